Background: an optimization exercise with open tools, aiming at small area. Do not read the settings as production practice. Where RTL was checked, it was by simulation tests only, not by an equivalence proof against the original. Order is by start time. A run may have started before the one above it ended, and the first run may already hold edits. The series may have gaps, and a smaller design here may also do less where the tests do not look. Only the layout flow was run in runs 5 to 8; the RTL was not checked for function there. No activity file was given, so power comes from the tool's default toggle rates.

[design/flow/design.v]
`timescale 1ns / 1ps
module CV_SYNCH
(
	input RXD, 
	input CLK, 
	input RST,
	output RXD_RG
);
reg a, b, c;
always@(posedge CLK, posedge RST)
begin
	if(RST)
	begin
		a <= 1'b1;
		b <= 1'b1;
		c <= 1'b1;
	end
	else
	begin
		a <= RXD;
		b <= a;
		c <= b;
	end
end 
assign RXD_RG = c;
endmodule
`timescale 1ns / 1ps
module CV_DIVIDER #
(
	parameter DIV_VALUE =  4,
	parameter CNT_WDT = 9
)
(
	input CLK, 
	input RST,
	output reg UART_CE
);
reg [CNT_WDT - 1:0] counter;
always @(posedge CLK, posedge RST) begin
	if(RST)
		counter <= {CNT_WDT{1'b0}};
	else if(counter == DIV_VALUE - 1)
		counter <= {CNT_WDT{1'b0}};
	else
		counter <= counter + 1;
end
always @(posedge CLK, posedge RST) begin
	if(RST)
		UART_CE <= 1'b0;
	else if(counter == {CNT_WDT{1'b0}})
		UART_CE <= 1'b1;
	else
		UART_CE <= 1'b0;
end
endmodule
`timescale 1ns / 1ps
module RX_FSM
(
	input RXD_RG, 
	input CLK, 
	input RST, 
	input RX_CE,
	output reg [9:0] RX_DATA_T, 
	output reg RX_DATA_EN,
	output reg RXCT_R
);
localparam IDLE  = 3'd0,
		   RSTRB = 3'd1,
	       RDT   = 3'd2,
		   RPARB = 3'd3,
	       RSTB1 = 3'd4,
		   WEND  = 3'd5;
reg [2:0] STATE;
reg [2:0] RX_DATA_CT;
always@(posedge CLK, posedge RST)
begin
	if(RST)
	begin
		STATE      <= IDLE;
		RX_DATA_EN <= 1'b0;
		RXCT_R     <= 1'b1;
		RX_DATA_T  <= {10{1'b0}};
		RX_DATA_CT <= {3{1'b0}}; 
	end
	else
	begin
		case(STATE)
			IDLE:
				if(~RXD_RG)
				begin
					RX_DATA_EN   <= 1'b0;
					RX_DATA_T[9] <= 1'b0;
					RXCT_R       <= 1'b0;
					STATE        <= RSTRB;
				end
				else RX_DATA_EN <= 1'b0;
			RSTRB:
				if(RX_CE)
				begin
					if(RXD_RG)
					begin
						RXCT_R <= 1'b1;
						STATE  <= IDLE;
					end
					else STATE <= RDT; 
				end
			RDT:
				if(RX_CE)
				begin
					RX_DATA_T[7:0] <= {RXD_RG, RX_DATA_T[7:1]};
					RX_DATA_CT     <= RX_DATA_CT + 1'b1;
					if(RX_DATA_CT == 4'h7) STATE <= RPARB;
				end
			RPARB:
				if(RX_CE)
				begin		
					RX_DATA_T[8] <= ^(RX_DATA_T[7:0]) ^ RXD_RG;
					STATE <= RSTB1;
				end
			RSTB1:
				if(RX_CE)
				begin
					if(RXD_RG)
						begin
							RX_DATA_EN <= 1'b1;
							RXCT_R     <= 1'b1;
							STATE      <= IDLE;
						end
					else
						begin
							RX_DATA_T[9] <= 1'b1;
							STATE        <= WEND;
						end
				end
			WEND:
				begin
					if(RXD_RG) 
					begin
						RX_DATA_EN <= 1'b1;
						RXCT_R     <= 1'b1;
						STATE      <= IDLE;
					end
				end
		endcase
	end
end
endmodule
`timescale 1ns / 1ps
module RX_SAMPLE_COUNTER
(
	input UART_CE, 
	input RXCT_R, 
	input CLK, 
	input RST,
	output RX_CE
);
reg [3:0] RX_SAMP_CT; 
always@(posedge CLK, posedge RST)
begin
	if(RST) RX_SAMP_CT <= 4'd0;
	else if(RXCT_R) RX_SAMP_CT <= 4'd0;
	else if(UART_CE)
	begin
		RX_SAMP_CT <= RX_SAMP_CT + 1'b1;
	end
end
assign RX_CE = UART_CE & (~RX_SAMP_CT[3]) & RX_SAMP_CT[2] & RX_SAMP_CT[1] & RX_SAMP_CT[0];
endmodule
`timescale 1ns / 1ps
module TX_FSM
(
    input  CLK,
    input RST,
    input UART_CE,
    input TX_CE,
    input [7:0] TX_DATA_R,
    input TX_RDY_T,
    output reg TXCT_R,
    output reg TX_RDY_R,
    output reg TXD
);
localparam IDLE = 3'd0,
           WCE = 3'd1,
           TSTRB = 3'd2,
           TDT = 3'd3,
           TPARB = 3'd4,
           TSTB1 = 3'd5;
reg [2:0] STATE;
reg [2:0] TX_DATA_CT;
reg [7:0] TX_DATA;
reg TX_PAR_BIT_RG;
always@(posedge CLK, posedge RST)
begin
    if(RST)
    begin
        TX_DATA       <= 8'h00;
        TX_PAR_BIT_RG <= 1'b0;
        TX_RDY_R      <= 1'b1;
        TX_DATA_CT    <= 3'b000;
        TXD           <= 1'b1;
        TXCT_R        <= 1'b1;
        STATE         <= IDLE;
    end
    else
    begin
        case(STATE)
            IDLE:
                if (TX_RDY_T)
                begin
                    TX_DATA       <= TX_DATA_R;
                    TX_PAR_BIT_RG <= ^(TX_DATA_R);
                    TX_RDY_R      <= 1'b0;
                    if (UART_CE)
                    begin
                        TXD    <= 1'b0;
                        TXCT_R <= 1'b0;
                        STATE  <= TSTRB;
                    end
                    else STATE <= WCE;
                end 
            WCE:
                if (UART_CE)
                begin
                    TXD    <= 1'b0;
                    TXCT_R <= 1'b0;
                    STATE  <= TSTRB;
                end
            TSTRB:
                if (TX_CE)
                begin
                    TXD     <= TX_DATA[0];
                    TX_DATA <= {1'b0, TX_DATA[7:1]};
                    STATE   <= TDT;
                end
            TDT:
                if (TX_CE)
                begin
                    TX_DATA    <= {1'b0, TX_DATA[7:1]};
                    TX_DATA_CT <= TX_DATA_CT + 1'b1;
                    if (TX_DATA_CT == 4'h7)
                    begin
                        TXD   <= TX_PAR_BIT_RG;
                        STATE <= TPARB;
                    end
                    else TXD <= TX_DATA[0];
                end
           TPARB:
                if (TX_CE)
                begin
                    TXD   <= 1'b1;
                    STATE <= TSTB1;
                end
           TSTB1:
                if (TX_CE)
                begin
                    TXD      <= 1'b1; 
                    STATE    <= IDLE;
                    TX_RDY_R <= 1'b1;
                    TXCT_R   <= 1'b1;
                end
       endcase
    end
end
endmodule
`timescale 1ns / 1ps
module TX_SAMPLE_COUNTER
(
    input UART_CE,
    input TXCT_R,
    input CLK,
    input RST,
    output TX_CE
);
reg [3:0] TX_SAMP_CT;
always@(posedge CLK, posedge RST)
begin
    if (RST) TX_SAMP_CT         <= 4'd0;
    else if (TXCT_R) TX_SAMP_CT <= 4'd0;
    else if (UART_CE)
    begin
        TX_SAMP_CT <= TX_SAMP_CT + 1'b1;
    end
end
assign TX_CE = UART_CE & TX_SAMP_CT[3] & TX_SAMP_CT[2] & TX_SAMP_CT[1] & TX_SAMP_CT[0];
endmodule
`timescale 1ns / 1ps
module CV_UART
(
	input RXD, 
    input CLK, 
    input RST,
    input wire [7:0] TX_DATA_R,
	input TX_RDY_T,
	output wire RX_DATA_EN, 
	output wire [9:0] RX_DATA_T,
	output TX_RDY_R,
	output TXD
);
wire RXD_RG;
wire UART_CE;
wire RXCT_R;
wire RX_CE;
CV_SYNCH synch
(
	.RXD(RXD),
	.CLK(CLK),
	.RST(RST),
	.RXD_RG(RXD_RG)
);
CV_DIVIDER divider
(
	.CLK(CLK),
	.RST(RST),
	.UART_CE(UART_CE)
);
RX_FSM rx_fsm
(
	.RXD_RG(RXD_RG),
	.CLK(CLK),
	.RST(RST),
	.RX_CE(RX_CE),
	.RXCT_R(RXCT_R),
	.RX_DATA_EN(RX_DATA_EN),
	.RX_DATA_T(RX_DATA_T)
);
RX_SAMPLE_COUNTER rx_samp_ct
(
	.UART_CE(UART_CE),
	.CLK(CLK),
	.RST(RST),
	.RXCT_R(RXCT_R),
	.RX_CE(RX_CE)
);
wire TX_CE;
wire TXCT_R;
TX_FSM tx_fsm
(
    .RST(RST),
    .CLK(CLK),
    .UART_CE(UART_CE),
    .TX_CE(TX_CE),
    .TX_RDY_T(TX_RDY_T),
    .TX_DATA_R(TX_DATA_R),
    .TXCT_R(TXCT_R),
    .TX_RDY_R(TX_RDY_R),
    .TXD(TXD)
);
TX_SAMPLE_COUNTER tx_samp_ct
(
    .RST(RST),
    .CLK(CLK),
    .UART_CE(UART_CE),
    .TXCT_R(TXCT_R),
    .TX_CE(TX_CE)
);
endmodule
`timescale 1ns / 1ps
module CV_DC_ASCII_HEX
(
    input [7:0] ASCII,
    output reg [3:0] HEX, 
    output reg HEX_FLG
);
always@(*)
begin
    case(ASCII)
        8'h30: begin
            HEX = 4'h0;
            HEX_FLG = 1'b1;
        end
        8'h31: begin
            HEX = 4'h1;
            HEX_FLG = 1'b1;
        end
        8'h32: begin
            HEX = 4'h2;
            HEX_FLG = 1'b1;
        end
        8'h33: begin
            HEX = 4'h3;
            HEX_FLG = 1'b1;
        end
        8'h34: begin
            HEX = 4'h4;
            HEX_FLG = 1'b1;
        end
        8'h35: begin
            HEX = 4'h5;
            HEX_FLG = 1'b1;
        end
        8'h36: begin
            HEX = 4'h6;
            HEX_FLG = 1'b1;
        end
        8'h37: begin
            HEX = 4'h7;
            HEX_FLG = 1'b1;
        end
        8'h38: begin
            HEX = 4'h8;
            HEX_FLG = 1'b1;
        end
        8'h39: begin
            HEX = 4'h9;
            HEX_FLG = 1'b1;
        end
        8'h41, 8'h61: begin
            HEX = 4'hA;
            HEX_FLG = 1'b1;
        end
        8'h42, 8'h62: begin
            HEX = 4'hB;
            HEX_FLG = 1'b1;
        end
        8'h43, 8'h63: begin
            HEX = 4'hC;
            HEX_FLG = 1'b1;
        end
        8'h44, 8'h64: begin
            HEX = 4'hD;
            HEX_FLG = 1'b1;
        end
        8'h45, 8'h65: begin
            HEX = 4'hE;
            HEX_FLG = 1'b1;
        end 
        8'h46, 8'h66: begin
            HEX = 4'hF;
            HEX_FLG = 1'b1;
        end
        default: begin
            HEX= 4'hF;
            HEX_FLG = 1'b0;
        end
    endcase      
end
endmodule
`timescale 1ns / 1ps
module CV_DC_HEX_ASCII
(
    input [3:0] HEX,
    output reg [7:0] ASCII
);
always@(*)
begin
    case(HEX)
        4'h0: ASCII = 8'h30;
        4'h1: ASCII = 8'h31;
        4'h2: ASCII = 8'h32;
        4'h3: ASCII = 8'h33;
        4'h4: ASCII = 8'h34;
        4'h5: ASCII = 8'h35;
        4'h6: ASCII = 8'h36;
        4'h7: ASCII = 8'h37;
        4'h8: ASCII = 8'h38;
        4'h9: ASCII = 8'h39;
        4'hA: ASCII = 8'h41;
        4'hB: ASCII = 8'h42;
        4'hC: ASCII = 8'h43;
        4'hD: ASCII = 8'h44;
        4'hE: ASCII = 8'h45;
        4'hF: ASCII = 8'h46;
    endcase
end
endmodule
`timescale 1ns / 1ps
module CV_ANALYZER
( 
    input CLK,
    input RST,
    input RX_DATA_EN,
    input [7:0] RX_DATA_R,    
    input HEX_FLG,
    input [3:0] DC_ASCII_HEX,
    input CMD_RDY_R,
    output [7:0] ASCII_DATA,
    output reg [130:0] CMD_DATA_T,
    output reg CMD_RDY_T
);
localparam A_add = 1,
           D_add1 = 2,
           D_add2= 3,
           num3_add = 4,
           num6_add = 5,
           M_mul = 6,
           U_mul = 7,
           L_mul = 8,
           num6_mul = 9,
           num4_mul = 10,
           W_wr = 11,
           R_wr = 12,
           num4_wr = 13,
           num0_wr = 14,
           underline_wr = 15,
           num8_wr = 16,
           O_onff = 17,
           N_on = 18,
           num4_on = 19,
           num0_on = 20,
           underline_on = 21,
           num8_on = 22,
           F_off1 = 24,
           F_off2 = 25,
           num4_off = 26,
           num0_off = 27,
           underline_off = 28,
           num8_off = 29,
           L_led = 30,
           E_led = 31,
           D_led = 32,
           num4_led = 33,
           num0_led = 34,
           underline_led = 35,
           num8_led = 36;
localparam IDLE = 0,
           SROPR = 37,
           TRANS = 38,
           ROPR = 39,
           EROPR = 40,
           ERCMD = 41;
localparam A = 8'h41,
           D = 8'h44,
           E = 8'h45,
           F = 8'h46,
           L = 8'h4C,
           M = 8'h4D,
           N = 8'h4E,
           O = 8'h4F,
           R = 8'h52,
           U = 8'h55,
           W = 8'h57,
           underline = 8'h5F,
           space = 8'h20,
           CR = 8'h0D,
           LF = 8'h0A,
           number_0 = 8'h30,
           number_1 = 8'h31,
           number_2 = 8'h32,
           number_3 = 8'h33,
           number_4 = 8'h34,
           number_5 = 8'h35,
           number_6 = 8'h36,
           number_7 = 8'h37,                        
           number_8 = 8'h38;
localparam ADD36 = 3'b001,
           MUL64 = 3'b010,
           WR40_8 = 3'b111,
           ON40_8 = 3'b000,
           OFF40_8 = 3'b011,
           LED40_8 = 3'b100,
           error = 3'b101;
reg [3:0] END_CT;
reg [5:0] STATE; 
reg [3:0] DATA_CT;
reg OPR2_FLG;
always @(posedge CLK, posedge RST)
    begin
        if (RST)
        begin
            CMD_RDY_T <= 1'b0;
            CMD_DATA_T <= {131{1'b0}};
            DATA_CT <= 4'h0;
            OPR2_FLG <= 1'b0;
            STATE <= IDLE;
        end
        else 
        case(STATE)
            IDLE:
            begin
                if (RX_DATA_EN)
                begin
                    if (RX_DATA_R == A) STATE <= A_add; 
                    else if (RX_DATA_R == M) STATE <= M_mul; 
                    else if (RX_DATA_R == W) STATE <= W_wr;  
                    else if (RX_DATA_R == O) STATE <= O_onff; 
                    else if (RX_DATA_R == L) STATE <= L_led;  
                    else 
                    begin
                        CMD_DATA_T[130 -: 3] <= error;
                        CMD_RDY_T <= 1'b1;
                        STATE <= TRANS;
                    end
                end
            end
            A_add: begin
                if (RX_DATA_EN) 
                begin
                    if (RX_DATA_R == D) STATE <= D_add1;
                    else 
                    begin
                        CMD_DATA_T[130 -: 3] <= error;
                        CMD_RDY_T <= 1'b1;
                        STATE <= TRANS;
                    end
                end 
            end   
            D_add1: begin
                if (RX_DATA_EN)
                    if (RX_DATA_R == D) STATE <= D_add2;
                    else 
                    begin
                        CMD_DATA_T[130 -: 3] <= error;
                        CMD_RDY_T <= 1'b1;
                        STATE <= TRANS;
                    end 
            end    
            D_add2: begin
                if (RX_DATA_EN)
                    if (RX_DATA_R == number_3) STATE <= num3_add;
                    else 
                    begin
                        CMD_DATA_T[130 -: 3] <= error;
                        CMD_RDY_T <= 1'b1;
                        STATE <= TRANS;
                    end
            end
            num3_add: begin
                if (RX_DATA_EN)
                    if (RX_DATA_R == number_6)
                        STATE <= num6_add;
                    else 
                    begin
                        CMD_DATA_T[130 -: 3] <= error;
                        CMD_RDY_T <= 1'b1;
                        STATE <= TRANS;
                    end
            end
            num6_add: begin
                if (RX_DATA_EN)
                    if (RX_DATA_R == space)
                    begin
                        CMD_DATA_T[130 -: 3] <= 3'b001;
                        STATE <= SROPR;
                    end
                    else 
                    begin
                        CMD_DATA_T[130 -: 3] <= error;
                        CMD_RDY_T <= 1'b1;
                        STATE <= TRANS;
                    end
             end
            M_mul: begin
                if (RX_DATA_EN)
                    if (RX_DATA_R == U)
                        STATE <= U_mul;
                    else 
                    begin
                        CMD_DATA_T[130 -: 3] <= error;
                        CMD_RDY_T <= 1'b1;
                        STATE <= TRANS;
                    end
            end
            U_mul: begin
                if (RX_DATA_EN)
                    if (RX_DATA_R == L)
                        STATE <= L_mul;
                    else 
                    begin
                        CMD_DATA_T[130 -: 3] <= error;
                        CMD_RDY_T <= 1'b1;
                        STATE <= TRANS;
                    end
            end
            L_mul: begin
                if (RX_DATA_EN)
                    if (RX_DATA_R == number_6)
                        STATE <= num6_mul;
                    else 
                    begin
                        CMD_DATA_T[130 -: 3] <= error;
                        CMD_RDY_T <= 1'b1;
                        STATE <= TRANS;
                    end
            end
            num6_mul: begin
                if (RX_DATA_EN)
                    if (RX_DATA_R == number_4)
                        STATE <= num4_mul;
                    else 
                    begin
                        CMD_DATA_T[130 -: 3] <= error;
                        CMD_RDY_T <= 1'b1;
                        STATE <= TRANS;
                    end
            end
            num4_mul: begin
                if (RX_DATA_EN)
                    if (RX_DATA_R == space)
                    begin
                        STATE <= SROPR;
                        CMD_DATA_T[130 -: 3] <= MUL64;
                    end
                    else 
                    begin
                        CMD_DATA_T[130 -: 3] <= error;
                        CMD_RDY_T <= 1'b1;
                        STATE <= TRANS;
                    end
            end
            W_wr: begin
                if (RX_DATA_EN)
                    if (RX_DATA_R == R)
                        STATE <= R_wr;
                    else 
                    begin
                        CMD_DATA_T[130 -: 3] <= error;
                        CMD_RDY_T <= 1'b1;
                        STATE <= TRANS;
                    end
            end
            R_wr: begin
                if (RX_DATA_EN)
                    if (RX_DATA_R == number_4)
                        STATE <= num4_wr;
                    else
                    begin
                        CMD_DATA_T[130 -: 3] <= error;
                        CMD_RDY_T <= 1'b1;
                        STATE <= TRANS;
                    end
            end
            num4_wr: begin
                if (RX_DATA_EN)
                    if (RX_DATA_R == number_0)
                        STATE <= num0_wr;
                    else 
                    begin
                        CMD_DATA_T[130 -: 3] <= error;
                        CMD_RDY_T <= 1'b1;
                        STATE <= TRANS;
                    end
            end
            num0_wr: begin
                if (RX_DATA_EN)
                    if (RX_DATA_R == underline)
                        STATE <= underline_wr;
                    else 
                    begin
                        CMD_DATA_T[130 -: 3] <= error;
                        CMD_RDY_T <= 1'b1;
                        STATE <= TRANS;
                    end
            end
            underline_wr: begin
                if (RX_DATA_EN)
                    if (RX_DATA_R == number_8)
                        STATE <= num8_wr;
                    else 
                    begin
                        CMD_DATA_T[130 -: 3] <= error;
                        CMD_RDY_T <= 1'b1;
                        STATE <= TRANS;
                    end
            end
            num8_wr: begin
                if (RX_DATA_EN)
                    if (RX_DATA_R == space)
                    begin
                        STATE <= SROPR;
                        CMD_DATA_T[130 -: 3] <= WR40_8;
                    end
                    else 
                    begin
                        CMD_DATA_T[130 -: 3] <= error;
                        CMD_RDY_T <= 1'b1;
                        STATE <= TRANS;
                    end
            end
            O_onff: begin
                if (RX_DATA_EN)
                    if (RX_DATA_R == N)
                        STATE <= N_on;
                    else if (RX_DATA_R == F)
                        STATE <= F_off1;
                    else
                    begin
                        CMD_DATA_T[130 -: 3] <= error;
                        CMD_RDY_T <= 1'b1;
                        STATE <= TRANS;
                    end
            end
            N_on: begin
                if (RX_DATA_EN)
                    if (RX_DATA_R == number_4)
                        STATE <= num4_on;
                    else 
                    begin
                        CMD_DATA_T[130 -: 3] <= error;
                        CMD_RDY_T <= 1'b1;
                        STATE <= TRANS;
                    end
            end
            num4_on: begin
                if (RX_DATA_EN)
                    if (RX_DATA_R == number_0)
                        STATE <= num0_on;
                    else 
                    begin
                        CMD_DATA_T[130 -: 3] <= error;
                        CMD_RDY_T <= 1'b1;
                        STATE <= TRANS;
                    end
            end
            num0_on: begin
                if (RX_DATA_EN)
                    if (RX_DATA_R == underline)
                        STATE <= underline_on;
                    else 
                    begin
                        CMD_DATA_T[130 -: 3] <= error;
                        CMD_RDY_T <= 1'b1;
                        STATE <= TRANS;
                    end
            end
            underline_on: begin
                if (RX_DATA_EN)
                    if (RX_DATA_R == number_8)
                        STATE <= num8_on;
                    else 
                    begin
                        CMD_DATA_T[130 -: 3] <= error;
                        CMD_RDY_T <= 1'b1;
                        STATE <= TRANS;
                    end
            end
            num8_on: begin
                if (RX_DATA_EN)
                    if (RX_DATA_R == space)
                    begin
                        STATE <= SROPR;
                        CMD_DATA_T[130 -: 3] <= 3'b000;
                    end
                    else 
                    begin
                        CMD_DATA_T[130 -: 3] <= error;
                        CMD_RDY_T <= 1'b1;
                        STATE <= TRANS;
                    end
            end            
            F_off1: begin
                if (RX_DATA_EN)
                    if (RX_DATA_R == F)
                        STATE <= F_off2;
                    else 
                    begin
                        CMD_DATA_T[130 -: 3] <= error;
                        CMD_RDY_T <= 1'b1;
                        STATE <= TRANS;
                    end
            end
            F_off2: begin
                if (RX_DATA_EN)
                    if (RX_DATA_R == number_4)
                        STATE <= num4_off;
                    else 
                    begin
                        CMD_DATA_T[130 -: 3] <= error;
                        CMD_RDY_T <= 1'b1;
                        STATE <= TRANS;
                    end
            end
            num4_off: begin
                if (RX_DATA_EN)
                    if (RX_DATA_R == number_0)
                        STATE <= num0_off;
                    else 
                    begin
                        CMD_DATA_T[130 -: 3] <= error;
                        CMD_RDY_T <= 1'b1;
                        STATE <= TRANS;
                    end
            end
            num0_off: begin
                if (RX_DATA_EN)
                    if (RX_DATA_R == underline)
                        STATE <= underline_off;
                    else 
                    begin
                        CMD_DATA_T[130 -: 3] <= error;
                        CMD_RDY_T <= 1'b1;
                        STATE <= TRANS;
                    end
            end
            underline_off: begin
                if (RX_DATA_EN)
                    if (RX_DATA_R == number_8)
                        STATE <= num8_off;
                    else 
                    begin
                        CMD_DATA_T[130 -: 3] <= error;
                        CMD_RDY_T <= 1'b1;
                        STATE <= TRANS;
                    end
            end
            num8_off: begin
                if (RX_DATA_EN)
                    if (RX_DATA_R == space)
                    begin
                        STATE <= SROPR;
                        CMD_DATA_T[130 -: 3] <= OFF40_8;
                    end
                    else 
                    begin
                        CMD_DATA_T[130 -: 3] <= error;
                        CMD_RDY_T <= 1'b1;
                        STATE <= TRANS;
                    end
            end        
            L_led: begin
                if (RX_DATA_EN)
                    if (RX_DATA_R == E)
                        STATE <= E_led;
                    else 
                    begin
                        CMD_DATA_T[130 -: 3] <= error;
                        CMD_RDY_T <= 1'b1;
                        STATE <= TRANS;
                    end
            end
            E_led: begin
                if (RX_DATA_EN)
                    if (RX_DATA_R == D)
                        STATE <= D_led;
                    else 
                    begin
                        CMD_DATA_T[130 -: 3] <= error;
                        CMD_RDY_T <= 1'b1;
                        STATE <= TRANS;
                    end
            end
            D_led: begin
                if (RX_DATA_EN)
                    if (RX_DATA_R == number_4)
                        STATE <= num4_led;
                    else 
                    begin
                        CMD_DATA_T[130 -: 3] <= error;
                        CMD_RDY_T <= 1'b1;
                        STATE <= TRANS;
                    end
            end
            num4_led: begin
                if (RX_DATA_EN)
                    if (RX_DATA_R == number_0)
                        STATE <= num0_led;
                    else 
                    begin
                        CMD_DATA_T[130 -: 3] <= error;
                        CMD_RDY_T <= 1'b1;
                        STATE <= TRANS;
                    end
            end
            num0_led: begin
                if (RX_DATA_EN)
                    if (RX_DATA_R == underline)
                        STATE <= underline_led;
                    else 
                    begin
                        CMD_DATA_T[130 -: 3] <= error;
                        CMD_RDY_T <= 1'b1;
                        STATE <= TRANS;
                    end
            end
            underline_led: begin
                if (RX_DATA_EN)
                    if (RX_DATA_R == number_8)
                        STATE <= num8_led;
                    else 
                    begin
                        CMD_DATA_T[130 -: 3] <= error;
                        CMD_RDY_T <= 1'b1;
                        STATE <= TRANS;
                    end
            end
            num8_led: begin
                if (RX_DATA_EN)
                    if (RX_DATA_R == space)
                    begin
                        STATE <= SROPR;
                        CMD_DATA_T[130 -: 3] <= LED40_8;
                    end
                    else 
                    begin
                        CMD_DATA_T[130 -: 3] <= error;
                        CMD_RDY_T <= 1'b1;
                        STATE <= TRANS;
                    end
            end        
            SROPR: begin
                if (RX_DATA_EN)
                    if (HEX_FLG)
                    begin
                        CMD_DATA_T[127:0] <= {CMD_DATA_T[123:0], DC_ASCII_HEX};
                        DATA_CT <= DATA_CT + 1'b1;
                        STATE <= ROPR;
                    end
                    else
                    begin
                        CMD_DATA_T[130 -: 3] <= error;
                        CMD_RDY_T <= 1'b1;
                        STATE <= TRANS;
                    end
            end
            ROPR: begin
                if (RX_DATA_EN)
                    if (HEX_FLG)
                    begin
                        CMD_DATA_T[127:0] <= {CMD_DATA_T[123:0], DC_ASCII_HEX};
                        if (DATA_CT == END_CT)
                        begin
                            DATA_CT <= 4'b0000;
                            STATE <= EROPR;
                        end
                        else DATA_CT <= DATA_CT + 1'b1;
                    end
                    else begin
                        CMD_DATA_T[130 -: 3] <= error;
                        CMD_RDY_T <= 1'b1;
                        STATE <= TRANS;
                    end
            end
            EROPR: begin
                if (RX_DATA_EN)
                    if (~OPR2_FLG && (RX_DATA_R == space))
                        begin
                            OPR2_FLG <= 1'b1;
                            STATE <= SROPR;
                        end
                    else if (OPR2_FLG && (RX_DATA_R == CR))
                    begin
                        STATE <= ERCMD;
                    end
                    else
                    begin
                        CMD_DATA_T[130 -: 3] <= error;
                        CMD_RDY_T <= 1'b1;
                        STATE <= TRANS;
                    end
            end
            ERCMD: begin
                if (RX_DATA_EN)
                begin
                    CMD_RDY_T <= 1'b1;
                    if (RX_DATA_R == LF)
                        STATE <= TRANS;
                    else begin
                        CMD_DATA_T[130 -: 3] <= error;
                        STATE <= TRANS;
                    end
                end
            end
            TRANS: begin
                if (CMD_RDY_R)
                begin
                    CMD_RDY_T <= 1'b0;
                    OPR2_FLG <= 1'b0;
                    DATA_CT <= 4'h0;
                    STATE <= IDLE;
                end
            end
        endcase
    end
assign ASCII_DATA[7:0] = RX_DATA_R[7:0];
always @*
begin
    if (~OPR2_FLG) begin
        case (CMD_DATA_T [130 -: 3])
            3'b000: END_CT = 4'd9;
            3'b001: END_CT = 4'd8;
            3'b010: END_CT = 4'd15;
            3'b011: END_CT = 4'd9;
            3'b100: END_CT = 4'd9;
            3'b101: END_CT = 4'd0;
            3'b110: END_CT = 4'd0;
            3'b111: END_CT = 4'd9;
        endcase
    end
    else begin
        case (CMD_DATA_T [130 -: 3])
            3'b000: END_CT = 4'd1;
            3'b001: END_CT = 4'd8;
            3'b010: END_CT = 4'd15;
            3'b011: END_CT = 4'd1;
            3'b100: END_CT = 4'd1;
            3'b101: END_CT = 4'd0;
            3'b110: END_CT = 4'd0;
            3'b111: END_CT = 4'd1;
        endcase
    end
end
endmodule
`timescale 1ns / 1ps
module CV_HANDLER_CMD 
(
    input CLK,
    input RST,
    input CMD_RDY_T,
    input [130:0] CMD_DATA_T, 
    input RES_RDY_R,
    input S_EX_ACK,
    input [7:0] S_D_RD,
    output reg CMD_RDY_R,
    output reg RES_RDY_T,
    output [80:0] RES_DATA_T,
    output reg S_EX_REQ,
    output reg [39:0] S_ADDR, 
    output reg [2:0] S_CMD, 
    output reg [7:0] S_D_WR 
);
reg [2:0] STATE;
localparam WDATA = 0,
           ALZ = 1,
           WR = 2,
           IORD = 3,
           IOWR = 4,
           TRANS = 5;
localparam ADD36 = 3'b001,
           MUL64 = 3'b010,
           WR40_8 = 3'b111,
           ON40_8 = 3'b000,
           OFF40_8 = 3'b011,
           LED40_8 = 3'b100,
           ERR = 3'b101;
reg [63:0] RES_DATA;
reg [6:0] START_ADDR;
reg [6:0] END_ADDR;
wire [2:0] RES_TYPE;
reg [130:0] CMD_DATA;
always @(posedge CLK, posedge RST)
begin
    if (RST)
    begin
        CMD_DATA <= {131{1'b0}}; 
        CMD_RDY_R <= 1'b1;
        RES_RDY_T <= 1'b0;
        RES_DATA <= {64{1'b0}};
        S_EX_REQ <= 1'b0;
        S_ADDR <= {40{1'b0}}; 
        S_CMD <= 3'b000;
        S_D_WR <= 8'h00;
        STATE <= WDATA;
    end
    else case (STATE)
        WDATA:
        if (CMD_RDY_T)
        begin
            CMD_DATA <= CMD_DATA_T; 
            CMD_RDY_R <= 1'b0;
            STATE <= ALZ;
        end
        ALZ:
        if (CMD_DATA[130:128] == 3'b001) 
        begin
            RES_DATA <= CMD_DATA[71:36] + CMD_DATA[35:0];
            RES_RDY_T <= 1'b1;
            STATE <= TRANS;
        end
        else if (CMD_DATA[130:128] == MUL64)
        begin
            RES_DATA <= CMD_DATA[127:64] * CMD_DATA[63:0];
            RES_RDY_T <= 1'b1;
            STATE <= TRANS;
        end
        else if (CMD_DATA[130:128] == ERR)
        begin
            RES_RDY_T <= 1'b1;
            STATE <= TRANS;
        end
        else if (CMD_DATA[130:128] == 3'b000 | CMD_DATA[130:128] == OFF40_8)
        begin
            S_EX_REQ <= 1'b1;
            S_ADDR <= CMD_DATA[47:8];
            S_CMD <= 3'b100; 
            STATE <= IORD;
        end
        else if (CMD_DATA[130:128] == LED40_8)
        begin
            S_EX_REQ <= 1'b1;
            S_ADDR <= CMD_DATA[47:8];
            S_CMD <= 3'b000; 
            S_D_WR <= CMD_DATA[7:0];
            STATE <= WR;
        end
        else if (CMD_DATA[130:128] == WR40_8)
        begin
            S_EX_REQ <= 1'b1;
            S_ADDR <= CMD_DATA[47:8];
            S_CMD <= 3'b001; 
            S_D_WR <= CMD_DATA[7:0];
            STATE <= WR;
        end
        WR:
        if (S_EX_ACK)
        begin
            RES_RDY_T <= 1'b1;
            S_EX_REQ <= 1'b0;
            STATE <= TRANS;
        end
        IORD:
        if (S_EX_ACK)
        begin
            S_CMD <= 3'b000; 
            if (CMD_DATA[130:128] == 3'b000) S_D_WR <= S_D_RD | CMD_DATA[7:0];
            else if (CMD_DATA[130:128] == OFF40_8) S_D_WR <= S_D_RD & ~CMD_DATA[7:0];
            STATE <= IOWR;
        end
        IOWR:
        if (S_EX_ACK)
        begin
            RES_RDY_T <= 1'b1;
            S_EX_REQ <= 1'b0;
            STATE <= TRANS;
        end
        TRANS:
        if (RES_RDY_R)
        begin
            RES_RDY_T <= 1'b0;
            CMD_RDY_R <= 1'b1;
            STATE <= WDATA;
        end
    endcase
end
always @(*)
begin
    case(CMD_DATA[130:128])
        3'b001:
        begin
            START_ADDR <= 7'h00;
            END_ADDR <= 7'h0D;
        end
        MUL64:
        begin
            START_ADDR <= 7'h0E;
            END_ADDR <= 7'h1B;
        end
        WR40_8:
        begin
            START_ADDR <= 7'h1C;
            END_ADDR <= 7'h29;
        end
        3'b000:
        begin
            START_ADDR <= 7'h2A;
            END_ADDR <= 7'h37;
        end
        OFF40_8:
        begin
            START_ADDR <= 7'h38;
            END_ADDR <= 7'h46;
        end
        LED40_8:
        begin
            START_ADDR <= 7'h47;
            END_ADDR <= 7'h55;
        end   
        ERR:
        begin
            START_ADDR <= 7'h56;
            END_ADDR <= 7'h65;
        end  
        default:
        begin
            START_ADDR <= 7'h00;
            END_ADDR <= 7'h00;     
        end
    endcase
end
assign RES_TYPE = CMD_DATA[130:128];
assign RES_DATA_T = {RES_TYPE, START_ADDR, END_ADDR, RES_DATA};
endmodule
`timescale 1ns / 1ps
module CV_GEN_MSG
(
    input CLK,
    input RST,
    input TX_RDY_R,
    output reg TX_RDY_T,
    output reg [7:0] TX_DATA_T,
    input RES_RDY_T,
    input [80:0] RES_DATA_R,
    output reg RES_RDY_R,
    input [7:0] DC_ASCII_DATA,
    output reg [3:0] HEX_DATA,
    input [7:0] DATA,
    output reg [6:0] ADDR
);
localparam IDLE = 0,
           TRES = 1,
           TMEM = 2,
           TDT = 3,
           TCR = 4,
           TLF = 5;
reg [2:0] STATE;
reg [6:0] END_ADDR;
reg [63:0] RES_DATA;
reg RES_FLG;
reg [3:0] RES_CT; 
wire [3:0] CT_MX; 
always@(posedge CLK, posedge RST)
begin
    if (RST)
    begin
        TX_RDY_T <= 1'b0;
        TX_DATA_T <= 8'h00;
        RES_RDY_R <= 1'b1;
        RES_CT <= 4'b0000; 
        ADDR <= {7{1'b0}};
        END_ADDR <= {7{1'b0}};
        RES_DATA <= {64{1'b0}};
        RES_FLG <= 1'b0;
        STATE <= IDLE;
    end
    else
    case (STATE)
        IDLE: 
        begin
            if (RES_RDY_T)
            begin
                RES_RDY_R <= 1'b0;
                ADDR <= RES_DATA_R[77 -: 7];
                END_ADDR <= RES_DATA_R[70 -: 7];
                RES_DATA <= RES_DATA_R[63:0];
                RES_FLG <= (RES_DATA_R[80 -: 3] == 3'b001) | (RES_DATA_R[80 -: 3] == 3'b010);
                RES_CT <= CT_MX; 
                STATE <= TRES;
            end
        end
        TRES:
        begin
            TX_DATA_T <= DATA;
            TX_RDY_T <= 1'b1;
            ADDR <= ADDR + 1'b1;
            STATE <= TMEM;
        end
        TMEM:
        begin
            if (TX_RDY_R)
            begin
                if (ADDR == END_ADDR+1)
                begin
                    if (RES_FLG)
                    begin
                        RES_FLG <= 1'b0;
                        TX_DATA_T <= DC_ASCII_DATA;
                        RES_CT <= RES_CT + 1'b1;
                        STATE <= TDT;
                    end
                    else
                    begin
                        TX_DATA_T <= 8'h0D;
                        STATE <= TCR;
                    end
                end
                else
                begin
                    TX_DATA_T <= DATA;
                    ADDR <= ADDR + 1'b1;
                end
            end
        end
        TDT:
        begin
            if (TX_RDY_R)
            begin
                if (~|RES_CT) 
                begin
                    TX_DATA_T <= 8'h0D;
                    STATE <= TCR; 
                end
                else
                begin
                    TX_DATA_T <= DC_ASCII_DATA;
                    RES_CT <= RES_CT + 1'b1;
                end
            end 
        end
        TCR:
        begin
            if (TX_RDY_R)
            begin
                TX_DATA_T <= 8'h0A;
                STATE <= TLF;
            end
        end
        TLF:
            if (TX_RDY_R)
            begin
                TX_RDY_T <= 1'b0;
                RES_RDY_R <= 1'b1;
                STATE <= IDLE;
            end
    endcase
end
assign CT_MX = (RES_DATA_R[80 -: 3] == 3'b001) ? 7 : 0;
always @*
begin
    case (RES_CT)
        4'b0000: HEX_DATA <= RES_DATA[63:60];
        4'b0001: HEX_DATA <= RES_DATA[59:56];
        4'b0010: HEX_DATA <= RES_DATA[55:52];
        4'b0011: HEX_DATA <= RES_DATA[51:48];
        4'b0100: HEX_DATA <= RES_DATA[47:44];
        4'b0101: HEX_DATA <= RES_DATA[43:40];
        4'b0110: HEX_DATA <= RES_DATA[39:36];
        4'b0111: HEX_DATA <= RES_DATA[35:32];
        4'b1000: HEX_DATA <= RES_DATA[31:28];
        4'b1001: HEX_DATA <= RES_DATA[27:24];
        4'b1010: HEX_DATA <= RES_DATA[23:20];
        4'b1011: HEX_DATA <= RES_DATA[19:16];
        4'b1100: HEX_DATA <= RES_DATA[15:12];
        4'b1101: HEX_DATA <= RES_DATA[11:8];
        4'b1110: HEX_DATA <= RES_DATA[7:4];
        4'b1111: HEX_DATA <= RES_DATA[3:0];
    endcase
end
endmodule
`timescale 1ns / 1ps
module CV_INFS_40B
(
    input T_S_EX_REQ,
          input wire [39:0] T_S_ADDR,
          input wire [2:0] T_S_CMD,
          input wire [7:0] T_S_D_WR,
    output T_S_EX_ACK,
           output wire [7:0] T_S_D_RD,
    output I1_S_EX_REQ,
           output I1_S_ADDR,
           output wire [2:0] I1_S_CMD,
           output wire [7:0] I1_S_D_WR,
    input I1_S_EX_ACK,
          input wire [7:0] I1_S_D_RD,
    output I2_S_EX_REQ,
           output wire [4:0] I2_S_ADDR,
           output wire [2:0] I2_S_CMD,
           output wire [7:0] I2_S_D_WR,
    input I2_S_EX_ACK,
          input wire [7:0] I2_S_D_RD                             
);
reg [1:0] EN;
always@(*)
begin
    casex({T_S_CMD, T_S_ADDR})
        43'bx00001011110111010100111001100110001110111x: EN = 2'b01;
        43'bx0110011011011111010001101011000101111xxxxx: EN = 2'b10;
        default: EN = 2'b00;
    endcase
end
assign I1_S_EX_REQ = EN[0] & T_S_EX_REQ;
assign I2_S_EX_REQ = EN[1] & T_S_EX_REQ;
assign I1_S_ADDR = T_S_ADDR[0];
assign I2_S_ADDR = T_S_ADDR[4:0];
assign I1_S_CMD = T_S_CMD;
assign I2_S_CMD = T_S_CMD;
assign I1_S_D_WR = T_S_D_WR;
assign I2_S_D_WR = T_S_D_WR;
assign T_S_EX_ACK = (I1_S_EX_ACK | ~EN[0]) & (I2_S_EX_ACK | ~EN[1]);
assign T_S_D_RD = (I1_S_D_RD | ~{8{EN[0]}}) & (I2_S_D_RD | ~{8{EN[1]}});
endmodule
`timescale 1ns / 1ps
module CV_RAM #(parameter AW = 5)
(
    input CLK,
    input S_EX_REQ,
    input [AW - 1:0] S_ADDR,
    input [2:0] S_CMD,
    input [7:0] S_D_WR,
    output S_EX_ACK,
    output [7:0] S_D_RD,
    input [AW - 1:0] ADDR,
    output [7:0] DATA
);
assign S_EX_ACK = 1;
reg [7:0] ROM0 [0:2**AW - 1];
assign DATA = ROM0[ADDR];
assign S_D_RD = ROM0[S_ADDR];
always@(posedge CLK) begin
    if(S_CMD[2:0]==1 & S_EX_REQ) begin
        ROM0[S_ADDR] <= S_D_WR;
    end
end
endmodule
`timescale 1ns / 1ps
module CV_CNTRL_LEDS 
(
    input CLK,
    input RST,
    input S_EX_REQ,
    input S_ADDR,
    input [2:0] S_CMD,
    input [7:0] S_D_WR,
    output S_EX_ACK,
    output reg [7:0] S_D_RD,
    output [7:0] LED,
    input [7:0] DATA,
    output reg [4:0] ADDR
);
reg [7:0] MASK;
always @*
begin
    if (S_ADDR)
        S_D_RD <= {3'b000, ADDR};
    else
        S_D_RD <= MASK;
end
always @(posedge CLK, posedge RST) begin
    if (RST) begin
        ADDR <= 5'b0000;
    end else if (S_EX_REQ & ~S_CMD[2] & S_ADDR) begin
        ADDR <= S_D_WR[4:0];
    end
end
always @(posedge CLK, posedge RST) begin
    if (RST) begin
        MASK <= 8'h00;
    end else if (S_EX_REQ & ~S_CMD[2] & ~S_ADDR) begin
        MASK <= S_D_WR;
    end
end
assign S_EX_ACK = 1'b1;
assign LED = DATA & MASK;
endmodule
`timescale 1ns / 1ps
module CV_ROM(
	input [6:0] ADDR,
	output [7:0] DATA
);
reg [7:0] ROM0 [127:0];
initial
	$readmemh("ROM.mem", ROM0);
assign DATA = ROM0[ADDR];
endmodule
`timescale 1ns / 1ps
module CV_LR5_TOP
(
    input CLK,
    input SYS_NRST,
    input UART_RXD,
    output wire UART_TXD,
    output [7:0] LED
);
wire [130:0] CMD_DATA_T; 
wire CMD_RDY_T;
wire CMD_RDY_R;
wire [80:0] RES_DATA_R;
wire RES_RDY_T;
wire RES_RDY_R;
wire RST;
wire CE_1KHz;
wire TX_RDY_T;
wire TX_RDY_R;
wire [7:0] TX_DATA_R;
wire [9:0]RX_DATA_T;
wire RX_DATA_EN;
wire [3:0] DC_HEX_DATA;
wire [3:0] HEX_DATA;
wire HEX_FLG;
wire [7:0] DC_ASCII_DATA;
wire [7:0] ASCII_DATA;
wire [6:0] ADDR;
wire [7:0] DATA; 
wire S_EX_REQ;
wire [7:0] S_D_RD;
wire [39:0] S_ADDR;
wire [2:0] S_CMD;
wire [7:0] S_D_WR;
wire I2_S_EX_REQ;
wire I1_S_EX_REQ;
wire I1_S_ADDR;
wire [2:0] I1_S_CMD;
wire [7:0] I1_S_D_WR;
wire I1_S_EX_ACK;
wire [7:0] I1_S_D_RD;
wire [4:0] I2_S_ADDR;
wire [2:0] I2_S_CMD;
wire [7:0] I2_S_D_WR;
wire I2_S_EX_ACK;
wire [7:0] I2_S_D_RD;
reg [1:0] SYNC_RST;
always@(posedge CLK, negedge SYS_NRST)
begin
    if(!SYS_NRST) SYNC_RST <= 2'b11;
    else SYNC_RST          <= {SYNC_RST[0], 1'b0};
end
assign RST = SYNC_RST[1];
CV_UART uart
(
    .RXD(UART_RXD),
    .CLK(CLK),
    .RST(RST),
    .TX_DATA_R(TX_DATA_R),
    .TX_RDY_T(TX_RDY_T),
    .RX_DATA_EN(RX_DATA_EN),
    .RX_DATA_T(RX_DATA_T),
    .TX_RDY_R(TX_RDY_R),
    .TXD(UART_TXD)
);
CV_DC_ASCII_HEX dc_ascii_hex
(
    .ASCII(ASCII_DATA),
    .HEX(DC_HEX_DATA),
    .HEX_FLG(HEX_FLG)
);
CV_DC_HEX_ASCII dc_hex_ascii
(
    .HEX(HEX_DATA),
    .ASCII(DC_ASCII_DATA)
);
CV_ANALYZER analyzer
(
    .CLK(CLK),
    .RST(RST),
    .RX_DATA_EN(RX_DATA_EN),
    .RX_DATA_R(RX_DATA_T[7:0]),
    .HEX_FLG(HEX_FLG),
    .DC_ASCII_HEX(DC_HEX_DATA),
    .CMD_RDY_R(CMD_RDY_R),
    .ASCII_DATA(ASCII_DATA),
    .CMD_DATA_T(CMD_DATA_T),
    .CMD_RDY_T(CMD_RDY_T)    
);
CV_HANDLER_CMD handler
(
    .CLK(CLK),
    .RST(RST),
    .CMD_RDY_T(CMD_RDY_T),
    .CMD_DATA_T(CMD_DATA_T),
    .RES_RDY_R(RES_RDY_R),
    .S_EX_ACK(S_EX_ACK),
    .S_D_RD(S_D_RD),
    .CMD_RDY_R(CMD_RDY_R),
    .RES_RDY_T(RES_RDY_T),
    .RES_DATA_T(RES_DATA_R),
    .S_EX_REQ(S_EX_REQ),
    .S_ADDR(S_ADDR), 
    .S_CMD(S_CMD), 
    .S_D_WR(S_D_WR) 
);
CV_GEN_MSG gen_msg 
(
    .CLK(CLK),
    .RST(RST),
    .TX_RDY_R(TX_RDY_R),
    .TX_RDY_T(TX_RDY_T),
    .TX_DATA_T(TX_DATA_R),
    .RES_RDY_T(RES_RDY_T),
    .RES_DATA_R (RES_DATA_R),
    .RES_RDY_R(RES_RDY_R),
    .DC_ASCII_DATA(DC_ASCII_DATA),
    .HEX_DATA(HEX_DATA),
    .ADDR(ADDR),
    .DATA(DATA)
);
CV_INFS_40B inf
(
    .T_S_EX_REQ(S_EX_REQ),
    .T_S_ADDR(S_ADDR),
    .T_S_CMD(S_CMD),
    .T_S_D_WR(S_D_WR),
    .T_S_EX_ACK(S_EX_ACK),
    .T_S_D_RD(S_D_RD),
    .I1_S_EX_ACK(I1_S_EX_ACK),
    .I1_S_D_RD(I1_S_D_RD),
    .I1_S_EX_REQ(I1_S_EX_REQ),
    .I1_S_ADDR(I1_S_ADDR),
    .I1_S_CMD(I1_S_CMD),
    .I1_S_D_WR(I1_S_D_WR),
    .I2_S_EX_REQ(I2_S_EX_REQ),
    .I2_S_ADDR(I2_S_ADDR),
    .I2_S_CMD(I2_S_CMD),
    .I2_S_D_WR(I2_S_D_WR),
    .I2_S_EX_ACK(I2_S_EX_ACK),
    .I2_S_D_RD(I2_S_D_RD)
);
wire [7:0] DATA_1;
wire [4:0] ADDR_1;
CV_RAM ram 
(
    .CLK(CLK),
    .S_EX_REQ(I2_S_EX_REQ),
    .S_ADDR(I2_S_ADDR),
    .S_CMD(I2_S_CMD),
    .S_D_WR(I2_S_D_WR),
    .S_EX_ACK(I2_S_EX_ACK),
    .S_D_RD(I2_S_D_RD),
    .ADDR(ADDR_1),
    .DATA(DATA_1)
);
CV_CNTRL_LEDS led 
( 
    .CLK(CLK),
    .RST(RST),
    .S_EX_REQ(I1_S_EX_REQ),
    .S_ADDR(I1_S_ADDR),
    .S_CMD(I1_S_CMD),
    .S_D_WR(I1_S_D_WR),
    .S_EX_ACK(I1_S_EX_ACK),
    .S_D_RD(I1_S_D_RD),
    .LED(LED),
    .DATA(DATA_1),
    .ADDR(ADDR_1)
);
CV_ROM rom
(
    .ADDR(ADDR),
    .DATA(DATA)
);
endmodule
[design/flow/ROM.mem]
52 // R           ADD36
65 // e
73 // s
75 // u
6C // l
74 // t
20 //  
41 // A
44 // D
44 // D
33 // 3
36 // 6
3A // :
20 //  
52 // R           MUL64
65 // e
73 // s
75 // u
6C // l
74 // t
20 //  
4D // M
55 // U
4C // L
36 // 6
34 // 4
3A // :
20 //  
53 // S           WR40_8
75 // u
63 // c
63 // c
65 // e
73 // s
73 // s
20 //  
57 // W
52 // R
34 // 4
30 // 0
5F // _
38 // 8
53 // S           ON40_8
75 // u
63 // c
63 // c
65 // e
73 // s
73 // s
20 //  
4F // O
4E // N
34 // 4
30 // 0
5F // _
38 // 8
53 // S          OFF 40_8
75 // u
63 // c
63 // c
65 // e
73 // s
73 // s
20 //  
4F // O
46 // F
46 // F
34 // 4
30 // 0
5F // _
38 // 8
53 // S          LED40_8
75 // u
63 // c
63 // c
65 // e
73 // s
73 // s
20 //  
4C // L
45 // E
44 // D
34 // 4
30 // 0
5F // _
38 // 8
45 // E           ERROR
72 // r
72 // r
6F // o
72 // r
20 //  
63 // c
6F // o
6D // m
6D // m
61 // a
6E // n
64 // d
21 // !
21 // !
21 // !
[design/flow/run.sh]
#!/bin/bash
# synth_recipe.tcl (not shown) runs the flow's synth.tcl, then flattens the netlist and writes it again
# the make line also repeats each setting of config.mk as NAME=value (left out here)
make -C /OpenROAD-flow-scripts/flow DESIGN_CONFIG=/design/flow/config.mk WORK_HOME=/design/flow/orfs CLKGATE_MAP_FILE= SYNTH_SCRIPT=/design/flow/synth_recipe.tcl finish
[design/flow/config.mk]
export PLATFORM = sky130hd
export DESIGN_NAME = CV_LR5_TOP
export DESIGN_NICKNAME = CV_LR5_TOP
export VERILOG_FILES = /design/flow/design.v
export SDC_FILE = /design/flow/constraint.sdc
export NUM_CORES = 4
export LEC_CHECK = 0
export CAP_MARGIN = 20
export CORE_MARGIN = 2
export CORE_UTILIZATION = 40
export SLEW_MARGIN = 20
[design/flow/constraint.sdc]
create_clock -name core_clock -period 15.0 [get_ports {CLK}]
set_input_delay 3.0000 -clock core_clock [delete_from_list [all_inputs] [get_ports {CLK}]]
set_output_delay 3.0000 -clock core_clock [all_outputs]
set_load 0.01 [all_outputs]
==> results.sh, run 1 <==
export IMPL_fin_crit_sh_pct=65.9
export IMPL_die_area_um2=262000
export IMPL_detailedPlacementHpwl_um=242000
export IMPL_path_max_fanout=33
export IMPL_m1WireLength_um=133000
export IMPL_total_i_o_pin_count=12
export IMPL_first_global_vias=79300
export IMPL_critPathMaxStageDelay_ns=0.81
export IMPL_dieWidth_um=512
export IMPL_worst_setup_hold_path_clk_slew_ns=0.07
export IMPL_grt_overflow=0
export IMPL_start_util_pct=40.2
export IMPL_cpMaxStageDelayCell="sky130_fd_sc_hd__dfrtp_2"
export IMPL_maxSlewViolCount=0
export IMPL_buffer_depth_of_the_longest_clock_path=3
export IMPL_final_setup_viol_count=0
export IMPL_total_of_cells_resized_after_clock_tree_synthesis=0
export IMPL_wl_met3_um=28400
export IMPL_grt_max_degree=157
export IMPL_grt_total_usage_pct=25.0
export IMPL_detailed_place_area_um2=106000
export IMPL_design_final_nets=12300
export IMPL_post_layout_util_pct=42.6
export IMPL_critical_path_top_cell_by_count="sky130_fd_sc_hd__fa_1"
export IMPL_met2_wirelength_um=149000
export IMPL_cp_data_arrival_time_ns=10.50
export IMPL_postSynthRegisterBits=814
export IMPL_grt_first_pass_wirelength_um=496000
export IMPL_die_h_um=512
export IMPL_postSynthAreaPerCell_um2=9.88
export IMPL_synth_yosys_seq_area_share_pct=21.0
export IMPL_final_hold_fails=0
export IMPL_synthDominantAreaCellType="sky130_fd_sc_hd__fa_1"
export IMPL_result_of_the_run="complete, no violations"
export IMPL_postSynth_asyncResetShare_pct=68.6
export IMPL_drc_errors=0
export IMPL_drtAntennaViolNets=0
export IMPL_tritoncts_clock_tree="done"
export IMPL_fin_area_um2=109000
export IMPL_finalWirelength_um=321000
export IMPL_required_worst_endpoint_ns=15.61
export IMPL_fmax_mhz=101
export IMPL_layout_cells_most_common="sky130_fd_sc_hd__inv_1"
export IMPL_antenna_found_initial=21
export IMPL_n_fill_cell=24600
export IMPL_clkLatencyLatePin_ns=0.76
export IMPL_post_synth_main_area_contributors="sky130_fd_sc_hd__fa_1 (36%), sky130_fd_sc_hd__dfrtp_1 (13%), sky130_fd_sc_hd__edfxtp_1 (7.4%)"
export IMPL_timing_max_cap_violations=0
export IMPL_postCtsHoldBufs=0
export IMPL_drive_gt1_share_pct=8.95
export IMPL_finalCriticalPeriod_ns=9.88
export IMPL_synthesis_yosys_warnings=17
export IMPL_hold_class="flop to asynchronous set/reset pin"
export IMPL_top_layer_used="met5"
export IMPL_cts_sinks=814
export IMPL_worstSetupEndpointType="flop"
export IMPL_cts_post_setup_buffers_inserted=0
export IMPL_detailedRoute_firstPassIterationCount=6
export IMPL_finalClockSkew_ns=0.0820
export IMPL_synthCells=10400
export IMPL_synth_top_area_share_pct=35.5
export IMPL_synth_cell_area_um2=103000
export IMPL_syn2layout_area_growth_pct=6.04
export IMPL_finalWeightedCongestion=0.946
export IMPL_first_iter_violations=7095
export IMPL_critical_path_start_type="flop"
export IMPL_critical_path_class="flop to flop"
export IMPL_yosysUniqueCellTypes=102
export IMPL_synth_enable_flop_cells=256
export IMPL_ctsHtreeMaxLevel=3
export IMPL_drt_wirelength_per_cell_um=23.8
export IMPL_slew_headroom_pct=23.1
export IMPL_cts_root_buffer_cell="sky130_fd_sc_hd__clkbuf_16"
export IMPL_fin_tns_setup_ns=0
export IMPL_placement_io_buffers=11
export IMPL_rsz_0062_raised_after_global_routing="false"
export IMPL_detailroute_via_count=73600
export IMPL_worst_pin_slew_ns=1.15
export IMPL_row_count=186
export IMPL_vias_per_cell=5.45
export IMPL_cts_buffers_inserted=88
export IMPL_synth_fp_nets=12700
export IMPL_most_common_layout_cells="sky130_fd_sc_hd__inv_1 (1972), sky130_fd_sc_hd__fa_1 (1832), sky130_fd_sc_hd__nand2_1 (1608), sky130_fd_sc_hd__and2_1 (916), sky130_fd_sc_hd__dfrtp_1 (485)"
export IMPL_synth_flop_cell="sky130_fd_sc_hd__dfrtp_1"
export IMPL_core_area_um2=257000
==> per-layer routing <==
metal	vias to the layer above	global-route usage, %
li1	31200	-
met1	38800	34.2
met2	3096	39.8
met3	542	5.01
met4	6	7.87
met5	-	0
==> metrics by stage <==
| stage | hold slack (ns) | setup slack [ns] | instances |
|---|---|---|---|
| 4_1_cts | 0.144 | 5.13 | 13500 |
| 2_1_floorplan | 0.345 | 6.36 | 10400 |
| 3_3_place_gp | 0.137 | 5.25 | 13300 |
| 3_5_place_dp | 0.136 | 5.24 | 13300 |
| 6_report | 0.137 | 5.12 | 13500 |
| 5_1_grt | 0.159 | 4.65 | 13500 |
==> path summary, 6_finish.rpt <==
check | from | to | slack, ns | depth (start not counted)
worst min register to register | SYNC_RST[1] | uart.rx_fsm.STATE[1] | 0.14 | 1
min in group core_clock | SYNC_RST[0] | SYNC_RST[1] | 0.36 | 0
max in group asynchronous | SYNC_RST[1] | gen_msg.RES_DATA[15] | 11.94 | 4
worst max register to register | handler.CMD_DATA[4] | handler.RES_DATA[60] | 5.12 | 29
worst min-delay path | SYNC_RST[1] | uart.rx_fsm.STATE[1] | 0.14 | 1
worst max-delay path | handler.CMD_DATA[4] | handler.RES_DATA[60] | 5.12 | 29
==> worst max-delay path, delay by kind of cell (launching register included) <==
family	cells	cell delay (ns)
compound gates	4	0.81
fa+ha+maj	11	5.48
buf+inv	6	0.82
flops	1	0.81
simple gates	8	1.72
==> logic make-up (layout without fill, tap and decap cells) <==
group                      after synthesis  in the layout  share of synthesized area [%]
adders and majority gates             2214           2214                           40.2
xor gates and xnor gates               243            243                           2.06
DFF                                    814            814                           21.0
AOI/OAI and AO/OA                      846            846                           5.27
muxes                                  509            509                           7.17
and+or+nand+nor                       3173           3173                           14.6
buffers and inverters                 2648           2321                           9.70
other                                    1              5                        0.00363
==> sequential cells by signal, summed over array words and instances, names as in the netlist, 8 cells and up <==
name	cells
gen_msg.RES_DATA	64
uart.divider.counter	9
analyzer.CMD_DATA_T	131
handler.S_ADDR	40
ram.ROM0	256
handler.RES_DATA	64
led.MASK	8
handler.CMD_DATA	131
handler.S_D_WR	8
uart.rx_fsm.RX_DATA_T	8
==> layout make-up <==
type	count	area (um^2)	area share (%)
well taps	3384	4230	3.87
clock inverters	47	619	0.566
inverters	1979	7430	6.79
clock buffers	115	2410	2.21
multi-input cells	6986	71600	65.4
diodes	4	10.0	0.00915
flip-flops and latches	814	21800	19.9
repair buffers	180	1400	1.28
==> Yosys cell counts (15+ instances only) <==
| cell | count |
|---|---|
| sky130_fd_sc_hd__fa_1 | 1832 |
| sky130_fd_sc_hd__mux2_2 | 320 |
| sky130_fd_sc_hd__nand3_1 | 57 |
| sky130_fd_sc_hd__and2_1 | 916 |
| sky130_fd_sc_hd__o21a_1 | 15 |
| sky130_fd_sc_hd__edfxtp_1 | 256 |
| sky130_fd_sc_hd__nor2b_1 | 53 |
| sky130_fd_sc_hd__nor4_1 | 20 |
| sky130_fd_sc_hd__nand2_1 | 1608 |
| sky130_fd_sc_hd__o21ai_1 | 32 |
| sky130_fd_sc_hd__a2111oi_0 | 20 |
| sky130_fd_sc_hd__o21ai_0 | 168 |
| sky130_fd_sc_hd__a21oi_1 | 261 |
| sky130_fd_sc_hd__xnor2_1 | 177 |
| sky130_fd_sc_hd__ha_1 | 380 |
| sky130_fd_sc_hd__xor2_1 | 66 |
| sky130_fd_sc_hd__clkbuf_1 | 585 |
| sky130_fd_sc_hd__buf_1 | 30 |
| sky130_fd_sc_hd__a21o_1 | 50 |
| sky130_fd_sc_hd__a31oi_1 | 43 |
| sky130_fd_sc_hd__o22ai_1 | 22 |
| sky130_fd_sc_hd__a22oi_1 | 33 |
| sky130_fd_sc_hd__buf_2 | 52 |
| sky130_fd_sc_hd__nand2b_1 | 33 |
| sky130_fd_sc_hd__nor2_1 | 277 |
| sky130_fd_sc_hd__mux2i_1 | 34 |
| sky130_fd_sc_hd__nand4_1 | 38 |
| sky130_fd_sc_hd__o211ai_1 | 17 |
| sky130_fd_sc_hd__nor3_1 | 66 |
| sky130_fd_sc_hd__mux4_2 | 152 |
| sky130_fd_sc_hd__a211oi_1 | 20 |
| sky130_fd_sc_hd__and3_1 | 33 |
| sky130_fd_sc_hd__o31ai_1 | 16 |
| sky130_fd_sc_hd__dfrtp_1 | 547 |
| sky130_fd_sc_hd__inv_1 | 1973 |
Power of run 1 is not shown: the default activity estimate is doubtful for this run.
==> inputs of run 2 (changes only) <==
==> design/flow/design.v (replaced) <==
`timescale 1ns / 1ps
module CV_LR5_TOP
(
    input CLK,
    input SYS_NRST,
    input UART_RXD,
    output wire UART_TXD,
    output [7:0] LED
);
localparam T_ADD = 3'd0, T_MUL = 3'd1, T_WR = 3'd2, T_ON = 3'd3,
           T_OFF = 3'd4, T_LED = 3'd5, T_ERR = 3'd6;
localparam S_IDLE = 4'd0, S_KW = 4'd1, S_SP1 = 4'd2, S_OP1 = 4'd3,
           S_SP2 = 4'd4, S_OP2 = 4'd5, S_TAIL = 4'd6, S_EXEC = 4'd7,
           S_TX = 4'd8;
reg [7:0] ph;
always @(posedge CLK) ph <= ph + 8'd1;
wire [5:0] p6 = ph[5:0];
wire pass_beg = (p6 == 6'd0);
wire pass_end = (p6 == 6'd63);
reg s1, s2;
always @(posedge CLK) begin
    s1 <= UART_RXD;
    s2 <= s1;
end
localparam RX_ARM = 2'd0, RX_BSY = 2'd1, RX_SKP = 2'd2, RX_RST = 2'd3;
reg [1:0] rxst;
reg [7:0] rsh;
wire rx_smp = (p6 == 6'd62);
always @(posedge CLK, negedge SYS_NRST)
begin
    if (!SYS_NRST) rxst <= RX_RST;
    else if (rx_smp)
        case (rxst)
            RX_ARM:  if (!s2) rxst <= RX_BSY;
            RX_BSY:  if (rsh[0]) rxst <= RX_SKP;
            default: rxst <= RX_ARM;
        endcase
end
always @(posedge CLK)
begin
    if (rx_smp) begin
        if (rxst == RX_ARM) begin
            if (!s2) rsh <= 8'h80;
        end
        else if (rxst == RX_BSY) rsh <= {s2, rsh[7:1]};
    end
end
wire rx_done = (rxst == RX_SKP) & pass_end;
wire [7:0] ch = rsh;
wire is_dig = (ch[7:4] == 4'h3) & (~ch[3] | (ch[2:1] == 2'b00));
wire is_let = (ch[7:5] == 3'b010 | ch[7:5] == 3'b011) & ~ch[4] & ~ch[3] &
              (ch[2:0] != 3'd0) & (ch[2:0] != 3'd7);
wire hexok = is_dig | is_let;
wire [3:0] hv = ch[6] ? ch[3:0] + 4'd9 : ch[3:0];
reg [3:0] st;
reg [2:0] ty;
reg [4:0] c;
reg wp;            
reg [4:0] dg;      
reg mled, mram;    
reg [7:0] rom_ch;
always @(*)
begin
    case ({ty, c})
        8'd0: rom_ch = 8'h0D;
        8'd1: rom_ch = 8'h0A;
        8'd9: rom_ch = 8'h52;
        8'd10: rom_ch = 8'h65;
        8'd11: rom_ch = 8'h73;
        8'd12: rom_ch = 8'h75;
        8'd13: rom_ch = 8'h6C;
        8'd14: rom_ch = 8'h74;
        8'd15: rom_ch = 8'h20;
        8'd16: rom_ch = 8'h41;
        8'd17: rom_ch = 8'h44;
        8'd18: rom_ch = 8'h44;
        8'd19: rom_ch = 8'h33;
        8'd20: rom_ch = 8'h36;
        8'd21: rom_ch = 8'h3A;
        8'd22: rom_ch = 8'h20;
        8'd32: rom_ch = 8'h0D;
        8'd33: rom_ch = 8'h0A;
        8'd34: rom_ch = 8'h52;
        8'd35: rom_ch = 8'h65;
        8'd36: rom_ch = 8'h73;
        8'd37: rom_ch = 8'h75;
        8'd38: rom_ch = 8'h6C;
        8'd39: rom_ch = 8'h74;
        8'd40: rom_ch = 8'h20;
        8'd41: rom_ch = 8'h4D;
        8'd42: rom_ch = 8'h55;
        8'd43: rom_ch = 8'h4C;
        8'd44: rom_ch = 8'h36;
        8'd45: rom_ch = 8'h34;
        8'd46: rom_ch = 8'h3A;
        8'd47: rom_ch = 8'h20;
        8'd64: rom_ch = 8'h0D;
        8'd65: rom_ch = 8'h0A;
        8'd79: rom_ch = 8'h20;
        8'd82: rom_ch = 8'h53;
        8'd83: rom_ch = 8'h75;
        8'd84: rom_ch = 8'h63;
        8'd85: rom_ch = 8'h63;
        8'd86: rom_ch = 8'h65;
        8'd87: rom_ch = 8'h73;
        8'd88: rom_ch = 8'h73;
        8'd89: rom_ch = 8'h20;
        8'd90: rom_ch = 8'h57;
        8'd91: rom_ch = 8'h52;
        8'd92: rom_ch = 8'h34;
        8'd93: rom_ch = 8'h30;
        8'd94: rom_ch = 8'h5F;
        8'd95: rom_ch = 8'h38;
        8'd96: rom_ch = 8'h0D;
        8'd97: rom_ch = 8'h0A;
        8'd111: rom_ch = 8'h20;
        8'd114: rom_ch = 8'h53;
        8'd115: rom_ch = 8'h75;
        8'd116: rom_ch = 8'h63;
        8'd117: rom_ch = 8'h63;
        8'd118: rom_ch = 8'h65;
        8'd119: rom_ch = 8'h73;
        8'd120: rom_ch = 8'h73;
        8'd121: rom_ch = 8'h20;
        8'd122: rom_ch = 8'h4F;
        8'd123: rom_ch = 8'h4E;
        8'd124: rom_ch = 8'h34;
        8'd125: rom_ch = 8'h30;
        8'd126: rom_ch = 8'h5F;
        8'd127: rom_ch = 8'h38;
        8'd128: rom_ch = 8'h0D;
        8'd129: rom_ch = 8'h0A;
        8'd143: rom_ch = 8'h20;
        8'd145: rom_ch = 8'h53;
        8'd146: rom_ch = 8'h75;
        8'd147: rom_ch = 8'h63;
        8'd148: rom_ch = 8'h63;
        8'd149: rom_ch = 8'h65;
        8'd150: rom_ch = 8'h73;
        8'd151: rom_ch = 8'h73;
        8'd152: rom_ch = 8'h20;
        8'd153: rom_ch = 8'h4F;
        8'd154: rom_ch = 8'h46;
        8'd155: rom_ch = 8'h46;
        8'd156: rom_ch = 8'h34;
        8'd157: rom_ch = 8'h30;
        8'd158: rom_ch = 8'h5F;
        8'd159: rom_ch = 8'h38;
        8'd160: rom_ch = 8'h0D;
        8'd161: rom_ch = 8'h0A;
        8'd175: rom_ch = 8'h20;
        8'd177: rom_ch = 8'h53;
        8'd178: rom_ch = 8'h75;
        8'd179: rom_ch = 8'h63;
        8'd180: rom_ch = 8'h63;
        8'd181: rom_ch = 8'h65;
        8'd182: rom_ch = 8'h73;
        8'd183: rom_ch = 8'h73;
        8'd184: rom_ch = 8'h20;
        8'd185: rom_ch = 8'h4C;
        8'd186: rom_ch = 8'h45;
        8'd187: rom_ch = 8'h44;
        8'd188: rom_ch = 8'h34;
        8'd189: rom_ch = 8'h30;
        8'd190: rom_ch = 8'h5F;
        8'd191: rom_ch = 8'h38;
        8'd192: rom_ch = 8'h0D;
        8'd193: rom_ch = 8'h0A;
        8'd208: rom_ch = 8'h45;
        8'd209: rom_ch = 8'h72;
        8'd210: rom_ch = 8'h72;
        8'd211: rom_ch = 8'h6F;
        8'd212: rom_ch = 8'h72;
        8'd213: rom_ch = 8'h20;
        8'd214: rom_ch = 8'h63;
        8'd215: rom_ch = 8'h6F;
        8'd216: rom_ch = 8'h6D;
        8'd217: rom_ch = 8'h6D;
        8'd218: rom_ch = 8'h61;
        8'd219: rom_ch = 8'h6E;
        8'd220: rom_ch = 8'h64;
        8'd221: rom_ch = 8'h21;
        8'd222: rom_ch = 8'h21;
        8'd223: rom_ch = 8'h21;
        default: rom_ch = 8'h00;
    endcase
end
wire ty_arith = (ty == T_ADD) | (ty == T_MUL);
wire kwend = (ty == T_ADD) ? (c == 5'd20) :
             (ty == T_MUL) ? (c == 5'd13) : (c == 5'd31);
wire [3:0] slot = ~c[3:0];
reg ledm, ramm;
always @(*)
begin
    case (slot)
        4'd9: begin ledm = (hv == 4'h2); ramm = (hv == 4'h9); end
        4'd8: begin ledm = (hv == 4'hF); ramm = (hv == 4'hB); end
        4'd7: begin ledm = (hv == 4'h7); ramm = (hv == 4'h7); end
        4'd6: begin ledm = (hv == 4'h5); ramm = (hv == 4'hD); end
        4'd5: begin ledm = (hv == 4'h3); ramm = (hv == 4'h1); end
        4'd4: begin ledm = (hv == 4'h9); ramm = (hv == 4'hA); end
        4'd3: begin ledm = (hv == 4'h9); ramm = (hv == 4'hC); end
        4'd2: begin ledm = (hv == 4'h8); ramm = (hv == 4'h5); end
        4'd1: begin ledm = (hv == 4'hE); ramm = (hv[3:1] == 3'b111); end
        default: begin ledm = (hv[3:1] == 3'b111); ramm = 1'b1; end
    endcase
end
wire hact = (ty == T_MUL) & (|dg[3:0]);
reg [10:0] sh;
reg txd;
wire sh_empty = ~|sh;
wire isdig = ((ty == T_ADD) & c[4] & (c[3] | (&c[2:0]))) | ((ty == T_MUL) & c[4]);
wire dig_ok = (p6 == {~c[3:0], 2'b00});
reg [63:0] ra, rp;
wire [3:0] nib = {rp[60], rp[61], rp[62], rp[63]};
wire [7:0] hexch = (nib < 4'd10) ? {4'h3, nib} : {4'h4, nib - 4'd9};
wire [7:0] txch = isdig ? hexch : rom_ch;
wire tx_load = (st == S_TX) & sh_empty & (~isdig | dig_ok);
reg [4:0] c_start;
always @(*)
begin
    case (ty)
        T_ADD: c_start = 5'd9;
        T_MUL: c_start = 5'd2;
        T_WR, T_ON: c_start = 5'd18;
        T_OFF, T_LED: c_start = 5'd17;
        default: c_start = 5'd16;
    endcase
end
wire win = (ph[7:3] == {dg[0], dg[4:1]});
always @(posedge CLK, negedge SYS_NRST)
begin
    if (!SYS_NRST) begin
        st <= S_IDLE;
        wp <= 1'b0;
    end
    else begin
        if (wp & pass_end) begin
            wp <= 1'b0;
            if (st == S_OP1 | st == S_OP2) begin
                c <= c + 5'd1;
                if (c[3:0] == 4'd15) st <= (st == S_OP1) ? S_SP2 : S_TAIL;
            end
        end
        if (rx_done) begin
            case (st)
                S_IDLE: begin
                    st <= S_KW;
                    if (ch == 8'h41)      begin ty <= T_ADD; c <= 5'd17; end
                    else if (ch == 8'h4D) begin ty <= T_MUL; c <= 5'd10; end
                    else if (ch == 8'h57) begin ty <= T_WR;  c <= 5'd27; end
                    else if (ch == 8'h4F) begin ty <= T_ON;  c <= 5'd27; end
                    else if (ch == 8'h4C) begin ty <= T_LED; c <= 5'd26; end
                    else begin ty <= T_ERR; c <= 5'd16; st <= S_TX; end
                end
                S_KW: begin
                    if (ch == rom_ch) begin
                        c <= c + 5'd1;
                        if (kwend) st <= S_SP1;
                    end
                    else if (ty == T_ON & c == 5'd27 & ch == 8'h46) ty <= T_OFF;
                    else begin ty <= T_ERR; c <= 5'd16; st <= S_TX; end
                end
                S_SP1, S_SP2: begin
                    if (ch == 8'h20) begin
                        if (st == S_SP1) begin
                            mled <= 1'b1;
                            mram <= 1'b1;
                            st <= S_OP1;
                            c <= (ty == T_ADD) ? 5'd7 : (ty == T_MUL) ? 5'd0 : 5'd6;
                        end
                        else begin
                            st <= S_OP2;
                            c <= (ty == T_ADD) ? 5'd23 : (ty == T_MUL) ? 5'd16 : 5'd30;
                        end
                    end
                    else begin ty <= T_ERR; c <= 5'd16; st <= S_TX; end
                end
                S_OP1, S_OP2: begin
                    if (hexok) begin
                        wp <= 1'b1;
                        if (st == S_OP1) begin
                            mled <= mled & ledm;
                            mram <= mram & ramm;
                        end
                    end
                    else begin ty <= T_ERR; c <= 5'd16; st <= S_TX; end
                end
                S_TAIL: begin
                    if (ch == rom_ch) begin
                        c <= c + 5'd1;
                        if (c[0]) st <= S_EXEC;
                        else if (ty == T_ADD) wp <= 1'b1;
                    end
                    else begin ty <= T_ERR; c <= 5'd16; st <= S_TX; end
                end
                default: ;
            endcase
        end
        if (st == S_EXEC & win & (ph[2:0] == 3'd7)) begin
            st <= S_TX;
            c <= c_start;
        end
        if (tx_load) begin
            c <= c + 5'd1;
            if (c == 5'd1) st <= S_IDLE;
        end
    end
end
always @(posedge CLK)
begin
    if (rx_done & hexok & (st == S_OP1) & ~ty_arith) dg <= {hv, dg[1]};
    else if (rx_done & hexok & (st == S_OP2) & (ty == T_MUL)) dg <= {hv, 1'b1};
    else if (pass_end & hact) dg <= {dg[3:0], 1'b0};
end
reg pd, cy;
wire dbit = hv[p6[1:0]];
wire [3:0] slot2 = ty_arith ? slot : {dg[3:1], ~c[0]};
wire zero_m = wp & (st == S_OP1) & (ty == T_MUL);
wire add_m  = wp & (st == S_TAIL) & (ty == T_ADD);
wire aw_m   = wp & (st == S_OP1) & (p6[5:2] == slot);
wire pw_m   = wp & (st == S_OP2) & (ty != T_MUL) & (p6[5:2] == slot2);
wire sx = hact ? (pd & ~pass_beg) : rp[63];
wire sy = ra[63] & (~hact | dg[4]);
wire ss = sx ^ sy ^ cy;
wire rp_in = zero_m ? 1'b0 : (hact | add_m) ? ss : pw_m ? dbit : rp[63];
wire ra_in = aw_m ? dbit : ra[63];
always @(posedge CLK)
begin
    ra <= {ra[62:0], ra_in};
    rp <= {rp[62:0], rp_in};
    pd <= rp[63];
    cy <= pass_end ? 1'b0 : ((sx & sy) | (sx & cy) | (sy & cy));
end
reg [255:0] ram;
wire ram_we = (st == S_EXEC) & win & (ty == T_WR) & mram;
always @(posedge CLK) ram <= {ram[254:0], ram_we ? rp[63] : ram[255]};
reg [7:0] mask;
reg [4:0] laddr;
wire [7:0] d = {rp[56], rp[57], rp[58], rp[59], rp[60], rp[61], rp[62], rp[63]};
wire led_up = (st == S_EXEC) & win & (ph[2:0] == 3'd0) & mled &
              (ty == T_ON | ty == T_OFF | ty == T_LED);
always @(posedge CLK, negedge SYS_NRST)
begin
    if (!SYS_NRST) begin
        mask <= 8'h00;
        laddr <= 5'd0;
    end
    else if (led_up) begin
        if (dg[1])
            laddr <= (ty == T_ON) ? (laddr | d[4:0]) : (ty == T_OFF) ? (laddr & ~d[4:0]) : d[4:0];
        else
            mask <= (ty == T_ON) ? (mask | d) : (ty == T_OFF) ? (mask & ~d) : d;
    end
end
reg [7:0] ledreg;
always @(posedge CLK)
    if (ph == {laddr, 3'd0})
        ledreg <= {ram[248], ram[249], ram[250], ram[251], ram[252], ram[253], ram[254], ram[255]};
assign LED = ledreg & mask;
always @(posedge CLK, negedge SYS_NRST)
begin
    if (!SYS_NRST) begin
        sh <= 11'd0;
        txd <= 1'b1;
    end
    else if (tx_load) sh <= {1'b1, ^txch, txch, 1'b0};
    else if (pass_beg) begin
        txd <= sh[0] | ~|sh[10:1];
        sh <= {1'b0, sh[10:1]};
    end
end
assign UART_TXD = txd;
endmodule
removed: design/flow/ROM.mem
==> run 2 against run 1 <==
  * Design area down 85%
  * Synthesized area down 86%
  * Clock skew down 0.051 ns
  * Register-to-register slack better by 5.8 ns
  * Non-clock buffer count down 157
  * Die area down 85%
  * Critical path depth down 28
  * Maximum frequency up 110%
  * First-iteration DRC count down 87%
  * Setup slack better by 5.3 ns
  * Synthesized cell count down 88%
  * Critical endpoint is now UART_TXD
  * Largest cell class is now registers
==> results.sh, run 2 <==
export IMPL_synth_top_area_share_pct=53.9
export IMPL_ctsHtreeMaxLevel=2
export IMPL_postSynthAreaPerCell_um2=11.8
export IMPL_finalClockSkew_ns=0.0314
export IMPL_design_final_nets=1284
export IMPL_finalWeightedCongestion=0.901
export IMPL_largest_reg_flops=256
export IMPL_synthCells=1250
export IMPL_worst_pin_slew_ns=0.935
export IMPL_postSynthRegisterBits=459
export IMPL_n_fill_cell=3383
export IMPL_cpMaxStageDelayCell="sky130_fd_sc_hd__dfstp_2"
export IMPL_cts_root_buffer_cell="sky130_fd_sc_hd__clkbuf_16"
export IMPL_synth_simple_area_share_pct=12.5
export IMPL_critical_path_start_type="flop"
export IMPL_vias_per_cell=5.26
export IMPL_largest_family_of_logic_cells_by_synthesized_area="simple AND/OR/NAND/NOR gates"
export IMPL_cp_data_arrival_time_ns=1.61
export IMPL_layout_top_registers="ram x256, ra x64, rp x64"
export IMPL_synthDominantAreaCellType="sky130_fd_sc_hd__dfxtp_1"
export IMPL_core_area_um2=36400
export IMPL_fin_crit_sh_pct=30.7
export IMPL_postCtsHoldBufs=0
export IMPL_grt_max_degree=70
export IMPL_buffer_depth_of_the_longest_clock_path=3
export IMPL_postSynth_asyncResetShare_pct=6.97
export IMPL_grt_first_pass_wirelength_um=50000
export IMPL_row_count=70
export IMPL_die_area_um2=38300
export IMPL_post_synth_main_area_contributors="sky130_fd_sc_hd__dfxtp_1 (54%), sky130_fd_sc_hd__edfxtp_1 (6.3%), sky130_fd_sc_hd__dfrtp_1 (4.9%)"
export IMPL_antennaDiodeCount=0
export IMPL_hold_class="flop to flop"
export IMPL_cts_buffers_inserted=43
export IMPL_detailedPlacementHpwl_um=20300
export IMPL_antenna_found_initial=0
export IMPL_fmax_mhz=217
export IMPL_slew_headroom_pct=37.1
export IMPL_grt_met2_usage_pct=23.8
export IMPL_layout_cells_most_common="sky130_fd_sc_hd__dfxtp_1"
export IMPL_rsz_0062_raised_after_global_routing="false"
export IMPL_critPathMaxStageDelay_ns=0.53
export IMPL_clkLatencyLatePin_ns=0.57
export IMPL_tritoncts_clock_tree="done"
export IMPL_synth_enable_flop_cells=31
export IMPL_timing_critical_path_from="txd"
export IMPL_detailedRoute_firstPassIterationCount=5
export IMPL_grt_busiest_layer="met2"
export IMPL_synth_area_mux_share_pct=1.30
export IMPL_cts_post_setup_buffers_inserted=0
export IMPL_final_hold_fails=0
export IMPL_worstSetupEndpointType="primary output"
export IMPL_synth_yosys_seq_area_share_pct=65.6
export IMPL_die_h_um=196
export IMPL_path_max_fanout=2
export IMPL_total_of_cells_resized_after_clock_tree_synthesis=0
export IMPL_dieWidth_um=196
export IMPL_cellPowerDensity_nw_per_um2=152
export IMPL_timing_max_cap_violations=0
export IMPL_detailroute_via_count=9245
export IMPL_most_common_layout_cells="sky130_fd_sc_hd__dfxtp_1 (396), sky130_fd_sc_hd__nand2_1 (82), sky130_fd_sc_hd__nor2_1 (67), sky130_fd_sc_hd__o21ai_0 (62), sky130_fd_sc_hd__a21oi_1 (47)"
export IMPL_syn2layout_area_growth_pct=12.4
export IMPL_r2r_start="c[0]"
export IMPL_cts_sinks=459
export IMPL_synth_fp_nets=1278
export IMPL_drt_wirelength_per_cell_um=17.9
export IMPL_first_global_vias=8885
export IMPL_gr_met3_demand_resource_pct=3.78
export IMPL_critical_path_class="flop to primary output"
export IMPL_finalCriticalPeriod_ns=4.61
export IMPL_drc_errors=0
export IMPL_finalWirelength_um=31400
export IMPL_synth_cell_area_um2=14700
export IMPL_total_i_o_pin_count=12
export IMPL_synth_compound_area_share_pct=12.4
export IMPL_synthesis_yosys_warnings=1
export IMPL_drtAntennaViolNets=0
export IMPL_maxSlewViolCount=0
export IMPL_drive_gt1_share_pct=9.54
export IMPL_result_of_the_run="complete, no violations"
export IMPL_yosys_cell_count_top_type="sky130_fd_sc_hd__dfxtp_1"
export IMPL_max_flop_register="ram"
export IMPL_final_setup_viol_count=0
export IMPL_grt_total_usage_pct=16.5
export IMPL_worstPathCellList="clkdlybuf4s50_1"
export IMPL_synth_common_cells="sky130_fd_sc_hd__dfxtp_1 (396), sky130_fd_sc_hd__nand2_1 (82), sky130_fd_sc_hd__nor2_1 (67), sky130_fd_sc_hd__o21ai_0 (62), sky130_fd_sc_hd__a21oi_1 (47)"
export IMPL_critical_path_n_buffers_inverters=1
export IMPL_fin_area_um2=16500
export IMPL_synth_xor_area_share_pct=2.92
export IMPL_fin_tns_setup_ns=0
export IMPL_synthAdderAreaFrac_pct=2.18
export IMPL_worst_setup_hold_path_clk_slew_ns=0.06
export IMPL_power_leakage_uw=0.00631
export IMPL_placement_io_buffers=11
export IMPL_globalRouteMet1Util_pct=23.5
export IMPL_required_worst_endpoint_ns=12.00
export IMPL_first_iter_violations=905
export IMPL_vdd_ir_drop_max_uv=114
export IMPL_hold_start="ram[1]"
export IMPL_yosysUniqueCellTypes=94
export IMPL_grt_overflow=0
export IMPL_start_util_pct=40.4
export IMPL_critPathTopFamily="flip-flops"
export IMPL_synth_flop_cell="sky130_fd_sc_hd__dfxtp_1"
export IMPL_detailed_place_area_um2=15200
==> run 2: changes by cell type after synthesis, moves of 396 or more <==
cell	change
sky130_fd_sc_hd__fa_1	-1831
sky130_fd_sc_hd__dfrtp_1	-518
sky130_fd_sc_hd__nand2_1	-1526
sky130_fd_sc_hd__inv_1	-1947
sky130_fd_sc_hd__clkbuf_1	-556
sky130_fd_sc_hd__and2_1	-897
sky130_fd_sc_hd__dfxtp_1	+396
==> run 2: through the flow <==
step                setup slack [ns]  hold WS [ns]  total power, uW  utilization (%)  instances
floorplan                      11.32         0.310             1460                -       1250
global placement               10.51         0.312             1520             41.7       1679
detailed placement             10.49         0.312             1520             41.7       1679
CTS                            10.37         0.316             2540             45.4       1757
global route                   10.34         0.325             2610             45.4       1757
finish                         10.39         0.305             2520             45.4       1757
==> run 2: layout make-up <==
class	instances	area (um^2)	area share (%)
flip-flops and latches	459	9660	58.4
multi-input cells	699	4630	28.0
clock buffers	61	1210	7.34
well taps	468	586	3.54
repair buffers	23	195	1.18
clock inverters	17	141	0.855
inverters	30	115	0.696
==> run 2: worst reg2reg max path, stage by stage (launching register included) <==
cell and delay (ns):
sky130_fd_sc_hd__edfxtp_1 0.36, sky130_fd_sc_hd__buf_4 0.22, sky130_fd_sc_hd__inv_1 0.41, sky130_fd_sc_hd__ha_1 0.55, sky130_fd_sc_hd__nor2b_1 0.41, sky130_fd_sc_hd__a21oi_1 0.17
sky130_fd_sc_hd__o221ai_1 0.30, sky130_fd_sc_hd__a31oi_2 0.19, sky130_fd_sc_hd__xnor2_1 0.19, sky130_fd_sc_hd__a2111oi_4 0.54, sky130_fd_sc_hd__nand2_4 0.18, sky130_fd_sc_hd__o41ai_2 0.38
==> run 2: kinds of logic after synthesis <==
group | after synthesis
xor+xnor | 46
fa+ha+maj | 25
simple gates | 348
flops | 459
mux | 16
compound gates | 264
buf+inv | 92
==> run 2: worst paths after layout <==
| path | slack (ns) | end | depth (start not counted) |
|---|---|---|---|
| worst max-delay path | 10.39 | UART_TXD | 1 |
| worst min-delay path | 0.30 | ram[2] | 0 |
| worst max register to register | 10.92 | c[1] | 11 |
| worst min register to register | 0.30 | ram[2] | 0 |
| max in group asynchronous | 12.08 | mask[3] | 2 |
| min in group asynchronous | 2.51 | st[0] | 2 |
==> run 2: per-layer routing <==
metal | vias to the layer above | wire [um]
met3 | 73 | 2330
met2 | 348 | 13100
met5 | - | 0
met1 | 4397 | 14700
li1 | 4427 | -
met4 | 0 | 1220
==> run 2: where the power goes <==
group          leakage (uW)  internal, uW  switching, uW
registers           0.00394          1250           34.1
logic               0.00170          81.2            128
clock network      0.000664           573            449
total               0.00631          1900            612
==> inputs of run 3 (changes only) <==
--- a/design/flow/config.mk
+++ b/design/flow/config.mk
@@ -9,3 +9,4 @@
 export CORE_MARGIN = 2
-export CORE_UTILIZATION = 40
+export CORE_UTILIZATION = 60
+export CTS_BUF_LIST = sky130_fd_sc_hd__clkbuf_2 sky130_fd_sc_hd__clkbuf_4
 export SLEW_MARGIN = 20
==> run 3 against run 2 <==
  * Via count is 3.7% higher
  * Synthesized area stayed put
  * Hold slack worse by 0.031 ns
  * Sequential power hardly changed
  * Sequential share of layout area is 0.73 points higher
  * Largest cell class unchanged
  * Largest power group unchanged
==> results.sh, run 3 <==
export IMPL_result_of_the_run="complete, no violations"
export IMPL_cts_sinks=459
export IMPL_grt_first_pass_wirelength_um=49700
export IMPL_synthesis_yosys_warnings=1
export IMPL_cts_post_setup_buffers_inserted=0
export IMPL_dpl_worst_slack_ns=10.56
export IMPL_globalRouteMet1Util_pct=35.2
export IMPL_grt_busiest_layer="met1"
export IMPL_die_area_um2=25800
export IMPL_required_worst_endpoint_ns=12.00
export IMPL_cp_data_arrival_time_ns=1.78
export IMPL_grt_total_usage_pct=24.3
export IMPL_r2r_start="c[1]"
export IMPL_grt_overflow=0
export IMPL_vias_per_cell=5.59
export IMPL_critPathTopFamily="flip-flops"
export IMPL_multi_input_area_um2=4620
export IMPL_grt_met2_usage_pct=34.4
export IMPL_finalWorstSetupSlack_ns=10.22
export IMPL_final_hold_fails=0
export IMPL_postSynthRegisterBits=459
export IMPL_max_flop_register="ram"
export IMPL_fin_crit_sh_pct=31.8
export IMPL_worst_hold_slack_ns=0.274
export IMPL_finalClockSkew_ns=0.0988
export IMPL_row_count=57
export IMPL_slew_headroom_pct=31.3
export IMPL_ff2ff_path_depth=10
export IMPL_timing_max_cap_violations=0
export IMPL_min_to="rp[21]"
export IMPL_critical_path_start_type="flop"
export IMPL_buffer_depth_of_the_longest_clock_path=3
export IMPL_maxSlewViolCount=0
export IMPL_finalWeightedCongestion=0.962
export IMPL_post_synth_main_area_contributors="sky130_fd_sc_hd__dfxtp_1 (54%), sky130_fd_sc_hd__edfxtp_1 (6.3%), sky130_fd_sc_hd__dfrtp_1 (4.9%)"
export IMPL_synth_top_area_share_pct=53.9
export IMPL_postSynth_asyncResetShare_pct=6.97
export IMPL_gr_met3_demand_resource_pct=5.84
export IMPL_detailroute_via_count=9583
export IMPL_synthCells=1250
export IMPL_start_util_pct=60.9
export IMPL_worst_pin_slew_ns=1.03
export IMPL_hold_start="rp[20]"
export IMPL_drtAntennaViolNets=0
export IMPL_synth_enable_flop_cells=31
export IMPL_most_common_layout_cells="sky130_fd_sc_hd__dfxtp_1 (396), sky130_fd_sc_hd__clkbuf_4 (156), sky130_fd_sc_hd__nand2_1 (82), sky130_fd_sc_hd__nor2_1 (67), sky130_fd_sc_hd__o21ai_0 (62)"
export IMPL_drc_errors=0
export IMPL_postCtsHoldBufs=0
export IMPL_layout_top_registers="ram x256, ra x64, rp x64"
export IMPL_worstSetupEndpointType="primary output"
export IMPL_reg_to_reg_critical_path_endpoint="c[1]"
export IMPL_synth_yosys_seq_area_share_pct=65.6
export IMPL_path_max_fanout=2
export IMPL_antenna_found_initial=1
export IMPL_grt_max_degree=70
export IMPL_cts_buffers_inserted=101
export IMPL_n_fill_cell=1768
export IMPL_detailedPlacementHpwl_um=19200
export IMPL_fin_tns_setup_ns=0
export IMPL_first_global_vias=9387
export IMPL_final_setup_viol_count=0
export IMPL_total_of_cells_resized_after_clock_tree_synthesis=0
export IMPL_total_i_o_pin_count=12
export IMPL_drt_wirelength_per_cell_um=17.9
export IMPL_cellPowerDensity_nw_per_um2=150
export IMPL_worst_setup_hold_path_clk_slew_ns=0.06
export IMPL_cpMaxStageDelayCell="sky130_fd_sc_hd__dfstp_2"
export IMPL_worstPathCellList="clkdlybuf4s50_1"
export IMPL_worst_hold_path_num_cells=0
export IMPL_fmax_mhz=209
export IMPL_design_final_nets=1341
export IMPL_sequential_cell_area_um2=9660
export IMPL_synth_common_cells="sky130_fd_sc_hd__dfxtp_1 (396), sky130_fd_sc_hd__nand2_1 (82), sky130_fd_sc_hd__nor2_1 (67), sky130_fd_sc_hd__o21ai_0 (62), sky130_fd_sc_hd__a21oi_1 (47)"
export IMPL_dieWidth_um=161
export IMPL_core_area_um2=24200
export IMPL_synthDominantAreaCellType="sky130_fd_sc_hd__dfxtp_1"
export IMPL_tritoncts_clock_tree="done"
export IMPL_yosysUniqueCellTypes=94
export IMPL_critical_path_n_buffers_inverters=1
export IMPL_finalCriticalPeriod_ns=4.78
export IMPL_synth_cell_area_um2=14700
export IMPL_postSynthAreaPerCell_um2=11.8
export IMPL_die_h_um=161
export IMPL_synth_flop_cell="sky130_fd_sc_hd__dfxtp_1"
export IMPL_critical_path_class="flop to primary output"
export IMPL_drive_gt1_share_pct=15.8
export IMPL_finalWirelength_um=30600
export IMPL_critPathMaxStageDelay_ns=0.53
export IMPL_post_layout_util_pct=67.6
export IMPL_hold_class="flop to flop"
export IMPL_layout_cells_most_common="sky130_fd_sc_hd__dfxtp_1"
export IMPL_yosys_cell_count_top_type="sky130_fd_sc_hd__dfxtp_1"
export IMPL_vdd_ir_drop_max_uv=119
export IMPL_power_leakage_uw=0.00643
export IMPL_ctsHtreeMaxLevel=3
export IMPL_placement_io_buffers=11
export IMPL_rsz_0062_raised_after_global_routing="false"
export IMPL_syn2layout_area_growth_pct=11.0
export IMPL_largest_reg_flops=256
export IMPL_design_power_total_uw=2450
export IMPL_setup_reg_to_reg_worst_slack_ns=11.10
export IMPL_clkLatencyLatePin_ns=0.78
export IMPL_synth_fp_nets=1278
export IMPL_detailedRoute_firstPassIterationCount=5
export IMPL_cts_root_buffer_cell="sky130_fd_sc_hd__clkbuf_4"
export IMPL_first_iter_violations=859
run 3: cell counts after synthesis:
Identical to the previous run, type by type.
run 3: layer usage:
| metal | up-vias | wire length [um] |
|---|---|---|
| li1 | 4597 | - |
| met4 | 0 | 1020 |
| met3 | 88 | 2110 |
| met5 | - | 0 |
| met1 | 4548 | 14400 |
| met2 | 350 | 13100 |
run 3: cell type report:
class                   count  area share, %
multi-input cells         699           28.3
diodes                      1         0.0153
repair buffers             22           1.15
inverters                  30          0.705
clock buffers             156           7.17
well taps                 324           2.48
clock inverters            23           1.04
flip-flops and latches    459           59.1
run 3: worst max-delay path by stage:
stage,start,cells past startpoint,slack (ns),end
floorplan,SYS_NRST,3,11.32,ty[0]
global placement,SYS_NRST,5,10.60,ty[0]
detailed placement,SYS_NRST,5,10.56,ty[2]
CTS,txd,1,10.16,UART_TXD
global route,mask[0],2,10.12,LED[0]
finish,txd,1,10.22,UART_TXD
run 3: report_power, final:
part	internal, uW	switching (uW)	leakage [uW]
Combinational	81.2	136	0.00169
Sequential	1250	33.6	0.00394
Clock	496	448	0.000797
Total	1830	618	0.00643
run 3: logic make-up (layout without fill, tap and decap cells):
group / count (synthesis) / in the layout / share of synthesized area [%]
adder cells (fa/ha/maj): 25 / 25 / 2.18
buffers and inverters: 92 / 231 / 2.99
AND/OR/NAND/NOR: 348 / 348 / 12.5
multiplexers: 16 / 16 / 1.30
other: 0 / 1 / 0
flip-flops: 459 / 459 / 65.6
XOR/XNOR: 46 / 46 / 2.92
AO/OA/AOI/OAI: 264 / 264 / 12.4
run 3: through the flow:
step | instances | cell area [um^2]
3_3_place_gp | 1534 | 15000
5_1_grt | 1714 | 16300
2_1_floorplan | 1250 | 14700
3_5_place_dp | 1534 | 15000
6_report | 1714 | 16300
4_1_cts | 1713 | 16300
==> inputs of run 4 (changes only) <==
--- a/design/flow/config.mk
+++ b/design/flow/config.mk
@@ -9,4 +9,4 @@
 export CORE_MARGIN = 2
-export CORE_UTILIZATION = 60
-export CTS_BUF_LIST = sky130_fd_sc_hd__clkbuf_2 sky130_fd_sc_hd__clkbuf_4
+export CORE_UTILIZATION = 40
+export CTS_BUF_LIST = sky130_fd_sc_hd__clkbuf_4
 export SLEW_MARGIN = 20
==> run 4 against run 3 <==
  * Still clean on timing, DRC and antenna
  * Clock power rose by 4.7%
  * Design area increased by 1.6%
  * Count of clock-buffer cells in the layout rose by 8
  * First-iteration DRC count increased by 5.4%
  * Cell count up 9.2%
  * Sequential power hardly changed
  * Critical endpoint unchanged
==> results.sh, run 4 <==
export IMPL_result_of_the_run="complete, no violations"
export IMPL_layout_cells_most_common="sky130_fd_sc_hd__dfxtp_1"
export IMPL_power_switching_uw=628
export IMPL_critical_path_start_type="flop"
export IMPL_fin_cells=1872
export IMPL_postSynth_asyncResetShare_pct=6.97
export IMPL_multi_input_area_um2=4630
export IMPL_drtAntennaViolNets=0
export IMPL_postSynthAreaPerCell_um2=11.8
export IMPL_slew_headroom_pct=36.4
export IMPL_dieWidth_um=196
export IMPL_path_max_fanout=2
export IMPL_switching_share_pct=25.3
export IMPL_core_area_um2=36400
export IMPL_maxSlewViolCount=0
export IMPL_row_count=70
export IMPL_grt_first_pass_wirelength_um=51500
export IMPL_hold_start="ram[12]"
export IMPL_grt_overflow=0
export IMPL_first_iter_violations=905
export IMPL_grt_total_usage_pct=17.0
export IMPL_critPathMaxStageDelay_ns=0.53
export IMPL_timing_max_cap_violations=0
export IMPL_timing_critical_path_from="txd"
export IMPL_placed_cells_incl_taps=1679
export IMPL_n_fill_cell=3449
export IMPL_critical_path_class="flop to primary output"
export IMPL_power_combinational_fraction_pct=8.5
export IMPL_met2_wirelength_um=13500
export IMPL_largest_reg_flops=256
export IMPL_p_int_uw=1850
export IMPL_critPathTopFamily="flip-flops"
export IMPL_die_h_um=196
export IMPL_cts_post_setup_buffers_inserted=0
export IMPL_buffer_depth_of_the_longest_clock_path=3
export IMPL_max_flop_register="ram"
export IMPL_final_setup_viol_count=0
export IMPL_total_i_o_pin_count=12
export IMPL_synthCells=1250
export IMPL_hold_class="flop to flop"
export IMPL_drive_gt1_share_pct=16.5
export IMPL_worst_setup_hold_path_clk_slew_ns=0.06
export IMPL_synthesis_yosys_warnings=1
export IMPL_finalWeightedCongestion=0.901
export IMPL_synthDominantAreaCellType="sky130_fd_sc_hd__dfxtp_1"
export IMPL_antenna_found_initial=2
export IMPL_synth_top_area_share_pct=53.9
export IMPL_rsz_0062_raised_after_global_routing="false"
export IMPL_cts_buffers_inserted=105
export IMPL_finalCriticalPeriod_ns=4.83
export IMPL_finalClockSkew_ns=0.0828
export IMPL_vias_per_cell=5.18
export IMPL_worst_pin_slew_ns=0.940
export IMPL_vdd_ir_drop_max_uv=85.8
export IMPL_synth_fp_nets=1278
export IMPL_fin_tns_setup_ns=0
export IMPL_drt_wirelength_per_cell_um=17.1
export IMPL_cellPowerDensity_nw_per_um2=149
export IMPL_fin_crit_sh_pct=32.2
export IMPL_worstSetupEndpointType="primary output"
export IMPL_cts_root_buffer_cell="sky130_fd_sc_hd__clkbuf_4"
export IMPL_final_hold_fails=0
export IMPL_tritoncts_clock_tree="done"
export IMPL_syn2layout_area_growth_pct=12.8
export IMPL_cts_sinks=459
export IMPL_detailedPlacementHpwl_um=20300
export IMPL_m1WireLength_um=15100
export IMPL_synth_flop_cell="sky130_fd_sc_hd__dfxtp_1"
export IMPL_yosysUniqueCellTypes=94
export IMPL_worst_hold_slack_ns=0.270
export IMPL_ctsHtreeMaxLevel=3
export IMPL_die_area_um2=38300
export IMPL_pwr_share_seq_pct=51.7
export IMPL_layout_top_registers="ram x256, ra x64, rp x64"
export IMPL_clkPwrFrac_pct=39.8
export IMPL_synth_cell_area_um2=14700
export IMPL_top_layer_used="met4"
export IMPL_synth_yosys_seq_area_share_pct=65.6
export IMPL_sequential_cell_area_um2=9660
export IMPL_start_util_pct=40.4
export IMPL_total_of_cells_resized_after_clock_tree_synthesis=0
export IMPL_finalWirelength_um=31900
export IMPL_cpMaxStageDelayCell="sky130_fd_sc_hd__dfstp_2"
export IMPL_clkLatencyLatePin_ns=0.79
export IMPL_wl_met3_um=1990
export IMPL_r2r_start="c[0]"
export IMPL_most_common_layout_cells="sky130_fd_sc_hd__dfxtp_1 (396), sky130_fd_sc_hd__clkbuf_4 (164), sky130_fd_sc_hd__nand2_1 (82), sky130_fd_sc_hd__nor2_1 (67), sky130_fd_sc_hd__o21ai_0 (62)"
export IMPL_drc_errors=0
export IMPL_required_worst_endpoint_ns=12.00
export IMPL_detailroute_via_count=9690
export IMPL_yosys_cell_count_top_type="sky130_fd_sc_hd__dfxtp_1"
export IMPL_post_synth_main_area_contributors="sky130_fd_sc_hd__dfxtp_1 (54%), sky130_fd_sc_hd__edfxtp_1 (6.3%), sky130_fd_sc_hd__dfrtp_1 (4.9%)"
export IMPL_placement_io_buffers=11
export IMPL_cp_data_arrival_time_ns=1.83
export IMPL_postCtsHoldBufs=0
export IMPL_synth_common_cells="sky130_fd_sc_hd__dfxtp_1 (396), sky130_fd_sc_hd__nand2_1 (82), sky130_fd_sc_hd__nor2_1 (67), sky130_fd_sc_hd__o21ai_0 (62), sky130_fd_sc_hd__a21oi_1 (47)"
export IMPL_postSynthRegisterBits=459
export IMPL_post_layout_util_pct=45.6
export IMPL_fmax_mhz=207
export IMPL_critical_path_n_buffers_inverters=1
export IMPL_design_final_nets=1346
export IMPL_synth_enable_flop_cells=31
export IMPL_first_global_vias=9480
export IMPL_design_power_total_uw=2480
export IMPL_power_leakage_uw=0.00649
export IMPL_detailedRoute_firstPassIterationCount=5
export IMPL_worstPathCellList="clkdlybuf4s50_1"
export IMPL_grt_max_degree=70
-- run 4: cells by family after synthesis --
family / after synthesis / synth area share [%]
buf+inv: 92 / 2.99
fa+ha+maj: 25 / 2.18
compound gates: 264 / 12.4
xor+xnor: 46 / 2.92
simple gates: 348 / 12.5
flops: 459 / 65.6
mux: 16 / 1.30
-- run 4: routing by layer --
layer	global-route usage, %	up-vias
met3	4.31	89
met4	9.90	0
met2	23.9	368
met5	0	-
li1	-	4630
met1	23.6	4603
-- run 4: stage by stage --
step           instance area [um^2]  setup slack (ns)
2_1_floorplan                 14700             11.32
3_3_place_gp                  15200             10.51
3_5_place_dp                  15200             10.49
4_1_cts                       16600             10.09
5_1_grt                       16600             10.07
6_report                      16600             10.17
-- run 4: worst paths after layout --
kind,end,slack (ns),depth (start not counted)
worst max-delay path,UART_TXD,10.17,1
worst min-delay path,ram[13],0.27,0
worst max register to register,c[1],10.84,11
worst min register to register,ram[13],0.27,0
max in group asynchronous,mask[6],12.27,2
min in group asynchronous,st[1],2.28,2
-- run 4: final cells by class --
| cell class | count | area share [%] |
|---|---|---|
| multi-input cells | 699 | 27.9 |
| clock inverters | 27 | 1.11 |
| inverters | 30 | 0.693 |
| flip-flops and latches | 459 | 58.2 |
| clock buffers | 164 | 7.41 |
| well taps | 468 | 3.53 |
| repair buffers | 23 | 1.18 |
| diodes | 2 | 0.0301 |
-- run 4: power by group through the flow --
stage	clock [uW]	combinational, uW	sequential [uW]
2_1_floorplan	0	172	1290
3_3_place_gp	0	206	1310
3_5_place_dp	0	207	1310
4_1_cts	1030	208	1280
5_1_grt	1090	229	1290
6_report	988	210	1280
==> inputs of run 5 (changes only) <==
==> design/flow/design.v (replaced) <==
`timescale 1ns / 1ps
module CV_LR5_TOP
(
    input CLK,
    input SYS_NRST,
    input UART_RXD,
    output wire UART_TXD,
    output [7:0] LED
);
localparam T_ADD = 3'd0, T_MUL = 3'd1, T_WR = 3'd2, T_ON = 3'd3,
           T_OFF = 3'd4, T_LED = 3'd5, T_ERR = 3'd6;
localparam S_IDLE = 4'd0, S_KW = 4'd1, S_OP1 = 4'd3,
           S_SP2 = 4'd4, S_OP2 = 4'd5, S_CR = 4'd6, S_LF = 4'd7,
           S_EXEC = 4'd8, S_TX = 4'd9;
reg [7:0] ph;
always @(posedge CLK) ph <= ph + 8'd1;
wire [5:0] p6 = ph[5:0];
wire pass_beg = (p6 == 6'd0);
wire pass_end = (p6 == 6'd63);
reg s1, s2;
always @(posedge CLK) begin
    s1 <= UART_RXD;
    s2 <= s1;
end
localparam RX_ARM = 2'd0, RX_BSY = 2'd1, RX_SKP = 2'd2, RX_RST = 2'd3;
reg [1:0] rxst;
reg [7:0] rsh;
wire rx_smp = (p6 == 6'd62);
always @(posedge CLK, negedge SYS_NRST)
begin
    if (!SYS_NRST) rxst <= RX_RST;
    else if (rx_smp)
        case (rxst)
            RX_ARM:  if (!s2) rxst <= RX_BSY;
            RX_BSY:  if (rsh[0]) rxst <= RX_SKP;      
            default: rxst <= RX_ARM;
        endcase
end
always @(posedge CLK)
begin
    if (rx_smp) begin
        if (rxst == RX_ARM) begin
            if (!s2) rsh <= 8'h80;
        end
        else if (rxst == RX_BSY) rsh <= {s2, rsh[7:1]};
    end
end
wire rx_done = (rxst == RX_SKP) & pass_end;
wire [7:0] ch = rsh;
wire is_dig = (ch[7:4] == 4'h3) & (~ch[3] | (ch[2:1] == 2'b00));
wire is_let = (ch[7:6] == 2'b01) & ~ch[4] & ~ch[3] & (ch[2:0] != 3'd0) & (ch[2:0] != 3'd7);
wire hexok = is_dig | is_let;
wire [3:0] hv = ch[6] ? ch[3:0] + 4'd9 : ch[3:0];
reg [3:0] st;
reg [2:0] ty;
reg [4:0] c;
reg wp;            
reg [4:0] dg;      
reg mat;           
reg [7:0] rom_ch;
always @(*)
begin
    case ({ty, c})
        8'd2: rom_ch = 8'h52;
        8'd3: rom_ch = 8'h65;
        8'd4: rom_ch = 8'h73;
        8'd5: rom_ch = 8'h75;
        8'd6: rom_ch = 8'h6C;
        8'd7: rom_ch = 8'h74;
        8'd8: rom_ch = 8'h20;
        8'd9: rom_ch = 8'h41;
        8'd10: rom_ch = 8'h44;
        8'd11: rom_ch = 8'h44;
        8'd12: rom_ch = 8'h33;
        8'd13: rom_ch = 8'h36;
        8'd14: rom_ch = 8'h3A;
        8'd15: rom_ch = 8'h20;
        8'd25: rom_ch = 8'h0D;
        8'd26: rom_ch = 8'h0A;
        8'd32: rom_ch = 8'h0D;
        8'd33: rom_ch = 8'h0A;
        8'd34: rom_ch = 8'h52;
        8'd35: rom_ch = 8'h65;
        8'd36: rom_ch = 8'h73;
        8'd37: rom_ch = 8'h75;
        8'd38: rom_ch = 8'h6C;
        8'd39: rom_ch = 8'h74;
        8'd40: rom_ch = 8'h20;
        8'd41: rom_ch = 8'h4D;
        8'd42: rom_ch = 8'h55;
        8'd43: rom_ch = 8'h4C;
        8'd44: rom_ch = 8'h36;
        8'd45: rom_ch = 8'h34;
        8'd46: rom_ch = 8'h3A;
        8'd47: rom_ch = 8'h20;
        8'd66: rom_ch = 8'h53;
        8'd67: rom_ch = 8'h75;
        8'd68: rom_ch = 8'h63;
        8'd69: rom_ch = 8'h63;
        8'd70: rom_ch = 8'h65;
        8'd71: rom_ch = 8'h73;
        8'd72: rom_ch = 8'h73;
        8'd73: rom_ch = 8'h20;
        8'd74: rom_ch = 8'h57;
        8'd75: rom_ch = 8'h52;
        8'd76: rom_ch = 8'h34;
        8'd77: rom_ch = 8'h30;
        8'd78: rom_ch = 8'h5F;
        8'd79: rom_ch = 8'h38;
        8'd80: rom_ch = 8'h0D;
        8'd81: rom_ch = 8'h0A;
        8'd98: rom_ch = 8'h53;
        8'd99: rom_ch = 8'h75;
        8'd100: rom_ch = 8'h63;
        8'd101: rom_ch = 8'h63;
        8'd102: rom_ch = 8'h65;
        8'd103: rom_ch = 8'h73;
        8'd104: rom_ch = 8'h73;
        8'd105: rom_ch = 8'h20;
        8'd106: rom_ch = 8'h4F;
        8'd107: rom_ch = 8'h4E;
        8'd108: rom_ch = 8'h34;
        8'd109: rom_ch = 8'h30;
        8'd110: rom_ch = 8'h5F;
        8'd111: rom_ch = 8'h38;
        8'd112: rom_ch = 8'h0D;
        8'd113: rom_ch = 8'h0A;
        8'd130: rom_ch = 8'h53;
        8'd131: rom_ch = 8'h75;
        8'd132: rom_ch = 8'h63;
        8'd133: rom_ch = 8'h63;
        8'd134: rom_ch = 8'h65;
        8'd135: rom_ch = 8'h73;
        8'd136: rom_ch = 8'h73;
        8'd137: rom_ch = 8'h20;
        8'd138: rom_ch = 8'h4F;
        8'd139: rom_ch = 8'h46;
        8'd140: rom_ch = 8'h46;
        8'd141: rom_ch = 8'h34;
        8'd142: rom_ch = 8'h30;
        8'd143: rom_ch = 8'h5F;
        8'd144: rom_ch = 8'h38;
        8'd145: rom_ch = 8'h0D;
        8'd146: rom_ch = 8'h0A;
        8'd162: rom_ch = 8'h53;
        8'd163: rom_ch = 8'h75;
        8'd164: rom_ch = 8'h63;
        8'd165: rom_ch = 8'h63;
        8'd166: rom_ch = 8'h65;
        8'd167: rom_ch = 8'h73;
        8'd168: rom_ch = 8'h73;
        8'd169: rom_ch = 8'h20;
        8'd170: rom_ch = 8'h4C;
        8'd171: rom_ch = 8'h45;
        8'd172: rom_ch = 8'h44;
        8'd173: rom_ch = 8'h34;
        8'd174: rom_ch = 8'h30;
        8'd175: rom_ch = 8'h5F;
        8'd176: rom_ch = 8'h38;
        8'd177: rom_ch = 8'h0D;
        8'd178: rom_ch = 8'h0A;
        8'd194: rom_ch = 8'h45;
        8'd195: rom_ch = 8'h72;
        8'd196: rom_ch = 8'h72;
        8'd197: rom_ch = 8'h6F;
        8'd198: rom_ch = 8'h72;
        8'd199: rom_ch = 8'h20;
        8'd200: rom_ch = 8'h63;
        8'd201: rom_ch = 8'h6F;
        8'd202: rom_ch = 8'h6D;
        8'd203: rom_ch = 8'h6D;
        8'd204: rom_ch = 8'h61;
        8'd205: rom_ch = 8'h6E;
        8'd206: rom_ch = 8'h64;
        8'd207: rom_ch = 8'h21;
        8'd208: rom_ch = 8'h21;
        8'd209: rom_ch = 8'h21;
        8'd210: rom_ch = 8'h0D;
        8'd211: rom_ch = 8'h0A;
        default: rom_ch = 8'h00;
    endcase
end
wire ty_add = (ty == T_ADD);
wire ty_mul = (ty == T_MUL);
wire ty_arith = ty_add | ty_mul;
wire ty_short = (ty == T_WR) | (ty == T_ON);
wire kwdone = (rom_ch == 8'h3A) | (rom_ch == 8'h0D);
wire kwspec = (ty == T_ON) & (c == 5'd11) & (ch == 8'h46);    
wire last1 = ty_add ? (c[3:0] == 4'd8) : ty_mul ? (c[3:0] == 4'd15) : (c[3:0] == 4'd9);
wire last2 = ty_add ? (c[3:0] == 4'd8) : ty_mul ? (c[3:0] == 4'd15) : (c[3:0] == 4'd1);
wire hact = ty_mul & (|dg[3:0]);
reg [3:0] k;
reg txd;
reg [63:0] ra, rp;
wire isdig = c[4] & (ty_mul | (ty_add & (~c[3] | (c[2:0] == 3'd0))));
wire tx_bnd = (st == S_TX) & (p6 == {~c[3:0], 2'b00});
wire [3:0] nib = {rp[60], rp[61], rp[62], rp[63]};
wire [7:0] hexch = (nib < 4'd10) ? {4'h3, nib} : {4'h4, nib - 4'd9};
wire [7:0] txch = isdig ? hexch : rom_ch;
wire ch_end = tx_bnd & (k == 4'd11);
wire win = (ph[7:3] == {dg[0], dg[4:1]});
always @(posedge CLK, negedge SYS_NRST)
begin
    if (!SYS_NRST) begin
        st <= S_IDLE;
        wp <= 1'b0;
    end
    else begin
        if (wp & pass_end) begin
            wp <= 1'b0;
            if (st == S_OP1 | st == S_OP2) begin
                c <= c + 5'd1;
                if (st == S_OP1 & last1) st <= S_SP2;
                if (st == S_OP2 & last2) st <= S_CR;
            end
        end
        if (rx_done) begin
            case (st)
                S_IDLE: begin
                    st <= S_KW;
                    c <= 5'd11;
                    if (ch == 8'h41)      begin ty <= T_ADD; c <= 5'd10; end
                    else if (ch == 8'h4D) begin ty <= T_MUL; c <= 5'd10; end
                    else if (ch == 8'h57) ty <= T_WR;
                    else if (ch == 8'h4F) ty <= T_ON;
                    else if (ch == 8'h4C) ty <= T_LED;
                    else begin ty <= T_ERR; c <= 5'd2; st <= S_TX; end
                end
                S_KW: begin
                    if (kwdone & (ch == 8'h20)) begin
                        c <= 5'd0;
                        st <= S_OP1;
                    end
                    else if (~kwdone & (ch == rom_ch | kwspec)) begin
                        c <= c + 5'd1;
                        if (kwspec) ty <= T_OFF;
                    end
                    else begin ty <= T_ERR; c <= 5'd2; st <= S_TX; end
                end
                S_SP2: begin
                    if (ch == 8'h20) begin
                        c <= 5'd0;
                        st <= S_OP2;
                    end
                    else begin ty <= T_ERR; c <= 5'd2; st <= S_TX; end
                end
                S_OP1, S_OP2: begin
                    if (hexok) wp <= 1'b1;
                    else begin ty <= T_ERR; c <= 5'd2; st <= S_TX; end
                end
                S_CR: begin
                    if (ch == 8'h0D) begin
                        st <= S_LF;
                        if (ty_add) wp <= 1'b1;
                    end
                    else begin ty <= T_ERR; c <= 5'd2; st <= S_TX; end
                end
                S_LF: begin
                    if (ch == 8'h0A) st <= S_EXEC;
                    else begin ty <= T_ERR; c <= 5'd2; st <= S_TX; end
                end
                default: ;
            endcase
        end
        if (st == S_EXEC & win & (ph[2:0] == 3'd7)) begin
            st <= S_TX;
            c <= 5'd2;
        end
        if (ch_end) begin
            c <= c + 5'd1;
            if (txch == 8'h0A) st <= S_IDLE;
        end
    end
end
wire [63:0] led_k = {40'h2F753998EE, 24'd0};
wire [63:0] ram_k = {40'h9B7D1AC5E0, 24'd0};
wire a_ok = (ty == T_WR) ? ((p6 < 6'd29) | (ra[63] == ram_k[p6]))
                         : ((p6 < 6'd25) | (ra[63] == led_k[p6]));
always @(posedge CLK)
    if (st == S_SP2) mat <= a_ok & (mat | pass_beg);
always @(posedge CLK)
begin
    if (rx_done & hexok & (st == S_OP1) & ~ty_arith) dg <= {hv, dg[1]};
    else if (rx_done & hexok & (st == S_OP2) & ty_mul) dg <= {hv, 1'b1};
    else if (pass_end & hact) dg <= {dg[3:0], 1'b0};
end
reg pd, cy;
wire dbit = hv[p6[1:0]];
wire [3:0] slot = ~c[3:0];
wire [3:0] slot2 = ty_arith ? slot : {dg[3:1], ~c[0]};
wire zero_m = wp & (st == S_OP1) & ty_mul;
wire add_m  = wp & (st == S_LF) & ty_add;
wire aw_m   = wp & (st == S_OP1) & (p6[5:2] == slot);
wire pw_m   = wp & (st == S_OP2) & ~ty_mul & (p6[5:2] == slot2);
wire sx = hact ? (pd & ~pass_beg) : rp[63];
wire sy = ra[63] & (~hact | dg[4]);
wire ss = sx ^ sy ^ cy;
wire rp_in = zero_m ? 1'b0 : (hact | add_m) ? ss : pw_m ? dbit : rp[63];
wire ra_in = aw_m ? dbit : ra[63];
always @(posedge CLK)
begin
    ra <= {ra[62:0], ra_in};
    rp <= {rp[62:0], rp_in};
    pd <= rp[63];
    cy <= (pass_end | (add_m & (p6 == 6'd27))) ? 1'b0 : ((sx & sy) | (sx & cy) | (sy & cy));
end
reg [255:0] ram;
wire ram_we = (st == S_EXEC) & win & (ty == T_WR) & mat;
always @(posedge CLK) ram <= {ram[254:0], ram_we ? rp[63] : ram[255]};
reg [7:0] mask;
reg [4:0] laddr;
wire led_up = (st == S_EXEC) & win & mat & (ty == T_ON | ty == T_OFF | ty == T_LED);
wire lm_old = dg[1] ? laddr[0] : mask[0];
wire lm_new = (ty == T_ON) ? (lm_old | rp[63]) : (ty == T_OFF) ? (lm_old & ~rp[63]) : rp[63];
always @(posedge CLK, negedge SYS_NRST)
begin
    if (!SYS_NRST) begin
        mask <= 8'h00;
        laddr <= 5'd0;
    end
    else if (led_up) begin
        if (dg[1]) begin
            if (~ph[2] | (ph[1:0] == 2'd0)) laddr <= {lm_new, laddr[4:1]};
        end
        else mask <= {lm_new, mask[7:1]};
    end
end
reg [7:0] ledreg;
always @(posedge CLK)
    if (ph == {laddr, 3'd0})
        ledreg <= {ram[248], ram[249], ram[250], ram[251], ram[252], ram[253], ram[254], ram[255]};
assign LED = ledreg & mask;
always @(posedge CLK, negedge SYS_NRST)
begin
    if (!SYS_NRST) begin
        k <= 4'd0;
        txd <= 1'b1;
    end
    else if (tx_bnd) begin
        k <= (k == 4'd11) ? 4'd0 : k + 4'd1;
        case (k)
            4'd0: txd <= 1'b0;
            4'd1: txd <= txch[0];
            4'd2: txd <= txch[1];
            4'd3: txd <= txch[2];
            4'd4: txd <= txch[3];
            4'd5: txd <= txch[4];
            4'd6: txd <= txch[5];
            4'd7: txd <= txch[6];
            4'd8: txd <= txch[7];
            4'd9: txd <= ^txch;
            default: txd <= 1'b1;
        endcase
    end
end
assign UART_TXD = txd;
endmodule
--- a/design/flow/config.mk
+++ b/design/flow/config.mk
@@ -9,4 +9,6 @@
 export CORE_MARGIN = 2
-export CORE_UTILIZATION = 40
-export CTS_BUF_LIST = sky130_fd_sc_hd__clkbuf_4
+export CORE_UTILIZATION = 60
+export CTS_BUF_LIST = sky130_fd_sc_hd__clkbuf_16
+export CTS_CLUSTER_DIAMETER = 80
+export CTS_CLUSTER_SIZE = 25
 export SLEW_MARGIN = 20
==> run 5 against run 4 <==
  * Cell count shrank 25%
  * Total power shrank 12%
  * Combinational power grew about 20%
  * First-iteration DRC count shrank 48%
  * Setup slack gained 0.24 ns
  * Sequential share of layout area grew 5.9 points
  * Critical endpoint unchanged
  * Highest routed layer unchanged
==> results.sh, run 5 <==
export IMPL_synth_yosys_seq_area_share_pct=68.6
export IMPL_detailedPlacementHpwl_um=15500
export IMPL_grt_first_pass_wirelength_um=40400
export IMPL_fmax_mhz=218
export IMPL_cts_root_buffer_cell="sky130_fd_sc_hd__clkbuf_16"
export IMPL_worstPathCellList="clkdlybuf4s50_1"
export IMPL_critical_path_class="flop to primary output"
export IMPL_final_setup_viol_count=0
export IMPL_slew_headroom_pct=37.2
export IMPL_yosys_cell_count_top_type="sky130_fd_sc_hd__dfxtp_1"
export IMPL_post_synth_main_area_contributors="sky130_fd_sc_hd__dfxtp_1 (57%), sky130_fd_sc_hd__edfxtp_1 (6.5%), sky130_fd_sc_hd__dfrtp_1 (4.0%)"
export IMPL_dieWidth_um=156
export IMPL_postSynth_asyncResetShare_pct=5.54
export IMPL_worstSetupEndpointType="primary output"
export IMPL_finalClockSkew_ns=0.0154
export IMPL_synthCells=1121
export IMPL_finalWirelength_um=25000
export IMPL_cts_post_setup_buffers_inserted=0
export IMPL_power_leakage_uw=0.00571
export IMPL_fin_crit_sh_pct=30.6
export IMPL_row_count=55
export IMPL_layout_cells_most_common="sky130_fd_sc_hd__dfxtp_1"
export IMPL_most_common_layout_cells="sky130_fd_sc_hd__dfxtp_1 (396), sky130_fd_sc_hd__nor2_1 (59), sky130_fd_sc_hd__nand2_1 (58), sky130_fd_sc_hd__o21ai_0 (43), sky130_fd_sc_hd__a21oi_1 (36)"
export IMPL_die_h_um=156
export IMPL_placement_io_buffers=11
export IMPL_required_worst_endpoint_ns=12.00
export IMPL_maxSlewViolCount=0
export IMPL_antenna_found_initial=0
export IMPL_drive_gt1_share_pct=8.13
export IMPL_drt_wirelength_per_cell_um=17.8
export IMPL_design_power_total_uw=2180
export IMPL_largest_reg_flops=256
export IMPL_critical_path_n_buffers_inverters=1
export IMPL_synthDominantAreaCellType="sky130_fd_sc_hd__dfxtp_1"
export IMPL_grt_max_degree=60
export IMPL_grt_total_usage_pct=20.9
export IMPL_hold_start="ram[63]"
export IMPL_clkLatencyLatePin_ns=0.53
export IMPL_drtAntennaViolNets=0
export IMPL_finalWeightedCongestion=0.929
export IMPL_worst_hold_path_num_cells=0
export IMPL_vdd_ir_drop_max_uv=138
export IMPL_core_area_um2=22600
export IMPL_layout_top_registers="ram x256, ra x64, rp x64"
export IMPL_cts_sinks=451
export IMPL_result_of_the_run="complete, no violations"
export IMPL_n_fill_cell=1699
export IMPL_postSynthRegisterBits=451
export IMPL_start_util_pct=61.1
export IMPL_synth_top_area_share_pct=57.5
export IMPL_first_global_vias=7563
export IMPL_yosysUniqueCellTypes=89
export IMPL_first_iter_violations=472
export IMPL_fin_cells=1405
export IMPL_synthesis_yosys_warnings=1
export IMPL_worst_setup_hold_path_clk_slew_ns=0.10
export IMPL_cts_buffers_inserted=22
export IMPL_setup_reg_to_reg_worst_slack_ns=10.56
export IMPL_antennaDiodeCount=0
export IMPL_die_area_um2=24200
export IMPL_grt_overflow=0
export IMPL_cellPowerDensity_nw_per_um2=148
export IMPL_hold_class="flop to flop"
export IMPL_detailroute_via_count=7845
export IMPL_critical_path_start_type="flop"
export IMPL_rsz_0062_raised_after_global_routing="false"
export IMPL_critPathMaxStageDelay_ns=0.54
export IMPL_cpMaxStageDelayCell="sky130_fd_sc_hd__dfstp_2"
export IMPL_critPathTopFamily="flip-flops"
export IMPL_reg_to_reg_critical_path_endpoint="ty[0]"
export IMPL_detailedRoute_firstPassIterationCount=5
export IMPL_path_max_fanout=2
export IMPL_timing_max_cap_violations=0
export IMPL_cp_data_arrival_time_ns=1.59
export IMPL_ctsHtreeMaxLevel=1
export IMPL_design_final_nets=1142
export IMPL_total_i_o_pin_count=12
export IMPL_buffer_depth_of_the_longest_clock_path=3
export IMPL_vias_per_cell=5.58
export IMPL_detailed_place_area_um2=14100
export IMPL_synth_common_cells="sky130_fd_sc_hd__dfxtp_1 (396), sky130_fd_sc_hd__nor2_1 (59), sky130_fd_sc_hd__nand2_1 (58), sky130_fd_sc_hd__o21ai_0 (43), sky130_fd_sc_hd__a21oi_1 (36)"
export IMPL_r2r_start="c[1]"
export IMPL_fin_area_um2=14800
export IMPL_tritoncts_clock_tree="done"
export IMPL_synth_cell_area_um2=13800
export IMPL_postSynthAreaPerCell_um2=12.3
export IMPL_final_hold_fails=0
export IMPL_drc_errors=0
export IMPL_min_to="ram[64]"
export IMPL_synth_flop_cell="sky130_fd_sc_hd__dfxtp_1"
export IMPL_postCtsHoldBufs=0
export IMPL_total_of_cells_resized_after_clock_tree_synthesis=0
export IMPL_fin_tns_setup_ns=0
export IMPL_finalCriticalPeriod_ns=4.59
export IMPL_placed_cells_incl_taps=1371
export IMPL_worst_pin_slew_ns=0.927
export IMPL_synth_enable_flop_cells=30
export IMPL_syn2layout_area_growth_pct=6.92
export IMPL_max_flop_register="ram"
export IMPL_synth_fp_nets=1153
export IMPL_ff2ff_path_depth=12
==> run 5: layout make-up <==
cell class              instances  area, um^2  area share [%]
flip-flops and latches        451        9460            64.1
multi-input cells             586        3990            27.1
clock buffers                  23         576            3.90
well taps                     285         357            2.42
repair buffers                 20         178            1.20
inverters                      29         109           0.738
clock inverters                11        81.3           0.551
==> run 5: report_power, final <==
group          switching (uW)  internal, uW
logic                     149           102
registers                42.6          1240
clock network             349           298
==> run 5: routing by layer <==
metal | part of all wire [%] | track usage (%) | up-vias
met5 | 0 | 0 | -
met4 | 2.6 | 7.12 | 0
met3 | 5.0 | 3.06 | 50
met2 | 43 | 31.9 | 207
met1 | 49 | 31.0 | 3745
li1 | - | - | 3843
==> run 5: worst max-delay path by stage <==
| stage | slack (ns) | start | end | cells past startpoint |
|---|---|---|---|---|
| after floorplan | 11.05 | SYS_NRST | ty[0] | 2 |
| after global placement | 10.04 | SYS_NRST | ty[0] | 4 |
| after detailed placement | 10.02 | SYS_NRST | ty[0] | 4 |
| after CTS | 10.38 | mask[0] | LED[0] | 2 |
| after global routing | 10.29 | c[2] | txd | 15 |
| final | 10.41 | txd | UART_TXD | 1 |
==> run 5: kinds of logic after synthesis <==
kind of cell	synth area share [%]
AO/OA/AOI/OAI	9.79
multiplexers	2.78
XOR/XNOR	2.67
adder cells (fa/ha/maj)	2.68
AND/OR/NAND/NOR	10.9
buffers and inverters	2.58
flip-flops	68.6
==> run 5: metrics by stage <==
stage                     utilization (%)  hold slack, ns  worst slack, ns
after floorplan                         -           0.310            11.05
after global placement               62.4           0.311            10.04
after detailed placement             62.4           0.312            10.02
after CTS                            65.3           0.315            10.38
after global routing                 65.3           0.324            10.29
final                                65.3           0.317            10.41
==> inputs of run 6 (changes only) <==
--- a/design/flow/config.mk
+++ b/design/flow/config.mk
@@ -10,5 +10,5 @@
 export CORE_UTILIZATION = 60
-export CTS_BUF_LIST = sky130_fd_sc_hd__clkbuf_16
-export CTS_CLUSTER_DIAMETER = 80
-export CTS_CLUSTER_SIZE = 25
+export CTS_BUF_LIST = sky130_fd_sc_hd__clkbuf_8
+export CTS_CLUSTER_DIAMETER = 60
+export CTS_CLUSTER_SIZE = 15
 export SLEW_MARGIN = 20
==> run 6 against run 5 <==
  * Non-clock buffer count unchanged
  * Design area down 0.37%
  * Register-to-register slack about the same
  * Cell count up 1.3%
  * Largest power group unchanged
==> results.sh, run 6 <==
export IMPL_result_of_the_run="complete, no violations"
export IMPL_synth_common_cells="sky130_fd_sc_hd__dfxtp_1 (396), sky130_fd_sc_hd__nor2_1 (59), sky130_fd_sc_hd__nand2_1 (58), sky130_fd_sc_hd__o21ai_0 (43), sky130_fd_sc_hd__a21oi_1 (36)"
export IMPL_power_leakage_uw=0.00570
export IMPL_max_flop_register="ram"
export IMPL_total_i_o_pin_count=12
export IMPL_path_max_fanout=3
export IMPL_drt_wirelength_per_cell_um=17.2
export IMPL_syn2layout_area_growth_pct=6.52
export IMPL_synth_top_area_share_pct=57.5
export IMPL_cts_post_setup_buffers_inserted=0
export IMPL_synth_simple_area_share_pct=10.9
export IMPL_grt_first_pass_wirelength_um=39500
export IMPL_largest_family_of_logic_cells_by_synthesized_area="simple AND/OR/NAND/NOR gates"
export IMPL_synth_xor_area_share_pct=2.67
export IMPL_finalWirelength_um=24400
export IMPL_synth_yosys_seq_area_share_pct=68.6
export IMPL_largest_reg_flops=256
export IMPL_yosysUniqueCellTypes=89
export IMPL_fin_tns_setup_ns=0
export IMPL_timing_max_cap_violations=0
export IMPL_core_area_um2=22600
export IMPL_n_fill_cell=1709
export IMPL_start_util_pct=61.1
export IMPL_met2_wirelength_um=10200
export IMPL_grt_max_degree=60
export IMPL_synthDominantAreaCellType="sky130_fd_sc_hd__dfxtp_1"
export IMPL_top_layer_used="met4"
export IMPL_design_final_nets=1157
export IMPL_required_worst_endpoint_ns=12.00
export IMPL_buffer_depth_of_the_longest_clock_path=3
export IMPL_cts_root_buffer_cell="sky130_fd_sc_hd__clkbuf_8"
export IMPL_worst_hold_slack_ns=0.312
export IMPL_final_setup_viol_count=0
export IMPL_drtAntennaViolNets=0
export IMPL_critical_path_start_type="flop"
export IMPL_synthAdderAreaFrac_pct=2.68
export IMPL_die_h_um=156
export IMPL_finalCriticalPeriod_ns=4.62
export IMPL_row_count=55
export IMPL_grt_total_usage_pct=20.6
export IMPL_detailedPlacementHpwl_um=15500
export IMPL_clkLatencyLatePin_ns=0.56
export IMPL_most_common_layout_cells="sky130_fd_sc_hd__dfxtp_1 (396), sky130_fd_sc_hd__nor2_1 (59), sky130_fd_sc_hd__nand2_1 (58), sky130_fd_sc_hd__o21ai_0 (43), sky130_fd_sc_hd__clkbuf_8 (38)"
export IMPL_yosys_cell_count_top_type="sky130_fd_sc_hd__dfxtp_1"
export IMPL_final_hold_fails=0
export IMPL_wl_met3_um=1350
export IMPL_postCtsHoldBufs=0
export IMPL_finalWeightedCongestion=0.929
export IMPL_layout_top_registers="ram x256, ra x64, rp x64"
export IMPL_worst_setup_hold_path_clk_slew_ns=0.10
export IMPL_grt_overflow=0
export IMPL_die_area_um2=24200
export IMPL_finalClockSkew_ns=0.0267
export IMPL_synth_enable_flop_cells=30
export IMPL_synth_compound_area_share_pct=9.79
export IMPL_vias_per_cell=5.53
export IMPL_first_iter_violations=491
export IMPL_placed_cells_incl_taps=1371
export IMPL_synthCells=1121
export IMPL_fin_crit_sh_pct=30.8
export IMPL_cellPowerDensity_nw_per_um2=144
export IMPL_synth_cell_area_um2=13800
export IMPL_layout_cells_most_common="sky130_fd_sc_hd__dfxtp_1"
export IMPL_total_of_cells_resized_after_clock_tree_synthesis=0
export IMPL_m1WireLength_um=12200
export IMPL_first_global_vias=7471
export IMPL_ctsHtreeMaxLevel=2
export IMPL_post_synth_main_area_contributors="sky130_fd_sc_hd__dfxtp_1 (57%), sky130_fd_sc_hd__edfxtp_1 (6.5%), sky130_fd_sc_hd__dfrtp_1 (4.0%)"
export IMPL_synth_flop_cell="sky130_fd_sc_hd__dfxtp_1"
export IMPL_detailroute_via_count=7871
export IMPL_antennaDiodeCount=0
export IMPL_detailedRoute_firstPassIterationCount=5
export IMPL_synth_area_mux_share_pct=2.78
export IMPL_synthesis_yosys_warnings=1
export IMPL_worstSetupEndpointType="primary output"
export IMPL_postSynthRegisterBits=451
export IMPL_placement_io_buffers=11
export IMPL_drc_errors=0
export IMPL_tritoncts_clock_tree="done"
export IMPL_maxSlewViolCount=0
export IMPL_dieWidth_um=156
export IMPL_fin_cells=1423
export IMPL_critical_path_class="flop to primary output"
export IMPL_postSynthAreaPerCell_um2=12.3
export IMPL_cts_buffers_inserted=37
export IMPL_post_layout_util_pct=65.1
export IMPL_slew_headroom_pct=37.8
export IMPL_hold_class="flop to flop"
export IMPL_cts_sinks=451
export IMPL_fmax_mhz=216
export IMPL_synth_fp_nets=1153
export IMPL_drive_gt1_share_pct=9.49
export IMPL_antenna_found_initial=0
export IMPL_cp_data_arrival_time_ns=1.62
export IMPL_worst_pin_slew_ns=0.918
export IMPL_postSynth_asyncResetShare_pct=5.54
export IMPL_vdd_ir_drop_max_uv=125
export IMPL_rsz_0062_raised_after_global_routing="false"
==> run 6: cell counts after synthesis <==
Identical to the previous run, type by type.
==> run 6: report_power, final <==
| part | internal [uW] | total [uW] | switching [uW] |
|---|---|---|---|
| Clock | 237 | 593 | 356 |
| Sequential | 1240 | 1280 | 42.7 |
| Combinational | 102 | 251 | 149 |
| Total | 1580 | 2120 | 547 |
==> run 6: final timing paths <==
| path | cells after the start | slack (ns) | start | to |
|---|---|---|---|---|
| max | 2 | 10.38 | mask[0] | LED[0] |
| min | 0 | 0.31 | ram[63] | ram[64] |
| max reg2reg | 12 | 10.57 | c[1] | ty[0] |
| min reg2reg | 0 | 0.31 | ram[63] | ram[64] |
| max in group asynchronous | 2 | 11.80 | SYS_NRST | rxst[1] |
| min in group asynchronous | 2 | 2.86 | SYS_NRST | wp |
==> run 6: kinds of logic after synthesis <==
family / Yosys count
xor+xnor: 42
mux: 34
compound gates: 195
fa+ha+maj: 29
buf+inv: 84
flops: 451
simple gates: 286
==> run 6: layout make-up <==
type	instances	area [um^2]	area share [%]
Sequential cell	451	9460	64.4
Multi-Input combinational cell	586	3990	27.2
Clock buffer	38	523	3.56
Tap cell	285	357	2.43
Timing Repair Buffer	20	178	1.21
Inverter	29	109	0.741
Clock inverter	14	78.8	0.536
==> run 6: per-stage QoR <==
step,instance area (um^2),setup slack [ns],total power (uW)
after CTS,14700,10.33,2140
after global placement,14100,10.04,1550
after detailed placement,14100,10.02,1560
after floorplan,13800,11.05,1490
after global routing,14700,10.27,2230
final,14700,10.38,2120
==> run 6: layer usage <==
layer	vias to the layer above	global-route usage [%]
li1	3875	-
met1	3731	30.9
met2	216	29.5
met3	49	4.14
met4	0	8.13
met5	-	0
==> run 6: critical path, cell delays in order, from the launching register on <==
cell                              delay, ns
sky130_fd_sc_hd__dfrtp_1               0.40
sky130_fd_sc_hd__and2_1                0.13
sky130_fd_sc_hd__clkdlybuf4s50_1       0.53
==> inputs of run 7 (changes only) <==
==> design/flow/flow/run.sh (new file) <==
#!/bin/bash
set -euo pipefail
cd "$(dirname "$0")/.."
bash standard.sh SYNTH_SCRIPT="$PWD/flow/area_synth.tcl" finish > flow_make.log 2>&1
==> design/flow/flow/area_synth.tcl (new file) <==
# The standard flow's synthesis script (synth_recipe.tcl, beside flow/), with one change:
# the combinational logic is mapped by Yosys's default ABC script, which aims
# at area, instead of ORFS's delay-driven script with buffering and sizing.
# Flip-flop mapping, names and everything else are unchanged.
proc abc {args} {
  set keep [list]
  set skip 0
  foreach a $args {
    if { $skip } { set skip 0; continue }
    if { $a in {-script -constr -D} } { set skip 1; continue }
    lappend keep $a
  }
  yosys abc {*}$keep
}
source [file join [file dirname [file normalize [info script]]] .. synth_recipe.tcl]
==> design/flow/standard.sh (new file) <==
#!/bin/bash
# synth_recipe.tcl (not shown) runs the flow's synth.tcl, then flattens the netlist and writes it again
# the make line also repeats each setting of config.mk as NAME=value (left out here)
make -C /OpenROAD-flow-scripts/flow DESIGN_CONFIG=/design/flow/config.mk WORK_HOME=/design/flow/orfs CLKGATE_MAP_FILE= SYNTH_SCRIPT=/design/flow/synth_recipe.tcl "${@:-finish}"
removed: design/flow/run.sh
==> run 7 against run 6 <==
  * Clock power is 5.1% higher
  * First-iteration DRC count is 7.1% higher
  * Sequential share of layout area is 1.1 points higher
  * Non-clock buffer count down 1
  * Synthesized cell count is 5.2% lower
  * Sequential power barely moved
  * Critical path depth up 10
  * Setup slack worse by 0.45 ns
  * Design area fell by 1.7%
  * Sequential cell count did not move
  * Register-to-register slack worse by 0.64 ns
  * Critical path type is now flop to flop
  * Largest cell class unchanged
  * Largest power group unchanged
==> results.sh, run 7 <==
export IMPL_setup_reg_to_reg_worst_slack_ns=9.93
export IMPL_final_hold_fails=0
export IMPL_synth_yosys_seq_area_share_pct=71.3
export IMPL_gr_met3_demand_resource_pct=4.38
export IMPL_worst_hold_slack_ns=0.316
export IMPL_vias_per_cell=5.49
export IMPL_cts_sinks=451
export IMPL_grt_busiest_layer="met1"
export IMPL_finalCriticalPeriod_ns=5.07
export IMPL_synth_cell_area_um2=13300
export IMPL_synthCells=1063
export IMPL_finalWorstSetupSlack_ns=9.93
export IMPL_postSynth_asyncResetShare_pct=5.54
export IMPL_postSynthRegisterBits=451
export IMPL_design_final_nets=1155
export IMPL_first_global_vias=7418
export IMPL_fin_crit_sh_pct=33.8
export IMPL_synth_common_cells="sky130_fd_sc_hd__dfxtp_1 (396), sky130_fd_sc_hd__nand2_1 (64), sky130_fd_sc_hd__nor2_1 (63), sky130_fd_sc_hd__o21ai_0 (57), sky130_fd_sc_hd__a21oi_1 (54)"
export IMPL_drive_gt1_share_pct=5.19
export IMPL_cp_data_arrival_time_ns=5.27
export IMPL_max_flop_register="ram"
export IMPL_post_synth_main_area_contributors="sky130_fd_sc_hd__dfxtp_1 (60%), sky130_fd_sc_hd__edfxtp_1 (6.8%), sky130_fd_sc_hd__dfrtp_1 (4.2%)"
export IMPL_cts_buffers_inserted=39
export IMPL_slew_headroom_pct=31.7
export IMPL_vdd_ir_drop_max_uv=126
export IMPL_total_of_cells_resized_after_clock_tree_synthesis=0
export IMPL_layout_top_registers="ram x256, ra x64, rp x64"
export IMPL_maxSlewViolCount=0
export IMPL_dieWidth_um=153
export IMPL_yosys_cell_count_top_type="sky130_fd_sc_hd__dfxtp_1"
export IMPL_finalWeightedCongestion=0.967
export IMPL_total_i_o_pin_count=12
export IMPL_drc_errors=0
export IMPL_critical_path_start_type="flop"
export IMPL_drt_wirelength_per_cell_um=17.0
export IMPL_tritoncts_clock_tree="done"
export IMPL_antenna_found_initial=0
export IMPL_reg_to_reg_critical_path_endpoint="ty[0]"
export IMPL_final_setup_viol_count=0
export IMPL_layout_cells_most_common="sky130_fd_sc_hd__dfxtp_1"
export IMPL_core_area_um2=21800
export IMPL_finalClockSkew_ns=0.0191
export IMPL_worstPathCellList="clkinv_1 > ha_1 > nor3b_1 > a2111oi_0 > o211ai_1 > o311ai_0 > a2111o_1 > mux2_1 > or2_0 > a31o_1 > a21oi_1 > nor3b_1"
export IMPL_grt_total_usage_pct=20.5
export IMPL_cts_root_buffer_cell="sky130_fd_sc_hd__clkbuf_8"
export IMPL_rsz_0062_raised_after_global_routing="false"
export IMPL_cts_post_setup_buffers_inserted=0
export IMPL_required_worst_endpoint_ns=15.20
export IMPL_cellPowerDensity_nw_per_um2=139
export IMPL_grt_overflow=0
export IMPL_synth_fp_nets=1095
export IMPL_post_layout_util_pct=66.4
export IMPL_worst_hold_path_num_cells=0
export IMPL_fin_area_um2=14400
export IMPL_critical_path_n_buffers_inverters=1
export IMPL_fmax_mhz=197
export IMPL_synth_enable_flop_cells=30
export IMPL_detailed_place_area_um2=13800
export IMPL_timing_critical_path_from="c[0]"
export IMPL_die_area_um2=23300
export IMPL_grt_max_degree=41
export IMPL_synthesis_yosys_warnings=1
export IMPL_antennaDiodeCount=0
export IMPL_synthDominantAreaCellType="sky130_fd_sc_hd__dfxtp_1"
export IMPL_worst_setup_hold_path_clk_slew_ns=0.09
export IMPL_grt_first_pass_wirelength_um=38800
export IMPL_ctsHtreeMaxLevel=2
export IMPL_grt_met2_usage_pct=29.6
export IMPL_die_h_um=153
export IMPL_result_of_the_run="complete, no violations"
export IMPL_finalWirelength_um=24000
export IMPL_detailedPlacementHpwl_um=15700
export IMPL_hold_class="flop to flop"
export IMPL_synth_top_area_share_pct=59.8
export IMPL_first_iter_violations=526
export IMPL_row_count=54
export IMPL_fin_tns_setup_ns=0
export IMPL_critPathTopFamily="compound AO/OA/AOI/OAI gates"
export IMPL_r2r_start="c[0]"
export IMPL_placement_io_buffers=11
export IMPL_syn2layout_area_growth_pct=8.93
export IMPL_globalRouteMet1Util_pct=30.8
export IMPL_largest_reg_flops=256
export IMPL_dpl_worst_slack_ns=10.11
export IMPL_detailedRoute_firstPassIterationCount=7
export IMPL_drtAntennaViolNets=0
export IMPL_start_util_pct=61.0
export IMPL_synth_flop_cell="sky130_fd_sc_hd__dfxtp_1"
export IMPL_postCtsHoldBufs=0
export IMPL_ff2ff_path_depth=12
export IMPL_critical_path_class="flop to flop"
export IMPL_path_max_fanout=14
export IMPL_hold_start="ram[143]"
export IMPL_worstSetupEndpointType="flop"
export IMPL_min_to="ram[144]"
export IMPL_clkLatencyLatePin_ns=0.54
export IMPL_yosysUniqueCellTypes=64
export IMPL_critPathMaxStageDelay_ns=0.73
export IMPL_cpMaxStageDelayCell="sky130_fd_sc_hd__edfxtp_1"
export IMPL_most_common_layout_cells="sky130_fd_sc_hd__dfxtp_1 (396), sky130_fd_sc_hd__nand2_1 (64), sky130_fd_sc_hd__nor2_1 (63), sky130_fd_sc_hd__o21ai_0 (57), sky130_fd_sc_hd__a21oi_1 (54)"
export IMPL_power_leakage_uw=0.00559
export IMPL_detailroute_via_count=7776
export IMPL_buffer_depth_of_the_longest_clock_path=3
export IMPL_postSynthAreaPerCell_um2=12.5
export IMPL_critical_path_top_cell_by_count="sky130_fd_sc_hd__nor3b_1"
export IMPL_worst_pin_slew_ns=1.01
export IMPL_timing_max_cap_violations=0
-- run 7: changes by cell type after synthesis, sizes merged, moves of 14 or more --
cell / change
buf: -25
inv: -27
clkinv: +29
clkbuf: -30
xnor2: -14
a21oi: +18
-- run 7: layout make-up --
type	instances	area [um^2]
sequential	451	9460
tap	280	350
fill	1637	7310
clock buffer	40	551
clock inverter	15	114
inverter	31	116
timing repair buffer	19	170
multi-input combinational	581	3690
-- run 7: where the power goes --
part           switching [uW]  leakage, uW  internal [uW]  total [uW]
Combinational            81.4      0.00138           48.1         130
Clock                     368     0.000362            255         623
Sequential               30.8      0.00385           1230        1260
Total                     480      0.00559           1530        2020
-- run 7: worst max path at each step --
stage,to,depth (start not counted)
floorplan,ty[0],13
global placement,ty[0],4
detailed placement,ty[1],12
CTS,ty[0],12
global route,ty[0],12
finish,ty[0],12
-- run 7: logic make-up after synthesis --
| group | Yosys count | synth area share, % |
|---|---|---|
| muxes | 20 | 1.64 |
| AOI/OAI and AO/OA | 220 | 10.7 |
| and+or+nand+nor | 283 | 10.7 |
| adders and majority gates | 29 | 2.79 |
| xor gates and xnor gates | 29 | 1.92 |
| DFF | 451 | 71.3 |
| buffers and inverters | 31 | 0.877 |
-- run 7: layer usage --
metal	vias to the layer above	wire length (um)
li1	3866	-
met1	3598	11800
met2	253	9990
met3	59	1580
met4	0	621
met5	-	0
-- run 7: through the flow --
step           total power, uW  instances
2_1_floorplan             1370       1063
3_3_place_gp              1420       1362
3_5_place_dp              1420       1362
4_1_cts                   2040       1417
5_1_grt                   2100       1417
6_report                  2020       1417
==> inputs of run 8 (changes only) <==
==> design/flow/flow/run.sh (replaced) <==
#!/bin/bash
set -euo pipefail
cd "$(dirname "$0")/.."
bash standard.sh SYNTH_SCRIPT="$PWD/flow/area_synth.tcl" \
    "BUFFER_PORTS_ARGS=-buffer_cell sky130_fd_sc_hd__buf_1" finish > flow_make.log 2>&1
==> design/flow/config.mk (replaced) <==
export PLATFORM = sky130hd
export DESIGN_NAME = CV_LR5_TOP
export DESIGN_NICKNAME = CV_LR5_TOP
export VERILOG_FILES = /design/flow/design.v
export SDC_FILE = /design/flow/constraint.sdc
export NUM_CORES = 4
export LEC_CHECK = 0
export CAP_MARGIN = 0
export CORE_MARGIN = 2
export CORE_UTILIZATION = 70
export CTS_BUF_LIST = sky130_fd_sc_hd__clkbuf_4
export CTS_CLUSTER_DIAMETER = 50
export CTS_CLUSTER_SIZE = 10
export SLEW_MARGIN = 0
==> run 8 against run 7 <==
  * Still clean on timing, DRC and antenna
  * Hold slack worse by 0.030 ns
  * Count of clock-buffer cells in the layout up 27
  * Wire length up 15%
  * Clock power down 8.2%
  * Synthesized cell count unchanged
  * Total power down 1.7%
  * Via count up 7.9%
  * Combinational power up 8%
  * Register-to-register slack worse by 0.09 ns
  * Sequential share of layout area up 1.1 points
  * Maximum frequency down 1.7%
  * Critical path type unchanged
  * Critical endpoint unchanged
  * Largest cell class unchanged
==> results.sh, run 8 <==
export IMPL_worst_pin_slew_ns=0.967
export IMPL_placement_io_buffers=11
export IMPL_grt_max_degree=50
export IMPL_vias_per_cell=6.03
export IMPL_layout_cells_most_common="sky130_fd_sc_hd__dfxtp_1"
export IMPL_first_global_vias=8196
export IMPL_finalClockSkew_ns=0.0589
export IMPL_buffer_depth_of_the_longest_clock_path=3
export IMPL_r2r_start="c[0]"
export IMPL_cts_buffers_inserted=52
export IMPL_grt_overflow=0
export IMPL_postSynth_asyncResetShare_pct=5.54
export IMPL_most_common_layout_cells="sky130_fd_sc_hd__dfxtp_1 (396), sky130_fd_sc_hd__clkbuf_4 (67), sky130_fd_sc_hd__nand2_1 (64), sky130_fd_sc_hd__nor2_1 (63), sky130_fd_sc_hd__o21ai_0 (57)"
export IMPL_cts_sinks=451
export IMPL_synth_cell_area_um2=13300
export IMPL_result_of_the_run="complete, no violations"
export IMPL_syn2layout_area_growth_pct=7.06
export IMPL_start_util_pct=71.1
export IMPL_required_worst_endpoint_ns=15.38
export IMPL_synth_top_area_share_pct=59.8
export IMPL_synth_enable_flop_cells=30
export IMPL_critical_path_class="flop to flop"
export IMPL_ff2ff_path_depth=12
export IMPL_worst_setup_path_endpoint="ty[0]"
export IMPL_cts_post_setup_buffers_inserted=0
export IMPL_synth_fp_nets=1095
export IMPL_setup_reg_to_reg_worst_slack_ns=9.85
export IMPL_finalWeightedCongestion=0.964
export IMPL_timing_critical_path_from="c[0]"
export IMPL_synth_common_cells="sky130_fd_sc_hd__dfxtp_1 (396), sky130_fd_sc_hd__nand2_1 (64), sky130_fd_sc_hd__nor2_1 (63), sky130_fd_sc_hd__o21ai_0 (57), sky130_fd_sc_hd__a21oi_1 (54)"
export IMPL_reg_to_reg_critical_path_endpoint="ty[0]"
export IMPL_core_area_um2=18600
export IMPL_drt_wirelength_per_cell_um=19.9
export IMPL_total_i_o_pin_count=12
export IMPL_postSynthAreaPerCell_um2=12.5
export IMPL_synthesis_yosys_warnings=1
export IMPL_hold_class="flop to flop"
export IMPL_detailroute_via_count=8387
export IMPL_maxSlewViolCount=0
export IMPL_detailedRoute_firstPassIterationCount=5
export IMPL_total_of_cells_resized_after_clock_tree_synthesis=0
export IMPL_worst_setup_hold_path_clk_slew_ns=0.12
export IMPL_grt_first_pass_wirelength_um=44000
export IMPL_path_max_fanout=14
export IMPL_timing_max_cap_violations=0
export IMPL_fmax_mhz=194
export IMPL_ctsHtreeMaxLevel=2
export IMPL_slew_headroom_pct=34.7
export IMPL_first_iter_violations=776
export IMPL_layout_top_registers="ram x256, ra x64, rp x64"
export IMPL_drc_errors=0
export IMPL_vdd_ir_drop_max_uv=133
export IMPL_synthDominantAreaCellType="sky130_fd_sc_hd__dfxtp_1"
export IMPL_fin_tns_setup_ns=0
export IMPL_clkLatencyLatePin_ns=0.72
export IMPL_power_leakage_uw=0.00553
export IMPL_drtAntennaViolNets=0
export IMPL_max_flop_register="ram"
export IMPL_largest_reg_flops=256
export IMPL_drive_gt1_share_pct=7.19
export IMPL_synthCells=1063
export IMPL_fin_crit_sh_pct=34.4
export IMPL_synth_yosys_seq_area_share_pct=71.3
export IMPL_yosys_cell_count_top_type="sky130_fd_sc_hd__dfxtp_1"
export IMPL_final_hold_fails=0
export IMPL_row_count=50
export IMPL_cellPowerDensity_nw_per_um2=139
export IMPL_antenna_found_initial=4
export IMPL_finalWirelength_um=27700
export IMPL_cts_root_buffer_cell="sky130_fd_sc_hd__clkbuf_4"
export IMPL_worst_hold_slack_ns=0.285
export IMPL_post_synth_main_area_contributors="sky130_fd_sc_hd__dfxtp_1 (60%), sky130_fd_sc_hd__edfxtp_1 (6.8%), sky130_fd_sc_hd__dfrtp_1 (4.2%)"
export IMPL_rsz_0062_raised_after_global_routing="false"
export IMPL_tritoncts_clock_tree="done"
export IMPL_postCtsHoldBufs=0
export IMPL_synth_flop_cell="sky130_fd_sc_hd__dfxtp_1"
export IMPL_die_h_um=142
export IMPL_design_final_nets=1167
export IMPL_finalCriticalPeriod_ns=5.15
export IMPL_final_setup_viol_count=0
export IMPL_cp_data_arrival_time_ns=5.53
export IMPL_worstSetupEndpointType="flop"
export IMPL_critical_path_start_type="flop"
export IMPL_yosysUniqueCellTypes=64
export IMPL_postSynthRegisterBits=451
export IMPL_detailedPlacementHpwl_um=18000
export IMPL_die_area_um2=20100
export IMPL_dieWidth_um=142
export IMPL_grt_total_usage_pct=28.4
==> run 8: cell count changes in the layout (fill, tap and decap cells not counted), moves of 2 or more <==
cell / before / now
sky130_fd_sc_hd__inv_8: 5 / 0
sky130_fd_sc_hd__clkdlybuf4s50_1: 11 / 0
sky130_fd_sc_hd__clkinvlp_4: 2 / 0
sky130_fd_sc_hd__buf_1: 0 / 10
sky130_fd_sc_hd__diode_2: 0 / 2
sky130_fd_sc_hd__clkbuf_8: 40 / 0
sky130_fd_sc_hd__inv_1: 7 / 0
sky130_fd_sc_hd__clkbuf_4: 0 / 67
sky130_fd_sc_hd__clkinv_4: 0 / 2
==> run 8: how the worst min path moves through the flow <==
stage | start | to | slack (ns) | cells past startpoint
global placement | ram[95] | ram[96] | 0.31 | 0
CTS | ram[90] | ram[91] | 0.29 | 0
finish | rp[52] | rp[53] | 0.29 | 0
floorplan | ra[9] | ra[10] | 0.31 | 0
global route | rp[37] | rp[38] | 0.32 | 0
detailed placement | ram[116] | ram[117] | 0.31 | 0
==> run 8: critical path, stage by stage (launching register included) <==
cell	delay, ns
sky130_fd_sc_hd__edfxtp_1	0.77
sky130_fd_sc_hd__clkinv_1	0.40
sky130_fd_sc_hd__ha_1	0.43
sky130_fd_sc_hd__nor3b_1	0.54
sky130_fd_sc_hd__a2111oi_0	0.20
sky130_fd_sc_hd__o211ai_1	0.23
sky130_fd_sc_hd__o311ai_0	0.35
sky130_fd_sc_hd__a2111o_1	0.52
sky130_fd_sc_hd__mux2_1	0.35
sky130_fd_sc_hd__or2_0	0.29
sky130_fd_sc_hd__a31o_1	0.20
sky130_fd_sc_hd__a21oi_1	0.16
sky130_fd_sc_hd__nor3b_1	0.41
==> run 8: layer usage <==
metal	track usage, %	vias to the layer above	wire, um
met5	1.25	-	19
met4	12.0	2	875
met3	6.78	81	2230
met2	44.7	442	12800
met1	38.2	3956	11800
li1	-	3906	-
==> run 8: cell type report <==
type,instances,area (um^2)
clock inverters,6,40.0
diodes,2,5.00
multi-input cells,581,3690
well taps,234,293
clock buffers,67,503
inverters,31,116
flip-flops and latches,451,9460
fillers,1090,4440
repair buffers,18,95.1
==> run 8: stage by stage <==
stage          cells  instance area, um^2  setup slack [ns]  power, uW  util [%]
4_1_cts         1388                14200              10.0       1990      76.1
3_5_place_dp    1315                13700             10.04       1430      73.2
6_report        1390                14200              9.85       1980      76.2
3_3_place_gp    1315                13700             10.18       1420      73.2
5_1_grt         1390                14200              9.64       2050      76.2
2_1_floorplan   1063                13300             10.86       1370         -
==> run 8: kinds of logic after synthesis <==
kind of cell    share of synthesized area, %
xor+xnor                                1.92
simple gates                            10.7
flops                                   71.3
buf+inv                                0.877
compound gates                          10.7
mux                                     1.64
fa+ha+maj                               2.79
==> run 8: report_power, final <==
part           internal (uW)  leakage [uW]  switching [uW]  total [uW]
Clock                    207      0.000331             365         572
Sequential              1230       0.00385            35.6        1270
Combinational           48.5       0.00135            92.1         141
==> inputs of run 9 (changes only) <==
--- a/design/flow/design.v
+++ b/design/flow/design.v
@@ -9,9 +9,9 @@
 );
-localparam T_ADD = 3'd0, T_MUL = 3'd1, T_WR = 3'd2, T_ON = 3'd3,
-           T_OFF = 3'd4, T_LED = 3'd5, T_ERR = 3'd6;
-localparam S_IDLE = 4'd0, S_KW = 4'd1, S_OP1 = 4'd3,
+localparam T_ADD = 3'd1, T_MUL = 3'd5, T_WR = 3'd3, T_ON = 3'd7,
+           T_OFF = 3'd0, T_LED = 3'd4, T_ERR = 3'd2;
+localparam S_IDLE = 4'd0, S_KW = 4'd1, S_KW1 = 4'd2, S_OP1 = 4'd3,
            S_SP2 = 4'd4, S_OP2 = 4'd5, S_CR = 4'd6, S_LF = 4'd7,
            S_EXEC = 4'd8, S_TX = 4'd9;
-reg [7:0] ph;
-always @(posedge CLK) ph <= ph + 8'd1;
+reg [9:0] ph;
+always @(posedge CLK) ph <= ph + 10'd1;
 wire [5:0] p6 = ph[5:0];
@@ -63,20 +63,19 @@
     case ({ty, c})
-        8'd2: rom_ch = 8'h52;
-        8'd3: rom_ch = 8'h65;
-        8'd4: rom_ch = 8'h73;
-        8'd5: rom_ch = 8'h75;
-        8'd6: rom_ch = 8'h6C;
-        8'd7: rom_ch = 8'h74;
+        8'd1: rom_ch = 8'h53;
+        8'd2: rom_ch = 8'h75;
+        8'd3: rom_ch = 8'h63;
+        8'd4: rom_ch = 8'h63;
+        8'd5: rom_ch = 8'h65;
+        8'd6: rom_ch = 8'h73;
+        8'd7: rom_ch = 8'h73;
         8'd8: rom_ch = 8'h20;
-        8'd9: rom_ch = 8'h41;
-        8'd10: rom_ch = 8'h44;
-        8'd11: rom_ch = 8'h44;
-        8'd12: rom_ch = 8'h33;
-        8'd13: rom_ch = 8'h36;
-        8'd14: rom_ch = 8'h3A;
-        8'd15: rom_ch = 8'h20;
-        8'd25: rom_ch = 8'h0D;
-        8'd26: rom_ch = 8'h0A;
-        8'd32: rom_ch = 8'h0D;
-        8'd33: rom_ch = 8'h0A;
+        8'd9: rom_ch = 8'h4F;
+        8'd10: rom_ch = 8'h46;
+        8'd11: rom_ch = 8'h46;
+        8'd12: rom_ch = 8'h34;
+        8'd13: rom_ch = 8'h30;
+        8'd14: rom_ch = 8'h5F;
+        8'd15: rom_ch = 8'h38;
+        8'd16: rom_ch = 8'h0D;
+        8'd17: rom_ch = 8'h0A;
         8'd34: rom_ch = 8'h52;
@@ -88,93 +87,94 @@
         8'd40: rom_ch = 8'h20;
-        8'd41: rom_ch = 8'h4D;
-        8'd42: rom_ch = 8'h55;
-        8'd43: rom_ch = 8'h4C;
-        8'd44: rom_ch = 8'h36;
-        8'd45: rom_ch = 8'h34;
+        8'd41: rom_ch = 8'h41;
+        8'd42: rom_ch = 8'h44;
+        8'd43: rom_ch = 8'h44;
+        8'd44: rom_ch = 8'h33;
+        8'd45: rom_ch = 8'h36;
         8'd46: rom_ch = 8'h3A;
         8'd47: rom_ch = 8'h20;
-        8'd66: rom_ch = 8'h53;
-        8'd67: rom_ch = 8'h75;
-        8'd68: rom_ch = 8'h63;
-        8'd69: rom_ch = 8'h63;
-        8'd70: rom_ch = 8'h65;
-        8'd71: rom_ch = 8'h73;
-        8'd72: rom_ch = 8'h73;
-        8'd73: rom_ch = 8'h20;
-        8'd74: rom_ch = 8'h57;
-        8'd75: rom_ch = 8'h52;
-        8'd76: rom_ch = 8'h34;
-        8'd77: rom_ch = 8'h30;
-        8'd78: rom_ch = 8'h5F;
-        8'd79: rom_ch = 8'h38;
-        8'd80: rom_ch = 8'h0D;
-        8'd81: rom_ch = 8'h0A;
-        8'd98: rom_ch = 8'h53;
-        8'd99: rom_ch = 8'h75;
+        8'd57: rom_ch = 8'h0D;
+        8'd58: rom_ch = 8'h0A;
+        8'd66: rom_ch = 8'h45;
+        8'd67: rom_ch = 8'h72;
+        8'd68: rom_ch = 8'h72;
+        8'd69: rom_ch = 8'h6F;
+        8'd70: rom_ch = 8'h72;
+        8'd71: rom_ch = 8'h20;
+        8'd72: rom_ch = 8'h63;
+        8'd73: rom_ch = 8'h6F;
+        8'd74: rom_ch = 8'h6D;
+        8'd75: rom_ch = 8'h6D;
+        8'd76: rom_ch = 8'h61;
+        8'd77: rom_ch = 8'h6E;
+        8'd78: rom_ch = 8'h64;
+        8'd79: rom_ch = 8'h21;
+        8'd80: rom_ch = 8'h21;
+        8'd81: rom_ch = 8'h21;
+        8'd82: rom_ch = 8'h0D;
+        8'd83: rom_ch = 8'h0A;
+        8'd97: rom_ch = 8'h53;
+        8'd98: rom_ch = 8'h75;
+        8'd99: rom_ch = 8'h63;
         8'd100: rom_ch = 8'h63;
-        8'd101: rom_ch = 8'h63;
-        8'd102: rom_ch = 8'h65;
+        8'd101: rom_ch = 8'h65;
+        8'd102: rom_ch = 8'h73;
         8'd103: rom_ch = 8'h73;
-        8'd104: rom_ch = 8'h73;
-        8'd105: rom_ch = 8'h20;
-        8'd106: rom_ch = 8'h4F;
-        8'd107: rom_ch = 8'h4E;
-        8'd108: rom_ch = 8'h34;
-        8'd109: rom_ch = 8'h30;
-        8'd110: rom_ch = 8'h5F;
-        8'd111: rom_ch = 8'h38;
-        8'd112: rom_ch = 8'h0D;
-        8'd113: rom_ch = 8'h0A;
-        8'd130: rom_ch = 8'h53;
-        8'd131: rom_ch = 8'h75;
+        8'd104: rom_ch = 8'h20;
+        8'd105: rom_ch = 8'h57;
+        8'd106: rom_ch = 8'h52;
+        8'd107: rom_ch = 8'h34;
+        8'd108: rom_ch = 8'h30;
+        8'd109: rom_ch = 8'h5F;
+        8'd110: rom_ch = 8'h38;
+        8'd111: rom_ch = 8'h0D;
+        8'd112: rom_ch = 8'h0A;
+        8'd129: rom_ch = 8'h53;
+        8'd130: rom_ch = 8'h75;
+        8'd131: rom_ch = 8'h63;
         8'd132: rom_ch = 8'h63;
-        8'd133: rom_ch = 8'h63;
-        8'd134: rom_ch = 8'h65;
+        8'd133: rom_ch = 8'h65;
+        8'd134: rom_ch = 8'h73;
         8'd135: rom_ch = 8'h73;
-        8'd136: rom_ch = 8'h73;
-        8'd137: rom_ch = 8'h20;
-        8'd138: rom_ch = 8'h4F;
-        8'd139: rom_ch = 8'h46;
-        8'd140: rom_ch = 8'h46;
-        8'd141: rom_ch = 8'h34;
-        8'd142: rom_ch = 8'h30;
-        8'd143: rom_ch = 8'h5F;
-        8'd144: rom_ch = 8'h38;
-        8'd145: rom_ch = 8'h0D;
-        8'd146: rom_ch = 8'h0A;
-        8'd162: rom_ch = 8'h53;
-        8'd163: rom_ch = 8'h75;
-        8'd164: rom_ch = 8'h63;
-        8'd165: rom_ch = 8'h63;
-        8'd166: rom_ch = 8'h65;
-        8'd167: rom_ch = 8'h73;
-        8'd168: rom_ch = 8'h73;
-        8'd169: rom_ch = 8'h20;
-        8'd170: rom_ch = 8'h4C;
-        8'd171: rom_ch = 8'h45;
-        8'd172: rom_ch = 8'h44;
+        8'd136: rom_ch = 8'h20;
+        8'd137: rom_ch = 8'h4C;
+        8'd138: rom_ch = 8'h45;
+        8'd139: rom_ch = 8'h44;
+        8'd140: rom_ch = 8'h34;
+        8'd141: rom_ch = 8'h30;
+        8'd142: rom_ch = 8'h5F;
+        8'd143: rom_ch = 8'h38;
+        8'd144: rom_ch = 8'h0D;
+        8'd145: rom_ch = 8'h0A;
+        8'd160: rom_ch = 8'h0D;
+        8'd161: rom_ch = 8'h0A;
+        8'd162: rom_ch = 8'h52;
+        8'd163: rom_ch = 8'h65;
+        8'd164: rom_ch = 8'h73;
+        8'd165: rom_ch = 8'h75;
+        8'd166: rom_ch = 8'h6C;
+        8'd167: rom_ch = 8'h74;
+        8'd168: rom_ch = 8'h20;
+        8'd169: rom_ch = 8'h4D;
+        8'd170: rom_ch = 8'h55;
+        8'd171: rom_ch = 8'h4C;
+        8'd172: rom_ch = 8'h36;
         8'd173: rom_ch = 8'h34;
-        8'd174: rom_ch = 8'h30;
-        8'd175: rom_ch = 8'h5F;
-        8'd176: rom_ch = 8'h38;
-        8'd177: rom_ch = 8'h0D;
-        8'd178: rom_ch = 8'h0A;
-        8'd194: rom_ch = 8'h45;
-        8'd195: rom_ch = 8'h72;
-        8'd196: rom_ch = 8'h72;
-        8'd197: rom_ch = 8'h6F;
-        8'd198: rom_ch = 8'h72;
-        8'd199: rom_ch = 8'h20;
-        8'd200: rom_ch = 8'h63;
-        8'd201: rom_ch = 8'h6F;
-        8'd202: rom_ch = 8'h6D;
-        8'd203: rom_ch = 8'h6D;
-        8'd204: rom_ch = 8'h61;
-        8'd205: rom_ch = 8'h6E;
-        8'd206: rom_ch = 8'h64;
-        8'd207: rom_ch = 8'h21;
-        8'd208: rom_ch = 8'h21;
-        8'd209: rom_ch = 8'h21;
-        8'd210: rom_ch = 8'h0D;
-        8'd211: rom_ch = 8'h0A;
+        8'd174: rom_ch = 8'h3A;
+        8'd175: rom_ch = 8'h20;
+        8'd225: rom_ch = 8'h53;
+        8'd226: rom_ch = 8'h75;
+        8'd227: rom_ch = 8'h63;
+        8'd228: rom_ch = 8'h63;
+        8'd229: rom_ch = 8'h65;
+        8'd230: rom_ch = 8'h73;
+        8'd231: rom_ch = 8'h73;
+        8'd232: rom_ch = 8'h20;
+        8'd233: rom_ch = 8'h4F;
+        8'd234: rom_ch = 8'h4E;
+        8'd235: rom_ch = 8'h34;
+        8'd236: rom_ch = 8'h30;
+        8'd237: rom_ch = 8'h5F;
+        8'd238: rom_ch = 8'h38;
+        8'd239: rom_ch = 8'h0D;
+        8'd240: rom_ch = 8'h0A;
         default: rom_ch = 8'h00;
@@ -187,3 +187,3 @@
 wire kwdone = (rom_ch == 8'h3A) | (rom_ch == 8'h0D);
-wire kwspec = (ty == T_ON) & (c == 5'd11) & (ch == 8'h46);    
+wire kwspec = (ty == T_ON) & (c == 5'd10) & (ch == 8'h46);    
 wire last1 = ty_add ? (c[3:0] == 4'd8) : ty_mul ? (c[3:0] == 4'd15) : (c[3:0] == 4'd9);
@@ -191,3 +191,3 @@
 wire hact = ty_mul & (|dg[3:0]);
-reg [3:0] k;
+reg txb;           
 reg txd;
@@ -199,3 +199,4 @@
 wire [7:0] txch = isdig ? hexch : rom_ch;
-wire ch_end = tx_bnd & (k == 4'd11);
+wire [3:0] k = ph[9:6];
+wire ch_end = tx_bnd & txb & (k == 4'd11);
 wire win = (ph[7:3] == {dg[0], dg[4:1]});
@@ -219,10 +220,5 @@
                 S_IDLE: begin
-                    st <= S_KW;
-                    c <= 5'd11;
-                    if (ch == 8'h41)      begin ty <= T_ADD; c <= 5'd10; end
-                    else if (ch == 8'h4D) begin ty <= T_MUL; c <= 5'd10; end
-                    else if (ch == 8'h57) ty <= T_WR;
-                    else if (ch == 8'h4F) ty <= T_ON;
-                    else if (ch == 8'h4C) ty <= T_LED;
-                    else begin ty <= T_ERR; c <= 5'd2; st <= S_TX; end
+                    st <= S_KW1;
+                    ty <= {ch[3], ch[1], ch[0]};
+                    c <= 5'd9;
                 end
@@ -264,5 +260,12 @@
         end
+        if (st == S_KW1) begin
+            if (ch == rom_ch) begin
+                st <= S_KW;
+                c <= 5'd10;
+            end
+            else begin ty <= T_ERR; c <= 5'd2; st <= S_TX; end
+        end
         if (st == S_EXEC & win & (ph[2:0] == 3'd7)) begin
             st <= S_TX;
-            c <= 5'd2;
+            c <= ty_arith ? 5'd2 : 5'd1;
         end
@@ -335,7 +338,7 @@
     if (!SYS_NRST) begin
-        k <= 4'd0;
+        txb <= 1'b0;
         txd <= 1'b1;
     end
-    else if (tx_bnd) begin
-        k <= (k == 4'd11) ? 4'd0 : k + 4'd1;
+    else if (tx_bnd & (txb | (k == 4'd0))) begin
+        txb <= (k != 4'd11);
         case (k)
--- a/design/flow/config.mk
+++ b/design/flow/config.mk
@@ -10,5 +10,5 @@
 export CORE_UTILIZATION = 70
-export CTS_BUF_LIST = sky130_fd_sc_hd__clkbuf_4
-export CTS_CLUSTER_DIAMETER = 50
-export CTS_CLUSTER_SIZE = 10
+export CTS_BUF_LIST = sky130_fd_sc_hd__clkbuf_8
+export CTS_CLUSTER_DIAMETER = 45
+export CTS_CLUSTER_SIZE = 20
 export SLEW_MARGIN = 0
==> run 9 against run 8 <==
  * Critical path type unchanged
  * Critical path depth rose by 3
  * Count of clock-buffer cells in the layout fell by 31
  * Combinational power fell by 42%
  * Synthesized cell count fell by 1.7%
  * Register-to-register slack got worse by 1.1 ns
  * Sequential cell count rose by 6
  * Total power fell by 0.75%
  * Largest power group unchanged
  * Sequential share of layout area barely moved
  * Wire length rose by 9.0%
==> results.sh, run 9 <==
export IMPL_result_of_the_run="complete, no violations"
export IMPL_most_common_layout_cells="sky130_fd_sc_hd__dfxtp_1 (405), sky130_fd_sc_hd__nor2_1 (74), sky130_fd_sc_hd__nand2_1 (57), sky130_fd_sc_hd__a21oi_1 (51), sky130_fd_sc_hd__o21ai_0 (43)"
export IMPL_clkLatencyLatePin_ns=0.58
export IMPL_finalWeightedCongestion=0.898
export IMPL_timing_critical_path_from="rsh[0]"
export IMPL_vias_per_cell=6.18
export IMPL_start_util_pct=71.3
export IMPL_die_h_um=142
export IMPL_cts_root_buffer_cell="sky130_fd_sc_hd__clkbuf_8"
export IMPL_cts_post_setup_buffers_inserted=0
export IMPL_critical_path_class="flop to flop"
export IMPL_grt_overflow=0
export IMPL_rsz_0062_raised_after_global_routing="false"
export IMPL_core_area_um2=18600
export IMPL_worst_pin_slew_ns=1.19
export IMPL_hold_class="flop to flop"
export IMPL_synth_enable_flop_cells=30
export IMPL_power_switching_uw=464
export IMPL_grt_total_usage_pct=31.0
export IMPL_final_setup_viol_count=0
export IMPL_final_hold_fails=0
export IMPL_drtAntennaViolNets=0
export IMPL_ff2ff_path_depth=15
export IMPL_globalRouteMet1Util_pct=40.1
export IMPL_switching_share_pct=23.6
export IMPL_power_leakage_uw=0.00555
export IMPL_row_count=50
export IMPL_postCtsHoldBufs=0
export IMPL_antennaDiodeCount=0
export IMPL_syn2layout_area_growth_pct=7.95
export IMPL_max_flop_register="ram"
export IMPL_dieWidth_um=142
export IMPL_hold_start="ram[106]"
export IMPL_worstSetupEndpointType="flop"
export IMPL_post_synth_main_area_contributors="sky130_fd_sc_hd__dfxtp_1 (61%), sky130_fd_sc_hd__edfxtp_1 (6.8%), sky130_fd_sc_hd__dfrtp_1 (3.6%)"
export IMPL_n_fill_cell=1003
export IMPL_maxSlewViolCount=0
export IMPL_grt_first_pass_wirelength_um=47400
export IMPL_grt_busiest_layer="met2"
export IMPL_timing_max_cap_violations=0
export IMPL_detailedRoute_firstPassIterationCount=11
export IMPL_worst_hold_path_num_cells=0
export IMPL_drt_wirelength_per_cell_um=22.3
export IMPL_tritoncts_clock_tree="done"
export IMPL_drc_errors=0
export IMPL_cts_sinks=457
export IMPL_placed_cells_incl_taps=1299
export IMPL_critical_path_top_cell_by_count="sky130_fd_sc_hd__ha_1"
export IMPL_slew_headroom_pct=20.8
export IMPL_path_max_fanout=12
export IMPL_layout_cells_most_common="sky130_fd_sc_hd__dfxtp_1"
export IMPL_postSynth_asyncResetShare_pct=4.81
export IMPL_drive_gt1_share_pct=5.46
export IMPL_worstPathCellList="ha_1 > ha_1 > or3_1 > nor4_1 > nor3_1 > a2111oi_0 > o221a_1 > o21ai_0 > mux2i_1 > clkinv_1 > ha_1 > a221oi_1 > o2bb2ai_1 > a31o_1 > or4_1"
export IMPL_synthesis_yosys_warnings=1
export IMPL_cpMaxStageDelayCell="sky130_fd_sc_hd__nor4_1"
export IMPL_grt_max_degree=43
export IMPL_design_power_total_uw=1970
export IMPL_synth_top_area_share_pct=61.0
export IMPL_finalClockSkew_ns=0.0542
export IMPL_cts_buffers_inserted=35
export IMPL_first_iter_violations=871
export IMPL_worst_setup_hold_path_clk_slew_ns=0.12
export IMPL_fin_crit_sh_pct=41.8
export IMPL_synth_cell_area_um2=13300
export IMPL_fin_tns_setup_ns=0
export IMPL_reg_to_reg_critical_path_endpoint="rom_ch[3]"
export IMPL_power_combinational_fraction_pct=4.2
export IMPL_layout_top_registers="ram x256, ra x64, rp x64"
export IMPL_r2r_start="rsh[0]"
export IMPL_synthCells=1045
export IMPL_synth_flop_cell="sky130_fd_sc_hd__dfxtp_1"
export IMPL_p_int_uw=1500
export IMPL_design_final_nets=1132
export IMPL_die_area_um2=20100
export IMPL_yosysUniqueCellTypes=68
export IMPL_required_worst_endpoint_ns=15.42
export IMPL_synthDominantAreaCellType="sky130_fd_sc_hd__dfxtp_1"
export IMPL_largest_reg_flops=256
export IMPL_synth_fp_nets=1075
export IMPL_cp_data_arrival_time_ns=6.69
export IMPL_total_i_o_pin_count=12
export IMPL_grt_met2_usage_pct=50.1
export IMPL_clkPwrFrac_pct=32.7
export IMPL_total_of_cells_resized_after_clock_tree_synthesis=0
export IMPL_gr_met3_demand_resource_pct=7.93
export IMPL_critical_path_n_buffers_inverters=1
export IMPL_synth_common_cells="sky130_fd_sc_hd__dfxtp_1 (405), sky130_fd_sc_hd__nor2_1 (74), sky130_fd_sc_hd__nand2_1 (57), sky130_fd_sc_hd__a21oi_1 (51), sky130_fd_sc_hd__o21ai_0 (43)"
export IMPL_buffer_depth_of_the_longest_clock_path=3
export IMPL_antenna_found_initial=0
export IMPL_yosys_cell_count_top_type="sky130_fd_sc_hd__dfxtp_1"
export IMPL_fin_cells=1352
export IMPL_detailedPlacementHpwl_um=19100
export IMPL_cellPowerDensity_nw_per_um2=137
export IMPL_placement_io_buffers=11
export IMPL_pwr_share_seq_pct=63.1
export IMPL_postSynthAreaPerCell_um2=12.7
export IMPL_synth_yosys_seq_area_share_pct=71.9
export IMPL_fmax_mhz=159
export IMPL_critical_path_start_type="flop"
export IMPL_critPathTopFamily="simple AND/OR/NAND/NOR gates"
export IMPL_detailroute_via_count=8351
export IMPL_finalCriticalPeriod_ns=6.27
export IMPL_critPathMaxStageDelay_ns=0.95
export IMPL_finalWirelength_um=30200
export IMPL_first_global_vias=8480
export IMPL_setup_reg_to_reg_worst_slack_ns=8.73
export IMPL_min_to="ram[107]"
export IMPL_postSynthRegisterBits=457
export IMPL_vdd_ir_drop_max_uv=130
export IMPL_ctsHtreeMaxLevel=2
## run 9: kinds of logic (layout without fill, tap and decap cells)
kind of cell	Yosys count	in the layout	synth area share, %
AOI/OAI and AO/OA	202	202	10.0
xor gates and xnor gates	32	32	2.11
adders and majority gates	27	27	2.60
buffers and inverters	29	102	0.819
DFF	457	457	71.9
muxes	29	29	2.37
and+or+nand+nor	269	269	10.2
## run 9: final cells by class
type,instances,area [um^2],share of cell area (%)
Inverter,29,109,0.758
Sequential cell,457,9560,66.6
Multi-Input combinational cell,559,3630,25.3
Tap cell,234,293,2.04
Timing Repair Buffer,20,110,0.767
Clock inverter,17,153,1.06
Clock buffer,36,495,3.45
## run 9: through the flow
stage          utilization (%)  instance area, um^2  hold WS (ns)  setup WS [ns]
2_1_floorplan                -                13300         0.310           9.59
3_3_place_gp              73.5                13700         0.310           8.58
3_5_place_dp              73.5                13700         0.312           8.55
4_1_cts                   77.0                14400         0.330           8.97
5_1_grt                   77.0                14400         0.327           8.50
6_report                  77.0                14400         0.325           8.73
## run 9: worst max path at each step
stage	end	depth (start not counted)
after detailed placement	rom_ch[3]	9
after global placement	rom_ch[3]	9
after floorplan	rom_ch[3]	7
after CTS	rom_ch[3]	15
final	rom_ch[3]	15
after global routing	rom_ch[3]	15
## run 9: routing by layer
| metal | share of wire (%) | routed length [um] | vias up |
|---|---|---|---|
| met3 | 9.4 | 2850 | 124 |
| met1 | 40 | 11900 | 3941 |
| met2 | 47 | 14100 | 473 |
| met4 | 4.5 | 1350 | 0 |
| li1 | - | - | 3813 |
| met5 | 0 | 0 | - |
## run 9: power groups by stage
| stage | logic [uW] | clock network (uW) | registers [uW] |
|---|---|---|---|
| after CTS | 79.9 | 648 | 1240 |
| after global placement | 79.8 | 0 | 1270 |
| after floorplan | 55.6 | 0 | 1260 |
| after global routing | 87.9 | 686 | 1240 |
| after detailed placement | 79.0 | 0 | 1270 |
| final | 81.8 | 643 | 1240 |
==> inputs of run 10 (changes only) <==
--- a/design/flow/config.mk
+++ b/design/flow/config.mk
@@ -11,4 +11,4 @@
 export CTS_BUF_LIST = sky130_fd_sc_hd__clkbuf_8
-export CTS_CLUSTER_DIAMETER = 45
-export CTS_CLUSTER_SIZE = 20
+export CTS_CLUSTER_DIAMETER = 60
+export CTS_CLUSTER_SIZE = 18
 export SLEW_MARGIN = 0
==> run 10 against run 9 <==
  * Clock skew fell by 0.029 ns
  * Sequential share of layout area up 0.75 points
  * Sequential cell count did not move
  * Critical endpoint unchanged
==> results.sh, run 10 <==
export IMPL_drt_wirelength_per_cell_um=22.2
export IMPL_p_int_uw=1450
export IMPL_final_setup_viol_count=0
export IMPL_power_leakage_uw=0.00548
export IMPL_fin_tns_setup_ns=0
export IMPL_final_hold_fails=0
export IMPL_ff2ff_path_depth=15
export IMPL_synth_compound_area_share_pct=10.0
export IMPL_row_count=50
export IMPL_grt_overflow=0
export IMPL_fmax_mhz=161
export IMPL_worst_setup_hold_path_clk_slew_ns=0.12
export IMPL_postSynthAreaPerCell_um2=12.7
export IMPL_design_final_nets=1127
export IMPL_syn2layout_area_growth_pct=6.76
export IMPL_worst_hold_slack_ns=0.323
export IMPL_first_global_vias=8325
export IMPL_synth_fp_nets=1075
export IMPL_synth_enable_flop_cells=30
export IMPL_core_area_um2=18600
export IMPL_fin_crit_sh_pct=41.3
export IMPL_antennaDiodeCount=0
export IMPL_grt_total_usage_pct=30.2
export IMPL_drive_gt1_share_pct=4.34
export IMPL_postSynthRegisterBits=457
export IMPL_maxSlewViolCount=0
export IMPL_synth_cell_area_um2=13300
export IMPL_cts_root_buffer_cell="sky130_fd_sc_hd__clkbuf_8"
export IMPL_finalClockSkew_ns=0.0250
export IMPL_clkPwrFrac_pct=29.4
export IMPL_rsz_0062_raised_after_global_routing="false"
export IMPL_ctsHtreeMaxLevel=1
export IMPL_critical_path_start_type="flop"
export IMPL_total_i_o_pin_count=12
export IMPL_worst_pin_slew_ns=1.17
export IMPL_cp_data_arrival_time_ns=6.65
export IMPL_grt_first_pass_wirelength_um=46800
export IMPL_timing_max_cap_violations=0
export IMPL_synthCells=1045
export IMPL_power_combinational_fraction_pct=4.3
export IMPL_synth_xor_area_share_pct=2.11
export IMPL_synth_area_mux_share_pct=2.37
export IMPL_post_synth_main_area_contributors="sky130_fd_sc_hd__dfxtp_1 (61%), sky130_fd_sc_hd__edfxtp_1 (6.8%), sky130_fd_sc_hd__dfrtp_1 (3.6%)"
export IMPL_path_max_fanout=12
export IMPL_die_area_um2=20100
export IMPL_max_flop_register="ram"
export IMPL_antenna_found_initial=1
export IMPL_synthAdderAreaFrac_pct=2.60
export IMPL_switching_share_pct=22.4
export IMPL_tritoncts_clock_tree="done"
export IMPL_detailroute_via_count=8326
export IMPL_most_common_layout_cells="sky130_fd_sc_hd__dfxtp_1 (405), sky130_fd_sc_hd__nor2_1 (74), sky130_fd_sc_hd__nand2_1 (57), sky130_fd_sc_hd__a21oi_1 (51), sky130_fd_sc_hd__o21ai_0 (43)"
export IMPL_synth_top_area_share_pct=61.0
export IMPL_die_h_um=142
export IMPL_largest_reg_flops=256
export IMPL_synthesis_yosys_warnings=1
export IMPL_layout_cells_most_common="sky130_fd_sc_hd__dfxtp_1"
export IMPL_detailedRoute_firstPassIterationCount=7
export IMPL_postCtsHoldBufs=0
export IMPL_vias_per_cell=6.21
export IMPL_first_iter_violations=993
export IMPL_synth_common_cells="sky130_fd_sc_hd__dfxtp_1 (405), sky130_fd_sc_hd__nor2_1 (74), sky130_fd_sc_hd__nand2_1 (57), sky130_fd_sc_hd__a21oi_1 (51), sky130_fd_sc_hd__o21ai_0 (43)"
export IMPL_vdd_ir_drop_max_uv=120
export IMPL_pwr_share_seq_pct=66.2
export IMPL_drtAntennaViolNets=0
export IMPL_start_util_pct=71.3
export IMPL_result_of_the_run="complete, no violations"
export IMPL_yosysUniqueCellTypes=68
export IMPL_synth_yosys_seq_area_share_pct=71.9
export IMPL_worst_hold_path_num_cells=0
export IMPL_power_switching_uw=420
export IMPL_largest_family_of_logic_cells_by_synthesized_area="simple AND/OR/NAND/NOR gates"
export IMPL_dieWidth_um=142
export IMPL_synth_flop_cell="sky130_fd_sc_hd__dfxtp_1"
export IMPL_yosys_cell_count_top_type="sky130_fd_sc_hd__dfxtp_1"
export IMPL_synthDominantAreaCellType="sky130_fd_sc_hd__dfxtp_1"
export IMPL_slew_headroom_pct=21.9
export IMPL_placement_io_buffers=11
export IMPL_postSynth_asyncResetShare_pct=4.81
export IMPL_cts_post_setup_buffers_inserted=0
export IMPL_total_of_cells_resized_after_clock_tree_synthesis=0
export IMPL_cts_buffers_inserted=30
export IMPL_critical_path_class="flop to flop"
export IMPL_cellPowerDensity_nw_per_um2=132
export IMPL_detailedPlacementHpwl_um=19100
export IMPL_hold_class="flop to flop"
export IMPL_layout_top_registers="ram x256, ra x64, rp x64"
export IMPL_finalWirelength_um=29800
export IMPL_drc_errors=0
export IMPL_buffer_depth_of_the_longest_clock_path=3
export IMPL_grt_max_degree=43
export IMPL_synth_simple_area_share_pct=10.2
export IMPL_cts_sinks=457
export IMPL_worstSetupEndpointType="flop"
export IMPL_clkLatencyLatePin_ns=0.60
export IMPL_finalCriticalPeriod_ns=6.19
export IMPL_finalWeightedCongestion=0.898
export IMPL_required_worst_endpoint_ns=15.46
==> run 10: critical path: stages, from the launching register on <==
cell	delay [ns]
sky130_fd_sc_hd__edfxtp_1	0.61
sky130_fd_sc_hd__ha_1	0.31
sky130_fd_sc_hd__ha_1	0.18
sky130_fd_sc_hd__or3_1	0.31
sky130_fd_sc_hd__nor4_1	0.83
sky130_fd_sc_hd__nor3_1	0.20
sky130_fd_sc_hd__a2111oi_0	0.51
sky130_fd_sc_hd__o221a_1	0.26
sky130_fd_sc_hd__o21ai_0	0.12
sky130_fd_sc_hd__mux2i_1	0.66
sky130_fd_sc_hd__clkinv_1	0.54
sky130_fd_sc_hd__ha_1	0.46
sky130_fd_sc_hd__a221oi_1	0.29
sky130_fd_sc_hd__o2bb2ai_1	0.11
sky130_fd_sc_hd__a31o_1	0.22
sky130_fd_sc_hd__or4_1	0.45
==> run 10: cell families after synthesis <==
family,Yosys count
xor gates and xnor gates,32
AOI/OAI and AO/OA,202
buffers and inverters,29
and+or+nand+nor,269
DFF,457
muxes,29
adders and majority gates,27
==> run 10: per-stage QoR <==
stage	cell area [um^2]	cells	total power (uW)	util [%]	setup slack, ns
after global routing	14200	1340	1920	76.1	8.65
final	14200	1340	1870	76.1	8.81
after detailed placement	13700	1299	1350	73.5	8.55
after global placement	13700	1299	1350	73.5	8.58
after CTS	14200	1340	1880	76.1	9.15
after floorplan	13300	1045	1320	-	9.59
==> run 10: cell type report <==
| class | count | area (um^2) |
|---|---|---|
| clock buffer | 31 | 427 |
| clock inverter | 10 | 62.6 |
| fill | 1056 | 4450 |
| inverter | 29 | 109 |
| multi-input combinational | 559 | 3630 |
| sequential | 457 | 9560 |
| tap | 234 | 293 |
| timing repair buffer | 20 | 110 |
==> run 10: worst paths after layout <==
kind	startpoint	to	slack (ns)
hold / removal	ra[34]	ra[35]	0.32
setup reg to reg	rsh[0]	rom_ch[3]	8.81
setup / recovery	rsh[0]	rom_ch[3]	8.81
hold reg to reg	ra[34]	ra[35]	0.32
max in group asynchronous	SYS_NRST	rxst[1]	12.14
min in group asynchronous	SYS_NRST	mask[3]	2.47
==> run 10: power by group through the flow <==
stage	Sequential [uW]	Combinational, uW	Clock [uW]
floorplan	1260	55.6	0
CTS	1240	79.3	557
global route	1240	87.4	595
global placement	1270	79.8	0
finish	1240	81.4	552
detailed placement	1270	79.0	0
==> run 10: metal layers <==
metal | global-route usage [%] | wire length, um
met1 | 40.3 | 11900
met2 | 48.5 | 13700
met3 | 7.12 | 2960
met4 | 11.7 | 1240
met5 | 0 | 0
==> inputs of run 11 (changes only) <==
--- a/design/flow/design.v
+++ b/design/flow/design.v
@@ -10,3 +10,3 @@
 localparam T_ADD = 3'd1, T_MUL = 3'd5, T_WR = 3'd3, T_ON = 3'd7,
-           T_OFF = 3'd0, T_LED = 3'd4, T_ERR = 3'd2;
+           T_OFF = 3'd6, T_LED = 3'd4, T_ERR = 3'd0;
 localparam S_IDLE = 4'd0, S_KW = 4'd1, S_KW1 = 4'd2, S_OP1 = 4'd3,
@@ -59,125 +59,105 @@
 reg mat;           
-reg [7:0] rom_ch;
-always @(*)
-begin
-    case ({ty, c})
-        8'd1: rom_ch = 8'h53;
-        8'd2: rom_ch = 8'h75;
-        8'd3: rom_ch = 8'h63;
-        8'd4: rom_ch = 8'h63;
-        8'd5: rom_ch = 8'h65;
-        8'd6: rom_ch = 8'h73;
-        8'd7: rom_ch = 8'h73;
-        8'd8: rom_ch = 8'h20;
-        8'd9: rom_ch = 8'h4F;
-        8'd10: rom_ch = 8'h46;
-        8'd11: rom_ch = 8'h46;
-        8'd12: rom_ch = 8'h34;
-        8'd13: rom_ch = 8'h30;
-        8'd14: rom_ch = 8'h5F;
-        8'd15: rom_ch = 8'h38;
-        8'd16: rom_ch = 8'h0D;
-        8'd17: rom_ch = 8'h0A;
-        8'd34: rom_ch = 8'h52;
-        8'd35: rom_ch = 8'h65;
-        8'd36: rom_ch = 8'h73;
-        8'd37: rom_ch = 8'h75;
-        8'd38: rom_ch = 8'h6C;
-        8'd39: rom_ch = 8'h74;
-        8'd40: rom_ch = 8'h20;
-        8'd41: rom_ch = 8'h41;
-        8'd42: rom_ch = 8'h44;
-        8'd43: rom_ch = 8'h44;
-        8'd44: rom_ch = 8'h33;
-        8'd45: rom_ch = 8'h36;
-        8'd46: rom_ch = 8'h3A;
-        8'd47: rom_ch = 8'h20;
-        8'd57: rom_ch = 8'h0D;
-        8'd58: rom_ch = 8'h0A;
-        8'd66: rom_ch = 8'h45;
-        8'd67: rom_ch = 8'h72;
-        8'd68: rom_ch = 8'h72;
-        8'd69: rom_ch = 8'h6F;
-        8'd70: rom_ch = 8'h72;
-        8'd71: rom_ch = 8'h20;
-        8'd72: rom_ch = 8'h63;
-        8'd73: rom_ch = 8'h6F;
-        8'd74: rom_ch = 8'h6D;
-        8'd75: rom_ch = 8'h6D;
-        8'd76: rom_ch = 8'h61;
-        8'd77: rom_ch = 8'h6E;
-        8'd78: rom_ch = 8'h64;
-        8'd79: rom_ch = 8'h21;
-        8'd80: rom_ch = 8'h21;
-        8'd81: rom_ch = 8'h21;
-        8'd82: rom_ch = 8'h0D;
-        8'd83: rom_ch = 8'h0A;
-        8'd97: rom_ch = 8'h53;
-        8'd98: rom_ch = 8'h75;
-        8'd99: rom_ch = 8'h63;
-        8'd100: rom_ch = 8'h63;
-        8'd101: rom_ch = 8'h65;
-        8'd102: rom_ch = 8'h73;
-        8'd103: rom_ch = 8'h73;
-        8'd104: rom_ch = 8'h20;
-        8'd105: rom_ch = 8'h57;
-        8'd106: rom_ch = 8'h52;
-        8'd107: rom_ch = 8'h34;
-        8'd108: rom_ch = 8'h30;
-        8'd109: rom_ch = 8'h5F;
-        8'd110: rom_ch = 8'h38;
-        8'd111: rom_ch = 8'h0D;
-        8'd112: rom_ch = 8'h0A;
-        8'd129: rom_ch = 8'h53;
-        8'd130: rom_ch = 8'h75;
-        8'd131: rom_ch = 8'h63;
-        8'd132: rom_ch = 8'h63;
-        8'd133: rom_ch = 8'h65;
-        8'd134: rom_ch = 8'h73;
-        8'd135: rom_ch = 8'h73;
-        8'd136: rom_ch = 8'h20;
-        8'd137: rom_ch = 8'h4C;
-        8'd138: rom_ch = 8'h45;
-        8'd139: rom_ch = 8'h44;
-        8'd140: rom_ch = 8'h34;
-        8'd141: rom_ch = 8'h30;
-        8'd142: rom_ch = 8'h5F;
-        8'd143: rom_ch = 8'h38;
-        8'd144: rom_ch = 8'h0D;
-        8'd145: rom_ch = 8'h0A;
-        8'd160: rom_ch = 8'h0D;
-        8'd161: rom_ch = 8'h0A;
-        8'd162: rom_ch = 8'h52;
-        8'd163: rom_ch = 8'h65;
-        8'd164: rom_ch = 8'h73;
-        8'd165: rom_ch = 8'h75;
-        8'd166: rom_ch = 8'h6C;
-        8'd167: rom_ch = 8'h74;
-        8'd168: rom_ch = 8'h20;
-        8'd169: rom_ch = 8'h4D;
-        8'd170: rom_ch = 8'h55;
-        8'd171: rom_ch = 8'h4C;
-        8'd172: rom_ch = 8'h36;
-        8'd173: rom_ch = 8'h34;
-        8'd174: rom_ch = 8'h3A;
-        8'd175: rom_ch = 8'h20;
-        8'd225: rom_ch = 8'h53;
-        8'd226: rom_ch = 8'h75;
-        8'd227: rom_ch = 8'h63;
-        8'd228: rom_ch = 8'h63;
-        8'd229: rom_ch = 8'h65;
-        8'd230: rom_ch = 8'h73;
-        8'd231: rom_ch = 8'h73;
-        8'd232: rom_ch = 8'h20;
-        8'd233: rom_ch = 8'h4F;
-        8'd234: rom_ch = 8'h4E;
-        8'd235: rom_ch = 8'h34;
-        8'd236: rom_ch = 8'h30;
-        8'd237: rom_ch = 8'h5F;
-        8'd238: rom_ch = 8'h38;
-        8'd239: rom_ch = 8'h0D;
-        8'd240: rom_ch = 8'h0A;
-        default: rom_ch = 8'h00;
-    endcase
-end
+wire [7:0] rom_ch;
+wire [7:0] ri = {ty, c};
+assign rom_ch[0] = (~ri[3] & ~ri[4] & ri[6])
+                   | (~ri[3] & ~ri[4] & ~ri[5] & ri[7])
+                   | (~ri[0] & ~ri[2] & ~ri[3] & ~ri[5])
+                   | (ri[0] & ~ri[1] & ~ri[2] & ri[3] & ri[5])
+                   | (~ri[1] & ri[2] & ~ri[3] & ri[5])
+                   | (ri[0] & ri[2] & ri[5] & ri[6])
+                   | (~ri[2] & ri[3] & ~ri[5] & ~ri[6] & ~ri[7])
+                   | (ri[0] & ~ri[1] & ~ri[3] & ~ri[7])
+                   | (ri[0] & ri[1] & ~ri[2] & ~ri[3] & ri[5])
+                   | (~ri[0] & ri[1] & ri[2] & ~ri[5] & ri[7])
+                   | (~ri[0] & ~ri[1] & ri[2] & ri[3] & ~ri[6] & ~ri[7])
+                   | (~ri[0] & ri[1] & ~ri[2] & ri[3] & ~ri[6] & ri[7])
+                   | (~ri[0] & ~ri[1] & ~ri[2] & ~ri[3] & ~ri[4])
+                   | (ri[0] & ri[1] & ri[3] & ~ri[5] & ~ri[7])
+                   | (ri[0] & ~ri[1] & ~ri[2] & ri[3] & ri[6] & ri[7]);
+assign rom_ch[1] = (~ri[0] & ~ri[1] & ri[2] & ~ri[3])
+                   | (ri[0] & ~ri[2] & ~ri[3] & ri[6])
+                   | (ri[1] & ri[2] & ~ri[3] & ri[6])
+                   | (ri[0] & ~ri[1] & ri[3] & ri[5] & ri[6])
+                   | (~ri[0] & ri[2] & ri[3] & ri[5] & ~ri[6])
+                   | (~ri[0] & ri[4] & ri[5])
+                   | (ri[0] & ri[1] & ~ri[2] & ~ri[3] & ~ri[5])
+                   | (~ri[0] & ri[1] & ~ri[2] & ri[3] & ri[6])
+                   | (ri[0] & ~ri[1] & ~ri[2] & ~ri[3] & ri[7])
+                   | (~ri[0] & ri[1] & ri[2] & ~ri[5] & ri[7])
+                   | (ri[0] & ~ri[1] & ~ri[4] & ~ri[5] & ~ri[6] & ~ri[7])
+                   | (ri[0] & ~ri[2] & ~ri[5] & ri[6] & ri[7])
+                   | (~ri[0] & ri[1] & ~ri[2] & ~ri[3] & ri[5] & ~ri[6])
+                   | (~ri[0] & ri[2] & ~ri[3] & ~ri[5])
+                   | (ri[0] & ~ri[1] & ri[2] & ri[3] & ~ri[7])
+                   | (ri[0] & ri[1] & ~ri[3] & ~ri[5] & ri[7])
+                   | (~ri[0] & ~ri[1] & ~ri[2] & ri[3] & ~ri[5] & ~ri[7]);
+assign rom_ch[2] = (ri[0] & ~ri[1] & ri[2] & ri[5])
+                   | (ri[0] & ~ri[2] & ri[3] & ri[7])
+                   | (~ri[0] & ri[1] & ~ri[2] & ~ri[5])
+                   | (ri[0] & ri[3] & ri[5] & ri[6])
+                   | (ri[1] & ~ri[2] & ri[3] & ~ri[4] & ~ri[6])
+                   | (ri[0] & ri[1] & ~ri[3] & ri[5] & ~ri[6])
+                   | (~ri[0] & ri[2] & ri[3] & ~ri[5] & ri[7])
+                   | (ri[0] & ~ri[1] & ri[2] & ~ri[3])
+                   | (~ri[0] & ri[4] & ~ri[5] & ri[7])
+                   | (~ri[0] & ri[1] & ~ri[2] & ~ri[3] & ri[6])
+                   | (ri[1] & ri[2] & ~ri[3] & ri[5] & ~ri[6])
+                   | (ri[0] & ~ri[1] & ri[3] & ~ri[5] & ~ri[6] & ~ri[7])
+                   | (ri[0] & ri[3] & ri[4])
+                   | (~ri[0] & ri[1] & ri[3] & ~ri[5])
+                   | (ri[1] & ~ri[2] & ri[3] & ri[7])
+                   | (~ri[0] & ~ri[1] & ~ri[2] & ~ri[3] & ~ri[4])
+                   | (~ri[0] & ~ri[1] & ri[2] & ri[3] & ~ri[6] & ri[7]);
+assign rom_ch[3] = (ri[1] & ri[2] & ri[3] & ri[6])
+                   | (ri[4] & ri[7])
+                   | (~ri[0] & ri[1] & ri[2] & ri[5] & ~ri[6])
+                   | (ri[0] & ~ri[1] & ~ri[2] & ri[3] & ri[7])
+                   | (ri[1] & ri[4])
+                   | (ri[0] & ~ri[1] & ~ri[4] & ~ri[5] & ~ri[6] & ~ri[7])
+                   | (ri[4] & ri[5])
+                   | (ri[0] & ri[2] & ri[3] & ri[5] & ri[6])
+                   | (~ri[1] & ~ri[2] & ~ri[3] & ri[5] & ~ri[6])
+                   | (ri[1] & ~ri[2] & ri[3] & ~ri[5] & ~ri[7])
+                   | (ri[1] & ri[2] & ri[3] & ~ri[5] & ri[7])
+                   | (~ri[0] & ri[1] & ri[3] & ri[5] & ri[6] & ri[7])
+                   | (ri[0] & ~ri[2] & ri[3] & ri[5] & ~ri[6] & ri[7]);
+assign rom_ch[4] = (~ri[0] & ri[2] & ri[3] & ri[5])
+                   | (ri[1] & ri[2] & ~ri[5] & ri[7])
+                   | (~ri[1] & ri[2] & ri[5] & ~ri[6])
+                   | (~ri[0] & ri[1] & ~ri[3] & ri[6])
+                   | (~ri[1] & ri[2] & ri[3] & ri[7])
+                   | (ri[0] & ri[1] & ri[2] & ~ri[3] & ri[5])
+                   | (~ri[1] & ~ri[2] & ~ri[3] & ~ri[4] & ri[6])
+                   | (~ri[0] & ri[1] & ~ri[2] & ~ri[3] & ri[5])
+                   | (~ri[0] & ri[2] & ~ri[3] & ~ri[5] & ~ri[7])
+                   | (ri[1] & ~ri[2] & ri[3] & ri[6] & ~ri[7])
+                   | (ri[0] & ~ri[1] & ri[3] & ri[5] & ri[6] & ~ri[7])
+                   | (~ri[1] & ~ri[2] & ~ri[3] & ~ri[4] & ~ri[5])
+                   | (~ri[0] & ri[1] & ~ri[2] & ~ri[3] & ri[7])
+                   | (ri[0] & ri[1] & ~ri[2] & ri[3] & ri[5] & ri[6])
+                   | (ri[0] & ~ri[2] & ~ri[3] & ~ri[4] & ~ri[5] & ~ri[7])
+                   | (~ri[0] & ri[1] & ~ri[2] & ri[5] & ~ri[6] & ri[7]);
+assign rom_ch[5] = (ri[2] & ~ri[3])
+                   | (~ri[0] & ~ri[1] & ri[3])
+                   | (ri[0] & ri[2] & ~ri[6])
+                   | (ri[0] & ri[1] & ~ri[3] & ~ri[4])
+                   | (~ri[0] & ri[2] & ri[5])
+                   | (ri[3] & ~ri[5] & ~ri[6] & ~ri[7])
+                   | (ri[1] & ~ri[3] & ri[6])
+                   | (ri[0] & ri[2] & ~ri[5])
+                   | (~ri[1] & ~ri[3] & ~ri[5] & ~ri[7])
+                   | (ri[0] & ri[1] & ~ri[2] & ri[5] & ri[6])
+                   | (ri[1] & ~ri[3] & ~ri[5] & ri[7]);
+assign rom_ch[6] = (~ri[3] & ~ri[4] & ri[6])
+                   | (ri[1] & ~ri[2] & ~ri[4] & ~ri[6])
+                   | (~ri[0] & ri[2] & ~ri[3])
+                   | (~ri[1] & ~ri[4] & ~ri[5] & ~ri[6] & ~ri[7])
+                   | (ri[2] & ~ri[3] & ri[5])
+                   | (~ri[0] & ri[1] & ri[3] & ~ri[5])
+                   | (ri[0] & ~ri[1] & ri[5] & ri[6])
+                   | (ri[0] & ~ri[2] & ~ri[4] & ~ri[5] & ri[7])
+                   | (ri[2] & ~ri[3] & ri[7])
+                   | (~ri[0] & ri[1] & ~ri[2] & ~ri[4])
+                   | (ri[0] & ~ri[2] & ri[3] & ~ri[4] & ~ri[6]);
+assign rom_ch[7] = 1'b0;
 wire ty_add = (ty == T_ADD);
==> run 11 against run 10 <==
  * Total power up 7.3%
  * Still clean
  * Synthesized cell count down 2.8%
  * Critical path type unchanged
  * Wire length down 2.7%
  * Critical path depth down 3
  * Hold slack worse by 0.0040 ns
  * Synthesized area down 2.0%
  * Non-clock buffer count down 2
  * Sequential share of layout area up 0.33 points
  * Design area down 1.9%
  * Register-to-register slack better by 1.1 ns
  * Sequential power up 3%
  * Global-route usage down 0.65 points
==> results.sh, run 11 <==
export IMPL_detailedPlacementHpwl_um=18400
export IMPL_hold_class="flop to flop"
export IMPL_finalWorstSetupSlack_ns=9.94
export IMPL_cts_sinks=450
export IMPL_fin_area_um2=13900
export IMPL_tritoncts_clock_tree="done"
export IMPL_maxSlewViolCount=0
export IMPL_synth_yosys_seq_area_share_pct=72.3
export IMPL_largest_family_of_logic_cells_by_synthesized_area="simple AND/OR/NAND/NOR gates"
export IMPL_synth_simple_area_share_pct=12.0
export IMPL_critical_path_start_type="flop"
export IMPL_finalCriticalPeriod_ns=5.06
export IMPL_synth_enable_flop_cells=30
export IMPL_cts_root_buffer_cell="sky130_fd_sc_hd__clkbuf_8"
export IMPL_die_h_um=140
export IMPL_synthAdderAreaFrac_pct=2.07
export IMPL_detailedRoute_firstPassIterationCount=8
export IMPL_drtAntennaViolNets=0
export IMPL_start_util_pct=72.0
export IMPL_fin_crit_sh_pct=33.8
export IMPL_yosysUniqueCellTypes=66
export IMPL_m1WireLength_um=11800
export IMPL_cp_data_arrival_time_ns=5.53
export IMPL_cellPowerDensity_nw_per_um2=144
export IMPL_postSynth_asyncResetShare_pct=4.89
export IMPL_postSynthAreaPerCell_um2=12.8
export IMPL_critical_path_n_buffers_inverters=1
export IMPL_wl_met3_um=2250
export IMPL_finalWeightedCongestion=0.934
export IMPL_design_final_nets=1089
export IMPL_worst_pin_slew_ns=1.10
export IMPL_rsz_0062_raised_after_global_routing="false"
export IMPL_detailed_place_area_um2=13400
export IMPL_worstPathCellList="clkinv_1 > ha_1 > or4b_1 > o221ai_1 > a2111oi_0 > a21oi_1 > nand4b_1 > nor4_1 > o21ai_0 > a2111oi_0 > o21ai_0 > a21oi_1"
export IMPL_result_of_the_run="complete, no violations"
export IMPL_finalWirelength_um=29000
export IMPL_layout_top_registers="ram x256, ra x64, rp x64"
export IMPL_drive_gt1_share_pct=4.36
export IMPL_required_worst_endpoint_ns=15.47
export IMPL_synth_area_mux_share_pct=2.37
export IMPL_core_area_um2=18100
export IMPL_postSynthRegisterBits=450
export IMPL_critPathTopFamily="compound AO/OA/AOI/OAI gates"
export IMPL_finalClockSkew_ns=0.0208
export IMPL_yosys_cell_count_top_type="sky130_fd_sc_hd__dfxtp_1"
export IMPL_vdd_ir_drop_max_uv=124
export IMPL_multi_input_area_um2=3510
export IMPL_cts_post_setup_buffers_inserted=0
export IMPL_first_iter_violations=977
export IMPL_total_of_cells_resized_after_clock_tree_synthesis=0
export IMPL_ctsHtreeMaxLevel=1
export IMPL_grt_overflow=0
export IMPL_synth_compound_area_share_pct=8.53
export IMPL_final_hold_fails=0
export IMPL_fmax_mhz=197
export IMPL_row_count=49
export IMPL_placement_io_buffers=11
export IMPL_synthCells=1016
export IMPL_grt_total_usage_pct=29.6
export IMPL_cts_buffers_inserted=29
export IMPL_antennaDiodeCount=0
export IMPL_timing_max_cap_violations=0
export IMPL_postCtsHoldBufs=0
export IMPL_worstSetupEndpointType="flop"
export IMPL_syn2layout_area_growth_pct=6.84
export IMPL_path_max_fanout=20
export IMPL_design_power_total_uw=2010
export IMPL_max_flop_register="ram"
export IMPL_die_area_um2=19700
export IMPL_most_common_layout_cells="sky130_fd_sc_hd__dfxtp_1 (398), sky130_fd_sc_hd__nand2_1 (62), sky130_fd_sc_hd__nor2_1 (59), sky130_fd_sc_hd__o21ai_0 (43), sky130_fd_sc_hd__a21oi_1 (38)"
export IMPL_detailroute_via_count=8179
export IMPL_final_setup_viol_count=0
export IMPL_synth_top_area_share_pct=61.2
export IMPL_layout_cells_most_common="sky130_fd_sc_hd__dfxtp_1"
export IMPL_grt_first_pass_wirelength_um=45700
export IMPL_critPathMaxStageDelay_ns=0.89
export IMPL_worst_setup_hold_path_clk_slew_ns=0.12
export IMPL_synthDominantAreaCellType="sky130_fd_sc_hd__dfxtp_1"
export IMPL_cpMaxStageDelayCell="sky130_fd_sc_hd__edfxtp_1"
export IMPL_first_global_vias=8249
export IMPL_largest_reg_flops=256
export IMPL_synth_fp_nets=1040
export IMPL_n_fill_cell=1006
export IMPL_synth_flop_cell="sky130_fd_sc_hd__dfxtp_1"
export IMPL_buffer_depth_of_the_longest_clock_path=3
export IMPL_synthesis_yosys_warnings=1
export IMPL_dieWidth_um=140
export IMPL_clkLatencyLatePin_ns=0.61
export IMPL_total_i_o_pin_count=12
export IMPL_post_synth_main_area_contributors="sky130_fd_sc_hd__dfxtp_1 (61%), sky130_fd_sc_hd__edfxtp_1 (6.9%), sky130_fd_sc_hd__dfrtp_1 (3.6%)"
export IMPL_critical_path_class="flop to flop"
export IMPL_dpl_worst_slack_ns=10.21
export IMPL_drt_wirelength_per_cell_um=22.1
export IMPL_sequential_cell_area_um2=9420
export IMPL_synth_cell_area_um2=13000
export IMPL_power_leakage_uw=0.00539
export IMPL_slew_headroom_pct=26.1
export IMPL_met2_wirelength_um=13500
export IMPL_drc_errors=0
export IMPL_fin_tns_setup_ns=0
export IMPL_antenna_found_initial=0
export IMPL_vias_per_cell=6.25
export IMPL_synth_common_cells="sky130_fd_sc_hd__dfxtp_1 (398), sky130_fd_sc_hd__nand2_1 (62), sky130_fd_sc_hd__nor2_1 (59), sky130_fd_sc_hd__o21ai_0 (43), sky130_fd_sc_hd__a21oi_1 (38)"
export IMPL_grt_max_degree=42
export IMPL_top_layer_used="met4"
export IMPL_synth_xor_area_share_pct=2.02
## run 11: path summary, 6_finish.rpt
check / from / endpoint / slack, ns / cells after the start
worst max-delay path: c[0] / ty[0] / 9.94 / 12
worst min-delay path: ram[29] / ram[30] / 0.32 / 0
worst max register to register: c[0] / ty[0] / 9.94 / 12
worst min register to register: ram[29] / ram[30] / 0.32 / 0
max in group asynchronous: SYS_NRST / laddr[4] / 11.99 / 1
min in group asynchronous: SYS_NRST / st[1] / 2.47 / 1
## run 11: cells by family (layout without fill, tap and decap cells)
kind of cell | count (synthesis) | in the layout
AND/OR/NAND/NOR | 294 | 294
buffers and inverters | 25 | 88
XOR/XNOR | 30 | 30
flip-flops | 450 | 450
adder cells (fa/ha/maj) | 21 | 21
AO/OA/AOI/OAI | 170 | 170
multiplexers | 26 | 26
## run 11: stage by stage
step | std cells | utilization, % | hold slack (ns)
3_5_place_dp | 1263 | 74.1 | 0.312
5_1_grt | 1308 | 77.0 | 0.331
4_1_cts | 1308 | 77.0 | 0.327
6_report | 1308 | 77.0 | 0.319
2_1_floorplan | 1016 | - | 0.310
3_3_place_gp | 1263 | 74.1 | 0.310
## run 11: area by class of cell
type                            count  area share, %
Clock inverter                     15          0.692
Tap cell                          229           2.06
Timing Repair Buffer               18          0.683
Clock buffer                       30           2.97
Inverter                           25          0.674
Sequential cell                   450           67.7
Multi-Input combinational cell    541           25.2
## run 11: worst register-to-register path, cell delays in order, from the launching register on
cell and delay, ns:
sky130_fd_sc_hd__edfxtp_1 0.89, sky130_fd_sc_hd__clkinv_1 0.28, sky130_fd_sc_hd__ha_1 0.37, sky130_fd_sc_hd__or4b_1 0.25, sky130_fd_sc_hd__o221ai_1 0.13, sky130_fd_sc_hd__a2111oi_0 0.89, sky130_fd_sc_hd__a21oi_1 0.15, sky130_fd_sc_hd__nand4b_1 0.21
sky130_fd_sc_hd__nor4_1 0.45, sky130_fd_sc_hd__o21ai_0 0.45, sky130_fd_sc_hd__a2111oi_0 0.53, sky130_fd_sc_hd__o21ai_0 0.15, sky130_fd_sc_hd__a21oi_1 0.17
## run 11: metal layers
layer	up-vias	global-route usage [%]
li1	3683	-
met5	-	0
met3	126	5.16
met4	0	13.8
met1	3884	39.4
met2	486	47.8
## run 11: where the power goes
group	switching, uW	internal (uW)
logic	111	64.4
registers	45.3	1240
clock network	348	204
total	504	1510
==> inputs of run 12 (changes only) <==
--- a/design/flow/config.mk
+++ b/design/flow/config.mk
@@ -13,2 +13,3 @@
 export CTS_CLUSTER_SIZE = 18
+export GPL_TIMING_DRIVEN = 0
 export SLEW_MARGIN = 0
==> run 12 against run 11 <==
  * Register-to-register slack about the same
  * Still clean on timing, DRC and antenna
  * Count of clock-buffer cells in the layout unchanged
  * Sequential cell count unchanged
  * Critical path depth decreased by 1
==> results.sh, run 12 <==
export IMPL_result_of_the_run="complete, no violations"
export IMPL_start_util_pct=72.0
export IMPL_drive_gt1_share_pct=3.92
export IMPL_fin_tns_setup_ns=0
export IMPL_power_switching_uw=489
export IMPL_yosysUniqueCellTypes=66
export IMPL_top_layer_used="met4"
export IMPL_worst_setup_hold_path_clk_slew_ns=0.11
export IMPL_finalClockSkew_ns=0.0364
export IMPL_detailedRoute_firstPassIterationCount=5
export IMPL_finalWeightedCongestion=0.928
export IMPL_finalCriticalPeriod_ns=5.08
export IMPL_core_area_um2=18100
export IMPL_layout_cells_most_common="sky130_fd_sc_hd__dfxtp_1"
export IMPL_synth_enable_flop_cells=30
export IMPL_dieWidth_um=140
export IMPL_worstSetupEndpointType="flop"
export IMPL_cpMaxStageDelayCell="sky130_fd_sc_hd__edfxtp_1"
export IMPL_postSynthAreaPerCell_um2=12.8
export IMPL_syn2layout_area_growth_pct=6.65
export IMPL_cts_sinks=450
export IMPL_total_of_cells_resized_after_clock_tree_synthesis=0
export IMPL_buffer_depth_of_the_longest_clock_path=3
export IMPL_most_common_layout_cells="sky130_fd_sc_hd__dfxtp_1 (398), sky130_fd_sc_hd__nand2_1 (62), sky130_fd_sc_hd__nor2_1 (59), sky130_fd_sc_hd__o21ai_0 (43), sky130_fd_sc_hd__a21oi_1 (38)"
export IMPL_first_global_vias=7617
export IMPL_grt_max_degree=42
export IMPL_slew_headroom_pct=8.68
export IMPL_detailroute_via_count=7806
export IMPL_path_max_fanout=40
export IMPL_synthDominantAreaCellType="sky130_fd_sc_hd__dfxtp_1"
export IMPL_postCtsHoldBufs=0
export IMPL_first_iter_violations=671
export IMPL_clkLatencyLatePin_ns=0.61
export IMPL_power_combinational_fraction_pct=7.9
export IMPL_final_hold_fails=0
export IMPL_grt_overflow=0
export IMPL_vias_per_cell=6.00
export IMPL_cts_buffers_inserted=30
export IMPL_fmax_mhz=197
export IMPL_switching_share_pct=24.5
export IMPL_timing_max_cap_violations=0
export IMPL_cts_post_setup_buffers_inserted=0
export IMPL_largest_reg_flops=256
export IMPL_synth_common_cells="sky130_fd_sc_hd__dfxtp_1 (398), sky130_fd_sc_hd__nand2_1 (62), sky130_fd_sc_hd__nor2_1 (59), sky130_fd_sc_hd__o21ai_0 (43), sky130_fd_sc_hd__a21oi_1 (38)"
export IMPL_m1WireLength_um=11100
export IMPL_synth_flop_cell="sky130_fd_sc_hd__dfxtp_1"
export IMPL_clkPwrFrac_pct=27.8
export IMPL_postSynth_asyncResetShare_pct=4.89
export IMPL_antennaDiodeCount=0
export IMPL_required_worst_endpoint_ns=15.45
export IMPL_design_final_nets=1084
export IMPL_n_fill_cell=1041
export IMPL_hold_class="flop to flop"
export IMPL_die_h_um=140
export IMPL_synthesis_yosys_warnings=1
export IMPL_grt_first_pass_wirelength_um=40800
export IMPL_post_synth_main_area_contributors="sky130_fd_sc_hd__dfxtp_1 (61%), sky130_fd_sc_hd__edfxtp_1 (6.9%), sky130_fd_sc_hd__dfrtp_1 (3.6%)"
export IMPL_critical_path_start_type="flop"
export IMPL_vdd_ir_drop_max_uv=137
export IMPL_drc_errors=0
export IMPL_cp_data_arrival_time_ns=5.53
export IMPL_maxSlewViolCount=0
export IMPL_pwr_share_seq_pct=64.3
export IMPL_critical_path_class="flop to flop"
export IMPL_grt_total_usage_pct=26.2
export IMPL_wl_met3_um=1580
export IMPL_fin_crit_sh_pct=33.8
export IMPL_synth_top_area_share_pct=61.2
export IMPL_final_setup_viol_count=0
export IMPL_placement_io_buffers=11
export IMPL_worstPathCellList="nor2b_1 > and3_1 > a2111oi_0 > clkbuf_2 > a21o_1 > nand4b_1 > nor4_1 > o21ai_0 > a2111oi_0 > o21ai_0 > a21oi_1"
export IMPL_antenna_found_initial=0
export IMPL_yosys_cell_count_top_type="sky130_fd_sc_hd__dfxtp_1"
export IMPL_synth_fp_nets=1040
export IMPL_cellPowerDensity_nw_per_um2=144
export IMPL_max_flop_register="ram"
export IMPL_worst_pin_slew_ns=1.37
export IMPL_tritoncts_clock_tree="done"
export IMPL_met2_wirelength_um=11700
export IMPL_cts_root_buffer_cell="sky130_fd_sc_hd__clkbuf_8"
export IMPL_worst_hold_slack_ns=0.320
export IMPL_layout_top_registers="ram x256, ra x64, rp x64"
export IMPL_critPathMaxStageDelay_ns=1.21
export IMPL_detailedPlacementHpwl_um=16700
export IMPL_power_leakage_uw=0.00536
export IMPL_synth_yosys_seq_area_share_pct=72.3
export IMPL_total_i_o_pin_count=12
export IMPL_ctsHtreeMaxLevel=1
export IMPL_rsz_0062_raised_after_global_routing="false"
export IMPL_finalWirelength_um=25100
export IMPL_drt_wirelength_per_cell_um=19.3
export IMPL_synthCells=1016
export IMPL_p_int_uw=1510
export IMPL_synth_cell_area_um2=13000
export IMPL_postSynthRegisterBits=450
export IMPL_row_count=49
export IMPL_die_area_um2=19700
export IMPL_drtAntennaViolNets=0
## run 12: changes by cell type in the layout (fill, tap and decap cells not counted), sizes merged
cell    change
clkinv      +1
inv         -2
buf         -6
## run 12: worst max-delay path: cells and delay by family, from the launching register on
kind                   cells  cell delay, ns
AOI/OAI and AO/OA          6            2.04
and+or+nand+nor            4            1.36
buffers and inverters      1            0.27
DFF                        1            1.21
## run 12: layout make-up
class	count	area, um^2	area share (%)
well taps	229	287	2.06
clock buffers	30	413	2.97
repair buffers	12	47.5	0.342
clock inverters	14	119	0.855
flip-flops and latches	450	9420	67.8
inverters	25	93.8	0.675
multi-input cells	541	3510	25.3
## run 12: metal layers
metal / vias up / GRT usage (%)
li1: 3680 / -
met1: 3730 / 37.1
met2: 324 / 42.1
met3: 72 / 4.00
met4: 0 / 8.45
met5: - / 0
## run 12: cell families (layout without fill, tap and decap cells)
logic type,Yosys count,in the layout,share of synthesized area [%]
xor gates and xnor gates,30,30,2.02
DFF,450,450,72.3
muxes,26,26,2.37
buffers and inverters,25,81,0.720
adders and majority gates,21,21,2.07
and+or+nand+nor,294,294,12.0
AOI/OAI and AO/OA,170,170,8.53
## run 12: per-stage QoR
| step | worst slack (ns) | instances | cell area, um^2 | power, uW | utilization, % |
|---|---|---|---|---|---|
| detailed placement | 9.88 | 1256 | 13400 | 1460 | 73.9 |
| CTS | 9.87 | 1300 | 13900 | 2000 | 76.8 |
| global placement | 9.99 | 1256 | 13400 | 1450 | 73.8 |
| floorplan | 11.24 | 1016 | 13000 | 1400 | - |
| finish | 9.92 | 1301 | 13900 | 2000 | 76.8 |
| global route | 9.62 | 1301 | 13900 | 2070 | 76.8 |
## run 12: final timing paths
path | start | end | slack, ns | cells after the start
max | c[2] | ty[0] | 9.92 | 11
min | ram[141] | ram[142] | 0.32 | 0
max reg2reg | c[2] | ty[0] | 9.92 | 11
min reg2reg | ram[141] | ram[142] | 0.32 | 0
max in group asynchronous | SYS_NRST | laddr[3] | 12.07 | 1
min in group asynchronous | SYS_NRST | st[0] | 2.46 | 1
## run 12: power groups by stage
stage / clock (uW) / combinational (uW) / sequential [uW]
2_1_floorplan: 0 / 112 / 1290
4_1_cts: 567 / 155 / 1280
3_5_place_dp: 0 / 154 / 1310
3_3_place_gp: 0 / 145 / 1310
6_report: 554 / 157 / 1280
5_1_grt: 607 / 174 / 1290
==> inputs of run 13 (changes only) <==
==> design/flow/flow/run.sh (replaced) <==
#!/bin/bash
set -euo pipefail
cd "$(dirname "$0")/.."
bash standard.sh SYNTH_SCRIPT="$PWD/flow/area_synth.tcl" ADDER_MAP_FILE= \
    "BUFFER_PORTS_ARGS=-buffer_cell sky130_fd_sc_hd__buf_1" finish > flow_make.log 2>&1
==> design/flow/flow/area_synth.tcl (replaced) <==
# The standard flow's synthesis script (synth_recipe.tcl, beside flow/), with one change:
# the combinational logic is mapped by ABC with an area-oriented script
# (&deepsyn resynthesis, then area mapping) instead of ORFS's delay-driven
# script with buffering and sizing.  Flip-flop mapping and names, and every
# other step, are those of the standard synthesis.
proc abc {args} {
  set keep [list]
  set skip 0
  foreach a $args {
    if { $skip } { set skip 0; continue }
    if { $a in {-script -constr -D} } { set skip 1; continue }
    lappend keep $a
  }
  yosys abc {*}$keep -script {+strash;&get,-n;&deepsyn,-T,60;&put;dch,-f;map,-a}
}
source [file join [file dirname [file normalize [info script]]] .. synth_recipe.tcl]
==> run 13 against run 12 <==
  * Still clean on timing, DRC and antenna
  * Register-to-register slack worse by 0.38 ns
  * Count of clock-buffer cells in the layout stayed put
  * Sequential power is 5% lower
  * Critical endpoint unchanged
  * Largest power group unchanged
==> results.sh, run 13 <==
export IMPL_critical_path_n_buffers_inverters=4
export IMPL_design_power_total_uw=1820
export IMPL_critPathMaxStageDelay_ns=0.72
export IMPL_post_synth_main_area_contributors="sky130_fd_sc_hd__dfxtp_1 (65%), sky130_fd_sc_hd__edfxtp_1 (7.3%), sky130_fd_sc_hd__nor2_1 (4.0%)"
export IMPL_drt_wirelength_per_cell_um=18.2
export IMPL_layout_cells_most_common="sky130_fd_sc_hd__dfxtp_1"
export IMPL_drtAntennaViolNets=0
export IMPL_cellPowerDensity_nw_per_um2=139
export IMPL_ctsHtreeMaxLevel=1
export IMPL_die_area_um2=18600
export IMPL_dieWidth_um=136
export IMPL_synth_top_area_share_pct=64.9
export IMPL_yosysUniqueCellTypes=38
export IMPL_finalWeightedCongestion=0.973
export IMPL_max_flop_register="ram"
export IMPL_finalWorstSetupSlack_ns=9.54
export IMPL_critical_path_top_cell_by_count="sky130_fd_sc_hd__clkinv_1"
export IMPL_cp_data_arrival_time_ns=5.90
export IMPL_clkLatencyLatePin_ns=0.63
export IMPL_finalCriticalPeriod_ns=5.46
export IMPL_grt_max_degree=31
export IMPL_hold_start="ram[142]"
export IMPL_total_i_o_pin_count=12
export IMPL_vdd_ir_drop_max_uv=131
export IMPL_path_max_fanout=11
export IMPL_synthDominantAreaCellType="sky130_fd_sc_hd__dfxtp_1"
export IMPL_synth_cell_area_um2=12300
export IMPL_postSynthAreaPerCell_um2=11.7
export IMPL_antenna_found_initial=1
export IMPL_synth_fp_nets=1054
export IMPL_cts_sinks=450
export IMPL_postCtsHoldBufs=0
export IMPL_total_of_cells_resized_after_clock_tree_synthesis=0
export IMPL_placement_io_buffers=11
export IMPL_final_setup_viol_count=0
export IMPL_largest_reg_flops=256
export IMPL_buffer_depth_of_the_longest_clock_path=3
export IMPL_worst_pin_slew_ns=1.00
export IMPL_grt_overflow=0
export IMPL_worst_setup_hold_path_clk_slew_ns=0.12
export IMPL_cpMaxStageDelayCell="sky130_fd_sc_hd__o41ai_1"
export IMPL_first_global_vias=7113
export IMPL_hold_class="flop to flop"
export IMPL_reg_to_reg_critical_path_endpoint="ty[0]"
export IMPL_cts_root_buffer_cell="sky130_fd_sc_hd__clkbuf_8"
export IMPL_postSynth_asyncResetShare_pct=4.89
export IMPL_fin_crit_sh_pct=36.4
export IMPL_min_to="ram[143]"
export IMPL_detailedRoute_firstPassIterationCount=5
export IMPL_power_leakage_uw=0.00499
export IMPL_finalClockSkew_ns=0.0221
export IMPL_design_final_nets=1099
export IMPL_cts_buffers_inserted=30
export IMPL_detailroute_via_count=7509
export IMPL_worstPathCellList="clkinv_1 > nor2_1 > clkinv_1 > a41oi_1 > nand3_1 > clkinv_1 > a21oi_1 > a2111oi_0 > a21oi_1 > nor2_1 > clkinv_1 > o21ai_0 > o21ai_0 > nand2_1 > nor2_1 > o41ai_1 > nand3_1 > o22ai_1"
export IMPL_postSynthRegisterBits=450
export IMPL_worst_hold_path_num_cells=0
export IMPL_synth_enable_flop_cells=30
export IMPL_die_h_um=136
export IMPL_result_of_the_run="complete, no violations"
export IMPL_tritoncts_clock_tree="done"
export IMPL_drive_gt1_share_pct=4.43
export IMPL_critical_path_start_type="flop"
export IMPL_syn2layout_area_growth_pct=6.90
export IMPL_start_util_pct=71.2
export IMPL_timing_max_cap_violations=0
export IMPL_most_common_layout_cells="sky130_fd_sc_hd__dfxtp_1 (398), sky130_fd_sc_hd__nor2_1 (132), sky130_fd_sc_hd__clkinv_1 (117), sky130_fd_sc_hd__nand2_1 (86), sky130_fd_sc_hd__o21ai_0 (61)"
export IMPL_r2r_start="ty[0]"
export IMPL_drc_errors=0
export IMPL_detailedPlacementHpwl_um=15500
export IMPL_worstSetupEndpointType="flop"
export IMPL_grt_first_pass_wirelength_um=38300
export IMPL_slew_headroom_pct=32.8
export IMPL_fmax_mhz=183
export IMPL_final_hold_fails=0
export IMPL_critPathTopFamily="compound AO/OA/AOI/OAI gates"
export IMPL_layout_top_registers="ram x256, ra x64, rp x64"
export IMPL_ff2ff_path_depth=18
export IMPL_grt_total_usage_pct=26.9
export IMPL_row_count=48
export IMPL_setup_reg_to_reg_worst_slack_ns=9.54
export IMPL_synth_common_cells="sky130_fd_sc_hd__dfxtp_1 (398), sky130_fd_sc_hd__nor2_1 (132), sky130_fd_sc_hd__clkinv_1 (117), sky130_fd_sc_hd__nand2_1 (86), sky130_fd_sc_hd__o21ai_0 (61)"
export IMPL_first_iter_violations=781
export IMPL_rsz_0062_raised_after_global_routing="false"
export IMPL_required_worst_endpoint_ns=15.44
export IMPL_core_area_um2=17200
export IMPL_fin_tns_setup_ns=0
export IMPL_yosys_cell_count_top_type="sky130_fd_sc_hd__dfxtp_1"
export IMPL_finalWirelength_um=24200
export IMPL_synth_yosys_seq_area_share_pct=76.7
export IMPL_dpl_worst_slack_ns=9.73
export IMPL_synthCells=1051
export IMPL_synthesis_yosys_warnings=1
export IMPL_synth_flop_cell="sky130_fd_sc_hd__dfxtp_1"
export IMPL_vias_per_cell=5.64
export IMPL_cts_post_setup_buffers_inserted=0
export IMPL_maxSlewViolCount=0
export IMPL_critical_path_class="flop to flop"
export IMPL_antennaDiodeCount=0
-- run 13: power by group --
| part | internal [uW] | switching [uW] |
|---|---|---|
| Clock | 192 | 358 |
| Sequential | 1210 | 6.63 |
| Combinational | 14.7 | 33.9 |
| Total | 1420 | 399 |
-- run 13: metal layers --
layer  vias to the layer above  wire length [um]  global-route usage [%]
li1                       3567                 -                       -
met1                      3453             10800                    39.5
met2                       398             10500                    39.9
met3                        91              1950                    5.11
met4                         0               932                    10.6
met5                         -                 0                       0
-- run 13: cell families after synthesis --
group	after synthesis	synth area share, %
simple gates	297	10.2
xor+xnor	18	1.28
buf+inv	117	3.58
flops	450	76.7
compound gates	169	8.18
-- run 13: how the worst max path moves through the flow --
stage / slack [ns] / depth (start not counted) / startpoint / end
after global placement: 9.64 / 18 / ty[0] / ty[2]
after detailed placement: 9.73 / 18 / ty[0] / ty[0]
after CTS: 9.68 / 18 / ty[0] / ty[0]
after floorplan: 11.31 / 20 / ty[0] / c[4]
final: 9.54 / 18 / ty[0] / ty[0]
after global routing: 9.15 / 18 / ty[0] / ty[0]
-- run 13: final cells by class --
cell class                      count  area (um^2)
Multi-Input combinational cell    484         2420
Sequential cell                   450         9420
Tap cell                          225          282
Fill cell                        1038         4110
Clock inverter                     13         93.8
Clock buffer                       30          413
Inverter                          117          439
Timing Repair Buffer               13         52.6
-- run 13: per-stage QoR --
stage	utilization, %	hold WS [ns]	area, um^2	std cells
after global placement	73.1	0.310	12600	1287
after floorplan	-	0.310	12300	1051
after CTS	76.1	0.313	13100	1331
final	76.2	0.315	13100	1332
after global routing	76.2	0.325	13100	1332
after detailed placement	73.2	0.312	12600	1288
==> inputs of run 14 (changes only) <==
--- a/design/flow/design.v
+++ b/design/flow/design.v
@@ -173,2 +173,3 @@
 reg txd;
+reg txp;           
 reg [63:0] ra, rp;
@@ -184,9 +185,5 @@
 begin
-    if (!SYS_NRST) begin
-        st <= S_IDLE;
-        wp <= 1'b0;
-    end
+    if (!SYS_NRST) st <= S_IDLE;
     else begin
         if (wp & pass_end) begin
-            wp <= 1'b0;
             if (st == S_OP1 | st == S_OP2) begin
@@ -223,10 +220,6 @@
                 S_OP1, S_OP2: begin
-                    if (hexok) wp <= 1'b1;
-                    else begin ty <= T_ERR; c <= 5'd2; st <= S_TX; end
+                    if (~hexok) begin ty <= T_ERR; c <= 5'd2; st <= S_TX; end
                 end
                 S_CR: begin
-                    if (ch == 8'h0D) begin
-                        st <= S_LF;
-                        if (ty_add) wp <= 1'b1;
-                    end
+                    if (ch == 8'h0D) st <= S_LF;
                     else begin ty <= T_ERR; c <= 5'd2; st <= S_TX; end
@@ -264,2 +257,5 @@
 always @(posedge CLK)
+    if (rx_done) wp <= ((st == S_OP1 | st == S_OP2) & hexok) | ((st == S_CR) & ty_add & (ch == 8'h0D));
+    else if (pass_end) wp <= 1'b0;
+always @(posedge CLK)
 begin
@@ -273,3 +269,3 @@
 wire [3:0] slot2 = ty_arith ? slot : {dg[3:1], ~c[0]};
-wire zero_m = wp & (st == S_OP1) & ty_mul;
+wire zero_m = wp & (st == S_OP1) & ty_arith;
 wire add_m  = wp & (st == S_LF) & ty_add;
@@ -287,3 +283,3 @@
     pd <= rp[63];
-    cy <= (pass_end | (add_m & (p6 == 6'd27))) ? 1'b0 : ((sx & sy) | (sx & cy) | (sy & cy));
+    cy <= pass_end ? 1'b0 : ((sx & sy) | (sx & cy) | (sy & cy));
 end
@@ -333,3 +329,3 @@
             4'd8: txd <= txch[7];
-            4'd9: txd <= ^txch;
+            4'd9: txd <= txp ^ txd;
             default: txd <= 1'b1;
@@ -338,2 +334,4 @@
 end
+always @(posedge CLK)
+    if (tx_bnd) txp <= (k != 4'd0) & (txp ^ txd);
 assign UART_TXD = txd;
==> design/flow/flow/area_synth.tcl (replaced) <==
# The standard flow's synthesis script (synth_recipe.tcl, beside flow/), with one change:
# the combinational logic is mapped by ABC with an area-oriented script
# (&deepsyn resynthesis, then area mapping with amap) instead of ORFS's
# delay-driven script with buffering and sizing.  Flip-flop mapping and
# names, and every other step, are those of the standard synthesis.
proc abc {args} {
  set keep [list]
  set skip 0
  foreach a $args {
    if { $skip } { set skip 0; continue }
    if { $a in {-script -constr -D} } { set skip 1; continue }
    lappend keep $a
  }
  yosys abc {*}$keep -script {+strash;&get,-n;&deepsyn,-T,60;&put;dch,-f;amap}
}
source [file join [file dirname [file normalize [info script]]] .. synth_recipe.tcl]
--- a/design/flow/config.mk
+++ b/design/flow/config.mk
@@ -9,3 +9,3 @@
 export CORE_MARGIN = 2
-export CORE_UTILIZATION = 70
+export CORE_UTILIZATION = 80
 export CTS_BUF_LIST = sky130_fd_sc_hd__clkbuf_8
==> run 14 against run 13 <==
  * The flow now stops in detailed placement (3_5_place_dp)
  * Synthesized area down 1.8%
  * Synthesized cell count shrank 8.1%
==> results.sh, run 14 <==
export IMPL_result_of_the_run="stopped before the end"
export IMPL_flow_stopped_at="detailed placement (3_5_place_dp)"
export IMPL_stop_error="[ERROR DPL-0033] detailed placement checks failed during check placement."
export IMPL_largest_family_of_logic_cells_by_synthesized_area="simple AND/OR/NAND/NOR gates"
export IMPL_synth_flop_cell="sky130_fd_sc_hd__dfxtp_1"
export IMPL_synth_fp_nets=969
export IMPL_synthAdderAreaFrac_pct=0
export IMPL_finalWeightedCongestion=1.08
export IMPL_detailedPlacementHpwl_um=18100
export IMPL_synth_common_cells="sky130_fd_sc_hd__dfxtp_1 (398), sky130_fd_sc_hd__nor2_1 (142), sky130_fd_sc_hd__clkinv_1 (78), sky130_fd_sc_hd__nand2_1 (43), sky130_fd_sc_hd__a21oi_1 (41)"
export IMPL_synth_enable_flop_cells=32
export IMPL_row_count=44
export IMPL_total_i_o_pin_count=12
export IMPL_postSynth_asyncResetShare_pct=4.66
export IMPL_synth_area_mux_share_pct=0
export IMPL_postSynthRegisterBits=451
export IMPL_post_synth_main_area_contributors="sky130_fd_sc_hd__dfxtp_1 (66%), sky130_fd_sc_hd__edfxtp_1 (8.0%), sky130_fd_sc_hd__nor2_1 (4.4%)"
export IMPL_die_h_um=127
export IMPL_synth_compound_area_share_pct=9.18
export IMPL_start_util_pct=82.3
export IMPL_synthesis_yosys_warnings=1
export IMPL_dieWidth_um=127
export IMPL_postSynthAreaPerCell_um2=12.5
export IMPL_yosysUniqueCellTypes=47
export IMPL_synth_cell_area_um2=12100
export IMPL_synthCells=966
export IMPL_synth_yosys_seq_area_share_pct=78.4
export IMPL_synth_xor_area_share_pct=0
export IMPL_placement_io_buffers=11
export IMPL_synth_top_area_share_pct=66.1
export IMPL_yosys_cell_count_top_type="sky130_fd_sc_hd__dfxtp_1"
export IMPL_synth_simple_area_share_pct=9.94
export IMPL_synthDominantAreaCellType="sky130_fd_sc_hd__dfxtp_1"
[run 14: metrics by stage]
step	setup slack [ns]	instance area, um^2	cells	power [uW]
3_3_place_gp	8.63	12300	1161	1280
2_1_floorplan	10.39	12100	966	1270
[run 14: power by group through the flow]
| stage | sequential, uW | clock [uW] | combinational (uW) |
|---|---|---|---|
| after floorplan | 1250 | 0 | 23.8 |
| after global placement | 1250 | 0 | 32.2 |
[run 14: worst min-delay path by stage]
stage              start      to  slack (ns)  depth (start not counted)
global placement  rp[59]  rp[60]        0.31                          0
floorplan          ra[9]  ra[10]        0.31                          0
[run 14: cells by family after synthesis]
| kind of cell | Yosys count |
|---|---|
| AOI/OAI and AO/OA | 163 |
| buffers and inverters | 78 |
| and+or+nand+nor | 274 |
| DFF | 451 |
==> inputs of run 15 (changes only) <==
--- a/design/flow/config.mk
+++ b/design/flow/config.mk
@@ -9,6 +9,6 @@
 export CORE_MARGIN = 2
-export CORE_UTILIZATION = 80
+export CORE_UTILIZATION = 70
 export CTS_BUF_LIST = sky130_fd_sc_hd__clkbuf_8
-export CTS_CLUSTER_DIAMETER = 60
-export CTS_CLUSTER_SIZE = 18
+export CTS_CLUSTER_DIAMETER = 55
+export CTS_CLUSTER_SIZE = 15
 export GPL_TIMING_DRIVEN = 0
==> run 15 against run 14 <==
  * Now clean on timing, DRC and antenna
  * Synthesized cell count decreased by 0.31%
  * Synthesized area unchanged
==> results.sh, run 15 <==
export IMPL_result_of_the_run="complete, no violations"
export IMPL_tritoncts_clock_tree="done"
export IMPL_synthesis_yosys_warnings=1
export IMPL_clkPwrFrac_pct=32.5
export IMPL_buffer_depth_of_the_longest_clock_path=3
export IMPL_postSynthAreaPerCell_um2=12.5
export IMPL_drive_gt1_share_pct=4.58
export IMPL_synth_fp_nets=966
export IMPL_synth_common_cells="sky130_fd_sc_hd__dfxtp_1 (398), sky130_fd_sc_hd__nor2_1 (144), sky130_fd_sc_hd__clkinv_1 (77), sky130_fd_sc_hd__nand2_1 (41)"
export IMPL_postCtsHoldBufs=0
export IMPL_fin_tns_setup_ns=0
export IMPL_worst_pin_slew_ns=1.25
export IMPL_grt_first_pass_wirelength_um=43300
export IMPL_cts_post_setup_buffers_inserted=0
export IMPL_path_max_fanout=10
export IMPL_yosysUniqueCellTypes=46
export IMPL_largest_reg_flops=256
export IMPL_row_count=47
export IMPL_final_hold_fails=0
export IMPL_post_synth_main_area_contributors="sky130_fd_sc_hd__dfxtp_1 (66%), sky130_fd_sc_hd__edfxtp_1 (8.0%), sky130_fd_sc_hd__nor2_1 (4.5%)"
export IMPL_grt_total_usage_pct=31.6
export IMPL_core_area_um2=16700
export IMPL_vias_per_cell=6.14
export IMPL_power_combinational_fraction_pct=2.1
export IMPL_fin_crit_sh_pct=46.4
export IMPL_synth_cell_area_um2=12100
export IMPL_first_global_vias=7674
export IMPL_synth_yosys_seq_area_share_pct=78.4
export IMPL_critical_path_class="flop to flop"
export IMPL_ctsHtreeMaxLevel=2
export IMPL_postSynth_asyncResetShare_pct=4.66
export IMPL_die_h_um=135
export IMPL_total_i_o_pin_count=12
export IMPL_vdd_ir_drop_max_uv=135
export IMPL_dpl_worst_slack_ns=8.56
export IMPL_min_to="ra[45]"
export IMPL_synth_flop_cell="sky130_fd_sc_hd__dfxtp_1"
export IMPL_multi_input_area_um2=2320
export IMPL_synthCells=963
export IMPL_synth_top_area_share_pct=66.1
export IMPL_hold_start="ra[44]"
export IMPL_finalWirelength_um=28200
export IMPL_finalWorstSetupSlack_ns=8.03
export IMPL_max_flop_register="ram"
export IMPL_detailroute_via_count=7657
export IMPL_grt_max_degree=30
export IMPL_cts_root_buffer_cell="sky130_fd_sc_hd__clkbuf_8"
export IMPL_dieWidth_um=135
export IMPL_layout_cells_most_common="sky130_fd_sc_hd__dfxtp_1"
export IMPL_n_fill_cell=927
export IMPL_worst_setup_hold_path_clk_slew_ns=0.11
export IMPL_detailedRoute_firstPassIterationCount=5
export IMPL_layout_top_registers="ram x256, ra x64, rp x64"
export IMPL_p_int_uw=1460
export IMPL_drtAntennaViolNets=0
export IMPL_antenna_found_initial=1
export IMPL_clkLatencyLatePin_ns=0.57
export IMPL_final_setup_viol_count=0
export IMPL_detailedPlacementHpwl_um=17300
export IMPL_drt_wirelength_per_cell_um=22.6
export IMPL_power_leakage_uw=0.00482
export IMPL_yosys_cell_count_top_type="sky130_fd_sc_hd__dfxtp_1"
export IMPL_finalClockSkew_ns=0.0342
export IMPL_power_switching_uw=406
export IMPL_setup_reg_to_reg_worst_slack_ns=8.03
export IMPL_slew_headroom_pct=16.5
export IMPL_ff2ff_path_depth=22
export IMPL_start_util_pct=72.2
export IMPL_rsz_0062_raised_after_global_routing="false"
export IMPL_cts_buffers_inserted=36
export IMPL_reg_to_reg_critical_path_endpoint="c[4]"
export IMPL_die_area_um2=18300
export IMPL_pwr_share_seq_pct=65.4
export IMPL_drc_errors=0
export IMPL_synthDominantAreaCellType="sky130_fd_sc_hd__dfxtp_1"
export IMPL_design_final_nets=1015
export IMPL_r2r_start="ty[0]"
export IMPL_worst_hold_path_num_cells=0
export IMPL_worst_hold_slack_ns=0.323
export IMPL_placement_io_buffers=11
export IMPL_fmax_mhz=144
export IMPL_first_iter_violations=1062
export IMPL_synth_enable_flop_cells=32
export IMPL_cp_data_arrival_time_ns=7.28
export IMPL_postSynthRegisterBits=451
export IMPL_syn2layout_area_growth_pct=7.68
export IMPL_hold_class="flop to flop"
export IMPL_finalCriticalPeriod_ns=6.97
export IMPL_most_common_layout_cells="sky130_fd_sc_hd__dfxtp_1 (398), sky130_fd_sc_hd__nor2_1 (144), sky130_fd_sc_hd__clkinv_1 (77), sky130_fd_sc_hd__nand2_1 (41), sky130_fd_sc_hd__clkbuf_8 (38)"
export IMPL_maxSlewViolCount=0
export IMPL_timing_max_cap_violations=0
export IMPL_cellPowerDensity_nw_per_um2=144
export IMPL_worstSetupEndpointType="flop"
export IMPL_critical_path_start_type="flop"
export IMPL_sequential_cell_area_um2=9460
export IMPL_total_of_cells_resized_after_clock_tree_synthesis=0
export IMPL_finalWeightedCongestion=0.919
export IMPL_switching_share_pct=21.7
export IMPL_grt_overflow=0
export IMPL_required_worst_endpoint_ns=15.32
export IMPL_cts_sinks=451
==> run 15: cell types whose count changed after synthesis, moves of 3 or more <==
cell and change:
sky130_fd_sc_hd__o21ai_0 +6, sky130_fd_sc_hd__o221ai_1 +3, sky130_fd_sc_hd__a21oi_1 -13, sky130_fd_sc_hd__o22ai_1 +3, sky130_fd_sc_hd__o22a_1 +3, sky130_fd_sc_hd__and2_0 +3, sky130_fd_sc_hd__nor3_1 -6
==> run 15: cells by family after synthesis <==
| kind of cell | share of synthesized area (%) |
|---|---|
| flops | 78.4 |
| buf+inv | 2.40 |
| xor+xnor | 0.0727 |
| simple gates | 9.97 |
| compound gates | 9.11 |
==> run 15: power groups by stage <==
stage	clock network [uW]	registers (uW)	logic, uW
3_3_place_gp	0	1250	36.2
3_5_place_dp	0	1250	36.4
4_1_cts	611	1220	36.7
2_1_floorplan	0	1250	24.1
6_report	608	1220	38.4
5_1_grt	656	1220	41.4
==> run 15: area by class of cell <==
cell class,count,share of cell area [%]
inverters,77,2.23
well taps,220,2.12
diodes,1,0.0193
repair buffers,11,0.328
multi-input cells,435,17.8
flip-flops and latches,451,72.9
clock buffers,38,4.03
clock inverters,14,0.588
==> run 15: per-layer routing <==
metal | track usage [%] | vias up | part of all wire [%]
li1 | - | 3389 | -
met1 | 39.7 | 3555 | 37
met2 | 51.2 | 555 | 47
met3 | 7.00 | 158 | 9.4
met4 | 17.5 | 0 | 6.0
met5 | 0 | - | 0
==> run 15: worst max-delay path, stage by stage, from the launching register on <==
cell                        delay, ns
sky130_fd_sc_hd__edfxtp_1        0.56
sky130_fd_sc_hd__clkinv_1        0.37
sky130_fd_sc_hd__nor2_1          1.04
sky130_fd_sc_hd__nor2_1          0.17
sky130_fd_sc_hd__or3_1           0.46
sky130_fd_sc_hd__o311ai_0        0.23
sky130_fd_sc_hd__a211oi_1        0.20
sky130_fd_sc_hd__a31oi_1         0.39
sky130_fd_sc_hd__nor2_1          0.18
sky130_fd_sc_hd__clkinv_1        0.12
sky130_fd_sc_hd__o22ai_1         0.08
sky130_fd_sc_hd__a2111oi_0       0.37
sky130_fd_sc_hd__o21ai_0         0.23
sky130_fd_sc_hd__a2111oi_0       0.72
sky130_fd_sc_hd__clkinv_1        0.16
sky130_fd_sc_hd__a21oi_1         0.24
sky130_fd_sc_hd__nor2_1          0.11
sky130_fd_sc_hd__a211oi_1        0.20
sky130_fd_sc_hd__nor2_1          0.07
sky130_fd_sc_hd__a2111oi_0       0.46
sky130_fd_sc_hd__nor2_1          0.13
sky130_fd_sc_hd__nor2_1          0.13
sky130_fd_sc_hd__a211oi_1        0.06
==> run 15: worst max-delay path by stage <==
stage           from   end  slack, ns  cells past startpoint
4_1_cts        ty[0]  c[4]       8.45                     22
2_1_floorplan   c[3]  c[4]      10.37                     22
3_5_place_dp   ty[0]  c[4]       8.56                     22
3_3_place_gp   ty[0]  c[4]       8.71                     22
5_1_grt        ty[0]  c[4]       7.65                     22
6_report       ty[0]  c[4]       8.03                     22
==> run 15: stage by stage <==
step / area [um^2] / util (%) / std cells / total power (uW)
after CTS: 13000 / 77.7 / 1246 / 1870
after detailed placement: 12400 / 74.1 / 1194 / 1290
after global routing: 13000 / 77.7 / 1246 / 1920
after floorplan: 12100 / - / 963 / 1270
final: 13000 / 77.7 / 1247 / 1870
after global placement: 12400 / 74.1 / 1194 / 1290
==> inputs of run 16 (changes only) <==
--- a/design/flow/config.mk
+++ b/design/flow/config.mk
@@ -11,4 +11,4 @@
 export CTS_BUF_LIST = sky130_fd_sc_hd__clkbuf_8
-export CTS_CLUSTER_DIAMETER = 55
-export CTS_CLUSTER_SIZE = 15
+export CTS_CLUSTER_DIAMETER = 60
+export CTS_CLUSTER_SIZE = 18
 export GPL_TIMING_DRIVEN = 0
==> run 16 against run 15 <==
  * Utilization down 0.56 points
  * Combinational power about the same
  * Highest routed layer unchanged
  * Total power down 2.6%
  * Sequential power about the same
  * Maximum frequency up 2.7%
  * Critical endpoint unchanged
  * Still clean on timing, DRC and antenna
  * Sequential share of layout area up 0.53 points
  * Hold slack worse by 0.0014 ns
  * Cell count down 0.56%
  * Synthesized cell count unchanged
  * Design area down 0.72%
==> results.sh, run 16 <==
export IMPL_power_leakage_uw=0.00478
export IMPL_drive_gt1_share_pct=4.02
export IMPL_maxSlewViolCount=0
export IMPL_most_common_layout_cells="sky130_fd_sc_hd__dfxtp_1 (398), sky130_fd_sc_hd__nor2_1 (144), sky130_fd_sc_hd__clkinv_1 (77), sky130_fd_sc_hd__nand2_1 (41)"
export IMPL_synth_flop_cell="sky130_fd_sc_hd__dfxtp_1"
export IMPL_yosysUniqueCellTypes=46
export IMPL_synthDominantAreaCellType="sky130_fd_sc_hd__dfxtp_1"
export IMPL_fin_cells=1240
export IMPL_syn2layout_area_growth_pct=6.90
export IMPL_synth_enable_flop_cells=32
export IMPL_timing_max_cap_violations=0
export IMPL_die_area_um2=18300
export IMPL_worst_pin_slew_ns=1.09
export IMPL_detailedPlacementHpwl_um=17300
export IMPL_row_count=47
export IMPL_postSynthRegisterBits=451
export IMPL_path_max_fanout=10
export IMPL_clkLatencyLatePin_ns=0.63
export IMPL_synth_top_area_share_pct=66.1
export IMPL_finalCriticalPeriod_ns=6.78
export IMPL_design_final_nets=1010
export IMPL_worst_hold_path_num_cells=0
export IMPL_post_synth_main_area_contributors="sky130_fd_sc_hd__dfxtp_1 (66%), sky130_fd_sc_hd__edfxtp_1 (8.0%), sky130_fd_sc_hd__nor2_1 (4.5%)"
export IMPL_drt_wirelength_per_cell_um=22.2
export IMPL_final_hold_fails=0
export IMPL_sequential_cell_area_um2=9460
export IMPL_yosys_cell_count_top_type="sky130_fd_sc_hd__dfxtp_1"
export IMPL_synthesis_yosys_warnings=1
export IMPL_slew_headroom_pct=27.2
export IMPL_total_i_o_pin_count=12
export IMPL_required_worst_endpoint_ns=15.34
export IMPL_hold_class="flop to flop"
export IMPL_die_h_um=135
export IMPL_grt_first_pass_wirelength_um=43300
export IMPL_rsz_0062_raised_after_global_routing="false"
export IMPL_ff2ff_path_depth=22
export IMPL_vdd_ir_drop_max_uv=164
export IMPL_dieWidth_um=135
export IMPL_antennaDiodeCount=0
export IMPL_cp_data_arrival_time_ns=7.12
export IMPL_detailed_place_area_um2=12400
export IMPL_drc_errors=0
export IMPL_tritoncts_clock_tree="done"
export IMPL_core_area_um2=16700
export IMPL_drtAntennaViolNets=0
export IMPL_worstSetupEndpointType="flop"
export IMPL_grt_overflow=0
export IMPL_finalWorstSetupSlack_ns=8.22
export IMPL_start_util_pct=72.2
export IMPL_grt_max_degree=30
export IMPL_first_iter_violations=1125
export IMPL_cts_buffers_inserted=30
export IMPL_synth_cell_area_um2=12100
export IMPL_cts_root_buffer_cell="sky130_fd_sc_hd__clkbuf_8"
export IMPL_ctsHtreeMaxLevel=1
export IMPL_n_fill_cell=939
export IMPL_cts_post_setup_buffers_inserted=0
export IMPL_dpl_worst_slack_ns=8.56
export IMPL_total_of_cells_resized_after_clock_tree_synthesis=0
export IMPL_postSynth_asyncResetShare_pct=4.66
export IMPL_layout_top_registers="ram x256, ra x64, rp x64"
export IMPL_final_setup_viol_count=0
export IMPL_fin_tns_setup_ns=0
export IMPL_critical_path_class="flop to flop"
export IMPL_placed_cells_incl_taps=1194
export IMPL_fin_crit_sh_pct=45.2
export IMPL_synthCells=963
export IMPL_critical_path_start_type="flop"
export IMPL_fin_area_um2=12900
export IMPL_first_global_vias=7718
export IMPL_buffer_depth_of_the_longest_clock_path=3
export IMPL_finalWirelength_um=27600
export IMPL_layout_cells_most_common="sky130_fd_sc_hd__dfxtp_1"
export IMPL_placement_io_buffers=11
export IMPL_synth_common_cells="sky130_fd_sc_hd__dfxtp_1 (398), sky130_fd_sc_hd__nor2_1 (144), sky130_fd_sc_hd__clkinv_1 (77), sky130_fd_sc_hd__nand2_1 (41)"
export IMPL_antenna_found_initial=0
export IMPL_postSynthAreaPerCell_um2=12.5
export IMPL_cellPowerDensity_nw_per_um2=141
export IMPL_grt_total_usage_pct=31.2
export IMPL_finalClockSkew_ns=0.0411
export IMPL_vias_per_cell=6.15
export IMPL_synth_yosys_seq_area_share_pct=78.4
export IMPL_largest_reg_flops=256
export IMPL_synth_fp_nets=966
export IMPL_cts_sinks=451
export IMPL_multi_input_area_um2=2310
export IMPL_fmax_mhz=147
export IMPL_worst_setup_hold_path_clk_slew_ns=0.11
export IMPL_postCtsHoldBufs=0
export IMPL_detailedRoute_firstPassIterationCount=6
export IMPL_detailroute_via_count=7631
export IMPL_finalWeightedCongestion=0.919
export IMPL_max_flop_register="ram"
export IMPL_result_of_the_run="complete, no violations"
run 16: critical path, cell delays in order, from the launching register on:
cell and delay [ns]:
sky130_fd_sc_hd__edfxtp_1 0.56, sky130_fd_sc_hd__clkinv_1 0.36, sky130_fd_sc_hd__nor2_1 0.92, sky130_fd_sc_hd__nor2_1 0.20, sky130_fd_sc_hd__or3_1 0.47, sky130_fd_sc_hd__o311ai_0 0.22
sky130_fd_sc_hd__a211oi_1 0.19, sky130_fd_sc_hd__a31oi_1 0.39, sky130_fd_sc_hd__nor2_1 0.19, sky130_fd_sc_hd__clkinv_1 0.12, sky130_fd_sc_hd__o22ai_1 0.08, sky130_fd_sc_hd__a2111oi_0 0.37
sky130_fd_sc_hd__o21ai_0 0.24, sky130_fd_sc_hd__a2111oi_0 0.66, sky130_fd_sc_hd__clkinv_1 0.16, sky130_fd_sc_hd__a21oi_1 0.23, sky130_fd_sc_hd__nor2_1 0.11, sky130_fd_sc_hd__a211oi_1 0.20
sky130_fd_sc_hd__nor2_1 0.07, sky130_fd_sc_hd__a2111oi_0 0.45, sky130_fd_sc_hd__nor2_1 0.13, sky130_fd_sc_hd__nor2_1 0.13, sky130_fd_sc_hd__a211oi_1 0.06
run 16: cell type report:
class | count | share of cell area, %
inverters | 77 | 2.24
well taps | 220 | 2.14
clock inverters | 15 | 0.738
clock buffers | 30 | 3.20
multi-input cells | 435 | 17.9
repair buffers | 12 | 0.369
flip-flops and latches | 451 | 73.4
run 16: metrics by stage:
| stage | util, % | hold slack (ns) | power (uW) |
|---|---|---|---|
| 3_5_place_dp | 74.1 | 0.312 | 1290 |
| 5_1_grt | 77.2 | 0.331 | 1860 |
| 6_report | 77.2 | 0.321 | 1820 |
| 4_1_cts | 77.1 | 0.315 | 1820 |
| 2_1_floorplan | - | 0.310 | 1270 |
| 3_3_place_gp | 74.1 | 0.310 | 1290 |
run 16: per-layer routing:
| metal | wire length, um | GRT usage, % | vias to the layer above |
|---|---|---|---|
| li1 | - | - | 3383 |
| met1 | 10500 | 39.4 | 3501 |
| met2 | 12600 | 51.0 | 580 |
| met3 | 2600 | 6.55 | 167 |
| met4 | 1860 | 16.5 | 0 |
| met5 | 0 | 0 | - |
run 16: worst paths after layout:
path                                from        to  slack, ns
worst max-delay path               ty[0]      c[4]       8.22
worst min-delay path            ram[200]  ram[201]       0.32
worst max register to register     ty[0]      c[4]       8.22
worst min register to register  ram[200]  ram[201]       0.32
max in group asynchronous       SYS_NRST       txb      12.11
min in group asynchronous       SYS_NRST     st[2]       2.41
run 16: cell families after synthesis:
logic type,after synthesis,synth area share [%]
DFF,451,78.4
xor gates and xnor gates,1,0.0727
and+or+nand+nor,273,9.97
buffers and inverters,77,2.40
AOI/OAI and AO/OA,161,9.11
run 16: power by group:
group	switching, uW	internal [uW]	leakage, uW
registers	6.86	1220	0.00376
clock network	366	192	0.000296
logic	27.8	10.5	0.000720
==> inputs of run 17 (changes only) <==
--- a/design/flow/design.v
+++ b/design/flow/design.v
@@ -24,3 +24,3 @@
 end
-localparam RX_ARM = 2'd0, RX_BSY = 2'd1, RX_SKP = 2'd2, RX_RST = 2'd3;
+localparam RX_RST = 2'd0, RX_ARM = 2'd1, RX_BSY = 2'd2, RX_SKP = 2'd3;
 reg [1:0] rxst;
@@ -210,3 +210,3 @@
                     end
-                    else begin ty <= T_ERR; c <= 5'd2; st <= S_TX; end
+                    else begin ty <= T_ERR; c <= 5'd0; st <= S_EXEC; end
                 end
@@ -217,6 +217,6 @@
                     end
-                    else begin ty <= T_ERR; c <= 5'd2; st <= S_TX; end
+                    else begin ty <= T_ERR; c <= 5'd0; st <= S_EXEC; end
                 end
                 S_OP1, S_OP2: begin
-                    if (~hexok) begin ty <= T_ERR; c <= 5'd2; st <= S_TX; end
+                    if (~hexok) begin ty <= T_ERR; c <= 5'd0; st <= S_EXEC; end
                 end
@@ -224,7 +224,10 @@
                     if (ch == 8'h0D) st <= S_LF;
-                    else begin ty <= T_ERR; c <= 5'd2; st <= S_TX; end
+                    else begin ty <= T_ERR; c <= 5'd0; st <= S_EXEC; end
                 end
                 S_LF: begin
-                    if (ch == 8'h0A) st <= S_EXEC;
-                    else begin ty <= T_ERR; c <= 5'd2; st <= S_TX; end
+                    if (ch == 8'h0A) begin
+                        c <= 5'd0;
+                        st <= S_EXEC;
+                    end
+                    else begin ty <= T_ERR; c <= 5'd0; st <= S_EXEC; end
                 end
@@ -238,7 +241,10 @@
             end
-            else begin ty <= T_ERR; c <= 5'd2; st <= S_TX; end
+            else begin ty <= T_ERR; c <= 5'd0; st <= S_EXEC; end
         end
-        if (st == S_EXEC & win & (ph[2:0] == 3'd7)) begin
-            st <= S_TX;
-            c <= ty_arith ? 5'd2 : 5'd1;
+        if (st == S_EXEC & pass_end) begin
+            c <= c + 5'd1;
+            if (c[2] & c[0]) begin
+                st <= S_TX;
+                c <= (ty_arith | (ty == T_ERR)) ? 5'd2 : 5'd1;
+            end
         end
==> run 17 against run 16 <==
  * Largest power group unchanged
  * Global-route usage down 0.89 points
  * Synthesized area decreased by 0.30%
  * Via count decreased by 1.8%
  * Highest routed layer unchanged
  * Maximum frequency up 13%
  * Utilization fell by 0.28 points
  * Wire length fell by 2.2%
  * Critical path depth decreased by 1
  * Setup slack improved by 0.79 ns
  * Register-to-register slack gained 0.79 ns
  * Clock skew fell by 0.023 ns
  * Sequential cell count unchanged
==> results.sh, run 17 <==
export IMPL_critPathMaxStageDelay_ns=0.74
export IMPL_core_area_um2=16700
export IMPL_synth_yosys_seq_area_share_pct=78.7
export IMPL_finalCriticalPeriod_ns=6.00
export IMPL_grt_total_usage_pct=30.3
export IMPL_most_common_layout_cells="sky130_fd_sc_hd__dfxtp_1 (398), sky130_fd_sc_hd__nor2_1 (118), sky130_fd_sc_hd__clkinv_1 (69), sky130_fd_sc_hd__o21ai_0 (43), sky130_fd_sc_hd__nand2_1 (37)"
export IMPL_slew_headroom_pct=27.6
export IMPL_grt_max_degree=30
export IMPL_cts_root_buffer_cell="sky130_fd_sc_hd__clkbuf_8"
export IMPL_fmax_mhz=167
export IMPL_worstPathCellList="clkinv_1 > nor2_1 > nor2_1 > o21ai_0 > nor2_1 > nor2_1 > o21ai_0 > a21oi_1 > nand3_1 > a41oi_1 > nand3_1 > o2111ai_1 > clkinv_1 > o22ai_1 > nand4_1 > a21boi_0 > nand3_1 > a221o_1 > a31oi_1 > o21ai_0 > o21a_1"
export IMPL_yosys_cell_count_top_type="sky130_fd_sc_hd__dfxtp_1"
export IMPL_rsz_0062_raised_after_global_routing="false"
export IMPL_placement_io_buffers=11
export IMPL_ctsHtreeMaxLevel=1
export IMPL_buffer_depth_of_the_longest_clock_path=3
export IMPL_cp_data_arrival_time_ns=6.39
export IMPL_cellPowerDensity_nw_per_um2=140
export IMPL_first_iter_violations=967
export IMPL_largest_reg_flops=256
export IMPL_maxSlewViolCount=0
export IMPL_worst_hold_slack_ns=0.327
export IMPL_vias_per_cell=6.13
export IMPL_path_max_fanout=16
export IMPL_worstSetupEndpointType="flop"
export IMPL_finalClockSkew_ns=0.0185
export IMPL_synth_cell_area_um2=12000
export IMPL_synthesis_yosys_warnings=1
export IMPL_worst_pin_slew_ns=1.06
export IMPL_max_flop_register="ram"
export IMPL_total_i_o_pin_count=12
export IMPL_finalWeightedCongestion=0.929
export IMPL_cts_sinks=451
export IMPL_cpMaxStageDelayCell="sky130_fd_sc_hd__edfxtp_1"
export IMPL_fin_tns_setup_ns=0
export IMPL_grt_overflow=0
export IMPL_post_synth_main_area_contributors="sky130_fd_sc_hd__dfxtp_1 (66%), sky130_fd_sc_hd__edfxtp_1 (8.0%), sky130_fd_sc_hd__dfrtp_1 (4.2%)"
export IMPL_synthCells=945
export IMPL_power_leakage_uw=0.00474
export IMPL_grt_first_pass_wirelength_um=42000
export IMPL_synth_top_area_share_pct=66.3
export IMPL_layout_cells_most_common="sky130_fd_sc_hd__dfxtp_1"
export IMPL_syn2layout_area_growth_pct=6.84
export IMPL_critical_path_top_cell_by_count="sky130_fd_sc_hd__nor2_1"
export IMPL_antennaDiodeCount=0
export IMPL_dpl_worst_slack_ns=9.29
export IMPL_critical_path_start_type="flop"
export IMPL_worst_setup_hold_path_clk_slew_ns=0.11
export IMPL_detailedRoute_firstPassIterationCount=10
export IMPL_dieWidth_um=135
export IMPL_die_area_um2=18200
export IMPL_postSynth_asyncResetShare_pct=4.66
export IMPL_vdd_ir_drop_max_uv=133
export IMPL_design_final_nets=993
export IMPL_cts_post_setup_buffers_inserted=0
export IMPL_postSynthAreaPerCell_um2=12.7
export IMPL_timing_max_cap_violations=0
export IMPL_postCtsHoldBufs=0
export IMPL_first_global_vias=7511
export IMPL_layout_top_registers="ram x256, ra x64, rp x64"
export IMPL_drtAntennaViolNets=0
export IMPL_final_setup_viol_count=0
export IMPL_fin_crit_sh_pct=40.0
export IMPL_drc_errors=0
export IMPL_detailroute_via_count=7493
export IMPL_synth_fp_nets=948
export IMPL_total_of_cells_resized_after_clock_tree_synthesis=0
export IMPL_synthDominantAreaCellType="sky130_fd_sc_hd__dfxtp_1"
export IMPL_synth_common_cells="sky130_fd_sc_hd__dfxtp_1 (398), sky130_fd_sc_hd__nor2_1 (118), sky130_fd_sc_hd__clkinv_1 (69), sky130_fd_sc_hd__o21ai_0 (43), sky130_fd_sc_hd__nand2_1 (37)"
export IMPL_result_of_the_run="complete, no violations"
export IMPL_clkLatencyLatePin_ns=0.62
export IMPL_yosysUniqueCellTypes=49
export IMPL_start_util_pct=72.0
export IMPL_critical_path_n_buffers_inverters=2
export IMPL_antenna_found_initial=1
export IMPL_postSynthRegisterBits=451
export IMPL_finalWorstSetupSlack_ns=9.00
export IMPL_drt_wirelength_per_cell_um=22.0
export IMPL_finalWirelength_um=26900
export IMPL_synth_flop_cell="sky130_fd_sc_hd__dfxtp_1"
export IMPL_die_h_um=135
export IMPL_cts_buffers_inserted=29
export IMPL_critical_path_class="flop to flop"
export IMPL_synth_enable_flop_cells=32
export IMPL_setup_reg_to_reg_worst_slack_ns=9.00
export IMPL_hold_class="flop to flop"
export IMPL_tritoncts_clock_tree="done"
export IMPL_detailedPlacementHpwl_um=17200
export IMPL_final_hold_fails=0
export IMPL_row_count=47
export IMPL_critPathTopFamily="compound AO/OA/AOI/OAI gates"
export IMPL_required_worst_endpoint_ns=15.39
export IMPL_drive_gt1_share_pct=3.79
==> run 17: changes by cell type after synthesis, sizes merged, moves of 4 or more <==
cell    before  now
clkinv      77   69
nand3       11   21
nor2       144  118
a21oi       28   32
nor3        32   26
a31oi       12    8
o21ai       29   43
nand2       41   37
==> run 17: routing by layer <==
layer  global-route usage (%)  vias up  part of all wire (%)
li1                         -     3347                     -
met2                     47.9      514                    46
met3                     5.59      150                   9.2
met5                        0        -                     0
met1                     40.9     3482                    40
met4                     14.7        0                   5.5
==> run 17: stage by stage <==
step | cell area (um^2) | total power, uW | cells | util (%)
floorplan | 12000 | 1270 | 945 | -
global placement | 12300 | 1280 | 1176 | 73.9
detailed placement | 12300 | 1280 | 1176 | 73.9
CTS | 12800 | 1800 | 1220 | 76.7
global route | 12800 | 1850 | 1223 | 76.9
finish | 12800 | 1800 | 1223 | 76.9
==> run 17: worst paths after layout <==
| path | from | end | cells after the start |
|---|---|---|---|
| setup / recovery | c[3] | c[3] | 21 |
| hold / removal | ram[138] | ram[139] | 0 |
| setup reg to reg | c[3] | c[3] | 21 |
| hold reg to reg | ram[138] | ram[139] | 0 |
| max in group asynchronous | SYS_NRST | txb | 1 |
| min in group asynchronous | SYS_NRST | mask[4] | 1 |
==> run 17: kinds of logic after synthesis <==
family | count (synthesis) | share of synthesized area, %
compound gates | 174 | 9.72
flops | 451 | 78.7
simple gates | 251 | 9.46
buf+inv | 69 | 2.15
==> run 17: layout make-up <==
class | instances | area [um^2]
Tap cell | 220 | 275
Multi-Input combinational cell | 425 | 2320
Clock inverter | 15 | 76.3
Inverter | 69 | 259
Clock buffer | 29 | 399
Fill cell | 965 | 3860
Sequential cell | 451 | 9460
Timing Repair Buffer | 14 | 58.8
==> run 17: power by group <==
part	internal, uW	switching (uW)	total, uW
registers	1210	4.72	1220
clock network	182	357	539
logic	11.3	30.3	41.6
total	1410	392	1800
==> inputs of run 18 (changes only) <==
--- a/design/flow/config.mk
+++ b/design/flow/config.mk
@@ -9,3 +9,3 @@
 export CORE_MARGIN = 2
-export CORE_UTILIZATION = 70
+export CORE_UTILIZATION = 75
 export CTS_BUF_LIST = sky130_fd_sc_hd__clkbuf_8
==> run 18 against run 17 <==
  * Still clean on timing, DRC and antenna
  * Sequential cell count unchanged
  * Cell count down 0.57%
  * First-iteration DRC count up 17%
  * Clock skew up 0.025 ns
  * Maximum frequency up 4.5%
  * Largest power group unchanged
==> results.sh, run 18 <==
export IMPL_detailedPlacementHpwl_um=18100
export IMPL_finalCriticalPeriod_ns=5.74
export IMPL_synth_cell_area_um2=12000
export IMPL_layout_top_registers="ram x256, ra x64, rp x64"
export IMPL_final_hold_fails=0
export IMPL_first_global_vias=7865
export IMPL_detailroute_via_count=7899
export IMPL_ctsHtreeMaxLevel=1
export IMPL_cellPowerDensity_nw_per_um2=141
export IMPL_power_leakage_uw=0.00473
export IMPL_tritoncts_clock_tree="done"
export IMPL_postSynthAreaPerCell_um2=12.7
export IMPL_maxSlewViolCount=0
export IMPL_largest_family_of_logic_cells_by_synthesized_area="compound AO/OA/AOI/OAI gates"
export IMPL_start_util_pct=76.2
export IMPL_worstSetupEndpointType="flop"
export IMPL_result_of_the_run="complete, no violations"
export IMPL_postCtsHoldBufs=0
export IMPL_postSynthRegisterBits=451
export IMPL_synth_xor_area_share_pct=0
export IMPL_max_flop_register="ram"
export IMPL_synthDominantAreaCellType="sky130_fd_sc_hd__dfxtp_1"
export IMPL_fin_tns_setup_ns=0
export IMPL_total_i_o_pin_count=12
export IMPL_postSynth_asyncResetShare_pct=4.66
export IMPL_drt_wirelength_per_cell_um=23.5
export IMPL_detailedRoute_firstPassIterationCount=10
export IMPL_finalWeightedCongestion=0.989
export IMPL_timing_max_cap_violations=0
export IMPL_grt_max_degree=30
export IMPL_timing_critical_path_from="c[3]"
export IMPL_critPathMaxStageDelay_ns=0.78
export IMPL_drive_gt1_share_pct=3.90
export IMPL_antenna_found_initial=0
export IMPL_critical_path_start_type="flop"
export IMPL_finalClockSkew_ns=0.0434
export IMPL_required_worst_endpoint_ns=15.38
export IMPL_most_common_layout_cells="sky130_fd_sc_hd__dfxtp_1 (398), sky130_fd_sc_hd__nor2_1 (118), sky130_fd_sc_hd__clkinv_1 (69), sky130_fd_sc_hd__o21ai_0 (43), sky130_fd_sc_hd__nand2_1 (37)"
export IMPL_synth_flop_cell="sky130_fd_sc_hd__dfxtp_1"
export IMPL_synth_compound_area_share_pct=9.72
export IMPL_cts_post_setup_buffers_inserted=0
export IMPL_grt_total_usage_pct=34.6
export IMPL_yosys_cell_count_top_type="sky130_fd_sc_hd__dfxtp_1"
export IMPL_slew_headroom_pct=21.1
export IMPL_finalWirelength_um=28600
export IMPL_total_of_cells_resized_after_clock_tree_synthesis=0
export IMPL_vias_per_cell=6.50
export IMPL_yosysUniqueCellTypes=49
export IMPL_placement_io_buffers=11
export IMPL_worst_setup_hold_path_clk_slew_ns=0.11
export IMPL_synth_enable_flop_cells=32
export IMPL_worstPathCellList="clkinv_1 > nor2_1 > nor2_1 > o21ai_0 > nor2_1 > nor2_1 > o21ai_0 > a21oi_1 > nand3_1 > a41oi_1 > nand3_1 > o2111ai_1 > clkinv_1 > o22ai_1 > nand4_1 > a21boi_0 > nand3_1 > a221o_1 > a31oi_1 > o21ai_0 > o21a_1"
export IMPL_fin_cells=1216
export IMPL_path_max_fanout=16
export IMPL_layout_cells_most_common="sky130_fd_sc_hd__dfxtp_1"
export IMPL_design_final_nets=992
export IMPL_critical_path_class="flop to flop"
export IMPL_synth_yosys_seq_area_share_pct=78.7
export IMPL_placed_cells_incl_taps=1172
export IMPL_row_count=46
export IMPL_fin_crit_sh_pct=38.3
export IMPL_drtAntennaViolNets=0
export IMPL_dieWidth_um=131
export IMPL_r2r_start="c[3]"
export IMPL_synthCells=945
export IMPL_hold_start="ra[29]"
export IMPL_hold_class="flop to flop"
export IMPL_worst_pin_slew_ns=1.17
export IMPL_syn2layout_area_growth_pct=6.88
export IMPL_fmax_mhz=174
export IMPL_largest_reg_flops=256
export IMPL_rsz_0062_raised_after_global_routing="false"
export IMPL_buffer_depth_of_the_longest_clock_path=3
export IMPL_synth_fp_nets=948
export IMPL_cts_buffers_inserted=30
export IMPL_cts_sinks=451
export IMPL_cp_data_arrival_time_ns=6.12
export IMPL_synth_area_mux_share_pct=0
export IMPL_grt_first_pass_wirelength_um=44300
export IMPL_drc_errors=0
export IMPL_critical_path_top_cell_by_count="sky130_fd_sc_hd__nor2_1"
export IMPL_synth_common_cells="sky130_fd_sc_hd__dfxtp_1 (398), sky130_fd_sc_hd__nor2_1 (118), sky130_fd_sc_hd__clkinv_1 (69), sky130_fd_sc_hd__o21ai_0 (43), sky130_fd_sc_hd__nand2_1 (37)"
export IMPL_die_h_um=131
export IMPL_post_synth_main_area_contributors="sky130_fd_sc_hd__dfxtp_1 (66%), sky130_fd_sc_hd__edfxtp_1 (8.0%), sky130_fd_sc_hd__dfrtp_1 (4.2%)"
export IMPL_cts_root_buffer_cell="sky130_fd_sc_hd__clkbuf_8"
export IMPL_synthAdderAreaFrac_pct=0
export IMPL_vdd_ir_drop_max_uv=115
export IMPL_die_area_um2=17100
export IMPL_first_iter_violations=1132
export IMPL_synth_top_area_share_pct=66.3
export IMPL_synth_simple_area_share_pct=9.46
export IMPL_grt_overflow=0
export IMPL_antennaDiodeCount=0
export IMPL_cpMaxStageDelayCell="sky130_fd_sc_hd__edfxtp_1"
export IMPL_clkLatencyLatePin_ns=0.64
export IMPL_synthesis_yosys_warnings=1
export IMPL_final_setup_viol_count=0
export IMPL_core_area_um2=15800
[run 18: cell families (layout without fill, tap and decap cells)]
logic type	Yosys count	in the layout
flops	451	451
buf+inv	69	124
compound gates	174	174
simple gates	251	251
[run 18: power by group]
| group | internal [uW] | total [uW] | switching, uW | leakage, uW |
|---|---|---|---|---|
| combinational | 11.0 | 38.7 | 27.7 | 0.000682 |
| clock | 191 | 554 | 363 | 0.000288 |
| sequential | 1210 | 1220 | 5.16 | 0.00377 |
[run 18: area by class of cell]
| cell class | instances | area, um^2 |
|---|---|---|
| fill | 729 | 2920 |
| clock inverter | 13 | 88.8 |
| clock buffer | 30 | 413 |
| timing repair buffer | 12 | 47.5 |
| sequential | 451 | 9460 |
| multi-input combinational | 425 | 2310 |
| inverter | 69 | 259 |
| tap | 216 | 270 |
[run 18: worst max-delay path: cells and delay by family (launching register included)]
family / cells / cell delay, ns
flops: 1 / 0.78
simple gates: 8 / 1.42
compound gates: 11 / 2.54
buf+inv: 2 / 0.78
[run 18: per-stage QoR]
step | util [%] | power, uW | hold slack [ns] | worst slack, ns | area (um^2)
floorplan | - | 1270 | 0.310 | 11.13 | 12000
global placement | 78.2 | 1280 | 0.310 | 9.65 | 12300
detailed placement | 78.2 | 1280 | 0.312 | 9.21 | 12300
CTS | 81.4 | 1810 | 0.317 | 8.97 | 12800
global route | 81.5 | 1860 | 0.318 | 8.96 | 12800
finish | 81.5 | 1810 | 0.311 | 9.26 | 12800
[run 18: layer usage]
layer / wire (um) / global-route usage, % / up-vias
met2: 13000 / 54.7 / 675
met4: 2100 / 19.6 / 0
met1: 10200 / 43.1 / 3639
met3: 3330 / 10.0 / 239
met5: 0 / 0 / -
li1: - / - / 3346
[run 18: path summary, 6_finish.rpt]
| check | to | slack, ns | depth (start not counted) |
|---|---|---|---|
| worst max register to register | c[3] | 9.26 | 21 |
| min in group asynchronous | st[0] | 2.43 | 1 |
| worst max-delay path | c[3] | 9.26 | 21 |
| worst min-delay path | ra[30] | 0.31 | 0 |
| max in group asynchronous | laddr[0] | 12.07 | 1 |
| worst min register to register | ra[30] | 0.31 | 0 |

[re-timing with driven ports]
The flow's constraints put no driver on any port. The routed layouts listed below were extracted and timed again, unchanged, in two steps. Step 1 assumes that a clkbuf_16 drives the clock port and a buf_2 every other input. Step 2 also shifts input and output timing later by t, the mid clock arrival at the registers, as if the neighbouring blocks saw the same clock. a / b / c = ideal / step 1 / step 2; a / b = the first two.
| run | t (ns) | setup WS [ns] | slew at the worst register clock pin (ns) |
|---|---|---|---|
| run 1 | 0.809 | 5.115 / 5.115 / 5.115 | 0.07 / 0.07 |
| run 2 | 0.597 | 10.394 / 10.347 / 10.555 | 0.07 / 0.07 |
| run 3 | 0.772 | 10.223 / 10.176 / 10.583 | 0.08 / 0.08 |
| run 4 | 0.792 | 10.171 / 10.130 / 10.526 | 0.08 / 0.08 |
| run 5 | 0.568 | 10.412 / 10.364 / 10.046 | 0.10 / 0.10 |
| run 6 | 0.585 | 10.379 / 10.336 / 10.053 | 0.10 / 0.10 |
| run 7 | 0.577 | 9.933 / 9.933 / 9.933 | 0.10 / 0.10 |
| run 8 | 0.732 | 9.847 / 9.847 / 9.847 | 0.12 / 0.12 |
| run 9 | 0.596 | 8.728 / 8.728 / 8.493 | 0.12 / 0.12 |
| run 10 | 0.628 | 8.808 / 8.808 / 8.473 | 0.12 / 0.12 |
| run 11 | 0.642 | 9.936 / 9.936 / 9.936 | 0.12 / 0.12 |
| run 12 | 0.632 | 9.923 / 9.923 / 9.923 | 0.11 / 0.11 |
| run 13 | 0.660 | 9.538 / 9.538 / 9.538 | 0.12 / 0.12 |
| run 15 | 0.596 | 8.034 / 8.034 / 8.034 | 0.11 / 0.11 |
| run 16 | 0.651 | 8.216 / 8.216 / 8.216 | 0.12 / 0.12 |
| run 17 | 0.659 | 9.002 / 9.002 / 9.002 | 0.12 / 0.12 |
| run 18 | 0.647 | 9.259 / 9.259 / 9.259 | 0.12 / 0.12 |
After both steps setup and hold are still met in every run listed. For run 5, which loses most, drivers alone change the setup slack by -0.048 ns; drivers and shift together by -0.366 ns.
